This is an optimization exercise on Yosys and OpenROAD, whose aim is small area, not a production implementation. At most, simulation tests tie the RTL to the original design; equivalence was not proved. The runs stand in the order in which they began. Some may have run side by side, so a run need not build on the results above it, and the first need not be the original design. Some runs may be left out. An edit can pass the tests and still lose a function that they never use. Function not checked in runs 3 to 9, 12 to 16 and 23: the RTL went through the layout flow alone. The clock port is modelled as an ideal driver; clocking choices that lean on that would not hold on a real chip. Power and IR drop assume default switching activity.

**flow/design.v**
```verilog
`timescale 1ns / 1ps
module top(
    input clk_100MHz,
    input rst,
    input reset_button,
    input saveH_button,
    input saveL_button,
    input [7:0] sensors_input,
    input [7:0] setup_input,
    output [7:0] cathodes,  
    output [7:0] anodes,  
    output [2:0] LED1,  
    output [2:0] LED2  
    );
    wire clk_1kHz;
    wire clk_1Hz;
    wire led_pwm;
    wire reset;
    wire reset_button_out;
    wire input_error;
    wire GOET;
    wire LOET;
    wire [7:0] high_threshold;
    wire [7:0] low_threshold;
    wire [7:0] sensor_data;
    wire [3:0] data_h;
    wire [3:0] data_t;
    wire [3:0] data_u;
    wire saveH_button_out;
    wire saveL_button_out;
    assign reset = rst | reset_button_out;
    debouncer debouncer (
    .clk_100MHz (clk_100MHz),
    .clk_1kHz (clk_1kHz),
    .reset (reset),
    .reset_button (reset_button),
    .saveH_button (saveH_button),
    .saveL_button (saveL_button),
    .reset_button_out (reset_button_out),  
    .saveH_button_out (saveH_button_out),
    .saveL_button_out (saveL_button_out)
    );
    clock_manager clock_manager (
    .clk_100MHz (clk_100MHz),
    .reset (reset),
    .clk_1kHz (clk_1kHz),
    .clk_1Hz (clk_1Hz),
    .led_pwm (led_pwm)
    );
    sensors_input_module sensors_input_module (
    .clk_100MHz (clk_100MHz),
    .reset (reset),
    .sensors_input (sensors_input),
    .data (sensor_data),
    .input_error (input_error)
    );
    threshold_comparator threshold_comparator (
    .clk_100MHz (clk_100MHz),
    .reset (reset),
    .sensor_data (sensor_data),
    .high_threshold (high_threshold),
    .low_threshold (low_threshold),
    .data_h (data_h),
    .data_t (data_t),
    .data_u (data_u),
    .GOET (GOET),
    .LOET (LOET)
    );
    threshold_programmer threshold_programmer (
    .clk_100MHz (clk_100MHz),
    .reset (reset),
    .saveH_button (saveH_button_out),
    .saveL_button (saveL_button_out),
    .setup_input (setup_input),
    .high_threshold (high_threshold),
    .low_threshold (low_threshold)
    );
    display_controller display_controller (
    .clk_100MHz (clk_100MHz),
    .clk_1kHz (clk_1kHz),
    .clk_1Hz (clk_1Hz),
    .led_pwm (led_pwm),
    .reset (reset),
    .input_error (input_error),
    .GOET (GOET),
    .LOET (LOET),
    .data_h (data_h),
    .data_t (data_t),
    .data_u (data_u),
    .anodes (anodes),
    .cathodes (cathodes),
    .LED1 (LED1),
    .LED2 (LED2)
    ); 
endmodule
`timescale 1ns / 1ps
module debouncer(
    input clk_100MHz,
    input clk_1kHz,
    input reset,
    input reset_button,
    input saveH_button,
    input saveL_button,
    output reg reset_button_out,
    output reg saveH_button_out,
    output reg saveL_button_out
    );
    reg prev_reset;
    reg prev_saveH;
    reg prev_saveL;
    always @(posedge clk_100MHz) begin
        if (reset) begin
            reset_button_out <= 0;
            saveH_button_out <= 0;
            saveL_button_out <= 0;
            prev_reset <= 0;
            prev_saveH <= 0;
            prev_saveL <= 0;
        end else if (clk_1kHz) begin
            reset_button_out <= reset_button & ~prev_reset;
            saveH_button_out <= saveH_button & ~prev_saveH;
            saveL_button_out <= saveL_button & ~prev_saveL;
            prev_reset <= reset_button;
            prev_saveH <= saveH_button;
            prev_saveL <= saveL_button;
         end
    end
endmodule
`timescale 1ns / 1ps
module clock_manager(
    input clk_100MHz,
    input reset,
    output clk_1kHz,
    output clk_1Hz,
    output led_pwm
    );
    reg [9:0] Q1;
    reg [19:0] Q2;
    always @(posedge clk_100MHz) begin
        if(reset) begin
            Q1 <= 10'd0;
        end else begin
        if(Q1 != 10'd999)
            Q1 <= Q1 + 1;
        else
            Q1 <= 10'd0;
        end
    end
    always @(posedge clk_100MHz) begin
        if(reset) begin
            Q2 <= 20'd0;
        end else begin
            if (Q2 != 20'd999999)
                Q2 <= Q2 + 1;
            else
                Q2 <= 20'd0;
        end
    end
    assign clk_1kHz = (Q1 == 10'd999) ? 1'b1 : 1'b0;
    assign clk_1Hz = (Q2 == 20'd999999) ? 1'b1 : 1'b0;
    assign led_pwm = (Q2 < 20'd499999) ? 1'b1 : 1'b0;
endmodule
`timescale 1ns / 1ps
module sensors_input_module(
    input clk_100MHz,
    input reset,
    input [7:0] sensors_input,
    output reg [7:0] data,
    output reg input_error
    );
    reg [7:0] stored_data;
    always @(*) begin
        if (reset) begin
        stored_data <= 8'd0;
        input_error <= 1'b0;
        end else begin
            input_error <= 1'b0;
            case(sensors_input)
                8'b0000_0000: stored_data <= 8'b0000_0000;
                8'b0000_0001: stored_data <= 8'b0000_1100;
                8'b0000_0011: stored_data <= 8'b0001_1001;
                8'b0000_0111: stored_data <= 8'b0010_0110;
                8'b0000_1111: stored_data <= 8'b0011_0010;
                8'b0001_1111: stored_data <= 8'b0011_1111;
                8'b0011_1111: stored_data <= 8'b0100_1011;
                8'b0111_1111: stored_data <= 8'b0101_1000;
                8'b1111_1111: stored_data <= 8'b0110_0100;
                default: begin
                    stored_data <= 8'b0000_0000;
                    input_error <= 1'b1;
                end
            endcase
        end
    end
    always @(posedge clk_100MHz) begin
        if (reset) begin
            data <= 8'd0;
        end else begin
            data <= stored_data;
        end
    end
endmodule
`timescale 1ns / 1ps
module threshold_programmer(
    input clk_100MHz,
    input reset,
    input saveH_button,
    input saveL_button,
    input [7:0] setup_input,
    output reg [7:0] high_threshold,
    output reg [7:0] low_threshold
    );
    reg input_error;
    reg [7:0] stored_data;
    always @(*) begin
        if (reset) begin
            input_error <= 1'b0;
            stored_data <= 8'd0;
        end else begin
            input_error <= 1'b0;
            case(setup_input)
                8'b0000_0000: stored_data <= 8'b0000_0000;
                8'b0000_0001: stored_data <= 8'b0000_1100;
                8'b0000_0011: stored_data <= 8'b0001_1001;
                8'b0000_0111: stored_data <= 8'b0010_0110;
                8'b0000_1111: stored_data <= 8'b0011_0010;
                8'b0001_1111: stored_data <= 8'b0011_1111;
                8'b0011_1111: stored_data <= 8'b0100_1011;
                8'b0111_1111: stored_data <= 8'b0101_1000;
                8'b1111_1111: stored_data <= 8'b0110_0100;
                default: begin
                    stored_data <= 8'b0000_0000;
                    input_error <= 1'b1;
                end
             endcase
         end
     end
     always @(posedge clk_100MHz) begin
        if (reset) begin
            high_threshold <= 8'd100;
            low_threshold <= 8'd0; 
        end else begin
            if (saveH_button & (stored_data > low_threshold) & ~input_error) begin
                high_threshold <= stored_data;
            end else if (saveL_button & (stored_data < high_threshold) & ~input_error) begin
                low_threshold <= stored_data; 
            end
        end 
     end
endmodule
`timescale 1ns / 1ps
module threshold_comparator(
    input clk_100MHz,
    input reset,
    input [7:0] sensor_data,
    input [7:0] high_threshold,
    input [7:0] low_threshold,
    output reg [3:0] data_h,
    output reg [3:0] data_t,
    output reg [3:0] data_u,
    output reg GOET,
    output reg LOET
    );
    always @(posedge clk_100MHz) begin
        if (reset) begin
            data_h <= 4'd0;
            data_t <= 4'd0;
            data_u <= 4'd0;
            GOET <= 1'd0;
            LOET <= 1'd0;
        end else begin
            if (sensor_data >= high_threshold) begin
                GOET <= 1'b1;
                LOET <= 1'b0;
            end else if (sensor_data <= low_threshold) begin
                GOET <= 1'b0;
                LOET <= 1'b1;
            end else begin
                GOET <= 1'b0;
                LOET <= 1'b0;
            end
            data_h <= sensor_data / 100;
            data_t <= (sensor_data % 100) / 10;
            data_u <= sensor_data % 10;
        end
    end 
endmodule
`timescale 1ns / 1ps
module display_controller(
    input  clk_100MHz,
    input  clk_1kHz,
    input  clk_1Hz,
    input  led_pwm,
    input  reset,
    input  input_error,
    input  GOET,
    input  LOET,
    input  [3:0] data_h,
    input  [3:0] data_t,
    input  [3:0] data_u,
    output reg [7:0] anodes,
    output reg [7:0] cathodes,
    output reg [2:0] LED1,
    output reg [2:0] LED2
    );
    reg [1:0] Q;
    wire [7:0] data_h_mux;
    wire [7:0] data_t_mux;
    wire [7:0] data_u_mux;
    wire [7:0] data_a_mux;
    wire blank_htt;
    bcd_to_7seg bcd_to_7seg_h (
    .reset (reset),
    .input_data (data_h),
    .blank (1'b1),
    .output_data (data_h_mux),
    .blank_out (blank_htt)
    );
    bcd_to_7seg bcd_to_7seg_t (
    .reset (reset),
    .input_data (data_t),
    .blank (blank_htt),
    .output_data (data_t_mux)
    );
    bcd_to_7seg bcd_to_7seg_u (
    .reset (reset),
    .input_data (data_u),
    .blank (1'b0),
    .output_data (data_u_mux)
    );
    alarm_to_7seg alarm_to_7seg (
    .reset (reset),
    .input_data ({input_error,GOET,LOET}),
    .output_data (data_a_mux)
    );
    always @(*) begin
    if (reset) begin
            anodes <= 8'd255;
            cathodes <= 8'd255;
            LED1 <= 3'd0;
            LED2 <= 3'd0;
        end else begin
            case(Q)
                2'b00: anodes <= 8'b0111_1111;
                2'b01: anodes <= 8'b1011_1111;
                2'b10: anodes <= 8'b1101_1111;
                2'b11: anodes <= 8'b1110_1111;
                default: anodes <= 8'b1111_1111;
            endcase
            case(Q)
                2'b00: cathodes <= data_h_mux;
                2'b01: cathodes <= data_t_mux;
                2'b10: cathodes <= data_u_mux;
                2'b11: cathodes <= data_a_mux;
                default: cathodes <= 8'b1111_1111;
            endcase 
            case({input_error,GOET,LOET})
                3'b000: LED1 <= {1'b0,1'b1,1'b0};  
                3'b001: LED1 <= {led_pwm,led_pwm,1'b0};  
                3'b010: LED1 <= {led_pwm,1'b0,1'b0};  
                3'b100: LED1 <= {1'b1,1'b0,1'b0};  
                3'b101: LED1 <= {1'b1,1'b0,1'b0};  
                3'b110: LED1 <= {1'b1,1'b0,1'b0};  
                default: LED1 <= {1'b0,1'b0,1'b0};  
            endcase
                LED2 <= LED1;
            end 
    end
    always @(posedge clk_100MHz) begin
        if (reset) begin
            Q <= 2'd0;
        end else begin
            if (clk_1kHz) begin
                if (Q != 2'd3)
                    Q <= Q + 1;
                else
                    Q <= 2'd0;
                end
            end
    end
endmodule
`timescale 1ns / 1ps
module bcd_to_7seg(
    input reset,
    input [3:0] input_data,
    input blank,
    output reg [7:0] output_data,
    output reg blank_out
    );
    always @(*) begin
        if (reset) begin
            blank_out = 1'b0;
            output_data <= 8'b1111_1111;
        end else begin
            blank_out = 1'b0;
            case(input_data)
                4'b0000: begin 
                    if(blank) begin
                        output_data = 8'b1111_1111;
                        blank_out = 1'b1;
                    end else begin
                        output_data = 8'b0000_0011;  
                        blank_out = 1'b1;
                    end
                end
                4'b0001: output_data = 8'b1001_1111;  
                4'b0010: output_data = 8'b0010_0101;  
                4'b0011: output_data = 8'b0000_1101;  
                4'b0100: output_data = 8'b1001_1001;  
                4'b0101: output_data = 8'b0100_1001;  
                4'b0110: output_data = 8'b0100_0001;  
                4'b0111: output_data = 8'b0001_1111;  
                4'b1000: output_data = 8'b0000_0001;  
                4'b1001: output_data = 8'b0000_1001;  
                default: output_data = 8'b1111_1111;  
            endcase
        end
    end
endmodule
`timescale 1ns / 1ps
module alarm_to_7seg(
    input reset,
    input [2:0] input_data,
    output reg [7:0] output_data
    );
    always @(*) begin
        if(reset) begin
            output_data <= 8'b1111_1111;
        end else begin
            case(input_data)
                3'b001: output_data = 8'b1110_0011;  
                3'b000: output_data = 8'b1100_0101;  
                3'b010: output_data = 8'b1001_0001;  
                3'b100: output_data = 8'b0110_0001;  
                3'b110: output_data = 8'b0110_0001;  
                3'b101: output_data = 8'b0110_0001;  
                default: output_data = 8'b1111_1111;  
            endcase
        end
    end
endmodule
```
**flow/run.sh**
```bash
#!/bin/bash
# synth_recipe.tcl (not shown) runs the flow's synth.tcl, then flattens the netlist and writes it again
# the make line also repeats each setting of config.mk as NAME=value (left out here)
make -C /OpenROAD-flow-scripts/flow DESIGN_CONFIG=/design/flow/config.mk WORK_HOME=/design/flow/orfs CLKGATE_MAP_FILE= SYNTH_SCRIPT=/design/flow/synth_recipe.tcl finish
```
**flow/config.mk**
```make
export PLATFORM = sky130hd
export DESIGN_NAME = top
export DESIGN_NICKNAME = top
export VERILOG_FILES = /design/flow/design.v
export SDC_FILE = /design/flow/constraint.sdc
export NUM_CORES = 4
export LEC_CHECK = 0
export CAP_MARGIN = 20
export CORE_MARGIN = 2
export CORE_UTILIZATION = 40
export SLEW_MARGIN = 20
```
**flow/constraint.sdc**
```tcl
create_clock -name core_clock -period 10.0 [get_ports {clk_100MHz}]
set_input_delay 2.0000 -clock core_clock [delete_from_list [all_inputs] [get_ports {clk_100MHz}]]
set_output_delay 2.0000 -clock core_clock [all_outputs]
set_load 0.01 [all_outputs]
```
==> results.cfg, run 1 <==
[floorplanning]
num_rows = 42
io_pins = 43
initial_core_util_pct = 40.7
dieArea_mm2 = 0.0143
coreArea_mm2 = 0.0131
die_x_um = 120
die_h_um = 120

[synthesis]
post-synth-top-count-cell = nor2_1
ys_warn_count = 8
syn-cell-area_mm2 = 0.00535
synth-main-ff-cell = dfxtp_1
synthDistinctLibCells = 81
postSynthAreaPerCell_um2 = 7.77
synth_seq_cells = 70
synth_commonest_cells = nor2_1, dfxtp_1, nand2_1
synth_edf_count = 0
syn-instance-count = 688
yosysTopAreaCellShare_pct = 26.2
synth_area_leaders = dfxtp_1, ha_1, nor2_1
ys_seq_area_share_pct = 26.2
async_reset_ff_share_pct = 0
synth_top_area_cell = dfxtp_1

[global_route]
grt_start_max_net_pins = 42
grt_antenna_before_repair = 0
grt_overflow = 0
grt_use_total_pct = 18.5
grt_pass1_wl_mm = 21.8
grt_pass1_vias = 4657

[clocking]
numCtsBuffers = 9
cts-htree-levels = 3
cts.sinks = 70
cts_setup_buffers = 0
clk_latency_ns = 0.34
clockRootBuffer = clkbuf_16
clk_path_buf_depth = 2
cts_resized = 0
path_clk_slew_ns = 0.06
cts_hold_buffers = 0
cts_tree = yes

[critical_path]
r2r-end = threshold_comparator.data_t[0]$_SDFF_PP0_
cp-end-kind = output port
crit_path_start_kind = primary input
cp.arrival_ns = 4.73
critical_path_buf_inv_count = 2
slowest_stage = clkdlybuf4s50_1
r2r_setup_slack_ns = 5.96
crit_chain = clkdlybuf4s50_1 > and3_1 > and3_1 > o21ai_0 > o221a_2 > a2111oi_0 > clkdlybuf4s50_1
worstPathMaxFanout = 6
crit_required_ns = 8.00
crit_family = buffers and inverters
ff2ff_path_depth = 13
critical-path-max-stage-delay_ns = 0.65
worstSetupPathType = primary input to output port
rr_startpoint = sensors_input_module.data[4]$_SDFF_PP0_

[finish]
fin_nets = 773
antenna_cells = 0
layout-drive-gt1-share_pct = 5.46
fin_cells = 890
final_area_mm2 = 0.00609
area_growth_syn_to_layout_pct = 14.0
n_fill_cell = 1289

[placed_design]
place_congestion = 0.917
port_buffers = 35
pre_cts_ws_ns = 3.29
dp_hpwl_mm = 9.51
place_area_mm2 = 0.00578
post-place-cells = 874

[drt]
num_vias = 4967
drt_pre_antenna_iters = 5
viasPerCell = 5.58
antenna_left = 0
wl_per_cell_um = 14.2
wirelength_mm = 12.7
drt_iter0_markers = 288
drc = 0

[power]
power_leakage_nw = 2.30
ir_drop_mv = 0.0763
powerDensity_mw_per_mm2 = 106

[sta]
final.setup.worst_slack_ns = 3.27
rsz0062_at_grt = no
tns_ns = 0
finalCriticalPeriod_ns = 6.73
finalMaxSlewViolations = 0
hold_ws_ns = 0.454
timing.final.crit_share_pct = 67.3
hold_viol = 0
skew_ns = 0.0103
slew_headroom_pct = 36.6
worst_pin_slew_ns = 0.949
clock.fmax_mhz = 149
setup_viol = 0

[hold_path]
worstHoldEndpoint = clock_manager.Q1[0]$_SDFF_PP0_
hold_depth = 1
hp-start = clock_manager.Q1[0]$_SDFF_PP0_
hold_path.class = flip-flop to flip-flop

[status]
status = finished clean

[flow_run]
maxCapViolCount = 0
==> cell usage in the layout (no fill, tap or decap), types with 8 or more instances in the layout <==
cell type / n
nor2_1: 96
dfxtp_1: 70
nand2_1: 47
ha_1: 43
a21oi_1: 40
inv_1: 36
clkdlybuf4s50_1: 35
o21ai_0: 28
nand3_1: 25
nor2b_1: 16
nor3_1: 13
nand4_1: 13
xor2_1: 13
xnor2_1: 13
o21a_1: 12
a31oi_1: 11
or3_1: 11
mux2i_1: 11
o211ai_1: 10
and3_1: 10
a21o_1: 9
clkbuf_16: 9
nand2b_1: 8
nor4_1: 8
==> layer usage <==
layer | wire (µm) | global-route usage [%] | up-vias
met3 | 446 | 3.90 | 20
met4 | 184 | 5.88 | 0
met2 | 5620 | 29.2 | 90
li1 | - | - | 2527
met5 | 0 | 0 | -
met1 | 6420 | 25.2 | 2330
==> metrics by stage <==
step           utilization, %  total power, mW
4_1_cts                  46.4            0.653
3_3_place_gp             44.0            0.326
3_5_place_dp             44.0            0.327
2_1_floorplan               -            0.311
6_report                 46.4            0.646
5_1_grt                  46.4            0.673
==> cell families (layout without fill, tap and decap cells) <==
| family | count (synthesis) | in the layout | synth area share [%] |
|---|---|---|---|
| AO/OA/AOI/OAI | 183 | 183 | 24.3 |
| XOR/XNOR | 26 | 26 | 4.26 |
| adder cells (fa/ha/maj) | 44 | 44 | 10.3 |
| buffers and inverters | 68 | 89 | 5.71 |
| flip-flops | 70 | 70 | 26.2 |
| multiplexers | 11 | 11 | 2.06 |
| other | 2 | 7 | 0.141 |
| AND/OR/NAND/NOR | 284 | 284 | 27.1 |
==> state kept, by name, summed over array words and instances (netlist names) <==
name and cells:
debouncer.saveL_button_out 1, threshold_programmer.high_threshold 7, clock_manager.Q1 10, threshold_comparator.data_h 1, debouncer.prev_reset 1, threshold_comparator.LOET 1
clock_manager.Q2 20, display_controller.Q 2, debouncer.prev_saveL 1, debouncer.reset_button_out 1, threshold_comparator.data_u 4, debouncer.saveH_button_out 1
threshold_programmer.low_threshold 7, threshold_comparator.data_t 4, sensors_input_module.data 7, threshold_comparator.GOET 1, debouncer.prev_saveH 1
==> how the worst max path moves through the flow <==
stage | start | to | cells after the start | slack [ns]
after floorplan | sensors_input[3] | LED2[1] | 6 | 4.18
after global placement | sensors_input[2] | LED2[1] | 7 | 3.43
after detailed placement | sensors_input[2] | LED2[1] | 7 | 3.29
after CTS | sensors_input[2] | LED2[1] | 7 | 3.30
after global routing | sensors_input[2] | cathodes[5] | 10 | 3.08
final | sensors_input[2] | LED2[1] | 7 | 3.27
==> power breakdown <==
group          switching, mW  internal [mW]  total [mW]
Combinational         0.0207         0.0167      0.0374
Sequential           0.00258          0.281       0.284
Clock                  0.124          0.201       0.324
Total                  0.147          0.499       0.646
==> final cells by class <==
class / count / area, µm² / area share [%]
clock buffer: 10 / 239 / 3.92
sequential: 70 / 1400 / 23.0
tap: 176 / 220 / 3.61
multi-input combinational: 555 / 3660 / 60.1
timing repair buffer: 37 / 365 / 6.00
clock inverter: 6 / 68.8 / 1.13
inverter: 36 / 135 / 2.22
==> inputs of run 2 (changes only) <==
==> flow/design.v (replaced) <==
`timescale 1ns / 1ps
module top(
    input clk_100MHz,
    input rst,
    input reset_button,
    input saveH_button,
    input saveL_button,
    input [7:0] sensors_input,
    input [7:0] setup_input,
    output reg [7:0] cathodes,  
    output reg [7:0] anodes,  
    output reg [2:0] LED1,  
    output reg [2:0] LED2  
    );
    function [3:0] level;
        input [7:0] c;
        case (c)
            8'b0000_0001: level = 4'd1;
            8'b0000_0011: level = 4'd2;
            8'b0000_0111: level = 4'd3;
            8'b0000_1111: level = 4'd4;
            8'b0001_1111: level = 4'd5;
            8'b0011_1111: level = 4'd6;
            8'b0111_1111: level = 4'd7;
            8'b1111_1111: level = 4'd8;
            default:      level = 4'd0;
        endcase
    endfunction
    function valid;
        input [7:0] c;
        valid = ~|(c[7:1] & ~c[6:0]);
    endfunction
    reg rb_out, sh_out, sl_out;
    reg prev_rb, prev_sh, prev_sl;
    wire reset = rst | rb_out;
    reg [9:0] scan;
    wire tick = (scan == 10'd690);
    always @(posedge clk_100MHz)
        if (reset | tick) scan <= 10'd0;
        else scan <= {scan[8:0], ~(scan[9] ^ scan[6])};
    reg [9:0] tcnt;
    always @(posedge clk_100MHz)
        if (reset) tcnt <= 10'd0;
        else if (tick) tcnt <= (tcnt == 10'd999) ? 10'd0 : tcnt + 10'd1;
    wire blink = (tcnt < 10'd499) | ((tcnt == 10'd499) & ~tick);
    wire [1:0] digit = tcnt[1:0];
    always @(posedge clk_100MHz)
        if (reset) begin
            rb_out <= 1'b0; sh_out <= 1'b0; sl_out <= 1'b0;
            prev_rb <= 1'b0; prev_sh <= 1'b0; prev_sl <= 1'b0;
        end else if (tick) begin
            rb_out <= reset_button & ~prev_rb;
            sh_out <= saveH_button & ~prev_sh;
            sl_out <= saveL_button & ~prev_sl;
            prev_rb <= reset_button;
            prev_sh <= saveH_button;
            prev_sl <= saveL_button;
        end
    reg [3:0] k1, k2;
    reg G, L;
    reg [2:0] hm1, lo;
    wire [3:0] sl = level(setup_input);
    wire sv = valid(setup_input);
    wire err = ~valid(sensors_input);
    always @(posedge clk_100MHz)
        if (reset) begin
            k1 <= 4'd0; k2 <= 4'd0; G <= 1'b0; L <= 1'b0;
            hm1 <= 3'd7; lo <= 3'd0;
        end else begin
            k1 <= level(sensors_input);
            k2 <= k1;
            G <= (k1 > {1'b0, hm1});
            L <= ~(k1 > {1'b0, hm1}) & (k1 <= {1'b0, lo});
            if (sh_out & sv & (sl > {1'b0, lo})) hm1 <= sl - 4'd1;
            else if (sl_out & sv & (sl <= {1'b0, hm1})) lo <= sl[2:0];
        end
    always @(*) begin
        if (reset) begin
            anodes = 8'hFF;
            cathodes = 8'hFF;
            LED1 = 3'd0;
        end else begin
            anodes = {~(4'b1000 >> digit), 4'hF};
            case (digit)
                2'd0: cathodes = (k2 == 4'd8) ? 8'h9F : 8'hFF;
                2'd1: case (k2)
                        4'd1: cathodes = 8'h9F;
                        4'd2: cathodes = 8'h25;
                        4'd3: cathodes = 8'h0D;
                        4'd4: cathodes = 8'h49;
                        4'd5: cathodes = 8'h41;
                        4'd6: cathodes = 8'h1F;
                        4'd7: cathodes = 8'h01;
                        4'd8: cathodes = 8'h03;
                        default: cathodes = 8'hFF;
                      endcase
                2'd2: case (k2)
                        4'd1: cathodes = 8'h25;
                        4'd2: cathodes = 8'h49;
                        4'd3: cathodes = 8'h01;
                        4'd5: cathodes = 8'h0D;
                        4'd6: cathodes = 8'h49;
                        4'd7: cathodes = 8'h01;
                        default: cathodes = 8'h03;
                      endcase
                default: case ({err, G, L})
                        3'b000: cathodes = 8'hC5;
                        3'b001: cathodes = 8'hE3;
                        3'b010: cathodes = 8'h91;
                        3'b100, 3'b101, 3'b110: cathodes = 8'h61;
                        default: cathodes = 8'hFF;
                      endcase
            endcase
            case ({err, G, L})
                3'b000: LED1 = 3'b010;
                3'b001: LED1 = {blink, blink, 1'b0};
                3'b010: LED1 = {blink, 1'b0, 1'b0};
                3'b100, 3'b101, 3'b110: LED1 = 3'b100;
                default: LED1 = 3'b000;
            endcase
        end
        LED2 = LED1;
    end
endmodule
==> run 2 against run 1 <==
Against the previous run: synthesized cell count is 52% lower; combinational power down 19%; worst setup slack improved by 0.54 ns; core utilization is 1.9 points higher; largest power group is now registers; cell area decreased by 46%; highest routed layer unchanged; power shrank 42%; cell count fell by 50%; still clean; hold slack lost 0.029 ns; critical path depth stayed put; global-route usage decreased by 2.1 points; die area fell by 47%.
==> results.cfg, run 2 <==
[status]
status = finished clean

[synthesis]
synthDistinctLibCells = 55
post-synth-top-count-cell = dfxtp_1
ys_seq_area_share_pct = 35.4
synth_area_leaders = dfxtp_1, ha_1, nand2_1
synth-main-ff-cell = dfxtp_1
yosysTopAreaCellShare_pct = 35.4
synth_seq_cells = 49
synth_top_area_cell = dfxtp_1
ys_warn_count = 1
syn-instance-count = 333
async_reset_ff_share_pct = 0
synth_commonest_cells = dfxtp_1, nand2_1, nor2_1
postSynthAreaPerCell_um2 = 8.33
syn-cell-area_mm2 = 0.00277
synth_edf_count = 0

[sta]
tns_ns = 0
slew_headroom_pct = 60.1
final.setup.worst_slack_ns = 3.81
worst_pin_slew_ns = 0.594
timing.final.crit_share_pct = 61.9
hold_viol = 0
rsz0062_at_grt = no
setup_viol = 0
hold_ws_ns = 0.425
skew_ns = 0.0106
finalMaxSlewViolations = 0
clock.fmax_mhz = 162
finalCriticalPeriod_ns = 6.19

[hold_path]
hold_path.class = flip-flop to flip-flop
worstHoldEndpoint = rb_out$_SDFFE_PN0N_
hp-start = prev_rb$_SDFFE_PN0N_
hold_depth = 1

[clocking]
cts_resized = 0
cts.sinks = 49
clk_path_buf_depth = 2
numCtsBuffers = 5
cts-htree-levels = 2
cts_hold_buffers = 0
cts_setup_buffers = 0
clockRootBuffer = clkbuf_8
clk_latency_ns = 0.30
cts_tree = yes
path_clk_slew_ns = 0.09

[floorplanning]
dieArea_mm2 = 0.00761
num_rows = 30
io_pins = 43
coreArea_mm2 = 0.00676
die_x_um = 87.3
die_h_um = 87.3
initial_core_util_pct = 41.0

[drt]
drt_iter0_markers = 95
drc = 0
drt_pre_antenna_iters = 4
wl_per_cell_um = 13.1
wirelength_mm = 5.81
num_vias = 2353
antenna_left = 0
viasPerCell = 5.32

[critical_path]
crit_family = buffers and inverters
crit_chain = clkdlybuf4s50_1 > inv_1 > a221o_1 > a21o_1 > o311a_1 > a31oi_1 > clkdlybuf4s50_1
critical-path-max-stage-delay_ns = 0.55
cp-end-kind = output port
crit_required_ns = 8.00
slowest_stage = clkdlybuf4s50_1
startpoint = sensors_input[6]
r2r_setup_slack_ns = 7.82
rr_startpoint = scan[9]$_SDFF_PP0_
worstPathMaxFanout = 6
r2r-end = tcnt[7]$_SDFFE_PN0N_
critical_path_buf_inv_count = 3
cpMostUsedCell = clkdlybuf4s50_1
worstSetupPathType = primary input to output port
ff2ff_path_depth = 4
crit_path_start_kind = primary input
cp.arrival_ns = 4.19

[placed_design]
dp_hpwl_mm = 4.30
place_congestion = 0.806
place_area_mm2 = 0.00314
port_buffers = 35
pre_cts_ws_ns = 3.82

[global_route]
grt_antenna_before_repair = 0
grt_pass1_wl_mm = 10.1
grt_start_max_net_pins = 41
grt_pass1_vias = 2239
grt_use_total_pct = 16.4
grt_overflow = 0

[power]
ir_drop_mv = 0.0552
power_leakage_nw = 1.26
powerDensity_mw_per_mm2 = 115

[finish]
mostFrequentLayoutCell = dfxtp_1
final_area_mm2 = 0.00326
mostFrequentLayoutCells = dfxtp_1, nand2_1, clkdlybuf4s50_1, nor2_1, o21ai_0
layout-drive-gt1-share_pct = 5.80
multi_input_comb_area_mm2 = 0.00165
n_fill_cell = 669
fin_nets = 400
fin_util_pct = 48.3
antenna_cells = 0
seq_area_um2 = 981
area_growth_syn_to_layout_pct = 17.6

[flow_run]
maxCapViolCount = 0
## run 2: power breakdown
group | switching [mW] | total, mW | leakage (nW) | internal (mW)
combinational | 0.0160 | 0.0304 | 0.810 | 0.0145
clock | 0.0667 | 0.148 | 0.0574 | 0.0813
sequential | 0.000979 | 0.197 | 0.396 | 0.196
total | 0.0837 | 0.376 | 1.26 | 0.292
## run 2: cell families after synthesis
| logic type | share of synthesized area, % |
|---|---|
| and+or+nand+nor | 26.9 |
| DFF | 35.4 |
| buffers and inverters | 6.00 |
| xor gates and xnor gates | 4.42 |
| AOI/OAI and AO/OA | 17.4 |
| other | 0.271 |
| muxes | 1.44 |
| adders and majority gates | 8.12 |
## run 2: layer usage
metal	routed length (µm)	track usage, %
met1	2910	21.8
met2	2500	26.9
met5	0	0
met4	122	5.59
met3	275	2.84
## run 2: worst max path at each step
stage | to | slack, ns | cells past startpoint
5_1_grt | cathodes[2] | 3.73 | 7
4_1_cts | cathodes[2] | 3.82 | 7
3_5_place_dp | cathodes[2] | 3.82 | 7
6_report | cathodes[2] | 3.81 | 7
2_1_floorplan | LED2[1] | 4.70 | 5
3_3_place_gp | cathodes[2] | 3.84 | 7
## run 2: layout make-up
type | count | share of cell area (%)
multi-input cells | 254 | 50.5
well taps | 80 | 3.07
clock buffers | 6 | 2.53
clock inverters | 2 | 1.15
flip-flops and latches | 49 | 30.1
inverters | 15 | 1.73
repair buffers | 36 | 11.0
## run 2: per-stage QoR
stage / instances / power [mW]
3_3_place_gp: 434 / 0.232
4_1_cts: 442 / 0.380
6_report: 442 / 0.376
2_1_floorplan: 338 / 0.219
3_5_place_dp: 434 / 0.232
5_1_grt: 442 / 0.391
==> inputs of run 3 (changes only) <==
--- a/flow/design.v
+++ b/flow/design.v
@@ -75,49 +75,27 @@
             else if (sl_out & sv & (sl <= {1'b0, hm1})) lo <= sl[2:0];
         end
+    wire [7:0] tens_pat =
+        (k2 == 4'd1) ? 8'h9F : (k2 == 4'd2) ? 8'h25 : (k2 == 4'd3) ? 8'h0D :
+        (k2 == 4'd4) ? 8'h49 : (k2 == 4'd5) ? 8'h41 : (k2 == 4'd6) ? 8'h1F :
+        (k2 == 4'd7) ? 8'h01 : (k2 == 4'd8) ? 8'h03 : 8'hFF;
+    wire [7:0] units_pat =
+        (k2 == 4'd1) ? 8'h25 : (k2 == 4'd2) ? 8'h49 : (k2 == 4'd3) ? 8'h01 :
+        (k2 == 4'd5) ? 8'h0D : (k2 == 4'd6) ? 8'h49 : (k2 == 4'd7) ? 8'h01 : 8'h03;
+    wire [7:0] hund_pat = (k2 == 4'd8) ? 8'h9F : 8'hFF;
+    wire [7:0] stat_pat =
+        err ? ((G & L) ? 8'hFF : 8'h61) :
+        G ? (L ? 8'hFF : 8'h91) :
+        L ? 8'hE3 : 8'hC5;
+    wire [7:0] digit_pat =
+        (digit == 2'd0) ? hund_pat : (digit == 2'd1) ? tens_pat :
+        (digit == 2'd2) ? units_pat : stat_pat;
+    wire [2:0] led =
+        err ? ((G & L) ? 3'b000 : 3'b100) :
+        G ? (L ? 3'b000 : {blink, 2'b00}) :
+        L ? {blink, blink, 1'b0} : 3'b010;
     always @(*) begin
-        if (reset) begin
-            anodes = 8'hFF;
-            cathodes = 8'hFF;
-            LED1 = 3'd0;
-        end else begin
-            anodes = {~(4'b1000 >> digit), 4'hF};
-            case (digit)
-                2'd0: cathodes = (k2 == 4'd8) ? 8'h9F : 8'hFF;
-                2'd1: case (k2)
-                        4'd1: cathodes = 8'h9F;
-                        4'd2: cathodes = 8'h25;
-                        4'd3: cathodes = 8'h0D;
-                        4'd4: cathodes = 8'h49;
-                        4'd5: cathodes = 8'h41;
-                        4'd6: cathodes = 8'h1F;
-                        4'd7: cathodes = 8'h01;
-                        4'd8: cathodes = 8'h03;
-                        default: cathodes = 8'hFF;
-                      endcase
-                2'd2: case (k2)
-                        4'd1: cathodes = 8'h25;
-                        4'd2: cathodes = 8'h49;
-                        4'd3: cathodes = 8'h01;
-                        4'd5: cathodes = 8'h0D;
-                        4'd6: cathodes = 8'h49;
-                        4'd7: cathodes = 8'h01;
-                        default: cathodes = 8'h03;
-                      endcase
-                default: case ({err, G, L})
-                        3'b000: cathodes = 8'hC5;
-                        3'b001: cathodes = 8'hE3;
-                        3'b010: cathodes = 8'h91;
-                        3'b100, 3'b101, 3'b110: cathodes = 8'h61;
-                        default: cathodes = 8'hFF;
-                      endcase
-            endcase
-            case ({err, G, L})
-                3'b000: LED1 = 3'b010;
-                3'b001: LED1 = {blink, blink, 1'b0};
-                3'b010: LED1 = {blink, 1'b0, 1'b0};
-                3'b100, 3'b101, 3'b110: LED1 = 3'b100;
-                default: LED1 = 3'b000;
-            endcase
-        end
+        anodes = reset ? 8'hFF : {~(4'b1000 >> digit), 4'hF};
+        cathodes = reset ? 8'hFF : digit_pat;
+        LED1 = reset ? 3'd0 : led;
         LED2 = LED1;
     end
==> flow/flow/run.sh (new file) <==
#!/bin/bash
# Standard ORFS layout, with port buffers of the smallest buffer cell.
cp standard.sh standard_sh_copy.txt
export BUFFER_PORTS_ARGS="-buffer_cell sky130_fd_sc_hd__buf_1"
bash standard.sh > standard.log 2>&1
==> flow/standard.sh (new file) <==
#!/bin/bash
# synth_recipe.tcl (not shown) runs the flow's synth.tcl, then flattens the netlist and writes it again
# the make line also repeats each setting of config.mk as NAME=value (left out here)
make -C /OpenROAD-flow-scripts/flow DESIGN_CONFIG=/design/flow/config.mk WORK_HOME=/design/flow/orfs CLKGATE_MAP_FILE= SYNTH_SCRIPT=/design/flow/synth_recipe.tcl "${@:-finish}"
removed: flow/run.sh
==> run 3 against run 2 <==
Against the previous run: synthesized cell count fell by 3.9%; first-iteration DRC count fell by 13%; still clean on timing, DRC and antenna; non-clock buffer count did not move; power fell by 19%; sequential share of layout area fell by 0.64 points; maximum frequency rose by 8.7%; clock skew fell by 0.0015 ns; critical path type unchanged; worst setup slack improved by 0.49 ns; critical path depth fell by 1.
==> results.cfg, run 3 <==
[synthesis]
synth_area_leaders = dfxtp_1, ha_1, nand2_1
synth_seq_cells = 42
async_reset_ff_share_pct = 0
synth-main-ff-cell = dfxtp_1
synth_top_area_cell = dfxtp_1
ys_warn_count = 1
synthDistinctLibCells = 55
syn-instance-count = 320
postSynthAreaPerCell_um2 = 8.18
yosysTopAreaCellShare_pct = 32.1
synth_commonest_cells = dfxtp_1, nand2_1, nor2_1
ys_seq_area_share_pct = 32.1
synth_edf_count = 0
syn-cell-area_mm2 = 0.00262
post-synth-top-count-cell = dfxtp_1

[drt]
wirelength_mm = 5.32
drt_iter0_markers = 83
viasPerCell = 5.22
num_vias = 2230
drc = 0
wl_per_cell_um = 12.4
antenna_left = 0
drt_pre_antenna_iters = 4

[sta]
slew_headroom_pct = 52.4
clock.fmax_mhz = 176
finalCriticalPeriod_ns = 5.70
rsz0062_at_grt = no
finalMaxSlewViolations = 0
hold_viol = 0
timing.final.crit_share_pct = 57.0
setup_viol = 0
skew_ns = 0.00915
tns_ns = 0
worst_pin_slew_ns = 0.715

[finish]
area_growth_syn_to_layout_pct = 9.08
layout-drive-gt1-share_pct = 5.14
mostFrequentLayoutCell = dfxtp_1
mostFrequentLayoutCells = dfxtp_1, buf_1, nand2_1, nor2_1, inv_1
antenna_cells = 0
fin_util_pct = 45.0
top_regs = scan x10, tcnt x10
fin_nets = 389

[power]
power_leakage_nw = 1.08
ir_drop_mv = 0.0434
powerDensity_mw_per_mm2 = 107

[clocking]
cts_tree = yes
cts.sinks = 42
clk_path_buf_depth = 2
cts_setup_buffers = 0
path_clk_slew_ns = 0.08
cts-htree-levels = 2
clockRootBuffer = clkbuf_8
cts_resized = 0
cts_hold_buffers = 0
clk_latency_ns = 0.30
numCtsBuffers = 5

[global_route]
grt_use_total_pct = 15.5
grt_pass1_wl_mm = 9.15
grt_overflow = 0
grt_pass1_vias = 2013
grt_antenna_before_repair = 0
grt_start_max_net_pins = 30

[critical_path]
r2r-end = tcnt[8]$_SDFFE_PP0P_
worstPathMaxFanout = 7
worstSetupEndpoint = LED1[1]
cp.arrival_ns = 3.70
cp-end-kind = output port
rr_startpoint = scan[9]$_SDFF_PP0_
worstSetupPathType = primary input to output port
r2r_setup_slack_ns = 7.85
ff2ff_path_depth = 4
startpoint = sensors_input[5]
crit_path_start_kind = primary input
crit_required_ns = 8.00

[floorplanning]
coreArea_mm2 = 0.00635
io_pins = 43
num_rows = 29
die_h_um = 84.9
dieArea_mm2 = 0.00721
die_x_um = 84.9
initial_core_util_pct = 41.2

[flow_run]
maxCapViolCount = 0

[placed_design]
port_buffers = 35
place_congestion = 0.943
dp_hpwl_mm = 3.98

[hold_path]
hold_path.class = flip-flop to flip-flop

[status]
status = finished clean
run 3: cell count changes after synthesis, sizes merged, moves of 5 or more:
cell,previous run,this run
inv,15,21
dfxtp,49,42
nor3,9,3
nor2b,11,5
nand2,37,32
run 3: layout make-up:
| cell class | instances | area (µm²) |
|---|---|---|
| fill | 642 | 3490 |
| multi-input combinational | 243 | 1610 |
| sequential | 42 | 841 |
| timing repair buffer | 36 | 139 |
| tap | 77 | 96.3 |
| inverter | 21 | 78.8 |
| clock buffer | 5 | 68.8 |
| clock inverter | 3 | 21.3 |
run 3: how the worst min path moves through the flow:
stage	startpoint	endpoint	slack, ns	depth (start not counted)
after floorplan	prev_rb$_SDFFE_PP0P_	rb_out$_SDFFE_PP0P_	0.40	1
after global routing	prev_rb$_SDFFE_PP0P_	rb_out$_SDFFE_PP0P_	0.45	1
after detailed placement	prev_rb$_SDFFE_PP0P_	rb_out$_SDFFE_PP0P_	0.42	1
after global placement	prev_rb$_SDFFE_PP0P_	rb_out$_SDFFE_PP0P_	0.41	1
final	prev_rb$_SDFFE_PP0P_	rb_out$_SDFFE_PP0P_	0.43	1
after CTS	prev_rb$_SDFFE_PP0P_	rb_out$_SDFFE_PP0P_	0.43	1
run 3: power breakdown:
| part | internal [mW] | switching (mW) | total, mW |
|---|---|---|---|
| clock | 0.0491 | 0.0611 | 0.110 |
| combinational | 0.00873 | 0.0166 | 0.0253 |
| sequential | 0.168 | 0.000989 | 0.169 |
| total | 0.226 | 0.0787 | 0.305 |
run 3: cells by family after synthesis:
family	synth area share, %
AO/OA/AOI/OAI	18.4
XOR/XNOR	4.68
adder cells (fa/ha/maj)	9.08
buffers and inverters	7.07
flip-flops	32.1
multiplexers	2.68
other	0.287
AND/OR/NAND/NOR	25.7
run 3: worst max-delay path, stage by stage:
cell       delay [ns]
buf_1            0.30
nor2b_1          0.14
a221oi_4         0.30
nand2_4          0.11
a2111oi_0        0.62
buf_1            0.22
run 3: per-stage QoR:
| step | hold slack, ns | instances | power [mW] | cell area (µm²) | setup slack, ns |
|---|---|---|---|---|---|
| after floorplan | 0.398 | 325 | 0.192 | 2640 | 4.28 |
| after CTS | 0.428 | 427 | 0.309 | 2860 | 4.29 |
| after global routing | 0.446 | 427 | 0.322 | 2860 | 4.22 |
| after global placement | 0.405 | 419 | 0.198 | 2770 | 4.37 |
| final | 0.425 | 427 | 0.305 | 2860 | 4.30 |
| after detailed placement | 0.415 | 419 | 0.199 | 2770 | 4.30 |
run 3: metal layers:
layer	vias up	GRT usage, %	part of all wire, %
li1	1174	-	-
met1	1010	20.4	50
met2	44	25.3	45
met3	2	3.70	4.0
met4	0	4.33	0.55
met5	-	0	0
==> inputs of run 4 (changes only) <==
==> flow/flow/run.sh (replaced) <==
#!/bin/bash
# The standard ORFS layout with two changes:
#  - synthesis maps the logic with an area-oriented abc script (flow/abc_area.script)
#    in place of ORFS's speed script; everything else in synthesis is the standard flow's own;
#  - port buffers use the smallest buffer cell.
set -euo pipefail
HERE=$(pwd)
{
  echo 'proc abc {args} {'
  echo '  set i [lsearch -exact $args -script]'
  echo "  if {\$i >= 0} { set args [lreplace \$args \$i [expr {\$i + 1}] -script $HERE/flow/abc_area.script] }"
  echo '  yosys abc {*}$args'
  echo '}'
  cat synth_recipe.tcl
} > area_synth.tcl
sed "s#SYNTH_SCRIPT=[^ ]*#SYNTH_SCRIPT=$HERE/area_synth.tcl#" standard.sh > area_standard.sh
grep -q "SYNTH_SCRIPT=$HERE/area_synth.tcl" area_standard.sh
export BUFFER_PORTS_ARGS="-buffer_cell sky130_fd_sc_hd__buf_1"
bash area_standard.sh > flow.log 2>&1
==> flow/flow/abc_area.script (new file) <==
strash
&get -n
&st
&deepsyn -T 30
&put
strash
dch -f
&get -n
&nf -R 1000
&put
topo
==> run 4 against run 3 <==
Against the previous run: still clean on timing, DRC and antenna; register-to-register slack got worse by 0.28 ns; core utilization rose by 1.4 points; combinational power fell by 13%; cell count fell by 8.7%; synthesized cell count fell by 13%; maximum frequency fell by 1.3%; clock-buffer cell count did not move; routed wire length fell by 15%; clock power rose by 5%.
==> results.cfg, run 4 <==
[status]
status = finished clean

[placed_design]
pre_cts_ws_ns = 4.23
dp_hpwl_mm = 3.53
port_buffers = 35
place_congestion = 0.875
place_area_mm2 = 0.00244
post-place-cells = 382

[sta]
rsz0062_at_grt = no
hold_viol = 0
worst_pin_slew_ns = 0.845
hold_ws_ns = 0.417
skew_ns = 0.00681
final.setup.worst_slack_ns = 4.23
clock.fmax_mhz = 173
slew_headroom_pct = 43.5
setup_viol = 0
timing.final.crit_share_pct = 57.7
finalCriticalPeriod_ns = 5.77
finalMaxSlewViolations = 0
tns_ns = 0

[global_route]
grt_start_max_net_pins = 17
grt_antenna_before_repair = 0
grt_use_total_pct = 15.5
grt_pass1_wl_mm = 7.89
grt_overflow = 0
grt_pass1_vias = 1799

[floorplanning]
die_x_um = 79.2
io_pins = 43
coreArea_mm2 = 0.00547
die_h_um = 79.2
dieArea_mm2 = 0.00627
num_rows = 27
initial_core_util_pct = 41.3

[clocking]
clk_latency_ns = 0.30
cts-htree-levels = 2
cts_tree = yes
numCtsBuffers = 5
cts_setup_buffers = 0
cts_hold_buffers = 0
path_clk_slew_ns = 0.09
clockRootBuffer = clkbuf_8
cts.sinks = 42
clk_path_buf_depth = 2
cts_resized = 0

[synthesis]
syn-instance-count = 278
async_reset_ff_share_pct = 0
synth-main-ff-cell = dfxtp_1
ys_seq_area_share_pct = 37.2
post-synth-top-count-cell = dfxtp_1
syn-cell-area_mm2 = 0.00226
synth_area_leaders = dfxtp_1, ha_1, nand2_1
ys_warn_count = 1
synth_top_area_cell = dfxtp_1
synth_edf_count = 0
synthDistinctLibCells = 39
postSynthAreaPerCell_um2 = 8.13
yosysTopAreaCellShare_pct = 37.2
synth_seq_cells = 42
synth_commonest_cells = dfxtp_1, nand2_1, clkinv_1, nor2_1, ha_1

[power]
power_switching_share_pct = 26.0
internal_power_mw = 0.228
pwr-share-seq_pct = 55.2
ir_drop_mv = 0.0649
clkPwrFrac_pct = 37.7
finalPower_mw = 0.308
power_leakage_nw = 0.962
p_comb_share_pct = 7.1
powerDensity_mw_per_mm2 = 122
p_sw_mw = 0.0802

[finish]
final_area_mm2 = 0.00254
antenna_cells = 0
n_fill_cell = 575
top_regs = scan x10, tcnt x10
seq_area_um2 = 841
layout-drive-gt1-share_pct = 2.83
fin_nets = 357
multi_input_comb_area_mm2 = 0.00128
fin_util_pct = 46.3
fin_cells = 390
mostFrequentLayoutCells = dfxtp_1, buf_1, nand2_1, nor2_1, clkinv_1
mostFrequentLayoutCell = dfxtp_1
area_growth_syn_to_layout_pct = 12.2

[drt]
drt_pre_antenna_iters = 4
viasPerCell = 5.07
wirelength_mm = 4.50
antenna_left = 0
wl_per_cell_um = 11.5
drc = 0
num_vias = 1979
drt_iter0_markers = 73

[critical_path]
cp-end-kind = output port
cp.arrival_ns = 3.77
crit_required_ns = 8.00
worstSetupPathType = primary input to output port
worstPathMaxFanout = 10
crit_path_start_kind = primary input

[hold_path]
hold_path.class = flip-flop to flip-flop

[flow_run]
maxCapViolCount = 0
## run 4: path summary, 6_finish.rpt
check,startpoint,cells after the start,slack [ns],endpoint
worst min register to register,prev_rb$_SDFFE_PP0P_,1,0.42,rb_out$_SDFFE_PP0P_
worst max register to register,scan[0]$_SDFF_PP0_,7,7.57,tcnt[7]$_SDFFE_PP0P_
worst min-delay path,prev_rb$_SDFFE_PP0P_,1,0.42,rb_out$_SDFFE_PP0P_
worst max-delay path,rst,7,4.23,cathodes[1]
## run 4: kinds of logic (layout without fill, tap and decap cells)
family	Yosys count	count (layout)	share of synthesized area (%)
AO/OA/AOI/OAI	57	57	16.4
XOR/XNOR	5	5	1.94
adder cells (fa/ha/maj)	19	19	10.5
buffers and inverters	33	68	6.97
flip-flops	42	42	37.2
multiplexers	1	1	0.498
other	2	7	0.332
AND/OR/NAND/NOR	119	119	26.2
## run 4: worst max-delay path: stages
cell      delay [ns]
buf_1           0.08
or2_0           0.41
a311oi_1        0.42
o31ai_1         0.17
a311oi_1        0.42
nand3_1         0.12
buf_1           0.15
## run 4: layout make-up
cell class,count,area share [%]
Multi-Input combinational cell,208,50.5
Sequential cell,42,33.2
Timing Repair Buffer,36,5.48
Inverter,24,3.55
Tap cell,72,3.55
Clock buffer,5,2.71
Clock inverter,3,1.04
## run 4: metal layers
metal  part of all wire, %  routed length, µm  vias up  global-route usage [%]
li1                      -                  -     1040                       -
met1                    50               2270      894                    20.7
met2                    45               2010       43                    25.4
met3                   4.3                192        2                    2.84
met4                  0.76                 34        0                    4.66
met5                     0                  0        -                       0
## run 4: power by group through the flow
| stage | combinational (mW) | sequential [mW] | clock [mW] |
|---|---|---|---|
| after detailed placement | 0.0221 | 0.174 | 0 |
| after global routing | 0.0253 | 0.171 | 0.127 |
| final | 0.0219 | 0.170 | 0.116 |
| after floorplan | 0.0158 | 0.174 | 0 |
| after global placement | 0.0220 | 0.174 | 0 |
| after CTS | 0.0222 | 0.170 | 0.120 |
==> inputs of run 5 (changes only) <==
--- a/flow/design.v
+++ b/flow/design.v
@@ -15,15 +15,6 @@
     function [3:0] level;
         input [7:0] c;
-        case (c)
-            8'b0000_0001: level = 4'd1;
-            8'b0000_0011: level = 4'd2;
-            8'b0000_0111: level = 4'd3;
-            8'b0000_1111: level = 4'd4;
-            8'b0001_1111: level = 4'd5;
-            8'b0011_1111: level = 4'd6;
-            8'b0111_1111: level = 4'd7;
-            8'b1111_1111: level = 4'd8;
-            default:      level = 4'd0;
-        endcase
+        level = {c[7], c[3] & ~c[7], (c[1] & ~c[3]) | (c[5] & ~c[7]),
+                 (c[0] & ~c[1]) | (c[2] & ~c[3]) | (c[4] & ~c[5]) | (c[6] & ~c[7])};
     endfunction
     function valid;
@@ -59,5 +50,6 @@
     reg [3:0] k1, k2;
     reg G, L;
-    reg [2:0] hm1, lo;
+    reg [2:0] h3, lo;
+    wire [3:0] high = {~|h3, h3};
     wire [3:0] sl = level(setup_input);
     wire sv = valid(setup_input);
@@ -66,12 +58,12 @@
         if (reset) begin
             k1 <= 4'd0; k2 <= 4'd0; G <= 1'b0; L <= 1'b0;
-            hm1 <= 3'd7; lo <= 3'd0;
+            h3 <= 3'd0; lo <= 3'd0;
         end else begin
-            k1 <= level(sensors_input);
+            k1 <= err ? 4'd0 : level(sensors_input);
             k2 <= k1;
-            G <= (k1 > {1'b0, hm1});
-            L <= ~(k1 > {1'b0, hm1}) & (k1 <= {1'b0, lo});
-            if (sh_out & sv & (sl > {1'b0, lo})) hm1 <= sl - 4'd1;
-            else if (sl_out & sv & (sl <= {1'b0, hm1})) lo <= sl[2:0];
+            G <= (k1 >= high);
+            L <= (k1 <= {1'b0, lo});
+            if (sh_out & sv & (sl > {1'b0, lo})) h3 <= sl[2:0];
+            else if (sl_out & sv & (sl < high)) lo <= sl[2:0];
         end
     wire [7:0] tens_pat =
==> flow/flow/run.sh (replaced) <==
#!/bin/bash
# The standard ORFS layout (standard.sh) with these changes:
#  - synthesis maps the logic with an area-oriented abc script (flow/abc_area.script)
#    in place of ORFS's speed script, and leaves adders to abc (no ADDER_MAP_FILE);
#    everything else in synthesis is the standard flow's own (synth_recipe.tcl);
#  - port buffers use the smallest buffer cell.
# Each tool's output is in orfs/logs/; make's output is in flow.log.
set -euo pipefail
HERE=$(pwd)
{
  echo 'proc abc {args} {'
  echo '  set i [lsearch -exact $args -script]'
  echo "  if {\$i >= 0} { set args [lreplace \$args \$i [expr {\$i + 1}] -script $HERE/flow/abc_area.script] }"
  echo '  yosys abc {*}$args'
  echo '}'
  cat synth_recipe.tcl
} > area_synth.tcl
sed -e "s#SYNTH_SCRIPT=[^ ]*#SYNTH_SCRIPT=$HERE/area_synth.tcl ADDER_MAP_FILE=#" standard.sh > area_standard.sh
grep -q "SYNTH_SCRIPT=$HERE/area_synth.tcl ADDER_MAP_FILE=" area_standard.sh
export BUFFER_PORTS_ARGS="-buffer_cell sky130_fd_sc_hd__buf_1"
bash area_standard.sh > flow.log 2>&1
==> run 5 against run 4 <==
Against the previous run: still clean on timing, DRC and antenna; clock power increased by 14%; combinational power increased by 3%; sequential share of layout area increased by 5.0 points; routed wire length decreased by 11%; via count decreased by 12%; core utilization increased by 0.67 points; cell count decreased by 14%; cell area decreased by 13%; highest routed layer unchanged.
==> results.cfg, run 5 <==
[floorplanning]
die_h_um = 73.4
dieArea_mm2 = 0.00539
coreArea_mm2 = 0.00469
initial_core_util_pct = 41.1
io_pins = 43
die_x_um = 73.4
num_rows = 25

[synthesis]
synth-main-ff-cell = dfxtp_1
synth_edf_count = 0
synthSimpleGateAreaFrac_pct = 26.0
synth_top_area_cell = dfxtp_1
ys_seq_area_share_pct = 43.6
postSynthAreaPerCell_um2 = 7.96
post-synth-top-count-cell = dfxtp_1
synth_seq_cells = 42
async_reset_ff_share_pct = 0
synth_compound_area_share_pct = 22.1
synth_fa_ha_area_share_pct = 0.519
synth_top_family_by_area = simple AND/OR/NAND/NOR gates
yosysTopAreaCellShare_pct = 43.6
synth-xor-area-share_pct = 0.909
syn-cell-area_mm2 = 0.00193
synth.mux.area_fraction_pct = 0
syn-instance-count = 242
synthDistinctLibCells = 41
ys_warn_count = 1
synth_area_leaders = dfxtp_1, nand2_1, nor2_1
synth_commonest_cells = dfxtp_1, nand2_1, nor2_1

[critical_path]
crit_chain = buf_1 > or2_0 > a21oi_1 > o22ai_1 > a21oi_1 > nor2_1 > a21o_1 > a22oi_1 > buf_1
worstPathMaxFanout = 9
r2r-end = tcnt[7]$_SDFFE_PP0P_
crit_family = compound AO/OA/AOI/OAI gates
cp-end-kind = output port
critical-path-max-stage-delay_ns = 0.37
cp.arrival_ns = 3.73
r2r_setup_slack_ns = 7.27
rr_startpoint = scan[0]$_SDFF_PP0_
ff2ff_path_depth = 9
critical_path_buf_inv_count = 2
crit_required_ns = 8.00
worstSetupPathType = primary input to output port
crit_path_start_kind = primary input
slowest_stage = or2_0

[status]
status = finished clean

[drt]
wirelength_mm = 4.01
drc = 0
viasPerCell = 5.14
drt_iter0_markers = 100
num_vias = 1732
wl_per_cell_um = 11.9
drt_pre_antenna_iters = 4
antenna_left = 0

[global_route]
met1_usage_pct = 22.3
grt_use_total_pct = 16.5
grtUsageMet2_pct = 24.2
grt_pass1_vias = 1558
met3_usage_pct = 5.35
grt_start_max_net_pins = 19
grt_overflow = 0
grt_most_used_layer = met2
grt_antenna_before_repair = 0
grt_pass1_wl_mm = 6.94

[finish]
fin_nets = 303
fin_util_pct = 47.0
mostFrequentLayoutCell = dfxtp_1
area_growth_syn_to_layout_pct = 14.5
mostFrequentLayoutCells = dfxtp_1, buf_1, nand2_1, nor2_1, a21oi_1
layout-drive-gt1-share_pct = 3.53
final_area_mm2 = 0.00221
antenna_cells = 0
top_regs = scan x10, tcnt x10

[sta]
tns_ns = 0
finalMaxSlewViolations = 0
skew_ns = 0.00993
clock.fmax_mhz = 174
rsz0062_at_grt = no
worst_pin_slew_ns = 0.625
hold_ws_ns = 0.430
setup_viol = 0
timing.final.crit_share_pct = 57.3
slew_headroom_pct = 57.3
hold_viol = 0
finalCriticalPeriod_ns = 5.73

[clocking]
cts_hold_buffers = 0
clk_latency_ns = 0.30
cts_tree = yes
cts_resized = 0
cts-htree-levels = 2
clk_path_buf_depth = 2
clockRootBuffer = clkbuf_8
cts.sinks = 42
path_clk_slew_ns = 0.09
cts_setup_buffers = 0
numCtsBuffers = 5

[power]
power_leakage_nw = 0.800
finalPower_mw = 0.325
ir_drop_mv = 0.110
powerDensity_mw_per_mm2 = 148

[hold_path]
hp-start = prev_rb$_SDFFE_PP0P_
hold_path.class = flip-flop to flip-flop
worstHoldEndpoint = rb_out$_SDFFE_PP0P_
hold_depth = 1

[placed_design]
place_area_mm2 = 0.00209
port_buffers = 35
dp_hpwl_mm = 3.01
place_congestion = 0.852

[flow_run]
maxCapViolCount = 0
-- run 5: layer usage --
metal  vias up  wire, µm  share of wire (%)
li1        917         -                  -
met1       757      1960                 49
met2        53      1690                 42
met3         5       295                7.4
met4         0        59                1.5
met5         -         0                  0
-- run 5: layout make-up --
| cell class | instances | area, µm² |
|---|---|---|
| clock buffers | 5 | 68.8 |
| clock inverters | 3 | 45.0 |
| fillers | 466 | 2490 |
| inverters | 15 | 56.3 |
| multi-input cells | 181 | 981 |
| flip-flops and latches | 42 | 841 |
| well taps | 54 | 67.6 |
| repair buffers | 37 | 146 |
-- run 5: worst max-delay path by stage --
stage,startpoint,end,slack [ns],cells past startpoint
floorplan,rst,cathodes[6],4.61,7
global placement,rst,cathodes[6],4.32,9
detailed placement,rst,cathodes[6],4.28,9
CTS,rst,cathodes[6],4.27,9
global route,rst,cathodes[6],4.05,9
finish,rst,cathodes[6],4.27,9
-- run 5: cells by family after synthesis --
family / after synthesis
xor gates and xnor gates: 2
buffers and inverters: 24
other: 2
adders and majority gates: 1
DFF: 42
AOI/OAI and AO/OA: 67
and+or+nand+nor: 104
-- run 5: stage by stage --
stage	worst slack [ns]	instances
final	4.27	337
after global routing	4.05	337
after CTS	4.27	337
after detailed placement	4.28	329
after global placement	4.32	329
after floorplan	4.61	247
-- run 5: worst reg2reg max path: cells and delay by family, from the launching register on --
kind,cells,cell delay (ns)
AND/OR/NAND/NOR,6,1.73
flip-flops,1,0.31
AO/OA/AOI/OAI,3,0.58
-- run 5: power breakdown --
group	switching (mW)	leakage [nW]	internal (mW)	total, mW
clock	0.0583	0.0504	0.0742	0.132
sequential	0.00145	0.340	0.169	0.170
combinational	0.0148	0.410	0.00779	0.0225
==> inputs of run 6 (changes only) <==
--- a/flow/flow/run.sh
+++ b/flow/flow/run.sh
@@ -19,3 +19,4 @@
 grep -q "SYNTH_SCRIPT=$HERE/area_synth.tcl ADDER_MAP_FILE=" area_standard.sh
 export BUFFER_PORTS_ARGS="-buffer_cell sky130_fd_sc_hd__buf_1"
+export CTS_ARGS="-repair_clock_nets -dont_use_dummy_load -buf_list {sky130_fd_sc_hd__clkbuf_16}"
 bash area_standard.sh > flow.log 2>&1
==> run 6 against run 5 <==
Against the previous run: clock-buffer cell count unchanged; largest cell class unchanged; hold slack got worse by 0.023 ns; first-iteration DRC count is 47% lower; critical path depth is the same; combinational power about the same; via count is 1.0% lower; maximum frequency down 7.2%; largest power group unchanged; highest routed layer unchanged; register-to-register slack better by 0.32 ns; core utilization is 0.24 points higher; worst setup slack lost 0.44 ns; synthesized area grew 0.39%; clock skew is 0.00088 ns lower.
==> results.cfg, run 6 <==
[synthesis]
synthDistinctLibCells = 43
synth_top_area_cell = dfxtp_1
synth-main-ff-cell = dfxtp_1
syn-instance-count = 236
synth_area_leaders = dfxtp_1, nor2_1, nand2_1
post-synth-top-count-cell = dfxtp_1
synth_edf_count = 0
synth_commonest_cells = dfxtp_1, nor2_1, nand2_1
syn-cell-area_mm2 = 0.00193
async_reset_ff_share_pct = 0
yosysTopAreaCellShare_pct = 43.5
synth_seq_cells = 42
ys_seq_area_share_pct = 43.5
ys_warn_count = 1
postSynthAreaPerCell_um2 = 8.20

[power]
power_switching_share_pct = 21.0
ir_drop_mv = 0.0726
p_comb_share_pct = 6.8
powerDensity_mw_per_mm2 = 152
clkPwrFrac_pct = 42.4
pwr-share-seq_pct = 50.8
p_sw_mw = 0.0707
power_leakage_nw = 0.825
internal_power_mw = 0.265

[clocking]
cts_resized = 0
cts_setup_buffers = 0
numCtsBuffers = 5
clockRootBuffer = clkbuf_16
path_clk_slew_ns = 0.05
cts.sinks = 42
clk_path_buf_depth = 2
cts_hold_buffers = 0
cts_tree = yes
cts-htree-levels = 2
clk_latency_ns = 0.28

[critical_path]
cp.arrival_ns = 4.17
crit_chain = buf_1 > or2_0 > a21oi_1 > nand2_1 > a2111oi_0 > nor2_1 > a21o_1 > a32oi_1 > buf_1
worstPathMaxFanout = 12
crit_path_start_kind = primary input
crit_required_ns = 8.00
slowest_stage = a2111oi_0
r2r_setup_slack_ns = 7.59
cp-end-kind = output port
cpMostUsedCell = buf_1
worstSetupPathType = primary input to output port
critical-path-max-stage-delay_ns = 0.58

[floorplanning]
dieArea_mm2 = 0.00541
io_pins = 43
num_rows = 25
initial_core_util_pct = 41.2
die_h_um = 73.5
die_x_um = 73.5
coreArea_mm2 = 0.00469

[finish]
top_regs = scan x10, tcnt x10
area_growth_syn_to_layout_pct = 14.6
mostFrequentLayoutCell = dfxtp_1
mostFrequentLayoutCells = dfxtp_1, buf_1, nor2_1, nand2_1, clkinv_1
fin_nets = 296
layout-drive-gt1-share_pct = 2.20
antenna_cells = 0

[drt]
drc = 0
wl_per_cell_um = 12.0
wirelength_mm = 3.91
antenna_left = 0
drt_iter0_markers = 53
viasPerCell = 5.24
num_vias = 1714
drt_pre_antenna_iters = 4

[placed_design]
place_congestion = 0.872
dp_hpwl_mm = 2.94
port_buffers = 35

[global_route]
grt_pass1_wl_mm = 6.62
grt_antenna_before_repair = 0
grt_pass1_vias = 1507
grt_start_max_net_pins = 14
grt_overflow = 0
grt_use_total_pct = 16.1

[sta]
hold_viol = 0
finalCriticalPeriod_ns = 6.17
slew_headroom_pct = 43.3
rsz0062_at_grt = no
finalMaxSlewViolations = 0
timing.final.crit_share_pct = 61.7
clock.fmax_mhz = 162
skew_ns = 0.00905
hold_ws_ns = 0.407
worst_pin_slew_ns = 0.847
tns_ns = 0
setup_viol = 0

[flow_run]
maxCapViolCount = 0

[status]
status = finished clean

[hold_path]
hold_path.class = flip-flop to flip-flop
## run 6: final timing paths
| path | startpoint | endpoint | depth (start not counted) |
|---|---|---|---|
| worst max register to register | scan[3]$_SDFF_PP0_ | tcnt[8]$_SDFFE_PP0P_ | 9 |
| worst min-delay path | prev_rb$_SDFFE_PP0P_ | rb_out$_SDFFE_PP0P_ | 1 |
| worst max-delay path | rst | cathodes[6] | 9 |
| worst min register to register | prev_rb$_SDFFE_PP0P_ | rb_out$_SDFFE_PP0P_ | 1 |
## run 6: per-stage QoR
| stage | power, mW | cells | util, % | worst slack, ns | instance area [µm²] |
|---|---|---|---|---|---|
| 5_1_grt | 0.351 | 327 | 47.3 | 3.65 | 2220 |
| 3_3_place_gp | 0.197 | 322 | 44.6 | 3.89 | 2090 |
| 6_report | 0.336 | 327 | 47.3 | 3.83 | 2220 |
| 4_1_cts | 0.341 | 327 | 47.3 | 3.84 | 2220 |
| 2_1_floorplan | 0.191 | 241 | - | 4.22 | 1950 |
| 3_5_place_dp | 0.197 | 322 | 44.6 | 3.85 | 2090 |
## run 6: final cells by class
class	count	area [µm²]
tap	54	67.6
sequential	42	841
inverter	16	60.1
timing repair buffer	36	139
clock buffer	5	125
fill	470	2470
multi-input combinational	174	985
## run 6: kinds of logic after synthesis
logic type,Yosys count,synth area share (%)
AOI/OAI and AO/OA,62,22.3
xor gates and xnor gates,2,0.906
buffers and inverters,25,6.60
DFF,42,43.5
muxes,1,0.582
other,2,0.388
and+or+nand+nor,102,25.7
## run 6: critical path, delay by kind of cell
kind / cells / cell delay, ns
AOI/OAI and AO/OA: 4 / 1.23
and+or+nand+nor: 3 / 0.69
buffers and inverters: 2 / 0.25
## run 6: metal layers
metal  vias up  wire, µm  part of all wire [%]  track usage [%]
met5         -         0                     0                0
met4         0       106                   2.7             9.90
met3         8       140                   3.6             3.70
met2        44      1670                    43             23.9
met1       761      1990                    51             20.9
li1        901         -                     -                -
## run 6: power groups by stage
stage	logic [mW]	registers [mW]	clock network, mW
after floorplan	0.0169	0.174	0
after global placement	0.0226	0.174	0
after detailed placement	0.0227	0.174	0
after CTS	0.0229	0.171	0.147
after global routing	0.0262	0.171	0.154
final	0.0228	0.171	0.142
==> inputs of run 7 (changes only) <==
--- a/flow/flow/run.sh
+++ b/flow/flow/run.sh
@@ -19,4 +19,4 @@
 grep -q "SYNTH_SCRIPT=$HERE/area_synth.tcl ADDER_MAP_FILE=" area_standard.sh
 export BUFFER_PORTS_ARGS="-buffer_cell sky130_fd_sc_hd__buf_1"
-export CTS_ARGS="-repair_clock_nets -dont_use_dummy_load -buf_list {sky130_fd_sc_hd__clkbuf_16}"
+export CTS_ARGS="-sink_clustering_enable -repair_clock_nets -dont_use_dummy_load -sink_clustering_size 50 -sink_clustering_max_diameter 500 -buf_list {sky130_fd_sc_hd__clkbuf_8 sky130_fd_sc_hd__clkbuf_16}"
 bash area_standard.sh > flow.log 2>&1
==> run 7 against run 6 <==
Against the previous run: still clean on timing, DRC and antenna; clock power decreased by 33%; global-route usage about the same; sequential cell count unchanged; combinational power about the same; power decreased by 14%; non-clock buffer count unchanged; sequential share of layout area increased by 0.99 points; hold slack improved by 0.0016 ns; maximum frequency increased by 0.14%; core utilization decreased by 1.2 points; clock skew increased by 0.0032 ns; synthesized area unchanged; critical path type unchanged; largest cell class unchanged; largest power group unchanged.
==> results.cfg, run 7 <==
[finish]
antenna_cells = 0
fin_util_pct = 46.1
fin_nets = 296
n_fill_cell = 476
multi_input_comb_area_um2 = 985
mostFrequentLayoutCell = dfxtp_1
area_growth_syn_to_layout_pct = 11.7
seq_area_um2 = 841
top_regs = scan x10, tcnt x10
layout-drive-gt1-share_pct = 2.20
mostFrequentLayoutCells = dfxtp_1, buf_1, nor2_1, nand2_1, clkinv_1

[global_route]
grt_pass1_wl_mm = 6.64
grt_antenna_before_repair = 0
grt_overflow = 0
grt_use_total_pct = 16.0
grt_start_max_net_pins = 14
grt_pass1_vias = 1502

[drt]
drt_iter0_markers = 62
num_vias = 1721
viasPerCell = 5.26
wirelength_mm = 3.93
drc = 0
drt_pre_antenna_iters = 4
antenna_left = 0
wl_per_cell_um = 12.0

[clocking]
path_clk_slew_ns = 0.06
cts.sinks = 42
cts_tree = yes
clockRootBuffer = clkbuf_8
clk_path_buf_depth = 2
cts_resized = 0
clk_latency_ns = 0.29
cts-htree-levels = 2
cts_setup_buffers = 0
cts_hold_buffers = 0
numCtsBuffers = 5

[sta]
finalMaxSlewViolations = 0
slew_headroom_pct = 43.0
tns_ns = 0
clock.fmax_mhz = 162
skew_ns = 0.0123
rsz0062_at_grt = no
hold_viol = 0
setup_viol = 0
finalCriticalPeriod_ns = 6.17
hold_ws_ns = 0.409
timing.final.crit_share_pct = 61.7
worst_pin_slew_ns = 0.852

[critical_path]
worstPathMaxFanout = 12
crit_required_ns = 8.00
cp.arrival_ns = 4.17
worstSetupPathType = primary input to output port
cp-end-kind = output port
crit_path_start_kind = primary input

[synthesis]
synth_area_leaders = dfxtp_1, nor2_1, nand2_1
yosysTopAreaCellShare_pct = 43.5
synthDistinctLibCells = 43
postSynthAreaPerCell_um2 = 8.20
post-synth-top-count-cell = dfxtp_1
synth_commonest_cells = dfxtp_1, nor2_1, nand2_1
async_reset_ff_share_pct = 0
synth_seq_cells = 42
synth-main-ff-cell = dfxtp_1
synth_edf_count = 0
syn-instance-count = 236
ys_warn_count = 1
ys_seq_area_share_pct = 43.5
synth_top_area_cell = dfxtp_1
syn-cell-area_mm2 = 0.00193

[placed_design]
port_buffers = 35
place_congestion = 0.872
dp_hpwl_mm = 2.94

[floorplanning]
dieArea_mm2 = 0.00541
initial_core_util_pct = 41.2
die_h_um = 73.5
die_x_um = 73.5
io_pins = 43
num_rows = 25
coreArea_mm2 = 0.00469

[power]
powerDensity_mw_per_mm2 = 133
ir_drop_mv = 0.0756
power_leakage_nw = 0.799
finalPower_mw = 0.288

[status]
status = finished clean

[hold_path]
hold_path.class = flip-flop to flip-flop

[flow_run]
maxCapViolCount = 0
==> run 7: cell counts after synthesis <==
Identical to the previous run, type by type.
==> run 7: cells by family after synthesis <==
| family | synth area share, % |
|---|---|
| XOR/XNOR | 0.906 |
| AO/OA/AOI/OAI | 22.3 |
| other | 0.388 |
| AND/OR/NAND/NOR | 25.7 |
| multiplexers | 0.582 |
| buffers and inverters | 6.60 |
| flip-flops | 43.5 |
==> run 7: critical path: stages <==
cell	delay [ns]
buf_1	0.08
or2_0	0.43
a21oi_1	0.31
nand2_1	0.14
a2111oi_0	0.56
nor2_1	0.12
a21o_1	0.20
a32oi_1	0.14
buf_1	0.17
==> run 7: worst paths after layout <==
check	from	endpoint	depth (start not counted)	slack, ns
max	rst	cathodes[6]	9	3.83
min	prev_rb$_SDFFE_PP0P_	rb_out$_SDFFE_PP0P_	1	0.41
max reg2reg	scan[3]$_SDFF_PP0_	tcnt[8]$_SDFFE_PP0P_	9	7.57
min reg2reg	prev_rb$_SDFFE_PP0P_	rb_out$_SDFFE_PP0P_	1	0.41
==> run 7: layout make-up <==
type / count / share of cell area, %
well taps: 54 / 3.13
repair buffers: 36 / 6.43
inverters: 16 / 2.78
multi-input cells: 174 / 45.6
flip-flops and latches: 42 / 38.9
clock buffers: 5 / 3.18
==> run 7: metal layers <==
metal  GRT usage, %  share of wire (%)
met2           23.7                 42
met5              0                  0
met1           21.4                 50
met4           9.49                3.7
met3           3.29                4.4
==> run 7: power by group <==
group,total [mW],leakage (nW),switching [mW],internal [mW]
sequential,0.171,0.340,0.00151,0.169
clock,0.0949,0.0359,0.0500,0.0449
combinational,0.0228,0.423,0.0148,0.00806
total,0.288,0.799,0.0663,0.222
==> run 7: per-stage QoR <==
step                      worst slack, ns  std cells  cell area [µm²]
after CTS                            3.84        327             2160
after detailed placement             3.85        322             2090
after global routing                 3.65        327             2160
after floorplan                      4.22        241             1950
final                                3.83        327             2160
after global placement               3.89        322             2090
==> inputs of run 8 (changes only) <==
--- a/flow/design.v
+++ b/flow/design.v
@@ -31,7 +31,8 @@
         else scan <= {scan[8:0], ~(scan[9] ^ scan[6])};
     reg [9:0] tcnt;
+    wire tcnt_last = (&tcnt[9:5]) & (&tcnt[2:0]);
     always @(posedge clk_100MHz)
         if (reset) tcnt <= 10'd0;
-        else if (tick) tcnt <= (tcnt == 10'd999) ? 10'd0 : tcnt + 10'd1;
+        else if (tick) tcnt <= tcnt_last ? 10'd0 : tcnt + 10'd1;
     wire blink = (tcnt < 10'd499) | ((tcnt == 10'd499) & ~tick);
     wire [1:0] digit = tcnt[1:0];
@@ -51,8 +52,10 @@
     reg G, L;
     reg [2:0] h3, lo;
-    wire [3:0] high = {~|h3, h3};
+    wire h8 = ~|h3;
     wire [3:0] sl = level(setup_input);
     wire sv = valid(setup_input);
     wire err = ~valid(sensors_input);
+    wire sl_gt_lo = sl[3] | (sl[2:0] > lo);
+    wire sl_lt_hi = ~sl[3] & (h8 | (sl[2:0] < h3));
     always @(posedge clk_100MHz)
         if (reset) begin
@@ -62,28 +65,29 @@
             k1 <= err ? 4'd0 : level(sensors_input);
             k2 <= k1;
-            G <= (k1 >= high);
-            L <= (k1 <= {1'b0, lo});
-            if (sh_out & sv & (sl > {1'b0, lo})) h3 <= sl[2:0];
-            else if (sl_out & sv & (sl < high)) lo <= sl[2:0];
+            G <= k1[3] | (~h8 & (k1[2:0] >= h3));
+            L <= ~k1[3] & (k1[2:0] <= lo);
+            if (sh_out & sv & sl_gt_lo) h3 <= sl[2:0];
+            else if (sl_out & sv & sl_lt_hi) lo <= sl[2:0];
         end
-    wire [7:0] tens_pat =
-        (k2 == 4'd1) ? 8'h9F : (k2 == 4'd2) ? 8'h25 : (k2 == 4'd3) ? 8'h0D :
-        (k2 == 4'd4) ? 8'h49 : (k2 == 4'd5) ? 8'h41 : (k2 == 4'd6) ? 8'h1F :
-        (k2 == 4'd7) ? 8'h01 : (k2 == 4'd8) ? 8'h03 : 8'hFF;
-    wire [7:0] units_pat =
-        (k2 == 4'd1) ? 8'h25 : (k2 == 4'd2) ? 8'h49 : (k2 == 4'd3) ? 8'h01 :
-        (k2 == 4'd5) ? 8'h0D : (k2 == 4'd6) ? 8'h49 : (k2 == 4'd7) ? 8'h01 : 8'h03;
-    wire [7:0] hund_pat = (k2 == 4'd8) ? 8'h9F : 8'hFF;
-    wire [7:0] stat_pat =
-        err ? ((G & L) ? 8'hFF : 8'h61) :
-        G ? (L ? 8'hFF : 8'h91) :
-        L ? 8'hE3 : 8'hC5;
+    reg [7:0] tens_pat, units_pat;
+    always @(*)
+        if (k2[3]) begin
+            tens_pat = 8'h03;
+            units_pat = 8'h03;
+        end else begin
+            tens_pat = (k2[2:0] == 3'd0) ? 8'hFF : (k2[2:0] == 3'd1) ? 8'h9F :
+                       (k2[2:0] == 3'd2) ? 8'h25 : (k2[2:0] == 3'd3) ? 8'h0D :
+                       (k2[2:0] == 3'd4) ? 8'h49 : (k2[2:0] == 3'd5) ? 8'h41 :
+                       (k2[2:0] == 3'd6) ? 8'h1F : 8'h01;
+            units_pat = (k2[2:0] == 3'd1) ? 8'h25 : (k2[2:0] == 3'd2) ? 8'h49 :
+                        (k2[2:0] == 3'd3) ? 8'h01 : (k2[2:0] == 3'd5) ? 8'h0D :
+                        (k2[2:0] == 3'd6) ? 8'h49 : (k2[2:0] == 3'd7) ? 8'h01 : 8'h03;
+        end
+    wire [7:0] hund_pat = k2[3] ? 8'h9F : 8'hFF;
+    wire [7:0] stat_pat = err ? 8'h61 : G ? 8'h91 : L ? 8'hE3 : 8'hC5;
     wire [7:0] digit_pat =
         (digit == 2'd0) ? hund_pat : (digit == 2'd1) ? tens_pat :
         (digit == 2'd2) ? units_pat : stat_pat;
-    wire [2:0] led =
-        err ? ((G & L) ? 3'b000 : 3'b100) :
-        G ? (L ? 3'b000 : {blink, 2'b00}) :
-        L ? {blink, blink, 1'b0} : 3'b010;
+    wire [2:0] led = err ? 3'b100 : G ? {blink, 2'b00} : L ? {blink, blink, 1'b0} : 3'b010;
     always @(*) begin
         anodes = reset ? 8'hFF : {~(4'b1000 >> digit), 4'hF};
--- a/flow/flow/run.sh
+++ b/flow/flow/run.sh
@@ -19,4 +19,4 @@
 grep -q "SYNTH_SCRIPT=$HERE/area_synth.tcl ADDER_MAP_FILE=" area_standard.sh
 export BUFFER_PORTS_ARGS="-buffer_cell sky130_fd_sc_hd__buf_1"
-export CTS_ARGS="-sink_clustering_enable -repair_clock_nets -dont_use_dummy_load -sink_clustering_size 50 -sink_clustering_max_diameter 500 -buf_list {sky130_fd_sc_hd__clkbuf_8 sky130_fd_sc_hd__clkbuf_16}"
+export CTS_ARGS="-sink_clustering_enable -repair_clock_nets -dont_use_dummy_load -buf_list {sky130_fd_sc_hd__clkbuf_4}"
 bash area_standard.sh > flow.log 2>&1
==> run 8 against run 7 <==
Against the previous run: clock skew grew 0.011 ns; clock-buffer cell count is the same; synthesized cell count shrank 0.42%; hold slack gained 0.0075 ns; combinational power shrank 7%; register-to-register slack lost 0.34 ns; still clean.
==> results.cfg, run 8 <==
[status]
status = finished clean

[clocking]
clk_latency_ns = 0.34
cts_tree = yes
cts_setup_buffers = 0
cts-htree-levels = 2
path_clk_slew_ns = 0.11
clockRootBuffer = clkbuf_4
cts_hold_buffers = 0
cts_resized = 0
cts.sinks = 42
numCtsBuffers = 5
clk_path_buf_depth = 2

[synthesis]
yosysTopAreaCellShare_pct = 43.7
synth-main-ff-cell = dfxtp_1
synth.mux.area_fraction_pct = 1.11
synth_top_area_cell = dfxtp_1
ys_warn_count = 1
synth_commonest_cells = dfxtp_1, nand2_1, nor2_1
synth_seq_cells = 42
synthSimpleGateAreaFrac_pct = 25.7
synth_fa_ha_area_share_pct = 2.08
ys_seq_area_share_pct = 43.7
synth_area_leaders = dfxtp_1, nand2_1, and2_0
post-synth-top-count-cell = dfxtp_1
postSynthAreaPerCell_um2 = 8.19
synthDistinctLibCells = 42
synth-xor-area-share_pct = 0
synth_edf_count = 0
syn-instance-count = 235
synth_top_family_by_area = simple AND/OR/NAND/NOR gates
syn-cell-area_mm2 = 0.00192
synth_compound_area_share_pct = 20.2
async_reset_ff_share_pct = 0

[drt]
num_vias = 1657
drc = 0
drt_pre_antenna_iters = 4
wirelength_mm = 3.73
wl_per_cell_um = 11.5
viasPerCell = 5.08
drt_iter0_markers = 54
antenna_left = 0

[sta]
skew_ns = 0.0236
setup_viol = 0
rsz0062_at_grt = no
clock.fmax_mhz = 162
tns_ns = 0
hold_viol = 0
final.setup.worst_slack_ns = 3.81
timing.final.crit_share_pct = 61.9
finalCriticalPeriod_ns = 6.19
slew_headroom_pct = 32.0
worst_pin_slew_ns = 0.994
finalMaxSlewViolations = 0

[finish]
fin_cells = 326
mostFrequentLayoutCells = dfxtp_1, buf_1, nand2_1, nor2_1, o21ai_0
fin_nets = 295
antenna_cells = 0
mostFrequentLayoutCell = dfxtp_1
area_growth_syn_to_layout_pct = 10.1
fin_util_pct = 45.2
n_fill_cell = 486
top_regs = scan x10, tcnt x10
layout-drive-gt1-share_pct = 2.21
final_area_mm2 = 0.00212

[floorplanning]
dieArea_mm2 = 0.00538
num_rows = 25
die_x_um = 73.4
die_h_um = 73.4
io_pins = 43
initial_core_util_pct = 41.0
coreArea_mm2 = 0.00469

[global_route]
grt_start_max_net_pins = 23
grt_antenna_before_repair = 0
grt_pass1_wl_mm = 6.29
grt_pass1_vias = 1498
grt_use_total_pct = 14.7
grt_overflow = 0

[flow_run]
maxCapViolCount = 0

[power]
power_leakage_nw = 0.767
powerDensity_mw_per_mm2 = 124
ir_drop_mv = 0.0709

[critical_path]
worstPathMaxFanout = 4
cp-end-kind = output port
crit_path_start_kind = primary input
crit_required_ns = 8.00
worstSetupPathType = primary input to output port
cp.arrival_ns = 4.19

[placed_design]
place_congestion = 0.861
port_buffers = 35
post-place-cells = 321
place_area_mm2 = 0.00208
pre_cts_ws_ns = 3.79
dp_hpwl_mm = 2.79

[hold_path]
hold_path.class = flip-flop to flip-flop
## run 8: layout make-up
| type | count | area (µm²) | share of cell area, % |
|---|---|---|---|
| Sequential cell | 42 | 841 | 39.7 |
| Timing Repair Buffer | 36 | 139 | 6.55 |
| Clock buffer | 5 | 37.5 | 1.77 |
| Multi-Input combinational cell | 172 | 971 | 45.8 |
| Inverter | 17 | 63.8 | 3.01 |
| Tap cell | 54 | 67.6 | 3.19 |
## run 8: final timing paths
kind	start	end	slack, ns	depth (start not counted)
worst max-delay path	sensors_input[3]	cathodes[2]	3.81	8
worst min-delay path	prev_rb$_SDFFE_PP0P_	rb_out$_SDFFE_PP0P_	0.42	1
worst max register to register	scan[0]$_SDFF_PP0_	tcnt[7]$_SDFFE_PP0P_	7.23	7
worst min register to register	prev_rb$_SDFFE_PP0P_	rb_out$_SDFFE_PP0P_	0.42	1
## run 8: logic make-up after synthesis
logic type,after synthesis
AO/OA/AOI/OAI,60
buffers and inverters,26
multiplexers,2
adder cells (fa/ha/maj),4
other,2
AND/OR/NAND/NOR,99
flip-flops,42
## run 8: per-stage QoR
step           power (mW)  hold slack [ns]
3_5_place_dp        0.195            0.402
5_1_grt             0.276            0.436
2_1_floorplan       0.189            0.391
6_report            0.263            0.416
3_3_place_gp        0.195            0.397
4_1_cts             0.267            0.418
## run 8: power by group
group	total (mW)	internal (mW)	switching [mW]
logic	0.0213	0.00745	0.0139
clock network	0.0715	0.0236	0.0479
registers	0.170	0.169	0.000987
## run 8: layer usage
layer	track usage, %	up-vias	wire (µm)
met3	3.29	6	161
met5	0	-	0
met1	18.5	716	1880
met2	24.3	45	1640
met4	5.86	0	48
li1	-	890	-
## run 8: critical path, stage by stage
cell and delay, ns:
buf_1 0.16, mux2_1 0.33, a2111oi_0 0.87, nand4_1 0.29, clkinv_1 0.13, nand2_1 0.07, a22oi_1 0.15, buf_1 0.17
==> inputs of run 9 (changes only) <==
--- a/flow/flow/run.sh
+++ b/flow/flow/run.sh
@@ -19,4 +19,4 @@
 grep -q "SYNTH_SCRIPT=$HERE/area_synth.tcl ADDER_MAP_FILE=" area_standard.sh
 export BUFFER_PORTS_ARGS="-buffer_cell sky130_fd_sc_hd__buf_1"
-export CTS_ARGS="-sink_clustering_enable -repair_clock_nets -dont_use_dummy_load -buf_list {sky130_fd_sc_hd__clkbuf_4}"
+export CTS_ARGS="-sink_clustering_enable -repair_clock_nets -dont_use_dummy_load -sink_clustering_size 50 -sink_clustering_max_diameter 500 -buf_list {sky130_fd_sc_hd__clkbuf_8 sky130_fd_sc_hd__clkbuf_16}"
 bash area_standard.sh > flow.log 2>&1
==> run 9 against run 8 <==
Against the previous run: global-route usage rose by 0.14 points; synthesized area did not move; largest cell class unchanged; core utilization rose by 0.67 points; cell area rose by 1.5%; routed wire length rose by 1.2%; combinational power barely moved.
==> results.cfg, run 9 <==
[status]
status = finished clean

[clocking]
clk_path_buf_depth = 2
path_clk_slew_ns = 0.07
clk_latency_ns = 0.29
numCtsBuffers = 5
cts_setup_buffers = 0
clockRootBuffer = clkbuf_8
cts-htree-levels = 2
cts.sinks = 42
cts_resized = 0
cts_tree = yes
cts_hold_buffers = 0

[synthesis]
async_reset_ff_share_pct = 0
ys_seq_area_share_pct = 43.7
synth_top_area_cell = dfxtp_1
synthSimpleGateAreaFrac_pct = 25.7
synth-xor-area-share_pct = 0
synth.mux.area_fraction_pct = 1.11
syn-cell-area_mm2 = 0.00192
synth_fa_ha_area_share_pct = 2.08
synth_area_leaders = dfxtp_1, nand2_1, and2_0
synth_top_family_by_area = simple AND/OR/NAND/NOR gates
synth-main-ff-cell = dfxtp_1
postSynthAreaPerCell_um2 = 8.19
synth_edf_count = 0
syn-instance-count = 235
yosysTopAreaCellShare_pct = 43.7
synthDistinctLibCells = 42
synth_seq_cells = 42
synth_commonest_cells = dfxtp_1, nand2_1, nor2_1
post-synth-top-count-cell = dfxtp_1
ys_warn_count = 1
synth_compound_area_share_pct = 20.2

[sta]
rsz0062_at_grt = no
worst_pin_slew_ns = 0.987
finalCriticalPeriod_ns = 6.18
skew_ns = 0.0141
slew_headroom_pct = 32.5
setup_viol = 0
timing.final.crit_share_pct = 61.8
hold_viol = 0
clock.fmax_mhz = 162
finalMaxSlewViolations = 0
tns_ns = 0

[global_route]
grt_antenna_before_repair = 0
grt_pass1_vias = 1494
grt_overflow = 0
grt_use_total_pct = 14.8
grt_start_max_net_pins = 23
grt_pass1_wl_mm = 6.30

[flow_run]
maxCapViolCount = 0

[hold_path]
hold_path.class = flip-flop to flip-flop
hold_depth = 1
worstHoldEndpoint = rb_out$_SDFFE_PP0P_
hp-start = prev_rb$_SDFFE_PP0P_

[critical_path]
cp.arrival_ns = 4.18
r2r-end = tcnt[6]$_SDFFE_PP0P_
crit_path_start_kind = primary input
r2r_setup_slack_ns = 7.23
cpMostUsedCell = buf_1
rr_startpoint = scan[0]$_SDFF_PP0_
ff2ff_path_depth = 7
worstSetupPathType = primary input to output port
slowest_stage = a2111oi_0
crit_required_ns = 8.00
crit_chain = buf_1 > mux2_1 > a2111oi_0 > nand4_1 > clkinv_1 > nand2_1 > a22oi_1 > buf_1
cp-end-kind = output port
worstPathMaxFanout = 4
critical-path-max-stage-delay_ns = 0.87

[floorplanning]
io_pins = 43
die_x_um = 73.4
dieArea_mm2 = 0.00538
die_h_um = 73.4
coreArea_mm2 = 0.00469
num_rows = 25
initial_core_util_pct = 41.0

[power]
ir_drop_mv = 0.0925
finalPower_mw = 0.287
power_leakage_nw = 0.780
powerDensity_mw_per_mm2 = 133

[drt]
wl_per_cell_um = 11.6
drt_iter0_markers = 51
drc = 0
antenna_left = 0
viasPerCell = 5.10
num_vias = 1664
drt_pre_antenna_iters = 4
wirelength_mm = 3.78

[finish]
mostFrequentLayoutCells = dfxtp_1, buf_1, nand2_1, nor2_1, o21ai_0
mostFrequentLayoutCell = dfxtp_1
top_regs = scan x10, tcnt x10
fin_nets = 295
layout-drive-gt1-share_pct = 2.21
area_growth_syn_to_layout_pct = 11.8
antenna_cells = 0

[placed_design]
port_buffers = 35
place_congestion = 0.861
dp_hpwl_mm = 2.79
## run 9: cell types whose count changed in the layout (fill, tap and decap cells not counted)
| cell | previous run | this run |
|---|---|---|
| clkbuf_4 | 5 | 0 |
| clkbuf_8 | 0 | 5 |
## run 9: kinds of logic after synthesis
| kind of cell | Yosys count |
|---|---|
| fa+ha+maj | 4 |
| buf+inv | 26 |
| simple gates | 99 |
| other cells | 2 |
| compound gates | 60 |
| mux | 2 |
| flops | 42 |
## run 9: final cells by class
cell class / instances / area, µm²
sequential: 42 / 841
clock buffer: 5 / 68.8
tap: 54 / 67.6
multi-input combinational: 172 / 971
timing repair buffer: 36 / 139
fill: 482 / 2540
inverter: 17 / 63.8
## run 9: critical path, delay by kind of cell
kind / cells / cell delay [ns]
mux: 1 / 0.33
compound gates: 2 / 1.02
simple gates: 2 / 0.36
buf+inv: 3 / 0.46
## run 9: power by group
part	total [mW]	internal (mW)	switching, mW
clock	0.0955	0.0450	0.0505
combinational	0.0213	0.00745	0.0138
sequential	0.170	0.169	0.00101
total	0.287	0.221	0.0653
## run 9: layer usage
| layer | up-vias | routed length, µm | global-route usage, % |
|---|---|---|---|
| met5 | - | 0 | 0 |
| met4 | 0 | 52 | 5.86 |
| met3 | 4 | 167 | 3.70 |
| met2 | 49 | 1650 | 24.4 |
| met1 | 723 | 1910 | 18.6 |
| li1 | 888 | - | - |
## run 9: worst max path at each step
| stage | start | to | slack, ns | cells after the start |
|---|---|---|---|---|
| floorplan | sensors_input[2] | LED2[1] | 4.20 | 6 |
| detailed placement | sensors_input[3] | LED1[1] | 3.79 | 6 |
| finish | sensors_input[3] | cathodes[2] | 3.82 | 8 |
| global route | sensors_input[3] | cathodes[2] | 3.50 | 8 |
| CTS | sensors_input[3] | LED1[1] | 3.79 | 6 |
| global placement | sensors_input[3] | LED2[1] | 3.88 | 6 |
## run 9: metrics by stage
step	utilization [%]	instance area [µm²]	hold slack (ns)	setup slack, ns	instances
6_report	45.8	2150	0.411	3.82	326
5_1_grt	45.8	2150	0.430	3.50	326
4_1_cts	45.8	2150	0.412	3.79	326
3_5_place_dp	44.4	2080	0.402	3.79	321
3_3_place_gp	44.4	2080	0.397	3.88	321
2_1_floorplan	-	1940	0.391	4.20	240
==> inputs of run 10 (changes only) <==
--- a/flow/design.v
+++ b/flow/design.v
@@ -23,5 +23,5 @@
     endfunction
     reg rb_out, sh_out, sl_out;
-    reg prev_rb, prev_sh, prev_sl;
+    reg prev_sh, prev_sl;
     wire reset = rst | rb_out;
     reg [9:0] scan;
@@ -40,10 +40,9 @@
         if (reset) begin
             rb_out <= 1'b0; sh_out <= 1'b0; sl_out <= 1'b0;
-            prev_rb <= 1'b0; prev_sh <= 1'b0; prev_sl <= 1'b0;
+            prev_sh <= 1'b0; prev_sl <= 1'b0;
         end else if (tick) begin
-            rb_out <= reset_button & ~prev_rb;
+            rb_out <= reset_button;
             sh_out <= saveH_button & ~prev_sh;
             sl_out <= saveL_button & ~prev_sl;
-            prev_rb <= reset_button;
             prev_sh <= saveH_button;
             prev_sl <= saveL_button;
==> run 10 against run 9 <==
Against the previous run: still clean; cell area down 3.2%; power decreased by 2.0%; sequential share of layout area rose by 0.33 points; core utilization grew 1.3 points; die area is 3.3% lower; hold slack better by 0.026 ns; synthesized area is 3.4% lower; critical endpoint is now LED2[1]; largest cell class unchanged.
==> results.cfg, run 10 <==
[status]
status = finished clean

[finish]
mostFrequentLayoutCell = dfxtp_1
fin_nets = 293
mostFrequentLayoutCells = dfxtp_1, buf_1, nand2_1, nor2_1, clkinv_1
area_growth_syn_to_layout_pct = 12.1
top_regs = scan x10, tcnt x10
antenna_cells = 0
layout-drive-gt1-share_pct = 2.22

[drt]
top_layer = met4
met1_length_mm = 1.95
wl_met3_um = 179
drc = 0
drt_iter0_markers = 115
viasPerCell = 5.14
antenna_left = 0
num_vias = 1655
wl_per_cell_um = 11.5
wirelength_mm = 3.71
wl_met2_mm = 1.51
drt_pre_antenna_iters = 4

[power]
ir_drop_mv = 0.0960
finalPower_mw = 0.281
powerDensity_mw_per_mm2 = 135
power_leakage_nw = 0.727

[clocking]
clk_latency_ns = 0.28
clk_path_buf_depth = 2
path_clk_slew_ns = 0.07
cts.sinks = 41
cts_resized = 0
cts_setup_buffers = 0
cts_tree = yes
numCtsBuffers = 5
clockRootBuffer = clkbuf_8
cts_hold_buffers = 0
cts-htree-levels = 2

[synthesis]
synth_fa_ha_area_share_pct = 0
synth_edf_count = 0
postSynthAreaPerCell_um2 = 7.97
synth_commonest_cells = dfxtp_1, nand2_1, nor2_1
syn-cell-area_mm2 = 0.00186
synth_top_area_cell = dfxtp_1
syn-instance-count = 233
synth_area_leaders = dfxtp_1, nand2_1, and2_0
synth_compound_area_share_pct = 19.5
synthSimpleGateAreaFrac_pct = 27.4
ys_seq_area_share_pct = 44.2
post-synth-top-count-cell = dfxtp_1
synth-xor-area-share_pct = 0.471
synth_seq_cells = 41
ys_warn_count = 1
synthDistinctLibCells = 39
yosysTopAreaCellShare_pct = 44.2
synth-main-ff-cell = dfxtp_1
synth.mux.area_fraction_pct = 0.606
synth_top_family_by_area = simple AND/OR/NAND/NOR gates
async_reset_ff_share_pct = 0

[critical_path]
crit_path_start_kind = primary input
cp-end-kind = output port
cp.arrival_ns = 3.54
crit_chain = buf_1 > clkinv_1 > a222oi_1 > o2111ai_1 > clkinv_1 > nand2_1 > nor3_1 > buf_1
worstPathMaxFanout = 6
slowest_stage = a222oi_1
critical-path-max-stage-delay_ns = 0.33
worstSetupPathType = primary input to output port
crit_required_ns = 8.00

[sta]
setup_viol = 0
timing.final.crit_share_pct = 55.4
tns_ns = 0
finalMaxSlewViolations = 0
hold_ws_ns = 0.437
hold_viol = 0
skew_ns = 0.00948
finalCriticalPeriod_ns = 5.54
worst_pin_slew_ns = 0.643
rsz0062_at_grt = no
clock.fmax_mhz = 180
slew_headroom_pct = 56.9

[floorplanning]
num_rows = 24
coreArea_mm2 = 0.00441
dieArea_mm2 = 0.00521
die_h_um = 72.2
initial_core_util_pct = 42.1
io_pins = 43
die_x_um = 72.2

[placed_design]
dp_hpwl_mm = 2.82
place_congestion = 0.954
port_buffers = 35

[global_route]
grt_use_total_pct = 15.5
grt_pass1_vias = 1410
grt_overflow = 0
grt_start_max_net_pins = 21
grt_pass1_wl_mm = 6.40
grt_antenna_before_repair = 0

[hold_path]
hold_path.class = flip-flop to flip-flop

[flow_run]
maxCapViolCount = 0
run 10: critical path, delay by kind of cell:
family          cells  cell delay, ns
simple gates        2            0.45
compound gates      2            0.56
buf+inv             4            0.53
run 10: area by class of cell:
cell class                      count  area, µm²
Multi-Input combinational cell    169        917
Clock buffer                        5       68.8
Inverter                           19       71.3
Fill cell                         447       2330
Timing Repair Buffer               36        139
Sequential cell                    41        821
Tap cell                           52       65.1
run 10: cell families after synthesis:
family / Yosys count
simple gates: 104
compound gates: 56
flops: 41
buf+inv: 28
other cells: 2
xor+xnor: 1
mux: 1
run 10: power by group:
group          switching [mW]  internal (mW)  leakage (nW)  total [mW]
clock network          0.0493         0.0449        0.0359      0.0942
logic                  0.0132        0.00726         0.359      0.0205
registers             0.00116          0.165         0.332       0.166
run 10: worst paths after layout:
kind,from,end,slack (ns),depth (start not counted)
worst max-delay path,sensors_input[1],LED2[1],4.46,8
worst min-delay path,prev_sl$_SDFFE_PP0P_,sl_out$_SDFFE_PP0P_,0.44,1
worst max register to register,scan[0]$_SDFF_PP0_,tcnt[8]$_SDFFE_PP0P_,7.64,9
worst min register to register,prev_sl$_SDFFE_PP0P_,sl_out$_SDFFE_PP0P_,0.44,1
run 10: layer usage:
layer | up-vias | GRT usage (%)
li1 | 880 | -
met1 | 722 | 22.1
met2 | 47 | 22.5
met3 | 6 | 3.33
met4 | 0 | 6.29
met5 | - | 0
run 10: per-stage QoR:
step,utilization [%],area (µm²),worst slack (ns),std cells
after floorplan,-,1880,4.44,238
after global placement,45.6,2010,4.46,317
after detailed placement,45.6,2010,4.43,317
after CTS,47.2,2080,4.43,322
after global routing,47.2,2080,4.19,322
final,47.2,2080,4.46,322
==> inputs of run 11 (changes only) <==
--- a/flow/flow/run.sh
+++ b/flow/flow/run.sh
@@ -19,4 +19,4 @@
 grep -q "SYNTH_SCRIPT=$HERE/area_synth.tcl ADDER_MAP_FILE=" area_standard.sh
 export BUFFER_PORTS_ARGS="-buffer_cell sky130_fd_sc_hd__buf_1"
-export CTS_ARGS="-sink_clustering_enable -repair_clock_nets -dont_use_dummy_load -sink_clustering_size 50 -sink_clustering_max_diameter 500 -buf_list {sky130_fd_sc_hd__clkbuf_8 sky130_fd_sc_hd__clkbuf_16}"
+export CTS_ARGS="-sink_clustering_enable -repair_clock_nets -dont_use_dummy_load -sink_clustering_size 10 -buf_list {sky130_fd_sc_hd__clkbuf_4}"
 bash area_standard.sh > flow.log 2>&1
==> run 11 against run 10 <==
Against the previous run: worst setup slack worse by 0.0012 ns; die area stayed put; via count is 0.73% higher; cell area shrank 1.5%; clock-buffer cell count unchanged; hold slack got worse by 0.0032 ns; power is 8.6% lower; register-to-register slack about the same; first-iteration DRC count down 13%.
==> results.cfg, run 11 <==
[critical_path]
cp.arrival_ns = 3.54
startpoint = sensors_input[1]
crit_required_ns = 8.00
worstPathMaxFanout = 6
rr_startpoint = scan[0]$_SDFF_PP0_
worstSetupPathType = primary input to output port
cp-end-kind = output port
crit_path_start_kind = primary input

[synthesis]
syn-cell-area_mm2 = 0.00186
synth_top_family_by_area = simple AND/OR/NAND/NOR gates
synthDistinctLibCells = 39
yosysTopAreaCellShare_pct = 44.2
syn-instance-count = 233
synth_seq_cells = 41
ys_warn_count = 1
synth-main-ff-cell = dfxtp_1
synth-xor-area-share_pct = 0.471
synth_fa_ha_area_share_pct = 0
synth_compound_area_share_pct = 19.5
synthSimpleGateAreaFrac_pct = 27.4
ys_seq_area_share_pct = 44.2
synth_area_leaders = dfxtp_1, nand2_1, and2_0
synth.mux.area_fraction_pct = 0.606
async_reset_ff_share_pct = 0
postSynthAreaPerCell_um2 = 7.97
post-synth-top-count-cell = dfxtp_1
synth_edf_count = 0
synth_commonest_cells = dfxtp_1, nand2_1, nor2_1
synth_top_area_cell = dfxtp_1

[placed_design]
pre_cts_ws_ns = 4.43
place_area_mm2 = 0.00201
dp_hpwl_mm = 2.82
port_buffers = 35
place_congestion = 0.954

[drt]
viasPerCell = 5.18
wirelength_mm = 3.69
antenna_left = 0
wl_per_cell_um = 11.5
num_vias = 1667
drt_pre_antenna_iters = 4
drt_iter0_markers = 100
drc = 0

[sta]
setup_viol = 0
tns_ns = 0
clock.fmax_mhz = 180
rsz0062_at_grt = no
finalMaxSlewViolations = 0
finalCriticalPeriod_ns = 5.54
final.setup.worst_slack_ns = 4.46
hold_viol = 0
skew_ns = 0.0170
worst_pin_slew_ns = 0.643
timing.final.crit_share_pct = 55.4
slew_headroom_pct = 56.9

[power]
powerDensity_mw_per_mm2 = 125
finalPower_mw = 0.257
ir_drop_mv = 0.0832
power_leakage_nw = 0.714

[global_route]
grt_pass1_vias = 1418
grt_start_max_net_pins = 21
grt_antenna_before_repair = 0
grt_overflow = 0
grt_use_total_pct = 15.6
grt_pass1_wl_mm = 6.44

[clocking]
numCtsBuffers = 5
cts_hold_buffers = 0
clockRootBuffer = clkbuf_4
cts_setup_buffers = 0
clk_latency_ns = 0.33
cts.sinks = 41
path_clk_slew_ns = 0.11
clk_path_buf_depth = 2
cts-htree-levels = 2
cts_resized = 0
cts_tree = yes

[finish]
mostFrequentLayoutCell = dfxtp_1
n_fill_cell = 455
fin_nets = 293
layout-drive-gt1-share_pct = 2.22
top_regs = scan x10, tcnt x10
mostFrequentLayoutCells = dfxtp_1, buf_1, nand2_1, nor2_1, clkinv_1
fin_util_pct = 46.5
final_area_mm2 = 0.00205
area_growth_syn_to_layout_pct = 10.4
antenna_cells = 0

[flow_run]
maxCapViolCount = 0

[floorplanning]
dieArea_mm2 = 0.00521
initial_core_util_pct = 42.1
io_pins = 43
die_x_um = 72.2
num_rows = 24
coreArea_mm2 = 0.00441
die_h_um = 72.2

[status]
status = finished clean

[hold_path]
hp-start = prev_sl$_SDFFE_PP0P_
hold_path.class = flip-flop to flip-flop
run 11: cell counts after synthesis:
No cell type changed its count.
run 11: layer usage:
layer  part of all wire [%]  vias up  global-route usage, %
met1                     52      728                   22.1
met3                    4.8        7                   3.33
met4                    1.3        0                   6.92
met5                      0        -                      0
li1                       -      882                      -
met2                     42       50                   22.8
run 11: area by class of cell:
cell class              count  area, µm²  area share (%)
multi-input cells         169        917            44.7
flip-flops and latches     41        821            40.0
repair buffers             36        139            6.77
inverters                  19       71.3            3.48
well taps                  52       65.1            3.17
clock buffers               5       37.5            1.83
run 11: critical path, stage by stage:
cell       delay, ns
buf_1           0.14
clkinv_1        0.10
a222oi_1        0.33
o2111ai_1       0.24
clkinv_1        0.10
nand2_1         0.14
nor3_1          0.31
buf_1           0.19
run 11: cell families after synthesis:
logic type / after synthesis
muxes: 1
AOI/OAI and AO/OA: 56
and+or+nand+nor: 104
DFF: 41
buffers and inverters: 28
other: 2
xor gates and xnor gates: 1
run 11: path summary, 6_finish.rpt:
path                                        endpoint  cells past startpoint  slack, ns
worst max-delay path                         LED2[1]                      8       4.46
worst min-delay path             sl_out$_SDFFE_PP0P_                      1       0.43
worst max register to register  tcnt[8]$_SDFFE_PP0P_                      9       7.63
worst min register to register   sl_out$_SDFFE_PP0P_                      1       0.43
run 11: power by group:
group / switching [mW] / internal (mW) / total [mW]
clock: 0.0466 / 0.0236 / 0.0702
sequential: 0.00116 / 0.165 / 0.166
combinational: 0.0132 / 0.00726 / 0.0204
total: 0.0609 / 0.196 / 0.257
run 11: stage by stage:
stage	hold slack (ns)	std cells
3_5_place_dp	0.423	317
2_1_floorplan	0.404	238
6_report	0.434	322
4_1_cts	0.438	322
3_3_place_gp	0.425	317
5_1_grt	0.461	322
==> inputs of run 12 (changes only) <==
--- a/flow/design.v
+++ b/flow/design.v
@@ -30,17 +30,18 @@
         if (reset | tick) scan <= 10'd0;
         else scan <= {scan[8:0], ~(scan[9] ^ scan[6])};
-    reg [9:0] tcnt;
-    wire tcnt_last = (&tcnt[9:5]) & (&tcnt[2:0]);
+    reg [9:0] u;
+    wire u_last = (&u[9:4]) & (&u[1:0]);
     always @(posedge clk_100MHz)
-        if (reset) tcnt <= 10'd0;
-        else if (tick) tcnt <= tcnt_last ? 10'd0 : tcnt + 10'd1;
-    wire blink = (tcnt < 10'd499) | ((tcnt == 10'd499) & ~tick);
-    wire [1:0] digit = tcnt[1:0];
+        if (reset) u <= 10'd12;
+        else if (tick) u <= u_last ? 10'd12 : u + 10'd1;
+    wire blink = ~u[9] & ~((&u[8:0]) & tick);
+    wire [1:0] digit = u[1:0];
+    always @(posedge clk_100MHz)
+        rb_out <= ~reset & tick & reset_button;
     always @(posedge clk_100MHz)
         if (reset) begin
-            rb_out <= 1'b0; sh_out <= 1'b0; sl_out <= 1'b0;
+            sh_out <= 1'b0; sl_out <= 1'b0;
             prev_sh <= 1'b0; prev_sl <= 1'b0;
         end else if (tick) begin
-            rb_out <= reset_button;
             sh_out <= saveH_button & ~prev_sh;
             sl_out <= saveL_button & ~prev_sl;
==> run 12 against run 11 <==
Against the previous run: synthesized area is 0.47% higher; largest power group unchanged; first-iteration DRC count decreased by 25%; critical path depth rose by 3; clock power fell by 0.6%; non-clock buffer count stayed put; clock skew about the same; die area up 0.44%; hold slack gained 0.014 ns; largest cell class unchanged; still clean; highest routed layer unchanged.
==> results.cfg, run 12 <==
[drt]
antenna_left = 0
wl_per_cell_um = 11.5
wirelength_mm = 3.73
num_vias = 1686
drc = 0
drt_pre_antenna_iters = 4
drt_iter0_markers = 75
viasPerCell = 5.17

[finish]
n_fill_cell = 468
fin_cells = 326
fin_util_pct = 46.7
mostFrequentLayoutCell = dfxtp_1
mostFrequentLayoutCells = dfxtp_1, buf_1, nand2_1, nor2_1, a21oi_1
top_regs = scan x10, u x10
fin_nets = 297
area_growth_syn_to_layout_pct = 10.3
antenna_cells = 0
layout-drive-gt1-share_pct = 2.19

[synthesis]
synth_top_area_cell = dfxtp_1
synth_area_leaders = dfxtp_1, nand2_1, a21oi_1
syn-instance-count = 237
synth_commonest_cells = dfxtp_1, nand2_1, nor2_1
async_reset_ff_share_pct = 0
postSynthAreaPerCell_um2 = 7.88
synth-main-ff-cell = dfxtp_1
synth_edf_count = 0
yosysTopAreaCellShare_pct = 44.0
ys_warn_count = 1
syn-cell-area_mm2 = 0.00187
post-synth-top-count-cell = dfxtp_1
synth_seq_cells = 41
synthDistinctLibCells = 38
ys_seq_area_share_pct = 44.0

[clocking]
numCtsBuffers = 5
cts-htree-levels = 2
clk_path_buf_depth = 2
cts.sinks = 41
cts_tree = yes
cts_hold_buffers = 0
clockRootBuffer = clkbuf_4
cts_setup_buffers = 0
path_clk_slew_ns = 0.11
clk_latency_ns = 0.34
cts_resized = 0

[critical_path]
critical-path-max-stage-delay_ns = 0.28
slowest_stage = nor3b_1
ff2ff_path_depth = 9
crit_required_ns = 8.00
crit_chain = buf_1 > nor2_1 > buf_4 > nand2_1 > a21oi_1 > clkinv_1 > a31oi_1 > nor3b_1 > a21o_1 > o21ai_0 > buf_1
crit_path_start_kind = primary input
cp-end-kind = output port
worstPathMaxFanout = 17
cpMostUsedCell = buf_1
worstSetupPathType = primary input to output port
cp.arrival_ns = 3.64

[placed_design]
place_congestion = 0.875
dp_hpwl_mm = 2.91
port_buffers = 35
post-place-cells = 321

[floorplanning]
num_rows = 24
dieArea_mm2 = 0.00523
coreArea_mm2 = 0.00441
die_x_um = 72.3
io_pins = 43
die_h_um = 72.3
initial_core_util_pct = 42.3

[global_route]
grt_pass1_vias = 1451
grt_start_max_net_pins = 18
grt_antenna_before_repair = 0
grt_use_total_pct = 15.7
grt_pass1_wl_mm = 6.43
grt_overflow = 0

[sta]
rsz0062_at_grt = no
clock.fmax_mhz = 177
skew_ns = 0.0173
finalCriticalPeriod_ns = 5.64
worst_pin_slew_ns = 0.665
setup_viol = 0
finalMaxSlewViolations = 0
slew_headroom_pct = 55.1
timing.final.crit_share_pct = 56.4
tns_ns = 0
hold_viol = 0

[power]
p_comb_share_pct = 8.5
power_switching_share_pct = 23.9
finalPower_mw = 0.258
ir_drop_mv = 0.0733
internal_power_mw = 0.196
power_leakage_nw = 0.743
p_sw_mw = 0.0615
clkPwrFrac_pct = 27.1
pwr-share-seq_pct = 64.5
powerDensity_mw_per_mm2 = 125

[hold_path]
hold_path.class = flip-flop to flip-flop
hold_depth = 1

[status]
status = finished clean

[flow_run]
maxCapViolCount = 0
-- run 12: worst paths after layout --
path / startpoint / slack [ns] / endpoint
worst max-delay path: rst / 4.36 / cathodes[5]
worst min-delay path: prev_sh$_SDFFE_PP0N_ / 0.45 / sh_out$_SDFFE_PP0N_
worst max register to register: scan[0]$_SDFF_PP0_ / 7.65 / u[9]$_SDFFE_PP0N_
worst min register to register: prev_sh$_SDFFE_PP0N_ / 0.45 / sh_out$_SDFFE_PP0N_
-- run 12: critical path, delay by kind of cell --
| kind | cells | cell delay (ns) |
|---|---|---|
| compound gates | 4 | 0.64 |
| buf+inv | 4 | 0.51 |
| simple gates | 3 | 0.50 |
-- run 12: logic make-up (layout without fill, tap and decap cells) --
group	count (synthesis)	count (layout)	synth area share, %
AND/OR/NAND/NOR	104	104	27.3
AO/OA/AOI/OAI	62	62	20.3
flip-flops	41	41	44.0
buffers and inverters	26	58	7.04
other	2	7	0.402
XOR/XNOR	1	1	0.469
multiplexers	1	1	0.536
-- run 12: layout make-up --
class | count | area (µm²) | area share [%]
clock buffer | 5 | 37.5 | 1.82
tap | 52 | 65.1 | 3.16
timing repair buffer | 36 | 139 | 6.74
sequential | 41 | 821 | 39.9
inverter | 17 | 63.8 | 3.10
multi-input combinational | 175 | 933 | 45.3
-- run 12: power groups by stage --
stage	Combinational [mW]	Sequential, mW	Clock [mW]
floorplan	0.0163	0.170	0
global placement	0.0216	0.170	0
detailed placement	0.0219	0.170	0
CTS	0.0220	0.166	0.0744
global route	0.0249	0.166	0.0806
finish	0.0218	0.166	0.0698
-- run 12: routing by layer --
metal  vias to the layer above  track usage [%]  part of all wire (%)
li1                        892                -                     -
met1                       735             21.2                    50
met2                        54             23.9                    42
met3                         5             5.14                   6.6
met4                         0             5.03                   1.4
met5                         -                0                     0
-- run 12: through the flow --
step | cell area (µm²) | setup slack, ns | hold slack [ns]
after floorplan | 1890 | 4.38 | 0.391
after global placement | 2020 | 4.42 | 0.428
after detailed placement | 2020 | 4.37 | 0.431
after CTS | 2060 | 4.36 | 0.448
after global routing | 2060 | 4.07 | 0.463
final | 2060 | 4.36 | 0.448
==> inputs of run 13 (changes only) <==
--- a/flow/design.v
+++ b/flow/design.v
@@ -26,7 +26,7 @@
     wire reset = rst | rb_out;
     reg [9:0] scan;
-    wire tick = (scan == 10'd690);
+    wire tick = ({scan[9], scan[7:3], scan[1:0]} == 8'b1_11011_11);
     always @(posedge clk_100MHz)
-        if (reset | tick) scan <= 10'd0;
+        if (reset | tick) scan <= 10'd443;
         else scan <= {scan[8:0], ~(scan[9] ^ scan[6])};
     reg [9:0] u;
==> run 13 against run 12 <==
Against the previous run: still clean on timing, DRC and antenna; via count grew 1.9%; synthesized area grew 0.74%; die area grew 0.69%; routed wire length grew 2.0%; clock skew grew 0.0070 ns; sequential power is essentially flat; worst setup slack gained 0.30 ns; critical path type unchanged; largest cell class unchanged; highest routed layer unchanged.
==> results.cfg, run 13 <==
[global_route]
grt_use_total_pct = 16.1
grt_pass1_wl_mm = 6.71
grt_antenna_before_repair = 0
grt_most_used_layer = met2
grt_start_max_net_pins = 20
met3_usage_pct = 3.75
met1_usage_pct = 19.8
grt_pass1_vias = 1599
grt_overflow = 0
grtUsageMet2_pct = 27.2

[synthesis]
synth_top_area_cell = dfxtp_1
postSynthAreaPerCell_um2 = 8.07
synthDistinctLibCells = 41
synth-main-ff-cell = dfxtp_1
syn-instance-count = 233
yosysTopAreaCellShare_pct = 43.6
syn-cell-area_mm2 = 0.00188
synth_seq_cells = 41
ys_warn_count = 1
synth_edf_count = 0
synth_commonest_cells = dfxtp_1, nand2_1, nor2_1, o21ai_0, clkinv_1
synth_area_leaders = dfxtp_1, nand2_1, o21ai_0
ys_seq_area_share_pct = 43.6
async_reset_ff_share_pct = 0
post-synth-top-count-cell = dfxtp_1

[drt]
wirelength_mm = 3.81
viasPerCell = 5.32
drc = 0
num_vias = 1718
drt_pre_antenna_iters = 4
wl_per_cell_um = 11.8
drt_iter0_markers = 92
antenna_left = 0

[clocking]
cts_tree = yes
numCtsBuffers = 5
path_clk_slew_ns = 0.13
clk_path_buf_depth = 2
cts_hold_buffers = 0
cts_setup_buffers = 0
cts_resized = 0
cts-htree-levels = 2
cts.sinks = 41
clk_latency_ns = 0.35
clockRootBuffer = clkbuf_4

[critical_path]
r2r-end = u[6]$_SDFFE_PP0N_
ff2ff_path_depth = 8
crit_path_start_kind = primary input
crit_required_ns = 8.00
r2r_setup_slack_ns = 7.86
worstSetupPathType = primary input to output port
worstPathMaxFanout = 5
cp-end-kind = output port
rr_startpoint = scan[5]$_SDFF_PP1_
cp.arrival_ns = 3.35

[sta]
finalCriticalPeriod_ns = 5.35
tns_ns = 0
timing.final.crit_share_pct = 53.5
worst_pin_slew_ns = 0.668
clock.fmax_mhz = 187
slew_headroom_pct = 55.5
rsz0062_at_grt = no
finalMaxSlewViolations = 0
setup_viol = 0
hold_viol = 0
skew_ns = 0.0242

[power]
power_leakage_nw = 0.733
ir_drop_mv = 0.0639
powerDensity_mw_per_mm2 = 127

[placed_design]
port_buffers = 35
dp_hpwl_mm = 2.96
place_congestion = 0.752
post-place-cells = 318

[floorplanning]
dieArea_mm2 = 0.00527
num_rows = 24
die_h_um = 72.6
initial_core_util_pct = 42.3
io_pins = 43
coreArea_mm2 = 0.00444
die_x_um = 72.6

[finish]
mostFrequentLayoutCell = dfxtp_1
area_growth_syn_to_layout_pct = 10.6
mostFrequentLayoutCells = dfxtp_1, buf_1, nand2_1, nor2_1, o21ai_0
n_fill_cell = 456
layout-drive-gt1-share_pct = 2.58
fin_cells = 323
seq_area_um2 = 821
fin_nets = 294
antenna_cells = 0
top_regs = scan x10, u x10
multi_input_comb_area_um2 = 955

[hold_path]
hold_depth = 1
hp-start = scan[8]$_SDFF_PP1_
worstHoldEndpoint = scan[9]$_SDFF_PP0_
hold_path.class = flip-flop to flip-flop

[status]
status = finished clean

[flow_run]
maxCapViolCount = 0
==> run 13: cell count changes in the layout (fill, tap and decap cells not counted), moves of 3 or more <==
cell / previous run / this run
a21oi_1: 18 / 12
or3_1: 0 / 5
and2_0: 13 / 9
a22oi_1: 5 / 2
nand2b_1: 2 / 6
nor2_1: 23 / 18
nand4_1: 1 / 4
==> run 13: worst max path at each step <==
stage                     startpoint     endpoint  slack [ns]
finish              sensors_input[3]  cathodes[4]        4.65
detailed placement  sensors_input[3]  cathodes[4]        4.64
floorplan                        rst  cathodes[5]        4.51
global route        sensors_input[3]  cathodes[4]        4.33
CTS                 sensors_input[3]  cathodes[4]        4.64
global placement    sensors_input[3]  cathodes[4]        4.62
==> run 13: per-layer routing <==
layer | vias to the layer above | routed length, µm
met5 | - | 0
met4 | 0 | 59
met1 | 766 | 1790
li1 | 900 | -
met2 | 45 | 1770
met3 | 7 | 191
==> run 13: through the flow <==
stage / setup WS [ns] / util, % / total power [mW] / hold WS (ns) / cell area [µm²]
final: 4.65 / 46.8 / 0.263 / 0.413 / 2080
after detailed placement: 4.64 / 46.0 / 0.197 / 0.406 / 2040
after floorplan: 4.51 / - / 0.190 / 0.391 / 1900
after global routing: 4.33 / 46.8 / 0.277 / 0.435 / 2080
after global placement: 4.62 / 46.0 / 0.196 / 0.396 / 2040
after CTS: 4.64 / 46.8 / 0.266 / 0.421 / 2080
==> run 13: area by class of cell <==
type                       count  area share [%]
inverter                      15            2.71
tap                           52            3.13
multi-input combinational    173            45.9
timing repair buffer          37            7.04
sequential                    41            39.4
clock buffer                   5            1.80
==> run 13: cells by family (layout without fill, tap and decap cells) <==
| group | count (synthesis) | in the layout | share of synthesized area, % |
|---|---|---|---|
| AND/OR/NAND/NOR | 106 | 106 | 28.7 |
| AO/OA/AOI/OAI | 57 | 57 | 19.1 |
| flip-flops | 41 | 41 | 43.6 |
| buffers and inverters | 24 | 57 | 6.59 |
| other | 2 | 7 | 0.399 |
| adder cells (fa/ha/maj) | 1 | 1 | 0.532 |
| XOR/XNOR | 1 | 1 | 0.466 |
| multiplexers | 1 | 1 | 0.532 |
==> run 13: report_power, final <==
part | total (mW) | switching [mW] | internal (mW)
sequential | 0.169 | 0.00207 | 0.167
clock | 0.0706 | 0.0471 | 0.0235
combinational | 0.0239 | 0.0148 | 0.00903
==> run 13: worst max-delay path, cell delays in order <==
cell	delay [ns]
buf_1	0.15
o22ai_1	0.11
a221oi_1	0.28
nand4_1	0.23
nor2_1	0.16
and2_0	0.15
or2_0	0.11
buf_1	0.15
==> inputs of run 14 (changes only) <==
==> flow/flow/run.sh (replaced) <==
#!/bin/bash
# The standard ORFS layout (standard.sh) with these changes:
#  - synthesis maps the logic with an area-oriented abc script (deepsyn, then
#    &nf), once per deepsyn seed, and keeps the smallest result (flow/abc_multi.tcl),
#    in place of ORFS's speed script; adders are left to abc (no ADDER_MAP_FILE);
#    everything else in synthesis is the standard flow's own (synth_recipe.tcl);
#  - port buffers use the smallest buffer cell;
#  - clock tree: clkbuf_4 buffers, clusters of up to 10 sinks, no dummy loads.
# Each tool's output is in orfs/logs/; make's output is in flow.log.
set -euo pipefail
HERE=$(pwd)
export ABC_DIR=$HERE/abc
export ABC_SEEDS="0 1 2 3 4 5 6 7"
mkdir -p $ABC_DIR
for s in $ABC_SEEDS; do
  printf '%s\n' strash '&get -n' '&st' "&deepsyn -T 10 -S $s" '&put' strash 'dch -f' \
    '&get -n' '&nf -R 1000' '&put' topo > $ABC_DIR/abc_area_s$s.script
done
{
  echo "source $HERE/flow/abc_multi.tcl"
  cat synth_recipe.tcl
} > area_synth.tcl
sed -e "s#SYNTH_SCRIPT=[^ ]*#SYNTH_SCRIPT=$HERE/area_synth.tcl ADDER_MAP_FILE=#" standard.sh > area_standard.sh
grep -q "SYNTH_SCRIPT=$HERE/area_synth.tcl ADDER_MAP_FILE=" area_standard.sh
export BUFFER_PORTS_ARGS="-buffer_cell sky130_fd_sc_hd__buf_1"
export CTS_ARGS="-sink_clustering_enable -repair_clock_nets -dont_use_dummy_load -sink_clustering_size 10 -buf_list {sky130_fd_sc_hd__clkbuf_4}"
bash area_standard.sh > flow.log 2>&1
==> flow/flow/abc_multi.tcl (new file) <==
# Sourced by the synthesis script before ORFS's synth.tcl. Replaces yosys's abc
# command as synth.tcl calls it: maps the logic once per deepsyn seed with an
# area-oriented abc script (abc_area_s<seed>.script, written by run.sh) and
# keeps the result with the smallest cell area.
proc abc {args} {
  set i [lsearch -exact $args -script]
  set lib [lindex $args [expr {[lsearch -exact $args -liberty] + 1}]]
  set best_area ""
  yosys design -save abc_in
  foreach seed $::env(ABC_SEEDS) {
    yosys design -load abc_in
    set script $::env(ABC_DIR)/abc_area_s$seed.script
    yosys abc {*}[lreplace $args $i [expr {$i + 1}] -script $script]
    yosys tee -q -o $::env(ABC_DIR)/abc_stat_s$seed.txt stat -liberty $lib
    set f [open $::env(ABC_DIR)/abc_stat_s$seed.txt]
    set txt [read $f]
    close $f
    regexp {Chip area for module '[^']*': ([0-9.]+)} $txt -> area
    puts "abc seed $seed: cell area $area"
    if { $best_area eq "" || $area < $best_area } {
      set best_area $area
      yosys design -save abc_best
    }
  }
  yosys design -load abc_best
  puts "abc: kept cell area $best_area"
}
removed: flow/flow/abc_area.script
==> run 14 against run 13 <==
Against the previous run: maximum frequency barely moved; via count fell by 6.2%; synthesized area fell by 1.1%; largest power group unchanged; highest routed layer unchanged.
==> results.cfg, run 14 <==
[synthesis]
synth_commonest_cells = dfxtp_1, nand2_1, nor2_1
synth_seq_cells = 41
synth_top_area_cell = dfxtp_1
synth_area_leaders = dfxtp_1, nand2_1, nor2_1
synth-xor-area-share_pct = 0.471
synth_compound_area_share_pct = 17.4
synth_fa_ha_area_share_pct = 3.23
postSynthAreaPerCell_um2 = 8.08
post-synth-top-count-cell = dfxtp_1
synth_edf_count = 0
syn-cell-area_mm2 = 0.00186
yosysTopAreaCellShare_pct = 44.1
synth-main-ff-cell = dfxtp_1
synth_top_family_by_area = simple AND/OR/NAND/NOR gates
async_reset_ff_share_pct = 0
synthDistinctLibCells = 39
ys_warn_count = 1
syn-instance-count = 230
synth.mux.area_fraction_pct = 0
ys_seq_area_share_pct = 44.1
synthSimpleGateAreaFrac_pct = 27.7

[global_route]
grt_start_max_net_pins = 15
grt_pass1_vias = 1458
grt_antenna_before_repair = 0
grt_overflow = 0
grt_use_total_pct = 16.3
grt_pass1_wl_mm = 6.56

[sta]
slew_headroom_pct = 43.0
skew_ns = 0.0200
hold_ws_ns = 0.424
finalCriticalPeriod_ns = 5.34
rsz0062_at_grt = no
timing.final.crit_share_pct = 53.4
final.setup.worst_slack_ns = 4.66
hold_viol = 0
finalMaxSlewViolations = 0
setup_viol = 0
clock.fmax_mhz = 187
tns_ns = 0
worst_pin_slew_ns = 0.847

[critical_path]
r2r_setup_slack_ns = 7.88
worstPathMaxFanout = 5
crit_path_start_kind = primary input
cp.arrival_ns = 3.34
cp-end-kind = output port
worstSetupPathType = primary input to output port
crit_required_ns = 8.00

[drt]
drt_iter0_markers = 98
num_vias = 1612
viasPerCell = 5.04
wl_per_cell_um = 11.6
drc = 0
antenna_left = 0
wirelength_mm = 3.71
drt_pre_antenna_iters = 4

[flow_run]
maxCapViolCount = 0

[status]
status = finished clean

[placed_design]
place_congestion = 0.858
pre_cts_ws_ns = 4.67
port_buffers = 35
dp_hpwl_mm = 2.78
place_area_mm2 = 0.00202

[clocking]
cts_setup_buffers = 0
clk_latency_ns = 0.34
numCtsBuffers = 5
cts_hold_buffers = 0
clockRootBuffer = clkbuf_4
cts.sinks = 41
path_clk_slew_ns = 0.10
clk_path_buf_depth = 2
cts_tree = yes
cts-htree-levels = 2
cts_resized = 0

[floorplanning]
coreArea_mm2 = 0.00441
die_x_um = 72.2
dieArea_mm2 = 0.00521
num_rows = 24
initial_core_util_pct = 42.1
die_h_um = 72.2
io_pins = 43

[finish]
antenna_cells = 0
area_growth_syn_to_layout_pct = 10.8
mostFrequentLayoutCell = dfxtp_1
mostFrequentLayoutCells = dfxtp_1, buf_1, nand2_1, nor2_1, o21ai_0
final_area_mm2 = 0.00206
layout-drive-gt1-share_pct = 2.61
fin_nets = 291
top_regs = scan x10, u x10

[power]
ir_drop_mv = 0.0960
finalPower_mw = 0.264
powerDensity_mw_per_mm2 = 128
power_leakage_nw = 0.747

[hold_path]
hold_path.class = flip-flop to flip-flop
## run 14: changes by cell type in the layout (fill, tap and decap cells not counted), sizes merged, moves of 3 or more
cell	before	now
a21oi	12	9
maj3	1	6
nand2	28	31
nor2	18	24
nor3	12	9
o211ai	3	0
## run 14: final timing paths
check	to	from	cells after the start
max	LED2[1]	sensors_input[1]	7
min	L$_SDFF_PP0_	k1[3]$_SDFF_PP0_	1
max reg2reg	u[8]$_SDFFE_PP0N_	scan[5]$_SDFF_PP1_	8
min reg2reg	L$_SDFF_PP0_	k1[3]$_SDFF_PP0_	1
## run 14: cell type report
cell class	count	area, µm²
clock buffer	5	37.5
fill	452	2350
inverter	15	56.3
multi-input combinational	170	933
sequential	41	821
tap	52	65.1
timing repair buffer	37	146
## run 14: layer usage
layer	track usage [%]	share of wire, %	wire length, µm	up-vias
met5	0	0	0	-
met4	5.66	0.73	27	0
met1	22.6	54	1990	705
met2	23.4	40	1490	40
met3	5.56	5.5	203	2
li1	-	-	-	865
## run 14: cells by family after synthesis
logic type	after synthesis
buf+inv	24
compound gates	51
other cells	2
simple gates	105
fa+ha+maj	6
xor+xnor	1
flops	41
## run 14: report_power, final
group | total [mW] | internal [mW] | switching, mW
clock network | 0.0701 | 0.0235 | 0.0466
logic | 0.0245 | 0.00942 | 0.0151
registers | 0.169 | 0.167 | 0.00222
total | 0.264 | 0.200 | 0.0639
## run 14: critical path, stage by stage
cell and delay [ns]:
buf_1 0.09, clkinv_1 0.10, a221oi_1 0.38, and4_1 0.26, nand2_1 0.13, nor3_1 0.21, buf_1 0.18
## run 14: per-stage QoR
step,instances,utilization [%]
final,320,46.7
after global routing,320,46.7
after CTS,320,46.7
after detailed placement,315,45.8
after global placement,315,45.8
after floorplan,235,-
==> inputs of run 15 (changes only) <==
--- a/flow/flow/run.sh
+++ b/flow/flow/run.sh
@@ -6,5 +6,5 @@
 #    everything else in synthesis is the standard flow's own (synth_recipe.tcl);
 #  - port buffers use the smallest buffer cell;
-#  - clock tree: clkbuf_4 buffers, clusters of up to 10 sinks, no dummy loads.
+#  - clock tree: clkbuf_4 buffers, clusters of up to 8 sinks, no dummy loads.
 # Each tool's output is in orfs/logs/; make's output is in flow.log.
 set -euo pipefail
@@ -24,4 +24,4 @@
 grep -q "SYNTH_SCRIPT=$HERE/area_synth.tcl ADDER_MAP_FILE=" area_standard.sh
 export BUFFER_PORTS_ARGS="-buffer_cell sky130_fd_sc_hd__buf_1"
-export CTS_ARGS="-sink_clustering_enable -repair_clock_nets -dont_use_dummy_load -sink_clustering_size 10 -buf_list {sky130_fd_sc_hd__clkbuf_4}"
+export CTS_ARGS="-sink_clustering_enable -repair_clock_nets -dont_use_dummy_load -sink_clustering_size 8 -buf_list {sky130_fd_sc_hd__clkbuf_4}"
 bash area_standard.sh > flow.log 2>&1
==> run 15 against run 14 <==
Against the previous run: combinational power about the same; cell area unchanged; routed wire length unchanged; clock power about the same; sequential share of layout area unchanged; worst setup slack unchanged; critical endpoint unchanged; largest cell class unchanged; via count unchanged.
==> results.cfg, run 15 <==
[sta]
hold_ws_ns = 0.424
final.setup.worst_slack_ns = 4.66
setup_viol = 0
clock.fmax_mhz = 187
finalMaxSlewViolations = 0
tns_ns = 0
hold_viol = 0
timing.final.crit_share_pct = 53.4
finalCriticalPeriod_ns = 5.34
worst_pin_slew_ns = 0.847
rsz0062_at_grt = no
slew_headroom_pct = 43.0
skew_ns = 0.0200

[finish]
antenna_cells = 0
n_fill_cell = 452
top_regs = scan x10, u x10
fin_cells = 320
mostFrequentLayoutCell = dfxtp_1
area_growth_syn_to_layout_pct = 10.8
final_area_mm2 = 0.00206
layout-drive-gt1-share_pct = 2.61
mostFrequentLayoutCells = dfxtp_1, buf_1, nand2_1, nor2_1, o21ai_0
fin_nets = 291
fin_util_pct = 46.7

[clocking]
numCtsBuffers = 5
clk_latency_ns = 0.34
cts_resized = 0
cts_setup_buffers = 0
clockRootBuffer = clkbuf_4
path_clk_slew_ns = 0.10
cts_tree = yes
cts.sinks = 41
clk_path_buf_depth = 2
cts-htree-levels = 2
cts_hold_buffers = 0

[power]
powerDensity_mw_per_mm2 = 128
power_leakage_nw = 0.747
finalPower_mw = 0.264
ir_drop_mv = 0.0960

[synthesis]
yosysTopAreaCellShare_pct = 44.1
syn-cell-area_mm2 = 0.00186
synthDistinctLibCells = 39
syn-instance-count = 230
post-synth-top-count-cell = dfxtp_1
synth_top_area_cell = dfxtp_1
synth_edf_count = 0
postSynthAreaPerCell_um2 = 8.08
synth_area_leaders = dfxtp_1, nand2_1, nor2_1
synth-main-ff-cell = dfxtp_1
ys_warn_count = 1
synth_seq_cells = 41
async_reset_ff_share_pct = 0
synth_commonest_cells = dfxtp_1, nand2_1, nor2_1
ys_seq_area_share_pct = 44.1

[placed_design]
place_area_mm2 = 0.00202
pre_cts_ws_ns = 4.67
post-place-cells = 315
dp_hpwl_mm = 2.78
place_congestion = 0.858
port_buffers = 35

[global_route]
grt_overflow = 0
met3_usage_pct = 5.56
met1_usage_pct = 22.6
grt_pass1_wl_mm = 6.56
grtUsageMet2_pct = 23.4
grt_most_used_layer = met2
grt_antenna_before_repair = 0
grt_use_total_pct = 16.3
grt_pass1_vias = 1458
grt_start_max_net_pins = 15

[critical_path]
crit_path_start_kind = primary input
cp-end-kind = output port
cp.arrival_ns = 3.34
critical-path-max-stage-delay_ns = 0.38
crit_chain = buf_1 > clkinv_1 > a221oi_1 > and4_1 > nand2_1 > nor3_1 > buf_1
worstPathMaxFanout = 5
worstSetupPathType = primary input to output port
crit_family = simple AND/OR/NAND/NOR gates
crit_required_ns = 8.00
slowest_stage = a221oi_1
r2r_setup_slack_ns = 7.88
critical_path_buf_inv_count = 3
cpMostUsedCell = buf_1

[flow_run]
maxCapViolCount = 0

[floorplanning]
num_rows = 24
coreArea_mm2 = 0.00441
io_pins = 43
dieArea_mm2 = 0.00521
die_x_um = 72.2
die_h_um = 72.2
initial_core_util_pct = 42.1

[drt]
num_vias = 1612
drc = 0
viasPerCell = 5.04
antenna_left = 0
drt_pre_antenna_iters = 4
wirelength_mm = 3.71
drt_iter0_markers = 98
wl_per_cell_um = 11.6

[status]
status = finished clean

[hold_path]
hold_path.class = flip-flop to flip-flop
-- run 15: logic make-up after synthesis --
group / count (synthesis) / share of synthesized area (%)
flops: 41 / 44.1
other cells: 2 / 0.404
fa+ha+maj: 6 / 3.23
buf+inv: 24 / 6.66
xor+xnor: 1 / 0.471
simple gates: 105 / 27.7
compound gates: 51 / 17.4
-- run 15: worst paths after layout --
kind | cells past startpoint | start | endpoint
max | 7 | sensors_input[1] | LED2[1]
min | 1 | k1[3]$_SDFF_PP0_ | L$_SDFF_PP0_
max reg2reg | 8 | scan[5]$_SDFF_PP1_ | u[8]$_SDFFE_PP0N_
min reg2reg | 1 | k1[3]$_SDFF_PP0_ | L$_SDFF_PP0_
-- run 15: area by class of cell --
cell class	instances	area (µm²)	share of cell area, %
multi-input combinational	170	933	45.3
inverter	15	56.3	2.73
timing repair buffer	37	146	7.11
sequential	41	821	39.9
clock buffer	5	37.5	1.82
tap	52	65.1	3.16
-- run 15: layer usage --
layer	share of wire [%]	wire length, µm	vias to the layer above
li1	-	-	865
met2	40	1490	40
met3	5.5	203	2
met4	0.73	27	0
met5	0	0	-
met1	54	1990	705
-- run 15: power breakdown --
group	internal [mW]	total, mW	switching, mW	leakage [nW]
Combinational	0.00942	0.0245	0.0151	0.390
Sequential	0.167	0.169	0.00222	0.334
Clock	0.0235	0.0701	0.0466	0.0230
Total	0.200	0.264	0.0639	0.747
==> inputs of run 16 (changes only) <==
--- a/flow/flow/run.sh
+++ b/flow/flow/run.sh
@@ -6,5 +6,5 @@
 #    everything else in synthesis is the standard flow's own (synth_recipe.tcl);
 #  - port buffers use the smallest buffer cell;
-#  - clock tree: clkbuf_4 buffers, clusters of up to 8 sinks, no dummy loads.
+#  - clock tree: clkbuf_4 buffers, clusters of up to 10 sinks, no dummy loads.
 # Each tool's output is in orfs/logs/; make's output is in flow.log.
 set -euo pipefail
@@ -24,4 +24,5 @@
 grep -q "SYNTH_SCRIPT=$HERE/area_synth.tcl ADDER_MAP_FILE=" area_standard.sh
 export BUFFER_PORTS_ARGS="-buffer_cell sky130_fd_sc_hd__buf_1"
-export CTS_ARGS="-sink_clustering_enable -repair_clock_nets -dont_use_dummy_load -sink_clustering_size 8 -buf_list {sky130_fd_sc_hd__clkbuf_4}"
+export SKIP_REPAIR_TIE_FANOUT=1
+export CTS_ARGS="-sink_clustering_enable -repair_clock_nets -dont_use_dummy_load -sink_clustering_size 10 -buf_list {sky130_fd_sc_hd__clkbuf_4}"
 bash area_standard.sh > flow.log 2>&1
--- a/flow/config.mk
+++ b/flow/config.mk
@@ -9,3 +9,4 @@
 export CORE_MARGIN = 2
 export CORE_UTILIZATION = 40
+export GPL_TIMING_DRIVEN = 0
 export SLEW_MARGIN = 20
==> run 16 against run 15 <==
Against the previous run: clock skew decreased by 0.0040 ns; combinational power increased by 8.2%; power increased by 1.0%; synthesized cell count unchanged; critical path depth increased by 2; cell area increased by 1.6%; critical endpoint is now cathodes[5].
==> results.cfg, run 16 <==
[status]
status = finished clean

[global_route]
grt_use_total_pct = 15.6
grt_antenna_before_repair = 0
grt_pass1_vias = 1447
grt_overflow = 0
grt_pass1_wl_mm = 6.36
grt_start_max_net_pins = 16

[placed_design]
port_buffers = 35
place_congestion = 0.794
dp_hpwl_mm = 2.79

[power]
ir_drop_mv = 0.0648
power_leakage_nw = 0.763
finalPower_mw = 0.266
powerDensity_mw_per_mm2 = 127

[finish]
fin_nets = 293
layout-drive-gt1-share_pct = 5.19
antenna_cells = 0
top_regs = scan x10, u x10
area_growth_syn_to_layout_pct = 12.6
mostFrequentLayoutCell = dfxtp_1
mostFrequentLayoutCells = dfxtp_1, buf_1, nand2_1, nor2_1, o21ai_0

[floorplanning]
coreArea_mm2 = 0.00441
initial_core_util_pct = 42.1
dieArea_mm2 = 0.00521
num_rows = 24
die_h_um = 72.2
io_pins = 43
die_x_um = 72.2

[critical_path]
worstSetupPathType = primary input to output port
crit_path_start_kind = primary input
crit_chain = buf_1 > nor2_1 > o21ai_0 > o21bai_1 > a31oi_1 > and3b_1 > a21o_1 > o21ai_0 > buf_1
slowest_stage = nor2_1
crit_required_ns = 8.00
r2r_setup_slack_ns = 7.84
cp-end-kind = output port
cp.arrival_ns = 4.10
worstPathMaxFanout = 15
critical-path-max-stage-delay_ns = 0.76

[sta]
setup_viol = 0
worst_pin_slew_ns = 1.01
finalCriticalPeriod_ns = 6.10
tns_ns = 0
rsz0062_at_grt = no
finalMaxSlewViolations = 0
slew_headroom_pct = 32.3
hold_viol = 0
skew_ns = 0.0161
clock.fmax_mhz = 164
timing.final.crit_share_pct = 61.0

[drt]
wirelength_mm = 3.70
antenna_left = 0
drc = 0
wl_per_cell_um = 11.5
viasPerCell = 5.16
num_vias = 1663
drt_iter0_markers = 71
drt_pre_antenna_iters = 4

[synthesis]
syn-instance-count = 230
async_reset_ff_share_pct = 0
synth-main-ff-cell = dfxtp_1
syn-cell-area_mm2 = 0.00186
yosysTopAreaCellShare_pct = 44.1
synth_area_leaders = dfxtp_1, nand2_1, nor2_1
synth_edf_count = 0
synth_seq_cells = 41
post-synth-top-count-cell = dfxtp_1
synthDistinctLibCells = 39
synth_top_area_cell = dfxtp_1
ys_seq_area_share_pct = 44.1
synth_commonest_cells = dfxtp_1, nand2_1, nor2_1
ys_warn_count = 1
postSynthAreaPerCell_um2 = 8.08

[clocking]
clk_latency_ns = 0.34
clockRootBuffer = clkbuf_4
clk_path_buf_depth = 2
cts_hold_buffers = 0
cts-htree-levels = 2
cts_setup_buffers = 0
cts.sinks = 41
cts_tree = yes
path_clk_slew_ns = 0.12
cts_resized = 0
numCtsBuffers = 5

[hold_path]
hold_path.class = flip-flop to flip-flop

[flow_run]
maxCapViolCount = 0
[run 16: logic make-up (layout without fill, tap and decap cells)]
logic type	after synthesis	after routing	synth area share, %
flops	41	41	44.1
fa+ha+maj	6	6	3.23
compound gates	51	51	17.4
xor+xnor	1	1	0.471
simple gates	105	105	27.7
buf+inv	24	64	6.66
other cells	2	2	0.404
[run 16: layout make-up]
class                   count  area, µm²
clock buffers               5       37.5
inverters                  15       56.3
repair buffers             35        131
multi-input cells         165        915
fillers                   474       2320
well taps                  52       65.1
flip-flops and latches     41        821
plain buffers               9       67.6
[run 16: metrics by stage]
stage | area, µm² | std cells | hold slack (ns) | util (%) | worst slack (ns)
after floorplan | 1860 | 230 | 0.391 | - | 4.57
after global placement | 2060 | 317 | 0.394 | 46.6 | 3.84
after detailed placement | 2060 | 317 | 0.402 | 46.6 | 3.85
after CTS | 2090 | 322 | 0.429 | 47.4 | 3.84
after global routing | 2090 | 322 | 0.447 | 47.4 | 3.69
final | 2090 | 322 | 0.425 | 47.4 | 3.90
[run 16: worst max-delay path: cells and delay by family]
family                 cells  cell delay, ns
AND/OR/NAND/NOR            2            0.99
AO/OA/AOI/OAI              5            0.89
buffers and inverters      2            0.22
[run 16: path summary, 6_finish.rpt]
check | cells after the start | start | endpoint
hold / removal | 1 | prev_sh$_SDFFE_PP0N_ | sh_out$_SDFFE_PP0N_
setup reg to reg | 8 | scan[5]$_SDFF_PP1_ | u[9]$_SDFFE_PP0N_
hold reg to reg | 1 | prev_sh$_SDFFE_PP0N_ | sh_out$_SDFFE_PP0N_
setup / recovery | 9 | rst | cathodes[5]
[run 16: routing by layer]
layer | part of all wire, % | up-vias | global-route usage (%)
met4 | 2.6 | 0 | 7.34
met5 | 0 | - | 0
met3 | 6.1 | 8 | 4.31
met2 | 41 | 48 | 23.4
met1 | 50 | 725 | 20.8
li1 | - | 882 | -
[run 16: report_power, final]
group	internal (mW)	switching [mW]
clock	0.0235	0.0473
combinational	0.0112	0.0153
sequential	0.167	0.00231
total	0.202	0.0649
==> inputs of run 17 (changes only) <==
--- a/flow/design.v
+++ b/flow/design.v
@@ -30,11 +30,18 @@
         if (reset | tick) scan <= 10'd443;
         else scan <= {scan[8:0], ~(scan[9] ^ scan[6])};
-    reg [9:0] u;
-    wire u_last = (&u[9:4]) & (&u[1:0]);
+    reg [1:0] digit;
+    reg [6:0] m;
+    reg phase;
+    wire m_last = ({m[6:5], m[3:0]} == 6'b10_0000);
+    wire m_step = tick & (&digit);
     always @(posedge clk_100MHz)
-        if (reset) u <= 10'd12;
-        else if (tick) u <= u_last ? 10'd12 : u + 10'd1;
-    wire blink = ~u[9] & ~((&u[8:0]) & tick);
-    wire [1:0] digit = u[1:0];
+        if (reset) begin
+            digit <= 2'd0; m <= 7'd0; phase <= 1'b0;
+        end else begin
+            if (tick) digit <= digit + 2'd1;
+            if (m_step) m <= m_last ? 7'd0 : {m[5:0], ~(m[6] ^ m[5])};
+            if (m_step & m_last) phase <= ~phase;
+        end
+    wire blink = ~phase & ~(m_step & m_last);
     always @(posedge clk_100MHz)
         rb_out <= ~reset & tick & reset_button;
--- a/flow/flow/run.sh
+++ b/flow/flow/run.sh
@@ -24,4 +24,5 @@
 grep -q "SYNTH_SCRIPT=$HERE/area_synth.tcl ADDER_MAP_FILE=" area_standard.sh
 export BUFFER_PORTS_ARGS="-buffer_cell sky130_fd_sc_hd__buf_1"
+export REMOVE_ABC_BUFFERS=1
 export SKIP_REPAIR_TIE_FANOUT=1
 export CTS_ARGS="-sink_clustering_enable -repair_clock_nets -dont_use_dummy_load -sink_clustering_size 10 -buf_list {sky130_fd_sc_hd__clkbuf_4}"
==> run 17 against run 16 <==
Against the previous run: clock power fell by 0.6%; die area shrank 1.2%; power grew 3.2%; core utilization down 1.7 points; maximum frequency is 1.7% higher; sequential share of layout area increased by 1.7 points; combinational power is 17% higher; first-iteration DRC count increased by 20%; global-route usage decreased by 0.75 points; clock-buffer cell count unchanged; register-to-register slack gained 0.16 ns.
==> results.cfg, run 17 <==
[drt]
num_vias = 1569
antenna_left = 0
drt_iter0_markers = 85
drt_pre_antenna_iters = 4
wirelength_mm = 3.55
wl_per_cell_um = 11.8
drc = 0
viasPerCell = 5.20

[status]
status = finished clean

[finish]
area_growth_syn_to_layout_pct = 9.20
seq_area_um2 = 821
largest_register_ffs = 10
mostFrequentLayoutCell = dfxtp_1
antenna_cells = 0
top_regs = scan x10, m x7
regMostFlops = scan
fin_nets = 273
multi_input_comb_area_um2 = 893
final_area_mm2 = 0.00200
layout-drive-gt1-share_pct = 2.40
n_fill_cell = 446
fin_util_pct = 45.7
mostFrequentLayoutCells = dfxtp_1, buf_1, nand2_1, nor2_1, clkinv_1

[sta]
hold_viol = 0
finalCriticalPeriod_ns = 6.00
skew_ns = 0.0283
tns_ns = 0
slew_headroom_pct = 49.2
hold_ws_ns = 0.423
timing.final.crit_share_pct = 60.0
clock.fmax_mhz = 167
rsz0062_at_grt = no
worst_pin_slew_ns = 0.762
setup_viol = 0
finalMaxSlewViolations = 0

[clocking]
cts_hold_buffers = 0
cts-htree-levels = 2
numCtsBuffers = 5
clk_latency_ns = 0.35
cts.sinks = 41
path_clk_slew_ns = 0.09
cts_tree = yes
clockRootBuffer = clkbuf_4
cts_resized = 0
cts_setup_buffers = 0
clk_path_buf_depth = 2

[flow_run]
maxCapViolCount = 0

[placed_design]
place_area_mm2 = 0.00196
place_congestion = 0.845
dp_hpwl_mm = 2.64
port_buffers = 35

[critical_path]
cp.arrival_ns = 4.00
cp-end-kind = output port
crit_required_ns = 8.00
crit_path_start_kind = primary input
worstPathMaxFanout = 18
worstSetupPathType = primary input to output port

[synthesis]
synthDistinctLibCells = 41
synth_commonest_cells = dfxtp_1, nand2_1, nor2_1
syn-cell-area_mm2 = 0.00184
yosysTopAreaCellShare_pct = 44.7
synth_seq_cells = 41
synth_edf_count = 0
synth_top_area_cell = dfxtp_1
post-synth-top-count-cell = dfxtp_1
synth_area_leaders = dfxtp_1, nand2_1, nor2_1
postSynthAreaPerCell_um2 = 8.38
ys_seq_area_share_pct = 44.7
syn-instance-count = 219
async_reset_ff_share_pct = 0
synth-main-ff-cell = dfxtp_1
ys_warn_count = 1

[global_route]
grt_most_used_layer = met2
met1_usage_pct = 20.8
grt_pass1_vias = 1388
grt_antenna_before_repair = 0
grt_start_max_net_pins = 19
grt_overflow = 0
grt_use_total_pct = 14.9
grtUsageMet2_pct = 21.2
met3_usage_pct = 4.78
grt_pass1_wl_mm = 6.04

[floorplanning]
die_x_um = 71.7
die_h_um = 71.7
initial_core_util_pct = 41.9
coreArea_mm2 = 0.00438
num_rows = 24
io_pins = 43
dieArea_mm2 = 0.00515

[power]
ir_drop_mv = 0.0695
powerDensity_mw_per_mm2 = 137
power_leakage_nw = 0.688

[hold_path]
hold_path.class = flip-flop to flip-flop
[run 17: stage by stage]
| stage | instances | worst slack, ns | power, mW |
|---|---|---|---|
| final | 302 | 4.00 | 0.275 |
| after global routing | 302 | 3.73 | 0.288 |
| after CTS | 302 | 3.61 | 0.278 |
| after detailed placement | 297 | 3.63 | 0.208 |
| after global placement | 297 | 3.61 | 0.208 |
| after floorplan | 210 | 4.38 | 0.197 |
[run 17: layout make-up]
cell class / count / area share [%]
Inverter: 15 / 2.81
Multi-Input combinational cell: 154 / 44.6
Timing Repair Buffer: 35 / 6.55
Sequential cell: 41 / 40.9
Tap cell: 52 / 3.25
Clock buffer: 5 / 1.87
[run 17: kinds of logic after synthesis]
kind of cell             count (synthesis)  share of synthesized area, %
AO/OA/AOI/OAI                           54                          19.8
XOR/XNOR                                 1                         0.477
adder cells (fa/ha/maj)                  3                          1.64
buffers and inverters                   24                          6.75
flip-flops                              41                          44.7
multiplexers                             2                          1.09
other                                    2                         0.409
AND/OR/NAND/NOR                         92                          25.2
[run 17: worst max-delay path, stage by stage]
cell,delay [ns]
buf_1,0.11
nor2_2,0.52
o21ai_0,0.34
a21o_1,0.24
a31oi_1,0.22
nor3b_1,0.33
o22ai_1,0.11
buf_1,0.14
[run 17: power breakdown]
group | leakage [nW] | internal [mW] | switching, mW | total [mW]
sequential | 0.334 | 0.168 | 0.00547 | 0.173
combinational | 0.331 | 0.0121 | 0.0189 | 0.0310
clock | 0.0230 | 0.0235 | 0.0469 | 0.0704
total | 0.688 | 0.204 | 0.0712 | 0.275
[run 17: routing by layer]
| metal | wire, µm | vias up | part of all wire (%) |
|---|---|---|---|
| li1 | - | 835 | - |
| met1 | 1850 | 683 | 52 |
| met2 | 1430 | 44 | 40 |
| met3 | 191 | 7 | 5.4 |
| met4 | 74 | 0 | 2.1 |
| met5 | 0 | - | 0 |
[run 17: path summary, 6_finish.rpt]
check                     startpoint                end  slack (ns)  cells after the start
setup / recovery                 rst        cathodes[5]        4.00                      8
hold / removal      k1[3]$_SDFF_PP0_       L$_SDFF_PP0_        0.42                      1
setup reg to reg  scan[6]$_SDFF_PP0_  m[5]$_SDFFE_PP0P_        8.00                      4
hold reg to reg     k1[3]$_SDFF_PP0_       L$_SDFF_PP0_        0.42                      1
==> inputs of run 18 (changes only) <==
--- a/flow/flow/run.sh
+++ b/flow/flow/run.sh
@@ -6,5 +6,7 @@
 #    everything else in synthesis is the standard flow's own (synth_recipe.tcl);
 #  - port buffers use the smallest buffer cell;
-#  - clock tree: clkbuf_4 buffers, clusters of up to 10 sinks, no dummy loads.
+#  - clock tree: clkbuf_4 buffers, clusters of up to 10 sinks, no dummy loads;
+#    after CTS, flow/post_cts.tcl upsizes any clock buffer whose sinks' slew is
+#    over 110 ps.
 # Each tool's output is in orfs/logs/; make's output is in flow.log.
 set -euo pipefail
@@ -27,3 +29,4 @@
 export SKIP_REPAIR_TIE_FANOUT=1
 export CTS_ARGS="-sink_clustering_enable -repair_clock_nets -dont_use_dummy_load -sink_clustering_size 10 -buf_list {sky130_fd_sc_hd__clkbuf_4}"
+export POST_CTS_TCL=$HERE/flow/post_cts.tcl
 bash area_standard.sh > flow.log 2>&1
==> flow/flow/post_cts.tcl (new file) <==
proc clk_worst_sink_slew { inst } {
  set net [get_nets -of_objects [get_pins [get_property $inst full_name]/X]]
  set worst 0
  foreach p [get_pins -of_objects $net -filter "direction == input"] {
    set s [get_property $p slew_max]
    if { $s > $worst } { set worst $s }
  }
  # in seconds or in the user time unit (ns)
  if { $worst < 1e-6 } { return [expr {$worst * 1e12}] }
  return [expr {$worst * 1e3}]
}
set clk_sizes {sky130_fd_sc_hd__clkbuf_4 sky130_fd_sc_hd__clkbuf_8 sky130_fd_sc_hd__clkbuf_16}
set clk_changed 0
for { set round 0 } { $round < 2 } { incr round } {
  estimate_parasitics -placement
  foreach inst [get_cells clkbuf_*] {
    set name [get_property $inst full_name]
    set ref [get_property $inst ref_name]
    set worst [clk_worst_sink_slew $inst]
    set i [lsearch -exact $clk_sizes $ref]
    puts "clock buffer $name $ref: worst sink slew [format %.1f $worst] ps"
    if { $worst > 110 && $i >= 0 && $i < [llength $clk_sizes] - 1 } {
      set to [lindex $clk_sizes [expr {$i + 1}]]
      puts "  upsized to $to"
      replace_cell $inst $to
      incr clk_changed
    }
  }
}
if { $clk_changed } {
  detailed_placement
  check_placement -verbose
  estimate_parasitics -placement
}
--- a/flow/config.mk
+++ b/flow/config.mk
@@ -8,5 +8,5 @@
 export CAP_MARGIN = 20
 export CORE_MARGIN = 2
-export CORE_UTILIZATION = 40
+export CORE_UTILIZATION = 65
 export GPL_TIMING_DRIVEN = 0
 export SLEW_MARGIN = 20
==> run 18 against run 17 <==
Against the previous run: hold slack worse by 0.0069 ns; cell count down 7.0%; largest cell class unchanged; still clean on timing, DRC and antenna; global-route usage up 9.3 points; die area down 37%; first-iteration DRC count up 4.7%; synthesized area unchanged; via count up 6.6%; clock-buffer cell count unchanged; synthesized cell count unchanged; routed wire length up 8.7%; clock power up about 10%; power up 3.0%.
==> results.cfg, run 18 <==
[status]
status = finished clean

[synthesis]
synth_edf_count = 0
syn-cell-area_mm2 = 0.00184
ys_seq_area_share_pct = 44.7
synth_commonest_cells = dfxtp_1, nand2_1, nor2_1
synth_top_family_by_area = simple AND/OR/NAND/NOR gates
synth-main-ff-cell = dfxtp_1
yosysTopAreaCellShare_pct = 44.7
synth_compound_area_share_pct = 19.8
postSynthAreaPerCell_um2 = 8.38
synthSimpleGateAreaFrac_pct = 25.2
syn-instance-count = 219
synth_fa_ha_area_share_pct = 1.64
synth.mux.area_fraction_pct = 1.09
synthDistinctLibCells = 41
synth_top_area_cell = dfxtp_1
synth_seq_cells = 41
synth-xor-area-share_pct = 0.477
async_reset_ff_share_pct = 0
post-synth-top-count-cell = dfxtp_1
ys_warn_count = 1
synth_area_leaders = dfxtp_1, nand2_1, nor2_1

[power]
pwr-share-seq_pct = 61.4
p_sw_mw = 0.0709
power_leakage_nw = 0.693
ir_drop_mv = 0.142
finalPower_mw = 0.283
p_comb_share_pct = 11.2
clkPwrFrac_pct = 27.5
internal_power_mw = 0.212
power_switching_share_pct = 25.1
powerDensity_mw_per_mm2 = 142

[drt]
wirelength_mm = 3.86
drt_iter0_markers = 89
wl_per_cell_um = 13.7
drt_pre_antenna_iters = 4
viasPerCell = 5.95
drc = 0
antenna_left = 0
num_vias = 1672

[finish]
area_growth_syn_to_layout_pct = 8.32
mostFrequentLayoutCell = dfxtp_1
layout-drive-gt1-share_pct = 2.00
fin_nets = 273
top_regs = scan x10, m x7
mostFrequentLayoutCells = dfxtp_1, buf_1, nand2_1, nor2_1, clkinv_1
final_area_mm2 = 0.00199
antenna_cells = 0
largest_register_ffs = 10
fin_cells = 281
regMostFlops = scan

[sta]
setup_viol = 0
finalMaxSlewViolations = 0
finalCriticalPeriod_ns = 6.46
slew_headroom_pct = 26.6
timing.final.crit_share_pct = 64.6
hold_viol = 0
worst_pin_slew_ns = 1.10
rsz0062_at_grt = no
clock.fmax_mhz = 155
tns_ns = 0
skew_ns = 0.0300

[critical_path]
crit_chain = buf_1 > nor2_1 > o21ai_0 > a21o_1 > a31oi_1 > nor3b_1 > o22ai_1 > buf_1
cp.arrival_ns = 4.46
critical_path_buf_inv_count = 2
crit_cells = 8
crit_required_ns = 8.00
critical-path-max-stage-delay_ns = 0.83
slowest_stage = nor2_1
r2r_setup_slack_ns = 7.96
r2r-end = m[5]$_SDFFE_PP0P_
crit_family = simple AND/OR/NAND/NOR gates
cp-end-kind = output port
worstSetupPathType = primary input to output port
worstPathMaxFanout = 18
worstSetupEndpoint = cathodes[5]
crit_path_start_kind = primary input
rr_startpoint = scan[6]$_SDFF_PP0_
ff2ff_path_depth = 4
startpoint = rst
cpMostUsedCell = buf_1

[clocking]
cts_tree = yes
path_clk_slew_ns = 0.07
clk_latency_ns = 0.33
cts.sinks = 41

[floorplanning]
dieArea_mm2 = 0.00326
initial_core_util_pct = 67.7
die_x_um = 57.1
io_pins = 43
die_h_um = 57.1
coreArea_mm2 = 0.00271
num_rows = 19

[global_route]
grt_antenna_before_repair = 0
grt_pass1_wl_mm = 6.35
grt_overflow = 0
grt_start_max_net_pins = 19
grt_pass1_vias = 1522
grt_use_total_pct = 24.2

[placed_design]
place_congestion = 0.871
port_buffers = 35
post-place-cells = 276
dp_hpwl_mm = 2.89
place_area_mm2 = 0.00194

[flow_run]
maxCapViolCount = 0

[hold_path]
hold_path.class = flip-flop to flip-flop
==> run 18: cell count changes in the layout (fill, tap and decap cells not counted) <==
cell / before / now
clkbuf_4: 5 / 3
clkbuf_8: 0 / 2
nor2_1: 19 / 20
nor2_2: 1 / 0
==> run 18: worst min path at each step <==
stage                     slack [ns]               start                 end  depth (start not counted)
after floorplan                 0.39    k1[3]$_SDFF_PP0_        L$_SDFF_PP0_                          1
after global placement          0.40  scan[2]$_SDFF_PP0_  scan[3]$_SDFF_PP1_                          1
after detailed placement        0.41  scan[2]$_SDFF_PP0_  scan[3]$_SDFF_PP1_                          1
after global routing            0.43  phase$_SDFFE_PP0P_  phase$_SDFFE_PP0P_                          1
final                           0.42  phase$_SDFFE_PP0P_  phase$_SDFFE_PP0P_                          1
==> run 18: kinds of logic after synthesis <==
| group | count (synthesis) |
|---|---|
| and+or+nand+nor | 92 |
| AOI/OAI and AO/OA | 54 |
| DFF | 41 |
| buffers and inverters | 24 |
| adders and majority gates | 3 |
| other | 2 |
| muxes | 2 |
| xor gates and xnor gates | 1 |
==> run 18: final cells by class <==
| class | count | area [µm²] |
|---|---|---|
| tap | 31 | 38.8 |
| timing repair buffer | 35 | 131 |
| fill | 207 | 722 |
| clock buffer | 5 | 50.0 |
| inverter | 15 | 56.3 |
| multi-input combinational | 154 | 891 |
| sequential | 41 | 821 |
==> run 18: power groups by stage <==
stage               sequential [mW]  clock, mW  combinational, mW
floorplan                     0.176          0             0.0215
global placement              0.177          0             0.0296
detailed placement            0.177          0             0.0311
global route                  0.175     0.0866             0.0356
finish                        0.174     0.0777             0.0317
==> run 18: through the flow <==
step                      worst slack, ns  hold WS [ns]  utilization [%]
after floorplan                      4.38         0.391                -
after global placement               3.72         0.397             71.5
after detailed placement             3.64         0.409             71.5
after global routing                 3.37         0.431             73.4
final                                3.54         0.416             73.4
==> run 18: per-layer routing <==
metal  vias up  global-route usage (%)  wire (µm)
met5         -                       0          0
met4         0                    5.32         12
met3         2                    5.44        176
met2        50                    44.8       2030
met1       781                    28.4       1640
li1        839                       -          -
==> inputs of run 19 (changes only) <==
--- a/flow/config.mk
+++ b/flow/config.mk
@@ -8,5 +8,5 @@
 export CAP_MARGIN = 20
 export CORE_MARGIN = 2
-export CORE_UTILIZATION = 65
+export CORE_UTILIZATION = 40
 export GPL_TIMING_DRIVEN = 0
 export SLEW_MARGIN = 20
==> run 19 against run 18 <==
Against the previous run: still clean on timing, DRC and antenna; first-iteration DRC count down 5.6%; maximum frequency up 7.4%; clock-buffer cell count unchanged; combinational power down 2%; sequential share of layout area down 0.59 points; global-route usage down 9.3 points; register-to-register slack better by 0.03 ns; routed wire length down 7.6%; clock power up 3.1%; cell area up 1.4%; critical path type unchanged; critical endpoint unchanged; highest routed layer unchanged.
==> results.cfg, run 19 <==
[finish]
mostFrequentLayoutCells = dfxtp_1, buf_1, nand2_1, nor2_1, clkinv_1
n_fill_cell = 444
layout-drive-gt1-share_pct = 2.40
mostFrequentLayoutCell = dfxtp_1
area_growth_syn_to_layout_pct = 9.88
largest_register_ffs = 10
antenna_cells = 0
seq_area_um2 = 821
multi_input_comb_area_um2 = 893
top_regs = scan x10, m x7
fin_nets = 273
regMostFlops = scan

[synthesis]
syn-cell-area_mm2 = 0.00184
ys_seq_area_share_pct = 44.7
synthDistinctLibCells = 41
synth_area_leaders = dfxtp_1, nand2_1, nor2_1
post-synth-top-count-cell = dfxtp_1
ys_warn_count = 1
synth_seq_cells = 41
synth-main-ff-cell = dfxtp_1
yosysTopAreaCellShare_pct = 44.7
async_reset_ff_share_pct = 0
synth_commonest_cells = dfxtp_1, nand2_1, nor2_1
synth_edf_count = 0
synth_top_area_cell = dfxtp_1
postSynthAreaPerCell_um2 = 8.38
syn-instance-count = 219

[floorplanning]
num_rows = 24
die_x_um = 71.7
coreArea_mm2 = 0.00438
die_h_um = 71.7
dieArea_mm2 = 0.00515
initial_core_util_pct = 41.9
io_pins = 43

[global_route]
grt_start_max_net_pins = 19
grt_pass1_vias = 1388
met1_usage_pct = 20.8
met3_usage_pct = 4.78
grt_most_used_layer = met2
grt_pass1_wl_mm = 6.04
grt_use_total_pct = 14.9
grt_overflow = 0
grtUsageMet2_pct = 21.2
grt_antenna_before_repair = 0

[hold_path]
hold_path.class = flip-flop to flip-flop

[sta]
finalCriticalPeriod_ns = 6.01
worst_pin_slew_ns = 0.762
rsz0062_at_grt = no
setup_viol = 0
skew_ns = 0.0144
tns_ns = 0
final.setup.worst_slack_ns = 3.99
clock.fmax_mhz = 166
timing.final.crit_share_pct = 60.1
hold_viol = 0
slew_headroom_pct = 49.2
finalMaxSlewViolations = 0

[status]
status = finished clean

[drt]
antenna_left = 0
wl_per_cell_um = 11.8
drc = 0
drt_iter0_markers = 84
viasPerCell = 5.19
drt_pre_antenna_iters = 4
wirelength_mm = 3.57
num_vias = 1567

[critical_path]
cpMostUsedCell = buf_1
worstSetupPathType = primary input to output port
crit_path_start_kind = primary input
cp-end-kind = output port
slowest_stage = nor2_2
crit_required_ns = 8.00
cp.arrival_ns = 4.01
crit_chain = buf_1 > nor2_2 > o21ai_0 > a21o_1 > a31oi_1 > nor3b_1 > o22ai_1 > buf_1
critical-path-max-stage-delay_ns = 0.53
worstPathMaxFanout = 18

[placed_design]
dp_hpwl_mm = 2.64
place_congestion = 0.845
pre_cts_ws_ns = 3.63
port_buffers = 35

[power]
finalPower_mw = 0.285
ir_drop_mv = 0.0719
powerDensity_mw_per_mm2 = 141
power_leakage_nw = 0.693

[clocking]
cts_tree = yes
path_clk_slew_ns = 0.08
clk_latency_ns = 0.33
cts.sinks = 41

[flow_run]
maxCapViolCount = 0
[run 19: changes by cell type in the layout (fill, tap and decap cells not counted)]
cell    delta
nor2_1     -1
nor2_2     +1
[run 19: path summary, 6_finish.rpt]
path,startpoint,endpoint,slack [ns],cells after the start
max,rst,cathodes[5],3.99,8
min,phase$_SDFFE_PP0P_,phase$_SDFFE_PP0P_,0.42,1
max reg2reg,scan[6]$_SDFF_PP0_,m[5]$_SDFFE_PP0P_,7.99,4
min reg2reg,phase$_SDFFE_PP0P_,phase$_SDFFE_PP0P_,0.42,1
[run 19: worst max-delay path, delay by kind of cell]
| kind | cells | cell delay [ns] |
|---|---|---|
| AO/OA/AOI/OAI | 4 | 0.91 |
| buffers and inverters | 2 | 0.25 |
| AND/OR/NAND/NOR | 2 | 0.86 |
[run 19: logic make-up after synthesis]
kind of cell,after synthesis,share of synthesized area (%)
AND/OR/NAND/NOR,92,25.2
XOR/XNOR,1,0.477
adder cells (fa/ha/maj),3,1.64
multiplexers,2,1.09
buffers and inverters,24,6.75
other,2,0.409
flip-flops,41,44.7
AO/OA/AOI/OAI,54,19.8
[run 19: through the flow]
step	hold WS [ns]	area, µm²	utilization [%]	instances
final	0.423	2020	46.0	302
after global routing	0.439	2020	46.0	302
after detailed placement	0.405	1960	44.8	297
after global placement	0.404	1960	44.8	297
after floorplan	0.391	1770	-	210
[run 19: final cells by class]
class                   count  area share [%]
repair buffers             35            6.51
clock buffers               5            2.48
well taps                  52            3.23
flip-flops and latches     41            40.7
inverters                  15            2.79
multi-input cells         154            44.3
[run 19: layer usage]
metal / vias up / share of wire [%]
li1: 834 / -
met3: 4 / 4.9
met2: 41 / 41
met4: 0 / 1.3
met1: 688 / 53
met5: - / 0
[run 19: power breakdown]
group	internal (mW)	switching [mW]
sequential	0.168	0.00549
combinational	0.0121	0.0189
clock	0.0321	0.0481
==> inputs of run 20 (changes only) <==
--- a/flow/design.v
+++ b/flow/design.v
@@ -56,6 +56,8 @@
             prev_sl <= saveL_button;
         end
-    reg [3:0] k1, k2;
+    reg [3:0] k1;
+    reg [2:0] k2;
     reg G, L;
+    wire k2_8 = G & ~|k2;
     reg [2:0] h3, lo;
     wire h8 = ~|h3;
@@ -67,9 +69,9 @@
     always @(posedge clk_100MHz)
         if (reset) begin
-            k1 <= 4'd0; k2 <= 4'd0; G <= 1'b0; L <= 1'b0;
+            k1 <= 4'd0; k2 <= 3'd0; G <= 1'b0; L <= 1'b0;
             h3 <= 3'd0; lo <= 3'd0;
         end else begin
             k1 <= err ? 4'd0 : level(sensors_input);
-            k2 <= k1;
+            k2 <= k1[2:0];
             G <= k1[3] | (~h8 & (k1[2:0] >= h3));
             L <= ~k1[3] & (k1[2:0] <= lo);
@@ -79,17 +81,17 @@
     reg [7:0] tens_pat, units_pat;
     always @(*)
-        if (k2[3]) begin
+        if (k2_8) begin
             tens_pat = 8'h03;
             units_pat = 8'h03;
         end else begin
-            tens_pat = (k2[2:0] == 3'd0) ? 8'hFF : (k2[2:0] == 3'd1) ? 8'h9F :
-                       (k2[2:0] == 3'd2) ? 8'h25 : (k2[2:0] == 3'd3) ? 8'h0D :
-                       (k2[2:0] == 3'd4) ? 8'h49 : (k2[2:0] == 3'd5) ? 8'h41 :
-                       (k2[2:0] == 3'd6) ? 8'h1F : 8'h01;
-            units_pat = (k2[2:0] == 3'd1) ? 8'h25 : (k2[2:0] == 3'd2) ? 8'h49 :
-                        (k2[2:0] == 3'd3) ? 8'h01 : (k2[2:0] == 3'd5) ? 8'h0D :
-                        (k2[2:0] == 3'd6) ? 8'h49 : (k2[2:0] == 3'd7) ? 8'h01 : 8'h03;
+            tens_pat = (k2 == 3'd0) ? 8'hFF : (k2 == 3'd1) ? 8'h9F :
+                       (k2 == 3'd2) ? 8'h25 : (k2 == 3'd3) ? 8'h0D :
+                       (k2 == 3'd4) ? 8'h49 : (k2 == 3'd5) ? 8'h41 :
+                       (k2 == 3'd6) ? 8'h1F : 8'h01;
+            units_pat = (k2 == 3'd1) ? 8'h25 : (k2 == 3'd2) ? 8'h49 :
+                        (k2 == 3'd3) ? 8'h01 : (k2 == 3'd5) ? 8'h0D :
+                        (k2 == 3'd6) ? 8'h49 : (k2 == 3'd7) ? 8'h01 : 8'h03;
         end
-    wire [7:0] hund_pat = k2[3] ? 8'h9F : 8'hFF;
+    wire [7:0] hund_pat = k2_8 ? 8'h9F : 8'hFF;
     wire [7:0] stat_pat = err ? 8'h61 : G ? 8'h91 : L ? 8'hE3 : 8'hC5;
     wire [7:0] digit_pat =
--- a/flow/flow/run.sh
+++ b/flow/flow/run.sh
@@ -2,5 +2,5 @@
 # The standard ORFS layout (standard.sh) with these changes:
 #  - synthesis maps the logic with an area-oriented abc script (deepsyn, then
-#    &nf), once per deepsyn seed, and keeps the smallest result (flow/abc_multi.tcl),
+#    &nf), once per deepsyn seed and variant, and keeps the smallest result (flow/abc_multi.tcl),
 #    in place of ORFS's speed script; adders are left to abc (no ADDER_MAP_FILE);
 #    everything else in synthesis is the standard flow's own (synth_recipe.tcl);
@@ -13,8 +13,11 @@
 HERE=$(pwd)
 export ABC_DIR=$HERE/abc
-export ABC_SEEDS="0 1 2 3 4 5 6 7"
+# deepsyn variants: seeds 0..15, and seeds 1..4 with two-input LUTs (-t)
+export ABC_SEEDS="0 1 2 3 4 5 6 7 8 9 10 11 12 13 14 15 1t 2t 3t 4t"
 mkdir -p $ABC_DIR
 for s in $ABC_SEEDS; do
-  printf '%s\n' strash '&get -n' '&st' "&deepsyn -T 10 -S $s" '&put' strash 'dch -f' \
+  opt="-S ${s%t}"
+  [[ $s == *t ]] && opt="$opt -t"
+  printf '%s\n' strash '&get -n' '&st' "&deepsyn -T 10 $opt" '&put' strash 'dch -f' \
     '&get -n' '&nf -R 1000' '&put' topo > $ABC_DIR/abc_area_s$s.script
 done
==> run 20 against run 19 <==
Against the previous run: still clean; sequential share of layout area shrank 0.84 points; global-route usage increased by 0.95 points; routed wire length rose by 5.0%; clock skew grew 0.0033 ns; hold slack worse by 0.0040 ns; power fell by 5.0%; first-iteration DRC count up 57%; cell count rose by 2.6%; clock-buffer cell count unchanged; combinational power shrank 24%; critical endpoint is now cathodes[1].
==> results.cfg, run 20 <==
[critical_path]
crit_required_ns = 8.00
cp-end-kind = output port
cp.arrival_ns = 4.30
worstSetupPathType = primary input to output port
crit_path_start_kind = primary input
worstPathMaxFanout = 4
ff2ff_path_depth = 6

[flow_run]
maxCapViolCount = 0

[clocking]
cts_tree = yes
clk_latency_ns = 0.34
path_clk_slew_ns = 0.08
cts.sinks = 40

[synthesis]
ys_seq_area_share_pct = 44.0
synth_top_area_cell = dfxtp_1
synth_edf_count = 0
synth-main-ff-cell = dfxtp_1
synth_seq_cells = 40
synth_area_leaders = dfxtp_1, nand2_1, o21ai_0
syn-cell-area_mm2 = 0.00182
yosysTopAreaCellShare_pct = 44.0
ys_warn_count = 1
syn-instance-count = 226
synth_commonest_cells = dfxtp_1, nand2_1, nor2_1
postSynthAreaPerCell_um2 = 8.06
synthDistinctLibCells = 38
async_reset_ff_share_pct = 0
post-synth-top-count-cell = dfxtp_1

[floorplanning]
die_x_um = 71.5
num_rows = 24
die_h_um = 71.5
coreArea_mm2 = 0.00438
initial_core_util_pct = 41.6
dieArea_mm2 = 0.00511
io_pins = 43

[global_route]
grt_pass1_wl_mm = 6.44
grt_use_total_pct = 15.8
grt_pass1_vias = 1455
grt_antenna_before_repair = 0
grt_start_max_net_pins = 16
grt_overflow = 0

[hold_path]
hold_depth = 1
hold_path.class = flip-flop to flip-flop

[sta]
finalMaxSlewViolations = 0
hold_viol = 0
final.setup.worst_slack_ns = 3.70
setup_viol = 0
slew_headroom_pct = 31.9
worst_pin_slew_ns = 1.02
timing.final.crit_share_pct = 63.0
rsz0062_at_grt = no
tns_ns = 0
finalCriticalPeriod_ns = 6.30
clock.fmax_mhz = 159
skew_ns = 0.0178

[drt]
drt_pre_antenna_iters = 4
viasPerCell = 5.38
num_vias = 1667
antenna_left = 0
drt_iter0_markers = 132
drc = 0
wirelength_mm = 3.75
wl_per_cell_um = 12.1

[placed_design]
port_buffers = 35
pre_cts_ws_ns = 3.86
place_congestion = 0.817
dp_hpwl_mm = 2.70

[finish]
area_growth_syn_to_layout_pct = 10.3
fin_nets = 281
antenna_cells = 0
mostFrequentLayoutCells = dfxtp_1, buf_1, nand2_1, nor2_1, o21ai_0
top_regs = scan x10, m x7, k1 x4
layout-drive-gt1-share_pct = 2.33
largest_register_ffs = 10
regMostFlops = scan
mostFrequentLayoutCell = dfxtp_1

[power]
ir_drop_mv = 0.0690
power_leakage_nw = 0.694
powerDensity_mw_per_mm2 = 134

[status]
status = finished clean
[run 20: changes by cell type after synthesis, moves of 3 or more]
cell,before,now
a21oi_1,6,14
o21ai_0,14,20
nor2_1,20,25
nor2b_1,3,7
nor3b_1,4,0
and2_0,3,6
and3_1,4,1
maj3_1,3,0
or2_0,4,1
or3_1,4,7
[run 20: final cells by class]
cell class              instances  area, µm²
repair buffers                 36        139
flip-flops and latches         40        801
well taps                      52       65.1
clock buffers                   5       50.0
inverters                      13       48.8
fillers                       460       2370
multi-input cells             164        906
[run 20: final timing paths]
path,end,slack (ns),from
worst min register to register,scan[3]$_SDFF_PP1_,0.42,scan[2]$_SDFF_PP0_
worst min-delay path,scan[3]$_SDFF_PP1_,0.42,scan[2]$_SDFF_PP0_
worst max register to register,lo[2]$_SDFFE_PP0P_,8.07,rb_out$_DFF_P_
worst max-delay path,cathodes[1],3.70,sensors_input[5]
[run 20: stage by stage]
step / cell area (µm²) / util, % / hold WS, ns / cells / total power, mW
global route: 2010 / 45.8 / 0.447 / 310 / 0.283
detailed placement: 1950 / 44.5 / 0.404 / 304 / 0.191
floorplan: 1750 / - / 0.391 / 217 / 0.183
global placement: 1950 / 44.5 / 0.397 / 304 / 0.191
finish: 2010 / 45.8 / 0.419 / 310 / 0.270
[run 20: cell families after synthesis]
| group | count (synthesis) | share of synthesized area, % |
|---|---|---|
| AND/OR/NAND/NOR | 92 | 24.0 |
| AO/OA/AOI/OAI | 66 | 23.1 |
| flip-flops | 40 | 44.0 |
| buffers and inverters | 22 | 6.39 |
| XOR/XNOR | 2 | 0.962 |
| multiplexers | 2 | 1.17 |
| other | 2 | 0.412 |
[run 20: where the power goes]
part	switching, mW	internal (mW)	total [mW]
logic	0.0147	0.00883	0.0235
registers	0.00195	0.163	0.165
clock network	0.0500	0.0321	0.0820
[run 20: layer usage]
layer | part of all wire (%) | GRT usage, % | routed length [µm]
met2 | 43 | 23.6 | 1610
met5 | 0 | 0 | 0
met1 | 50 | 21.4 | 1860
met4 | 1.6 | 5.87 | 59
met3 | 5.8 | 5.20 | 218
[run 20: critical path, stage by stage]
cell and delay [ns]:
buf_1 0.13, mux2_1 0.34, a2111oi_1 0.81, nand2_1 0.23, or3_1 0.38, nand2_1 0.11, o221ai_1 0.13, buf_1 0.15
==> inputs of run 21 (changes only) <==
--- a/flow/flow/run.sh
+++ b/flow/flow/run.sh
@@ -13,6 +13,6 @@
 HERE=$(pwd)
 export ABC_DIR=$HERE/abc
-# deepsyn variants: seeds 0..15, and seeds 1..4 with two-input LUTs (-t)
-export ABC_SEEDS="0 1 2 3 4 5 6 7 8 9 10 11 12 13 14 15 1t 2t 3t 4t"
+# deepsyn variants: seed 0..5, each without and with two-input LUTs (-t)
+export ABC_SEEDS="0 1 2 3 4 5 0t 1t 2t 3t 4t 5t"
 mkdir -p $ABC_DIR
 for s in $ABC_SEEDS; do
==> run 21 against run 20 <==
Against the previous run: clock-buffer cell count stayed put; largest power group unchanged; synthesized area stayed put; routed wire length stayed put; still clean; first-iteration DRC count stayed put.
==> results.cfg, run 21 <==
[status]
status = finished clean

[synthesis]
async_reset_ff_share_pct = 0
synth_area_leaders = dfxtp_1, nand2_1, o21ai_0
synth_commonest_cells = dfxtp_1, nand2_1, nor2_1
syn-instance-count = 226
syn-cell-area_mm2 = 0.00182
synth_top_area_cell = dfxtp_1
ys_warn_count = 1
synth_edf_count = 0
synth_seq_cells = 40
synth-main-ff-cell = dfxtp_1
postSynthAreaPerCell_um2 = 8.06
yosysTopAreaCellShare_pct = 44.0
post-synth-top-count-cell = dfxtp_1
ys_seq_area_share_pct = 44.0
synthDistinctLibCells = 38

[finish]
largest_register_ffs = 10
regMostFlops = scan
layout-drive-gt1-share_pct = 2.33
n_fill_cell = 460
mostFrequentLayoutCell = dfxtp_1
area_growth_syn_to_layout_pct = 10.3
top_regs = scan x10, m x7, k1 x4
fin_nets = 281
mostFrequentLayoutCells = dfxtp_1, buf_1, nand2_1, nor2_1, o21ai_0
fin_util_pct = 45.8
antenna_cells = 0

[power]
clkPwrFrac_pct = 30.4
p_sw_mw = 0.0666
internal_power_mw = 0.204
power_leakage_nw = 0.694
power_switching_share_pct = 24.7
p_comb_share_pct = 8.7
ir_drop_mv = 0.0690
pwr-share-seq_pct = 60.9
powerDensity_mw_per_mm2 = 134

[sta]
finalCriticalPeriod_ns = 6.30
clock.fmax_mhz = 159
rsz0062_at_grt = no
worst_pin_slew_ns = 1.02
tns_ns = 0
hold_viol = 0
slew_headroom_pct = 31.9
final.setup.worst_slack_ns = 3.70
finalMaxSlewViolations = 0
setup_viol = 0
skew_ns = 0.0178
timing.final.crit_share_pct = 63.0

[placed_design]
dp_hpwl_mm = 2.70
pre_cts_ws_ns = 3.86
port_buffers = 35
place_congestion = 0.817

[drt]
wl_per_cell_um = 12.1
antenna_left = 0
wirelength_mm = 3.75
drt_pre_antenna_iters = 4
num_vias = 1667
viasPerCell = 5.38
drc = 0
drt_iter0_markers = 132

[flow_run]
maxCapViolCount = 0

[global_route]
grtUsageMet2_pct = 23.6
grt_pass1_wl_mm = 6.44
grt_overflow = 0
grt_use_total_pct = 15.8
grt_start_max_net_pins = 16
grt_pass1_vias = 1455
met3_usage_pct = 5.20
grt_antenna_before_repair = 0
grt_most_used_layer = met2
met1_usage_pct = 21.4

[floorplanning]
die_h_um = 71.5
coreArea_mm2 = 0.00438
dieArea_mm2 = 0.00511
num_rows = 24
initial_core_util_pct = 41.6
die_x_um = 71.5
io_pins = 43

[hold_path]
hold_depth = 1
hold_path.class = flip-flop to flip-flop

[clocking]
cts_tree = yes
cts.sinks = 40
path_clk_slew_ns = 0.08
clk_latency_ns = 0.34

[critical_path]
ff2ff_path_depth = 6
critical-path-max-stage-delay_ns = 0.81
worstPathMaxFanout = 4
crit_path_start_kind = primary input
worstSetupPathType = primary input to output port
crit_chain = buf_1 > mux2_1 > a2111oi_1 > nand2_1 > or3_1 > nand2_1 > o221ai_1 > buf_1
cp-end-kind = output port
slowest_stage = a2111oi_1
crit_required_ns = 8.00
cp.arrival_ns = 4.30
-- run 21: cell counts after synthesis --
No cell type changed its count.
-- run 21: cells by family (layout without fill, tap and decap cells) --
group / Yosys count / after routing / share of synthesized area [%]
AND/OR/NAND/NOR: 92 / 92 / 24.0
AO/OA/AOI/OAI: 66 / 66 / 23.1
flip-flops: 40 / 40 / 44.0
buffers and inverters: 22 / 54 / 6.39
other: 2 / 2 / 0.412
XOR/XNOR: 2 / 2 / 0.962
multiplexers: 2 / 2 / 1.17
-- run 21: final cells by class --
class	instances	area, µm²	share of cell area, %
Clock buffer	5	50.0	2.49
Inverter	13	48.8	2.43
Multi-Input combinational cell	164	906	45.1
Sequential cell	40	801	39.9
Tap cell	52	65.1	3.24
Timing Repair Buffer	36	139	6.91
-- run 21: power groups by stage --
stage / Combinational [mW] / Clock (mW) / Sequential [mW]
global route: 0.0268 / 0.0909 / 0.165
finish: 0.0235 / 0.0820 / 0.165
global placement: 0.0228 / 0 / 0.168
detailed placement: 0.0230 / 0 / 0.168
floorplan: 0.0150 / 0 / 0.168
-- run 21: metrics by stage --
step	hold WS (ns)	cell area, µm²	power [mW]	instances
2_1_floorplan	0.391	1750	0.183	217
3_3_place_gp	0.397	1950	0.191	304
3_5_place_dp	0.404	1950	0.191	304
5_1_grt	0.447	2010	0.283	310
6_report	0.419	2010	0.270	310
-- run 21: critical path, delay by kind of cell --
| kind | cells | cell delay [ns] |
|---|---|---|
| multiplexers | 1 | 0.34 |
| buffers and inverters | 2 | 0.28 |
| AO/OA/AOI/OAI | 2 | 0.94 |
| AND/OR/NAND/NOR | 3 | 0.72 |
-- run 21: worst paths after layout --
path                                      endpoint          startpoint  slack, ns
worst min register to register  scan[3]$_SDFF_PP1_  scan[2]$_SDFF_PP0_       0.42
worst max register to register  lo[2]$_SDFFE_PP0P_      rb_out$_DFF_P_       8.07
worst min-delay path            scan[3]$_SDFF_PP1_  scan[2]$_SDFF_PP0_       0.42
worst max-delay path                   cathodes[1]    sensors_input[5]       3.70
-- run 21: routing by layer --
| metal | part of all wire (%) | wire, µm |
|---|---|---|
| met2 | 43 | 1610 |
| met3 | 5.8 | 218 |
| met4 | 1.6 | 59 |
| met5 | 0 | 0 |
| met1 | 50 | 1860 |
==> inputs of run 22 (changes only) <==
--- a/flow/config.mk
+++ b/flow/config.mk
@@ -6,7 +6,7 @@
 export NUM_CORES = 4
 export LEC_CHECK = 0
-export CAP_MARGIN = 20
+export CAP_MARGIN = 10
 export CORE_MARGIN = 2
 export CORE_UTILIZATION = 40
 export GPL_TIMING_DRIVEN = 0
-export SLEW_MARGIN = 20
+export SLEW_MARGIN = 10
==> run 22 against run 21 <==
Against the previous run: cell area shrank 0.37%; hold slack gained 0.0031 ns; sequential share of layout area grew 0.15 points; critical path depth is the same; cell count shrank 0.32%; sequential cell count is the same; clock skew grew 0.0040 ns; via count shrank 1.3%; non-clock buffer count shrank 1; synthesized cell count is the same; synthesized area is the same.
==> results.cfg, run 22 <==
[status]
status = finished clean

[power]
power_leakage_nw = 0.689
powerDensity_mw_per_mm2 = 133
ir_drop_mv = 0.0504

[global_route]
grt_overflow = 0
grt_antenna_before_repair = 0
met1_usage_pct = 21.4
grtUsageMet2_pct = 23.1
grt_start_max_net_pins = 16
grt_most_used_layer = met2
grt_use_total_pct = 15.3
grt_pass1_vias = 1488
grt_pass1_wl_mm = 6.40
met3_usage_pct = 3.80

[critical_path]
cp.arrival_ns = 4.17
crit_path_start_kind = primary input
r2r-end = lo[1]$_SDFFE_PP0P_
startpoint = sensors_input[5]
crit_family = compound AO/OA/AOI/OAI gates
cp-end-kind = output port
crit_chain = buf_1 > mux2_1 > a2111oi_1 > nand2_1 > or3_1 > nand2_1 > o221ai_1 > buf_1
worstSetupPathType = primary input to output port
ff2ff_path_depth = 6
worstPathMaxFanout = 4
slowest_stage = a2111oi_1
rr_startpoint = rb_out$_DFF_P_
crit_required_ns = 8.00
critical_path_buf_inv_count = 2
critical-path-max-stage-delay_ns = 0.73
r2r_setup_slack_ns = 8.04

[placed_design]
place_congestion = 0.817
port_buffers = 35
place_area_mm2 = 0.00195
post-place-cells = 304
dp_hpwl_mm = 2.72

[hold_path]
worstHoldEndpoint = scan[3]$_SDFF_PP1_
hp-start = scan[2]$_SDFF_PP0_
hold_depth = 1
hold_path.class = flip-flop to flip-flop

[sta]
hold_viol = 0
setup_viol = 0
slew_headroom_pct = 30.0
finalMaxSlewViolations = 0
clock.fmax_mhz = 162
worst_pin_slew_ns = 1.05
skew_ns = 0.0217
timing.final.crit_share_pct = 61.7
hold_ws_ns = 0.422
finalCriticalPeriod_ns = 6.17
tns_ns = 0
rsz0062_at_grt = no

[finish]
fin_cells = 309
top_regs = scan x10, m x7, k1 x4
n_fill_cell = 462
mostFrequentLayoutCell = dfxtp_1
antenna_cells = 0
area_growth_syn_to_layout_pct = 9.89
mostFrequentLayoutCells = dfxtp_1, buf_1, nand2_1, nor2_1, o21ai_0
final_area_mm2 = 0.00200
regMostFlops = scan
fin_util_pct = 45.7
layout-drive-gt1-share_pct = 1.95
fin_nets = 280
largest_register_ffs = 10

[drt]
viasPerCell = 5.33
drc = 0
drt_iter0_markers = 128
num_vias = 1646
antenna_left = 0
wl_per_cell_um = 11.9
wirelength_mm = 3.68
drt_pre_antenna_iters = 4

[synthesis]
synth_fa_ha_area_share_pct = 0
synthDistinctLibCells = 38
synth-xor-area-share_pct = 0.962
synth.mux.area_fraction_pct = 1.17
synth_seq_cells = 40
synth_area_leaders = dfxtp_1, nand2_1, o21ai_0
ys_warn_count = 1
ys_seq_area_share_pct = 44.0
synth_top_area_cell = dfxtp_1
post-synth-top-count-cell = dfxtp_1
synth-main-ff-cell = dfxtp_1
synthSimpleGateAreaFrac_pct = 24.0
postSynthAreaPerCell_um2 = 8.06
synth_compound_area_share_pct = 23.1
synth_commonest_cells = dfxtp_1, nand2_1, nor2_1
syn-instance-count = 226
yosysTopAreaCellShare_pct = 44.0
synth_edf_count = 0
synth_top_family_by_area = simple AND/OR/NAND/NOR gates
syn-cell-area_mm2 = 0.00182
async_reset_ff_share_pct = 0

[flow_run]
maxCapViolCount = 0

[floorplanning]
coreArea_mm2 = 0.00438
die_h_um = 71.5
io_pins = 43
dieArea_mm2 = 0.00511
die_x_um = 71.5
num_rows = 24
initial_core_util_pct = 41.6

[clocking]
path_clk_slew_ns = 0.08
cts.sinks = 40
clk_latency_ns = 0.33
cts_tree = yes
==> run 22: worst max-delay path by stage <==
stage | endpoint | depth (start not counted)
global route | cathodes[1] | 8
global placement | cathodes[1] | 8
detailed placement | cathodes[1] | 8
floorplan | cathodes[1] | 7
finish | cathodes[1] | 8
==> run 22: per-stage QoR <==
stage               setup WS (ns)  total power, mW
global route                 3.62            0.281
finish                       3.83            0.267
global placement             3.60            0.191
detailed placement           3.58            0.191
floorplan                    4.31            0.183
==> run 22: power by group <==
group	switching, mW	internal, mW
Combinational	0.0144	0.00858
Clock	0.0472	0.0321
Sequential	0.00194	0.163
Total	0.0635	0.203
==> run 22: logic make-up after synthesis <==
logic type | count (synthesis)
mux | 2
buf+inv | 22
flops | 40
simple gates | 92
compound gates | 66
xor+xnor | 2
other cells | 2
==> run 22: layer usage <==
| layer | share of wire, % | routed length (µm) |
|---|---|---|
| met2 | 44 | 1610 |
| met5 | 0 | 0 |
| met1 | 50 | 1850 |
| met4 | 0.84 | 31 |
| met3 | 4.9 | 182 |
==> run 22: worst reg2reg max path, cell delays in order, from the launching register on <==
cell and delay [ns]:
dfxtp_1 0.33, or2_0 0.50, nor2_1 0.34, o311ai_0 0.26
and2_0 0.26, nand2_1 0.07, o21ai_0 0.07
==> run 22: layout make-up <==
| class | instances | area (µm²) | area share (%) |
|---|---|---|---|
| sequential | 40 | 801 | 40.0 |
| multi-input combinational | 164 | 906 | 45.3 |
| clock buffer | 5 | 50.0 | 2.50 |
| tap | 52 | 65.1 | 3.25 |
| timing repair buffer | 35 | 131 | 6.56 |
| inverter | 13 | 48.8 | 2.44 |
==> inputs of run 23 (changes only) <==
--- a/flow/design.v
+++ b/flow/design.v
@@ -26,7 +26,7 @@
     wire reset = rst | rb_out;
     reg [9:0] scan;
-    wire tick = ({scan[9], scan[7:3], scan[1:0]} == 8'b1_11011_11);
+    wire tick = (&scan[8:6]) & (&scan[4:0]);
     always @(posedge clk_100MHz)
-        if (reset | tick) scan <= 10'd443;
+        if (reset | tick) scan <= 10'd499;
         else scan <= {scan[8:0], ~(scan[9] ^ scan[6])};
     reg [1:0] digit;
==> run 23 against run 22 <==
Against the previous run: clock power down 6.3%; via count fell by 2.6%; power is 1.4% lower; synthesized area decreased by 0.69%; global-route usage increased by 0.57 points; largest cell class unchanged; largest power group unchanged; highest routed layer unchanged.
==> results.cfg, run 23 <==
[status]
status = finished clean

[critical_path]
ff2ff_path_depth = 4
crit_required_ns = 8.00
cp.arrival_ns = 4.03
cp-end-kind = output port
r2r-end = m[5]$_SDFFE_PP0P_
r2r_setup_slack_ns = 8.12
crit_path_start_kind = primary input
worstPathMaxFanout = 3
worstSetupPathType = primary input to output port
rr_startpoint = rb_out$_DFF_P_

[placed_design]
pre_cts_ws_ns = 3.69
dp_hpwl_mm = 2.79
post-place-cells = 301
place_congestion = 0.888
port_buffers = 35

[power]
powerDensity_mw_per_mm2 = 133
ir_drop_mv = 0.0756
finalPower_mw = 0.263
power_leakage_nw = 0.668

[finish]
fin_nets = 278
n_fill_cell = 445
top_regs = scan x10, m x7, k1 x4
regMostFlops = scan
mostFrequentLayoutCell = dfxtp_1
largest_register_ffs = 10
fin_cells = 307
area_growth_syn_to_layout_pct = 9.75
antenna_cells = 0
layout-drive-gt1-share_pct = 1.96
mostFrequentLayoutCells = dfxtp_1, buf_1, nor2_1, nand2_1, clkinv_1

[floorplanning]
coreArea_mm2 = 0.00435
num_rows = 24
dieArea_mm2 = 0.00508
die_x_um = 71.3
io_pins = 43
initial_core_util_pct = 41.6
die_h_um = 71.3

[hold_path]
worstHoldEndpoint = L$_SDFF_PP0_
hold_depth = 1
hp-start = k1[3]$_SDFF_PP0_
hold_path.class = flip-flop to flip-flop

[synthesis]
synthSimpleGateAreaFrac_pct = 22.1
synth_fa_ha_area_share_pct = 0
synth_seq_cells = 40
yosysTopAreaCellShare_pct = 44.3
ys_seq_area_share_pct = 44.3
synth_compound_area_share_pct = 23.4
synth_commonest_cells = dfxtp_1, nor2_1, nand2_1
synth_top_area_cell = dfxtp_1
post-synth-top-count-cell = dfxtp_1
synthDistinctLibCells = 36
synth_edf_count = 0
syn-cell-area_mm2 = 0.00181
synth_area_leaders = dfxtp_1, nor2_1, o21ai_0
ys_warn_count = 1
async_reset_ff_share_pct = 0
synth-main-ff-cell = dfxtp_1
postSynthAreaPerCell_um2 = 8.11
synth_top_family_by_area = compound AO/OA/AOI/OAI gates
synth.mux.area_fraction_pct = 1.18
synth-xor-area-share_pct = 0.968
syn-instance-count = 223

[sta]
setup_viol = 0
slew_headroom_pct = 50.2
timing.final.crit_share_pct = 60.3
tns_ns = 0
worst_pin_slew_ns = 0.747
final.setup.worst_slack_ns = 3.97
finalCriticalPeriod_ns = 6.03
finalMaxSlewViolations = 0
hold_viol = 0
clock.fmax_mhz = 166
rsz0062_at_grt = no
skew_ns = 0.0183

[drt]
drc = 0
num_vias = 1604
wirelength_mm = 3.66
drt_pre_antenna_iters = 4
drt_iter0_markers = 34
viasPerCell = 5.22
antenna_left = 0
wl_per_cell_um = 11.9

[global_route]
grt_pass1_wl_mm = 6.27
grt_antenna_before_repair = 0
grt_start_max_net_pins = 14
grt_pass1_vias = 1432
grt_use_total_pct = 15.9
grt_overflow = 0

[clocking]
clk_latency_ns = 0.33
cts_tree = yes
cts.sinks = 40
path_clk_slew_ns = 0.09

[flow_run]
maxCapViolCount = 0
run 23: cell type report:
cell class,count,area [µm²],share of cell area [%]
Inverter,19,71.3,3.59
Tap cell,52,65.1,3.28
Sequential cell,40,801,40.3
Multi-Input combinational cell,155,870,43.8
Clock buffer,5,43.8,2.21
Timing Repair Buffer,36,135,6.81
run 23: layer usage:
metal,up-vias,GRT usage [%],routed length [µm]
met1,714,20.0,1830
met2,37,25.0,1630
met3,5,5.63,161
met4,0,5.87,43
met5,-,0,0
li1,848,-,-
run 23: report_power, final:
group | internal, mW | switching, mW
registers | 0.163 | 0.00225
logic | 0.00843 | 0.0152
clock network | 0.0278 | 0.0464
run 23: cell families (layout without fill, tap and decap cells):
family	after synthesis	count (layout)
muxes	2	2
xor gates and xnor gates	2	2
DFF	40	40
and+or+nand+nor	84	84
AOI/OAI and AO/OA	65	65
buffers and inverters	28	60
other	2	2
run 23: worst max-delay path by stage:
stage,start,endpoint,slack (ns),cells after the start
2_1_floorplan,sensors_input[4],cathodes[1],4.27,7
3_3_place_gp,sensors_input[4],cathodes[1],3.68,9
3_5_place_dp,sensors_input[4],cathodes[1],3.69,9
5_1_grt,sensors_input[4],cathodes[1],3.77,10
6_report,sensors_input[5],cathodes[1],3.97,9
run 23: worst max-delay path: stages:
cell       delay [ns]
buf_1            0.13
mux2_1           0.34
a2111oi_0        0.57
clkbuf_1         0.21
nand2_1          0.10
or3_1            0.36
nand3_1          0.12
o21ai_0          0.08
buf_1            0.13
run 23: through the flow:
| stage | hold WS [ns] | cell area (µm²) | utilization (%) |
|---|---|---|---|
| after global routing | 0.459 | 1990 | 45.6 |
| final | 0.440 | 1990 | 45.6 |
| after floorplan | 0.391 | 1740 | - |
| after detailed placement | 0.412 | 1940 | 44.5 |
| after global placement | 0.404 | 1940 | 44.5 |
==> inputs of run 24 (changes only) <==
--- a/flow/design.v
+++ b/flow/design.v
@@ -22,6 +22,8 @@
         valid = ~|(c[7:1] & ~c[6:0]);
     endfunction
-    reg rb_out, sh_out, sl_out;
+    reg sh_out, sl_out;
     reg prev_sh, prev_sl;
+    reg G, L;
+    wire rb_out = G & L;
     wire reset = rst | rb_out;
     reg [9:0] scan;
@@ -45,6 +47,4 @@
     wire blink = ~phase & ~(m_step & m_last);
     always @(posedge clk_100MHz)
-        rb_out <= ~reset & tick & reset_button;
-    always @(posedge clk_100MHz)
         if (reset) begin
             sh_out <= 1'b0; sl_out <= 1'b0;
@@ -58,5 +58,5 @@
     reg [3:0] k1;
     reg [2:0] k2;
-    reg G, L;
+    wire rb_load = tick & reset_button;
     wire k2_8 = G & ~|k2;
     reg [2:0] h3, lo;
@@ -74,6 +74,6 @@
             k1 <= err ? 4'd0 : level(sensors_input);
             k2 <= k1[2:0];
-            G <= k1[3] | (~h8 & (k1[2:0] >= h3));
-            L <= ~k1[3] & (k1[2:0] <= lo);
+            G <= rb_load | k1[3] | (~h8 & (k1[2:0] >= h3));
+            L <= rb_load | (~k1[3] & (k1[2:0] <= lo));
             if (sh_out & sv & sl_gt_lo) h3 <= sl[2:0];
             else if (sl_out & sv & sl_lt_hi) lo <= sl[2:0];
==> run 24 against run 23 <==
Against the previous run: core utilization shrank 0.17 points; register-to-register slack lost 0.10 ns; clock-buffer cell count is the same; global-route usage shrank 0.42 points; via count grew 0.12%; non-clock buffer count shrank 1; worst setup slack gained 0.24 ns; critical path depth shrank 4; cell count grew 0.33%; die area shrank 0.53%; sequential share of layout area shrank 0.86 points; critical endpoint is now LED1[1]; largest power group unchanged.
==> results.cfg, run 24 <==
[status]
status = finished clean

[floorplanning]
dieArea_mm2 = 0.00505
io_pins = 43
num_rows = 24
coreArea_mm2 = 0.00435
initial_core_util_pct = 41.3
die_h_um = 71.1
die_x_um = 71.1

[synthesis]
yosysTopAreaCellShare_pct = 43.4
ys_seq_area_share_pct = 43.4
synth_seq_cells = 39
synth-main-ff-cell = dfxtp_1
synthDistinctLibCells = 35
syn-cell-area_mm2 = 0.00180
synth_top_area_cell = dfxtp_1
synth_area_leaders = dfxtp_1, nand2_1, nor2_1
async_reset_ff_share_pct = 0
postSynthAreaPerCell_um2 = 8.00
synth_edf_count = 0
ys_warn_count = 1
synth_commonest_cells = dfxtp_1, nand2_1, nor2_1
post-synth-top-count-cell = dfxtp_1
syn-instance-count = 225

[hold_path]
hold_path.class = flip-flop to flip-flop
hold_depth = 1

[power]
pwr-share-seq_pct = 61.0
powerDensity_mw_per_mm2 = 134
power_leakage_nw = 0.693
p_sw_mw = 0.0651
p_comb_share_pct = 9.9
internal_power_mw = 0.201
power_switching_share_pct = 24.5
ir_drop_mv = 0.0766
clkPwrFrac_pct = 29.1

[finish]
mostFrequentLayoutCells = dfxtp_1, buf_1, nand2_1, nor2_1, clkinv_1
regMostFlops = scan
multi_input_comb_area_um2 = 887
mostFrequentLayoutCell = dfxtp_1
area_growth_syn_to_layout_pct = 9.94
n_fill_cell = 466
final_area_mm2 = 0.00198
top_regs = scan x10, m x7, k1 x4
fin_nets = 279
seq_area_um2 = 781
largest_register_ffs = 10
fin_cells = 308
layout-drive-gt1-share_pct = 1.95
antenna_cells = 0

[critical_path]
cp-end-kind = output port
cpMostUsedCell = buf_1
crit_chain = buf_1 > a21oi_1 > nand2b_1 > a211oi_1 > buf_1
critical-path-max-stage-delay_ns = 0.85
crit_path_start_kind = primary input
ff2ff_path_depth = 3
worstSetupPathType = primary input to output port
slowest_stage = a21oi_1
worstPathMaxFanout = 16
cp.arrival_ns = 3.79
crit_required_ns = 8.00

[sta]
slew_headroom_pct = 25.8
worst_pin_slew_ns = 1.11
clock.fmax_mhz = 173
timing.final.crit_share_pct = 57.9
rsz0062_at_grt = no
setup_viol = 0
tns_ns = 0
skew_ns = 0.0205
finalCriticalPeriod_ns = 5.79
hold_viol = 0
finalMaxSlewViolations = 0

[global_route]
grt_use_total_pct = 15.4
grt_start_max_net_pins = 17
grt_pass1_wl_mm = 6.18
grt_pass1_vias = 1373
grt_antenna_before_repair = 0
grt_overflow = 0

[drt]
num_vias = 1606
viasPerCell = 5.21
wl_per_cell_um = 11.4
drt_iter0_markers = 88
drc = 0
wirelength_mm = 3.52
drt_pre_antenna_iters = 5
antenna_left = 0

[flow_run]
maxCapViolCount = 0

[placed_design]
port_buffers = 35
place_area_mm2 = 0.00193
dp_hpwl_mm = 2.66
post-place-cells = 303
place_congestion = 0.880

[clocking]
cts.sinks = 39
path_clk_slew_ns = 0.09
clk_latency_ns = 0.34
cts_tree = yes
run 24: cell types whose count changed after synthesis, moves of 2 or more:
cell       delta
and2_0        -2
o22ai_1       -4
maj3_1        +2
or3_1         -3
o21ai_0       -4
nand2b_1      +4
nand2_1       +7
nor2_1        -2
a2111oi_0     -2
o221ai_1      +2
o31ai_1       +2
nand3_1       +2
clkinv_1      -2
nor3_1        +2
run 24: area by class of cell:
class / count / share of cell area (%)
multi-input combinational: 160 / 44.8
sequential: 39 / 39.5
timing repair buffer: 35 / 6.64
tap: 52 / 3.29
inverter: 17 / 3.23
clock buffer: 5 / 2.53
run 24: layer usage:
metal | vias up | share of wire (%) | GRT usage [%]
met5 | - | 0 | 0
met4 | 0 | 1.3 | 5.66
met3 | 5 | 5.0 | 5.56
met2 | 40 | 44 | 22.0
met1 | 713 | 50 | 21.5
li1 | 848 | - | -
run 24: logic make-up (layout without fill, tap and decap cells):
family,count (synthesis),count (layout),share of synthesized area [%]
AO/OA/AOI/OAI,60,60,21.9
XOR/XNOR,2,2,0.974
adder cells (fa/ha/maj),2,2,1.11
buffers and inverters,26,57,7.30
flip-flops,39,39,43.4
other,2,2,0.417
AND/OR/NAND/NOR,94,94,24.9
run 24: metrics by stage:
step,power [mW],setup slack (ns),hold slack [ns],utilization [%]
2_1_floorplan,0.183,4.59,0.391,-
3_3_place_gp,0.192,4.15,0.405,44.3
3_5_place_dp,0.192,4.16,0.417,44.3
5_1_grt,0.283,3.91,0.428,45.4
6_report,0.266,4.21,0.421,45.4
run 24: power by group through the flow:
stage / sequential, mW / clock, mW / combinational [mW]
3_3_place_gp: 0.166 / 0 / 0.0261
2_1_floorplan: 0.165 / 0 / 0.0177
5_1_grt: 0.163 / 0.0899 / 0.0307
3_5_place_dp: 0.166 / 0 / 0.0264
6_report: 0.162 / 0.0775 / 0.0263
run 24: path summary, 6_finish.rpt:
kind                    startpoint                 to  slack, ns
setup / recovery               rst            LED1[1]       4.21
hold / removal    k1[3]$_SDFF_PP0_       L$_SDFF_PP0_       0.42
setup reg to reg      G$_SDFF_PP0_  m[5]$_SDFFE_PP0P_       8.02
hold reg to reg   k1[3]$_SDFF_PP0_       L$_SDFF_PP0_       0.42
run 24: critical path: cells and delay by family:
| kind | cells | cell delay [ns] |
|---|---|---|
| buf+inv | 2 | 0.27 |
| compound gates | 2 | 1.21 |
| simple gates | 1 | 0.31 |
==> inputs of run 25 (changes only) <==
--- a/flow/flow/run.sh
+++ b/flow/flow/run.sh
@@ -31,5 +31,5 @@
 export REMOVE_ABC_BUFFERS=1
 export SKIP_REPAIR_TIE_FANOUT=1
-export CTS_ARGS="-sink_clustering_enable -repair_clock_nets -dont_use_dummy_load -sink_clustering_size 10 -buf_list {sky130_fd_sc_hd__clkbuf_4}"
+export CTS_ARGS="-sink_clustering_enable -repair_clock_nets -dont_use_dummy_load -sink_clustering_size 20 -sink_clustering_max_diameter 100 -sink_clustering_levels 1 -buf_list {sky130_fd_sc_hd__clkbuf_4 sky130_fd_sc_hd__clkbuf_8}"
 export POST_CTS_TCL=$HERE/flow/post_cts.tcl
 bash area_standard.sh > flow.log 2>&1
==> run 25 against run 24 <==
Against the previous run: critical endpoint unchanged; still clean on timing, DRC and antenna; clock skew shrank 0.0026 ns; via count fell by 0.25%; largest cell class unchanged; power grew 5.1%; synthesized cell count stayed put; critical path type unchanged.
==> results.cfg, run 25 <==
[finish]
regMostFlops = scan
area_growth_syn_to_layout_pct = 11.0
mostFrequentLayoutCell = dfxtp_1
layout-drive-gt1-share_pct = 1.95
fin_util_pct = 45.9
fin_nets = 279
top_regs = scan x10, m x7, k1 x4
fin_cells = 308
mostFrequentLayoutCells = dfxtp_1, buf_1, nand2_1, nor2_1, clkinv_1
antenna_cells = 0
final_area_mm2 = 0.00200
largest_register_ffs = 10
n_fill_cell = 464

[floorplanning]
dieArea_mm2 = 0.00505
io_pins = 43
coreArea_mm2 = 0.00435
num_rows = 24
die_x_um = 71.1
die_h_um = 71.1
initial_core_util_pct = 41.3

[synthesis]
synth_commonest_cells = dfxtp_1, nand2_1, nor2_1
synth-main-ff-cell = dfxtp_1
async_reset_ff_share_pct = 0
ys_warn_count = 1
synthDistinctLibCells = 35
synth_top_area_cell = dfxtp_1
postSynthAreaPerCell_um2 = 8.00
synth_area_leaders = dfxtp_1, nand2_1, nor2_1
synth_fa_ha_area_share_pct = 1.11
post-synth-top-count-cell = dfxtp_1
syn-instance-count = 225
syn-cell-area_mm2 = 0.00180
ys_seq_area_share_pct = 43.4
synthSimpleGateAreaFrac_pct = 24.9
yosysTopAreaCellShare_pct = 43.4
synth_edf_count = 0
synth-xor-area-share_pct = 0.974
synth.mux.area_fraction_pct = 0
synth_top_family_by_area = simple AND/OR/NAND/NOR gates
synth_seq_cells = 39
synth_compound_area_share_pct = 21.9

[power]
ir_drop_mv = 0.0763
power_leakage_nw = 0.701
powerDensity_mw_per_mm2 = 140

[critical_path]
cp-end-kind = output port
r2r-end = m[5]$_SDFFE_PP0P_
crit_path_start_kind = primary input
worstSetupPathType = primary input to output port
startpoint = rst
rr_startpoint = G$_SDFF_PP0_
ff2ff_path_depth = 3
r2r_setup_slack_ns = 8.07
cp.arrival_ns = 3.77
worstPathMaxFanout = 16
crit_required_ns = 8.00

[clocking]
clk_latency_ns = 0.28
cts_tree = yes
cts.sinks = 39
path_clk_slew_ns = 0.07

[drt]
drt_pre_antenna_iters = 5
wl_per_cell_um = 11.4
drc = 0
num_vias = 1602
antenna_left = 0
wirelength_mm = 3.52
drt_iter0_markers = 87
viasPerCell = 5.20

[global_route]
grt_overflow = 0
grt_pass1_wl_mm = 6.16
grt_start_max_net_pins = 17
grt_use_total_pct = 15.3
grt_pass1_vias = 1371
grt_antenna_before_repair = 0

[sta]
worst_pin_slew_ns = 1.10
finalMaxSlewViolations = 0
tns_ns = 0
rsz0062_at_grt = no
hold_viol = 0
setup_viol = 0
skew_ns = 0.0179
slew_headroom_pct = 27.0
timing.final.crit_share_pct = 57.7
clock.fmax_mhz = 173
finalCriticalPeriod_ns = 5.77

[placed_design]
port_buffers = 35
place_congestion = 0.880
place_area_mm2 = 0.00193
post-place-cells = 303
dp_hpwl_mm = 2.66

[flow_run]
maxCapViolCount = 0

[hold_path]
worstHoldEndpoint = scan[6]$_SDFF_PP1_
hold_depth = 1
hold_path.class = flip-flop to flip-flop
hp-start = scan[5]$_SDFF_PP1_

[status]
status = finished clean
-- run 25: cell counts after synthesis --
Identical to the previous run, type by type.
-- run 25: worst max path at each step --
stage,end,slack (ns),cells after the start
2_1_floorplan,LED1[1],4.59,5
3_3_place_gp,LED1[1],4.15,5
3_5_place_dp,LED1[1],4.16,5
5_1_grt,LED1[1],3.91,5
6_report,LED1[1],4.23,5
-- run 25: stage by stage --
step | hold slack (ns) | power (mW) | setup slack (ns)
detailed placement | 0.417 | 0.192 | 4.16
global placement | 0.405 | 0.192 | 4.15
global route | 0.425 | 0.297 | 3.91
floorplan | 0.391 | 0.183 | 4.59
finish | 0.407 | 0.279 | 4.23
-- run 25: critical path, cell delays in order --
cell and delay (ns):
buf_1 0.08, a21oi_1 0.83, nand2b_1 0.31, a211oi_1 0.36, buf_1 0.19
-- run 25: per-layer routing --
layer	vias to the layer above	routed length (µm)	GRT usage [%]
met5	-	0	0
met4	0	54	6.29
met3	6	179	4.27
met2	44	1520	22.0
met1	705	1760	21.5
li1	847	-	-
-- run 25: layout make-up --
cell class,count,area [µm²],area share [%]
timing repair buffer,35,131,6.58
multi-input combinational,160,887,44.4
tap,52,65.1,3.26
clock buffer,5,68.8,3.45
inverter,17,63.8,3.20
sequential,39,781,39.1
-- run 25: where the power goes --
| group | internal, mW | switching, mW |
|---|---|---|
| clock | 0.0448 | 0.0461 |
| sequential | 0.159 | 0.00292 |
| combinational | 0.00962 | 0.0166 |
| total | 0.214 | 0.0656 |
-- run 25: cells by family (layout without fill, tap and decap cells) --
family / count (synthesis) / after routing
flops: 39 / 39
buf+inv: 26 / 57
simple gates: 94 / 94
other cells: 2 / 2
fa+ha+maj: 2 / 2
xor+xnor: 2 / 2
compound gates: 60 / 60
==> inputs of run 26 (changes only) <==
==> flow/flow/run.sh (replaced) <==
#!/bin/bash
# The standard ORFS layout (standard.sh) with these changes:
#  - synthesis maps the logic with area-oriented abc scripts (deepsyn, optional
#    &mfs rounds, then &nf), one per deepsyn seed and variant, and keeps the
#    smallest result (flow/abc_multi.tcl), in place of ORFS's speed script; adders are left to abc (no ADDER_MAP_FILE);
#    everything else in synthesis is the standard flow's own (synth_recipe.tcl);
#  - port buffers use the smallest buffer cell;
#  - clock tree: clkbuf_4 buffers, clusters of up to 10 sinks, no dummy loads;
#    after CTS, flow/post_cts.tcl upsizes any clock buffer whose sinks' slew is
#    over 110 ps.
# Each tool's output is in orfs/logs/; make's output is in flow.log.
set -euo pipefail
HERE=$(pwd)
export ABC_DIR=$HERE/abc
# abc variants: deepsyn seeds 0..5, each followed directly by mapping (p),
# or by one (m) or two (h) rounds of 4-input LUT mapping and &mfs
# don't-care optimization before mapping
export ABC_SEEDS="0p 1p 2p 3p 4p 5p 0m 1m 2m 3m 4m 5m 0h 1h 2h 3h 4h 5h"
mkdir -p $ABC_DIR
for s in $ABC_SEEDS; do
  case $s in
    *p) mfs=() ;;
    *m) mfs=('&if -K 4 -a' '&mfs' '&st') ;;
    *h) mfs=('&if -K 4 -a' '&mfs' '&st' '&if -K 4 -a' '&mfs' '&st') ;;
  esac
  printf '%s\n' strash '&get -n' '&st' "&deepsyn -T 10 -S ${s%?}" "${mfs[@]}" '&put' strash 'dch -f' \
    '&get -n' '&nf -R 1000' '&put' topo > $ABC_DIR/abc_area_s$s.script
done
{
  echo "source $HERE/flow/abc_multi.tcl"
  cat synth_recipe.tcl
} > area_synth.tcl
sed -e "s#SYNTH_SCRIPT=[^ ]*#SYNTH_SCRIPT=$HERE/area_synth.tcl ADDER_MAP_FILE=#" standard.sh > area_standard.sh
grep -q "SYNTH_SCRIPT=$HERE/area_synth.tcl ADDER_MAP_FILE=" area_standard.sh
export BUFFER_PORTS_ARGS="-buffer_cell sky130_fd_sc_hd__buf_1"
export REMOVE_ABC_BUFFERS=1
export SKIP_REPAIR_TIE_FANOUT=1
export CTS_ARGS="-sink_clustering_enable -repair_clock_nets -dont_use_dummy_load -sink_clustering_size 10 -buf_list {sky130_fd_sc_hd__clkbuf_4}"
export POST_CTS_TCL=$HERE/flow/post_cts.tcl
bash area_standard.sh > flow.log 2>&1
==> run 26 against run 25 <==
Against the previous run: still clean; non-clock buffer count is the same; clock-buffer cell count unchanged; sequential cell count did not move; cell area shrank 2.0%; global-route usage down 0.16 points; clock skew rose by 0.0098 ns; routed wire length rose by 3.2%; hold slack gained 0.0071 ns; synthesized area is 1.0% lower; sequential power barely moved.
==> results.cfg, run 26 <==
[finish]
seq_area_um2 = 781
mostFrequentLayoutCell = dfxtp_1
area_growth_syn_to_layout_pct = 9.91
antenna_cells = 0
fin_util_pct = 45.3
mostFrequentLayoutCells = dfxtp_1, buf_1, nand2_1, nor2_1, a21oi_1
multi_input_comb_area_um2 = 880
n_fill_cell = 469
regMostFlops = scan
top_regs = scan x10, m x7, k1 x4
fin_nets = 276
layout-drive-gt1-share_pct = 2.37
largest_register_ffs = 10

[global_route]
grt_overflow = 0
grt_use_total_pct = 15.1
grt_start_max_net_pins = 19
grt_pass1_wl_mm = 6.20
grt_antenna_before_repair = 0
grt_pass1_vias = 1426

[critical_path]
crit_required_ns = 8.00
critical_path_buf_inv_count = 2
cp.arrival_ns = 3.67
critical-path-max-stage-delay_ns = 0.30
crit_chain = buf_1 > a21o_1 > nor2_1 > a21boi_0 > nand3_1 > nand2_1 > o21ai_0 > a221o_1 > buf_1
crit_path_start_kind = primary input
cp-end-kind = output port
crit_family = compound AO/OA/AOI/OAI gates
slowest_stage = a21boi_0
worstPathMaxFanout = 12
worstSetupPathType = primary input to output port
cpMostUsedCell = buf_1

[sta]
hold_viol = 0
finalCriticalPeriod_ns = 5.67
tns_ns = 0
setup_viol = 0
clock.fmax_mhz = 176
rsz0062_at_grt = no
timing.final.crit_share_pct = 56.7
finalMaxSlewViolations = 0
slew_headroom_pct = 35.0
hold_ws_ns = 0.415
skew_ns = 0.0278
worst_pin_slew_ns = 0.966

[drt]
num_vias = 1609
drc = 0
wirelength_mm = 3.63
viasPerCell = 5.28
drt_iter0_markers = 64
drt_pre_antenna_iters = 4
wl_per_cell_um = 11.9
antenna_left = 0

[synthesis]
syn-instance-count = 222
synth_top_area_cell = dfxtp_1
synth.mux.area_fraction_pct = 0
synth_edf_count = 0
synth_top_family_by_area = compound AO/OA/AOI/OAI gates
synth_fa_ha_area_share_pct = 0
synth_area_leaders = dfxtp_1, a21oi_1, nand2_1
synth-main-ff-cell = dfxtp_1
yosysTopAreaCellShare_pct = 43.9
synthSimpleGateAreaFrac_pct = 23.1
synthDistinctLibCells = 35
postSynthAreaPerCell_um2 = 8.02
synth_commonest_cells = dfxtp_1, nand2_1, a21oi_1, nor2_1, clkinv_1
ys_seq_area_share_pct = 43.9
ys_warn_count = 1
async_reset_ff_share_pct = 0
syn-cell-area_mm2 = 0.00178
synth_compound_area_share_pct = 24.7
synth-xor-area-share_pct = 0.984
synth_seq_cells = 39
post-synth-top-count-cell = dfxtp_1

[floorplanning]
io_pins = 43
die_h_um = 70.7
coreArea_mm2 = 0.00432
initial_core_util_pct = 41.2
dieArea_mm2 = 0.00500
die_x_um = 70.7
num_rows = 24

[clocking]
path_clk_slew_ns = 0.08
clk_latency_ns = 0.34
cts.sinks = 39
cts_tree = yes

[hold_path]
hold_path.class = flip-flop to flip-flop

[power]
power_switching_share_pct = 25.3
powerDensity_mw_per_mm2 = 135
internal_power_mw = 0.197
finalPower_mw = 0.263
p_comb_share_pct = 10.3
power_leakage_nw = 0.662
pwr-share-seq_pct = 61.6
ir_drop_mv = 0.0603
clkPwrFrac_pct = 28.1
p_sw_mw = 0.0665

[placed_design]
place_congestion = 0.797
dp_hpwl_mm = 2.68
port_buffers = 35

[status]
status = finished clean

[flow_run]
maxCapViolCount = 0
[run 26: cell count changes after synthesis, sizes merged, moves of 2 or more]
cell,previous run,this run
nor4,1,3
o22ai,3,5
and2,6,4
clkinv,17,15
a21oi,14,23
maj3,2,0
a221o,0,2
o21ai,14,11
nand2,30,25
[run 26: cells by family (layout without fill, tap and decap cells)]
kind of cell	count (synthesis)	after routing
xor+xnor	2	2
simple gates	87	87
other cells	2	2
flops	39	39
buf+inv	24	55
compound gates	68	68
[run 26: final cells by class]
class,count,share of cell area [%]
Tap cell,52,3.32
Multi-Input combinational cell,159,44.9
Inverter,15,2.88
Sequential cell,39,39.9
Clock buffer,5,2.24
Timing Repair Buffer,35,6.71
[run 26: stage by stage]
| step | area (µm²) | std cells | setup slack (ns) |
|---|---|---|---|
| 6_report | 1960 | 305 | 4.33 |
| 5_1_grt | 1960 | 305 | 4.16 |
| 3_5_place_dp | 1910 | 300 | 4.34 |
| 3_3_place_gp | 1910 | 300 | 3.96 |
| 2_1_floorplan | 1710 | 213 | 4.49 |
[run 26: final timing paths]
check                startpoint                 end  slack [ns]  cells after the start
max                         rst         cathodes[1]        4.33                      9
min          scan[5]$_SDFF_PP1_  scan[6]$_SDFF_PP1_        0.41                      1
max reg2reg  lo[1]$_SDFFE_PP0P_  lo[1]$_SDFFE_PP0P_        7.95                      6
min reg2reg  scan[5]$_SDFF_PP1_  scan[6]$_SDFF_PP1_        0.41                      1
[run 26: worst reg2reg max path, stage by stage, from the launching register on]
cell and delay (ns):
dfxtp_1 0.42, a22oi_1 0.09, a221o_1 0.37, a31oi_1 0.33, nor3b_1 0.57, a21oi_1 0.08, a21oi_1 0.14
[run 26: power groups by stage]
stage	combinational [mW]	clock, mW	sequential (mW)
6_report	0.0271	0.0740	0.162
5_1_grt	0.0306	0.0844	0.163
3_5_place_dp	0.0270	0	0.166
3_3_place_gp	0.0268	0	0.166
2_1_floorplan	0.0181	0	0.165
[run 26: layer usage]
| metal | GRT usage (%) | vias up | wire (µm) |
|---|---|---|---|
| met2 | 22.6 | 28 | 1540 |
| met3 | 3.56 | 7 | 143 |
| li1 | - | 842 | - |
| met1 | 21.6 | 732 | 1900 |
| met5 | 0 | - | 0 |
| met4 | 4.61 | 0 | 44 |
==> inputs of run 27 (changes only) <==
--- a/flow/flow/run.sh
+++ b/flow/flow/run.sh
@@ -16,5 +16,5 @@
 # or by one (m) or two (h) rounds of 4-input LUT mapping and &mfs
 # don't-care optimization before mapping
-export ABC_SEEDS="0p 1p 2p 3p 4p 5p 0m 1m 2m 3m 4m 5m 0h 1h 2h 3h 4h 5h"
+export ABC_SEEDS="6p 7p 8p 9p 10p 11p 6m 7m 8m 9m 10m 11m 6h 7h 8h 9h 10h 11h"
 mkdir -p $ABC_DIR
 for s in $ABC_SEEDS; do
==> run 27 against run 26 <==
Against the previous run: largest cell class unchanged; non-clock buffer count grew 1; die area up 0.94%; synthesized area rose by 0.98%; first-iteration DRC count fell by 7.8%; critical endpoint is now cathodes[2]; combinational power decreased by 4%; cell area rose by 1.8%; clock skew is 0.0025 ns lower; cell count down 1.3%; largest power group unchanged.
==> results.cfg, run 27 <==
[status]
status = finished clean

[synthesis]
syn-cell-area_mm2 = 0.00180
yosysTopAreaCellShare_pct = 43.4
synth_edf_count = 0
postSynthAreaPerCell_um2 = 8.29
syn-instance-count = 217
synth-main-ff-cell = dfxtp_1
post-synth-top-count-cell = dfxtp_1
synthDistinctLibCells = 38
synth_seq_cells = 39
ys_warn_count = 1
synth_area_leaders = dfxtp_1, a21oi_1, nor2_1
synth_top_area_cell = dfxtp_1
async_reset_ff_share_pct = 0
synth_commonest_cells = dfxtp_1, nor2_1, nand2_1
ys_seq_area_share_pct = 43.4

[drt]
antenna_left = 0
wl_per_cell_um = 11.7
drt_pre_antenna_iters = 4
drc = 0
wl_met2_mm = 1.53
num_vias = 1616
met1_length_mm = 1.74
wl_met3_um = 215
top_layer = met4
wirelength_mm = 3.52
viasPerCell = 5.37
drt_iter0_markers = 59

[floorplanning]
die_x_um = 71.0
die_h_um = 71.0
num_rows = 24
initial_core_util_pct = 41.3
io_pins = 43
dieArea_mm2 = 0.00505
coreArea_mm2 = 0.00435

[critical_path]
cp.arrival_ns = 3.53
worstSetupPathType = primary input to output port
rr_startpoint = scan[6]$_SDFF_PP1_
slowest_stage = or3_1
ff2ff_path_depth = 7
crit_required_ns = 8.00
crit_family = simple AND/OR/NAND/NOR gates
r2r_setup_slack_ns = 8.10
worstPathMaxFanout = 4
cp-end-kind = output port
critical_path_buf_inv_count = 2
r2r-end = phase$_SDFFE_PP0P_
crit_cells = 8
cpMostUsedCell = buf_1
crit_chain = buf_1 > mux2i_1 > nand2_1 > a211o_1 > or3_1 > nor2_1 > o22a_1 > buf_1
crit_path_start_kind = primary input
critical-path-max-stage-delay_ns = 0.35

[hold_path]
hold_path.class = flip-flop to flip-flop
hold_depth = 1
worstHoldEndpoint = scan[6]$_SDFF_PP1_
hp-start = scan[5]$_SDFF_PP1_

[global_route]
grt_antenna_before_repair = 0
grt_start_max_net_pins = 20
grt_pass1_vias = 1392
grt_use_total_pct = 14.8
grt_overflow = 0
grt_pass1_wl_mm = 6.02

[sta]
clock.fmax_mhz = 181
timing.final.crit_share_pct = 55.3
finalCriticalPeriod_ns = 5.53
finalMaxSlewViolations = 0
setup_viol = 0
tns_ns = 0
skew_ns = 0.0253
slew_headroom_pct = 48.7
hold_viol = 0
worst_pin_slew_ns = 0.763
hold_ws_ns = 0.409
rsz0062_at_grt = no
final.setup.worst_slack_ns = 4.47

[power]
powerDensity_mw_per_mm2 = 133
finalPower_mw = 0.265
ir_drop_mv = 0.101
power_leakage_nw = 0.694

[finish]
layout-drive-gt1-share_pct = 2.81
area_growth_syn_to_layout_pct = 10.8
fin_cells = 301
fin_util_pct = 45.7
mostFrequentLayoutCell = dfxtp_1
final_area_mm2 = 0.00199
n_fill_cell = 431
top_regs = scan x10, m x7, k1 x4
largest_register_ffs = 10
fin_nets = 272
mostFrequentLayoutCells = dfxtp_1, buf_1, nor2_1, nand2_1, a21oi_1
regMostFlops = scan
antenna_cells = 0

[clocking]
cts_tree = yes
path_clk_slew_ns = 0.08
cts.sinks = 39
clk_latency_ns = 0.33

[placed_design]
place_congestion = 0.779
place_area_mm2 = 0.00194
post-place-cells = 296
port_buffers = 35
dp_hpwl_mm = 2.63
pre_cts_ws_ns = 4.48

[flow_run]
maxCapViolCount = 0
run 27: cell count changes after synthesis, sizes merged, moves of 3 or more:
cell	delta
a21oi	-6
nand2	-5
a31oi	-3
and2	+3
mux2i	+3
nor3b	+3
run 27: where the power goes:
group | switching, mW | internal [mW] | total (mW)
clock | 0.0456 | 0.0320 | 0.0776
sequential | 0.00279 | 0.159 | 0.162
combinational | 0.0160 | 0.00987 | 0.0259
total | 0.0644 | 0.201 | 0.265
run 27: cells by family (layout without fill, tap and decap cells):
family | Yosys count | count (layout) | synth area share [%]
simple gates | 85 | 85 | 23.6
fa+ha+maj | 2 | 2 | 1.11
buf+inv | 23 | 55 | 6.68
mux | 3 | 3 | 1.67
flops | 39 | 39 | 43.4
compound gates | 61 | 61 | 22.1
xor+xnor | 2 | 2 | 0.974
other cells | 2 | 2 | 0.418
run 27: worst max path at each step:
| stage | start | end |
|---|---|---|
| finish | sensors_input[3] | cathodes[2] |
| global route | rst | cathodes[3] |
| detailed placement | sensors_input[1] | cathodes[2] |
| global placement | rst | cathodes[3] |
| floorplan | rst | cathodes[3] |
run 27: layout make-up:
class / instances / area (µm²) / area share [%]
sequential: 39 / 781 / 39.2
clock buffer: 5 / 50.0 / 2.51
timing repair buffer: 36 / 143 / 7.16
inverter: 14 / 52.6 / 2.64
multi-input combinational: 155 / 901 / 45.2
tap: 52 / 65.1 / 3.27
run 27: per-layer routing:
metal / vias up / track usage, %
li1: 834 / -
met1: 727 / 19.8
met3: 4 / 4.70
met2: 51 / 22.3
met4: 0 / 5.66
met5: - / 0

[what the ideal ports hide]
How much do the figures lean on ideal ports? The routed layouts below were timed once more, with nothing changed but the port constraints. Step 1 assumes that a clkbuf_16 drives the clock port and a buf_2 every other input. Step 2 also shifts input and output timing later by t, the mid clock arrival at the registers, as if the neighbouring blocks saw the same clock. Slacks: ideal / step 1 / step 2; pairs: ideal / step 1.
run | shift t [ns] | setup WS [ns] | latest minus earliest clock arrival (ns) | worst register clock-pin slew, ns | worst data-port slew with drivers (ns)
run 1 | 0.376 | 3.274 / 3.252 / 3.252 | 0.010 / 0.010 | 0.06 / 0.06 | 0.03
run 2 | 0.326 | 3.810 / 3.762 / 3.762 | 0.010 / 0.011 | 0.09 / 0.09 | 0.05
run 3 | 0.320 | 4.303 / 4.281 / 4.281 | 0.009 / 0.010 | 0.09 / 0.09 | 0.03
run 4 | 0.319 | 4.226 / 4.207 / 4.207 | 0.007 / 0.008 | 0.09 / 0.09 | 0.03
run 5 | 0.318 | 4.268 / 4.248 / 4.248 | 0.010 / 0.010 | 0.09 / 0.09 | 0.04
run 6 | 0.306 | 3.825 / 3.804 / 3.804 | 0.009 / 0.009 | 0.06 / 0.06 | 0.03
run 7 | 0.315 | 3.834 / 3.813 / 3.813 | 0.013 / 0.012 | 0.08 / 0.08 | 0.03
run 8 | 0.355 | 3.814 / 3.793 / 3.793 | 0.024 / 0.024 | 0.12 / 0.12 | 0.04
run 9 | 0.308 | 3.821 / 3.800 / 3.800 | 0.014 / 0.015 | 0.08 / 0.08 | 0.04
run 10 | 0.303 | 4.459 / 4.430 / 4.430 | 0.010 / 0.010 | 0.07 / 0.07 | 0.03
run 11 | 0.349 | 4.458 / 4.429 / 4.429 | 0.018 / 0.017 | 0.11 / 0.11 | 0.03
run 12 | 0.353 | 4.356 / 4.333 / 4.333 | 0.018 / 0.018 | 0.11 / 0.11 | 0.03
run 13 | 0.362 | 4.653 / 4.630 / 4.630 | 0.024 / 0.024 | 0.13 / 0.13 | 0.03
run 14 | 0.354 | 4.657 / 4.633 / 4.633 | 0.021 / 0.021 | 0.11 / 0.11 | 0.03
run 15 | 0.354 | 4.657 / 4.633 / 4.633 | 0.021 / 0.021 | 0.11 / 0.11 | 0.03
run 16 | 0.358 | 3.898 / 3.875 / 3.875 | 0.017 / 0.017 | 0.12 / 0.12 | 0.03
run 17 | 0.359 | 3.997 / 3.978 / 3.978 | 0.032 / 0.032 | 0.12 / 0.12 | 0.03
run 18 | 0.334 | 3.540 / 3.519 / 3.519 | 0.030 / 0.030 | 0.10 / 0.10 | 0.03
run 19 | 0.350 | 3.986 / 3.966 / 3.966 | 0.015 / 0.015 | 0.09 / 0.09 | 0.03
run 20 | 0.358 | 3.704 / 3.683 / 3.683 | 0.018 / 0.019 | 0.09 / 0.09 | 0.03
run 21 | 0.358 | 3.704 / 3.683 / 3.683 | 0.018 / 0.019 | 0.09 / 0.09 | 0.03
run 22 | 0.343 | 3.830 / 3.807 / 3.807 | 0.023 / 0.023 | 0.09 / 0.09 | 0.03
run 23 | 0.346 | 3.970 / 3.945 / 3.945 | 0.018 / 0.018 | 0.10 / 0.10 | 0.03
run 24 | 0.350 | 4.213 / 4.186 / 4.186 | 0.021 / 0.021 | 0.09 / 0.09 | 0.03
run 25 | 0.302 | 4.231 / 4.204 / 4.204 | 0.021 / 0.022 | 0.07 / 0.07 | 0.03
run 26 | 0.344 | 4.334 / 4.314 / 4.314 | 0.028 / 0.028 | 0.11 / 0.11 | 0.03
run 27 | 0.345 | 4.466 / 4.439 / 4.439 | 0.025 / 0.025 | 0.09 / 0.09 | 0.03
After both steps setup and hold are still met in every run listed. The setup slack of run 2, which loses most, moves by -0.048 ns with the drivers and by -0.048 ns with both steps.
